This is an optimization exercise on Yosys and OpenROAD, whose aim is small area, not a production implementation.
The RTL was checked by simulation tests, not by an equivalence proof against the original design.
Order is by start time. A run may have started before the one above it ended, and the first run may already hold edits.
Some runs may be left out. An edit can pass the tests and still lose a function that they never use.

==> flow/run.sh <==
#!/bin/bash
# synth_recipe.tcl (not shown) runs the flow's synth.tcl, then flattens the netlist and writes it again
# the make line also repeats each setting of config.mk as NAME=value (left out here)
make -C /OpenROAD-flow-scripts/flow DESIGN_CONFIG=/design/flow/config.mk WORK_HOME=/design/flow/orfs CLKGATE_MAP_FILE= SYNTH_SCRIPT=/design/flow/synth_recipe.tcl finish
==> flow/config.mk <==
export PLATFORM = sky130hd
export DESIGN_NAME = vfr_nn
export DESIGN_NICKNAME = vfr_nn
export VERILOG_FILES = /design/flow/design.v
export SDC_FILE = /design/flow/constraint.sdc
export NUM_CORES = 4
export LEC_CHECK = 0
export CAP_MARGIN = 20
export CELL_PAD_IN_SITES_DETAIL_PLACEMENT = 2
export CELL_PAD_IN_SITES_GLOBAL_PLACEMENT = 2
export CORE_MARGIN = 2
export CORE_UTILIZATION = 22
export PLACE_DENSITY = 0.4
export SLEW_MARGIN = 20
==> flow/constraint.sdc <==
create_clock -name core_clock -period 12.0 [get_ports {clk}]
set_input_delay 2.4000 -clock core_clock [delete_from_list [all_inputs] [get_ports {clk}]]
set_output_delay 2.4000 -clock core_clock [all_outputs]
set_load 0.01 [all_outputs]
==> flow/design.v <==
module relu_neuron #(
  parameter WIDTH = 16,
  parameter FRAC = 8
)(
    input                           clk,
    input                           rst,
    input 	signed	[WIDTH-1:0] 	input1,
    input 	signed 	[WIDTH-1:0] 	input2,
    input 	signed 	[WIDTH-1:0] 	weight1,
    input 	signed 	[WIDTH-1:0] 	weight2,
    input 	signed 	[WIDTH-1:0] 	bias,
    output 	reg signed 	[WIDTH-1:0] result
);
    wire	signed	[2*WIDTH-1:0]   mult1_full, mult2_full;
    wire 	signed	[WIDTH-1:0]     mult1_scaled, mult2_scaled;
    reg 	signed	[WIDTH-1:0]     mult1_reg, mult2_reg;
    reg     signed  [WIDTH-1:0]     bias_reg;
    wire 	signed	[WIDTH:0]       sum_partial, sum_total;
    reg     signed  [WIDTH:0]       sum_total_reg;
    assign mult1_full = input1 * weight1;
    assign mult2_full = input2 * weight2;
    assign mult1_scaled = mult1_full >>> FRAC;
    assign mult2_scaled = mult2_full >>> FRAC;
    always @(posedge clk or posedge rst) begin
        if (rst) begin
            mult1_reg <= {WIDTH{1'b0}};
            mult2_reg <= {WIDTH{1'b0}};
            bias_reg  <= {WIDTH{1'b0}};
        end else begin
            mult1_reg <= mult1_scaled;
            mult2_reg <= mult2_scaled;
            bias_reg  <= bias;
        end
    end
    assign sum_partial = mult1_reg + mult2_reg;
    assign sum_total = sum_partial + bias_reg;
    always @(posedge clk or posedge rst) begin
        if (rst) begin
            sum_total_reg <= {(WIDTH+1){1'b0}};
        end else begin
            sum_total_reg <= sum_total;
        end
    end
    always @(posedge clk or posedge rst) begin
        if (rst) begin
            result <= {WIDTH{1'b0}};
        end else begin
            result <= sum_total_reg[WIDTH] ? {WIDTH{1'b0}} : sum_total_reg[WIDTH-1:0];
        end
    end
endmodule
module sigmoid_neuron #(
  parameter WIDTH = 16,
  parameter FRAC = 8
)(
    input                           clk,
    input                           rst,
    input 	signed	[WIDTH-1:0] 	input1,
    input 	signed 	[WIDTH-1:0] 	input2,
    input 	signed	[WIDTH-1:0] 	input3,
    input 	signed 	[WIDTH-1:0] 	input4,
    input 	signed 	[WIDTH-1:0] 	weight1,
    input 	signed 	[WIDTH-1:0] 	weight2,
    input 	signed 	[WIDTH-1:0] 	weight3,
    input 	signed 	[WIDTH-1:0] 	weight4,
    input 	signed 	[WIDTH-1:0] 	bias,
    output 	reg signed 	[WIDTH-1:0] result
);
    wire	signed	[2*WIDTH-1:0]   mult1_full, mult2_full, mult3_full, mult4_full;
    wire 	signed	[WIDTH-1:0]     mult1_scaled, mult2_scaled, mult3_scaled, mult4_scaled;
    reg 	signed	[WIDTH-1:0]     mult1_reg, mult2_reg, mult3_reg, mult4_reg;
    reg     signed  [WIDTH-1:0]     bias_reg;
    wire 	signed	[WIDTH:0]       sum_partial, sum_total;
    reg     signed  [WIDTH:0]       sum_total_reg;
    wire    signed  [WIDTH-1:0]     sigmoid_out;
    assign mult1_full = input1 * weight1;
    assign mult2_full = input2 * weight2;
    assign mult3_full = input3 * weight3;
    assign mult4_full = input4 * weight4;
    assign mult1_scaled = mult1_full >>> FRAC;
    assign mult2_scaled = mult2_full >>> FRAC;
    assign mult3_scaled = mult3_full >>> FRAC;
    assign mult4_scaled = mult4_full >>> FRAC;
    always @(posedge clk or posedge rst) begin
        if (rst) begin
            mult1_reg <= {WIDTH{1'b0}};
            mult2_reg <= {WIDTH{1'b0}};
            mult3_reg <= {WIDTH{1'b0}};
            mult4_reg <= {WIDTH{1'b0}};
            bias_reg  <= {WIDTH{1'b0}};
        end else begin
            mult1_reg <= mult1_scaled;
            mult2_reg <= mult2_scaled;
            mult3_reg <= mult3_scaled;
            mult4_reg <= mult4_scaled;
            bias_reg  <= bias;
        end
    end
    assign sum_partial = mult1_reg + mult2_reg + mult3_reg + mult4_reg;
    assign sum_total = sum_partial + bias_reg;
    always @(posedge clk or posedge rst) begin
        if (rst) begin
            sum_total_reg <= {(WIDTH+1){1'b0}};
        end else begin
            sum_total_reg <= sum_total;
        end
    end
    function signed [WIDTH-1:0] sigmoid_lut;
        input signed [WIDTH:0] x;
        begin
            if (x <= -17'sd1024) begin   
                sigmoid_lut = 16'h0000;   
            end
            else if (x >= 17'sd1024) begin   
                sigmoid_lut = 16'h0100;   
            end
            else if (x <= -17'sd768) begin   
                sigmoid_lut = 16'h0005;   
            end
            else if (x <= -17'sd512) begin   
                sigmoid_lut = 16'h0012;   
            end
            else if (x <= -17'sd256) begin   
                sigmoid_lut = 16'h0049;   
            end
            else if (x <= 17'sd0) begin      
                sigmoid_lut = 16'h0080;   
            end
            else if (x <= 17'sd256) begin    
                sigmoid_lut = 16'h00B7;   
            end
            else if (x <= 17'sd512) begin    
                sigmoid_lut = 16'h00EE;   
            end
            else if (x <= 17'sd768) begin    
                sigmoid_lut = 16'h00FB;   
            end
            else begin                        
                sigmoid_lut = 16'h0100;   
            end
        end
    endfunction
    assign sigmoid_out = sigmoid_lut(sum_total_reg);
    always @(posedge clk or posedge rst) begin
        if (rst) begin
            result <= {WIDTH{1'b0}};
        end else begin
            result <= sigmoid_out;
        end
    end
endmodule
module vfr_nn #(
    parameter WIDTH = 16,
    parameter FRAC = 8
)(
    input                           clk,
    input                           rst,
    input signed    [WIDTH-1:0]     f1_input1,
    input signed    [WIDTH-1:0]     f2_input2,
    input signed    [WIDTH-1:0]     h1_w1,       
    input signed    [WIDTH-1:0]     h1_w2,       
    input signed    [WIDTH-1:0]     h1_bias,     
    input signed    [WIDTH-1:0]     h2_w1,       
    input signed    [WIDTH-1:0]     h2_w2,       
    input signed    [WIDTH-1:0]     h2_bias,     
    input signed    [WIDTH-1:0]     h3_w1,       
    input signed    [WIDTH-1:0]     h3_w2,       
    input signed    [WIDTH-1:0]     h3_bias,     
    input signed    [WIDTH-1:0]     h4_w1,       
    input signed    [WIDTH-1:0]     h4_w2,       
    input signed    [WIDTH-1:0]     h4_bias,     
    input signed    [WIDTH-1:0]     out_w11,      
    input signed    [WIDTH-1:0]     out_w12,      
    input signed    [WIDTH-1:0]     out_w13,      
    input signed    [WIDTH-1:0]     out_w14,      
    input signed    [WIDTH-1:0]     out_bias1,    
    input signed    [WIDTH-1:0]     out_w21,      
    input signed    [WIDTH-1:0]     out_w22,      
    input signed    [WIDTH-1:0]     out_w23,      
    input signed    [WIDTH-1:0]     out_w24,      
    input signed    [WIDTH-1:0]     out_bias2,    
    input signed    [WIDTH-1:0]     out_w31,      
    input signed    [WIDTH-1:0]     out_w32,      
    input signed    [WIDTH-1:0]     out_w33,      
    input signed    [WIDTH-1:0]     out_w34,      
    input signed    [WIDTH-1:0]     out_bias3,    
    input signed    [WIDTH-1:0]     out_w41,      
    input signed    [WIDTH-1:0]     out_w42,      
    input signed    [WIDTH-1:0]     out_w43,      
    input signed    [WIDTH-1:0]     out_w44,      
    input signed    [WIDTH-1:0]     out_bias4,    
    input signed    [WIDTH-1:0]     out_w51,      
    input signed    [WIDTH-1:0]     out_w52,      
    input signed    [WIDTH-1:0]     out_w53,      
    input signed    [WIDTH-1:0]     out_w54,      
    input signed    [WIDTH-1:0]     out_bias5,    
    input signed    [WIDTH-1:0]     out_w61,      
    input signed    [WIDTH-1:0]     out_w62,      
    input signed    [WIDTH-1:0]     out_w63,      
    input signed    [WIDTH-1:0]     out_w64,      
    input signed    [WIDTH-1:0]     out_bias6,    
    input signed    [WIDTH-1:0]     out_w71,      
    input signed    [WIDTH-1:0]     out_w72,      
    input signed    [WIDTH-1:0]     out_w73,      
    input signed    [WIDTH-1:0]     out_w74,      
    input signed    [WIDTH-1:0]     out_bias7,    
    input signed    [WIDTH-1:0]     out_w81,      
    input signed    [WIDTH-1:0]     out_w82,      
    input signed    [WIDTH-1:0]     out_w83,      
    input signed    [WIDTH-1:0]     out_w84,      
    input signed    [WIDTH-1:0]     out_bias8,    
    input signed    [WIDTH-1:0]     out_w91,      
    input signed    [WIDTH-1:0]     out_w92,      
    input signed    [WIDTH-1:0]     out_w93,      
    input signed    [WIDTH-1:0]     out_w94,      
    input signed    [WIDTH-1:0]     out_bias9,    
    input signed    [WIDTH-1:0]     out_w101,      
    input signed    [WIDTH-1:0]     out_w102,      
    input signed    [WIDTH-1:0]     out_w103,      
    input signed    [WIDTH-1:0]     out_w104,      
    input signed    [WIDTH-1:0]     out_bias10,    
    output signed   [WIDTH-1:0]     net_output1,
    output signed   [WIDTH-1:0]     net_output2,
    output signed   [WIDTH-1:0]     net_output3,
    output signed   [WIDTH-1:0]     net_output4,
    output signed   [WIDTH-1:0]     net_output5,
    output signed   [WIDTH-1:0]     net_output6,
    output signed   [WIDTH-1:0]     net_output7,
    output signed   [WIDTH-1:0]     net_output8,
    output signed   [WIDTH-1:0]     net_output9,
    output signed   [WIDTH-1:0]     net_output10
);
    wire signed [WIDTH-1:0] hidden1_out;
    wire signed [WIDTH-1:0] hidden2_out;
    wire signed [WIDTH-1:0] hidden3_out;
    wire signed [WIDTH-1:0] hidden4_out;
    relu_neuron #(
        .WIDTH(WIDTH),
        .FRAC(FRAC)
    ) hidden_neuron1 (
        .clk(clk),
        .rst(rst),
        .input1(f1_input1),
        .input2(f2_input2),
        .weight1(h1_w1),
        .weight2(h1_w2),
        .bias(h1_bias),
        .result(hidden1_out)
    );
    relu_neuron #(
        .WIDTH(WIDTH),
        .FRAC(FRAC)
    ) hidden_neuron2 (
        .clk(clk),
        .rst(rst),
        .input1(f1_input1),
        .input2(f2_input2),
        .weight1(h2_w1),
        .weight2(h2_w2),
        .bias(h2_bias),
        .result(hidden2_out)
    );
    relu_neuron #(
        .WIDTH(WIDTH),
        .FRAC(FRAC)
    ) hidden_neuron3 (
        .clk(clk),
        .rst(rst),
        .input1(f1_input1),
        .input2(f2_input2),
        .weight1(h3_w1),
        .weight2(h3_w2),
        .bias(h3_bias),
        .result(hidden3_out)
    );
    relu_neuron #(
        .WIDTH(WIDTH),
        .FRAC(FRAC)
    ) hidden_neuron4 (
        .clk(clk),
        .rst(rst),
        .input1(f1_input1),
        .input2(f2_input2),
        .weight1(h4_w1),
        .weight2(h4_w2),
        .bias(h4_bias),
        .result(hidden4_out)
    );
    sigmoid_neuron #(
        .WIDTH(WIDTH),
        .FRAC(FRAC)
    ) output_neuron1 (
        .clk(clk),
        .rst(rst),
        .input1(hidden1_out),
        .input2(hidden2_out),
        .input3(hidden3_out),
        .input4(hidden4_out),
        .weight1(out_w11),
        .weight2(out_w12),
        .weight3(out_w13),
        .weight4(out_w14),
        .bias(out_bias1),
        .result(net_output1)
    );
    sigmoid_neuron #(
        .WIDTH(WIDTH),
        .FRAC(FRAC)
    ) output_neuron2 (
        .clk(clk),
        .rst(rst),
        .input1(hidden1_out),
        .input2(hidden2_out),
        .input3(hidden3_out),
        .input4(hidden4_out),
        .weight1(out_w21),
        .weight2(out_w22),
        .weight3(out_w23),
        .weight4(out_w24),
        .bias(out_bias2),
        .result(net_output2)
    );
    sigmoid_neuron #(
        .WIDTH(WIDTH),
        .FRAC(FRAC)
    ) output_neuron3 (
        .clk(clk),
        .rst(rst),
        .input1(hidden1_out),
        .input2(hidden2_out),
        .input3(hidden3_out),
        .input4(hidden4_out),
        .weight1(out_w31),
        .weight2(out_w32),
        .weight3(out_w33),
        .weight4(out_w34),
        .bias(out_bias3),
        .result(net_output3)
    );
    sigmoid_neuron #(
        .WIDTH(WIDTH),
        .FRAC(FRAC)
    ) output_neuron4 (
        .clk(clk),
        .rst(rst),
        .input1(hidden1_out),
        .input2(hidden2_out),
        .input3(hidden3_out),
        .input4(hidden4_out),
        .weight1(out_w41),
        .weight2(out_w42),
        .weight3(out_w43),
        .weight4(out_w44),
        .bias(out_bias4),
        .result(net_output4)
    );
    sigmoid_neuron #(
        .WIDTH(WIDTH),
        .FRAC(FRAC)
    ) output_neuron5 (
        .clk(clk),
        .rst(rst),
        .input1(hidden1_out),
        .input2(hidden2_out),
        .input3(hidden3_out),
        .input4(hidden4_out),
        .weight1(out_w51),
        .weight2(out_w52),
        .weight3(out_w53),
        .weight4(out_w54),
        .bias(out_bias5),
        .result(net_output5)
    );
    sigmoid_neuron #(
        .WIDTH(WIDTH),
        .FRAC(FRAC)
    ) output_neuron6 (
        .clk(clk),
        .rst(rst),
        .input1(hidden1_out),
        .input2(hidden2_out),
        .input3(hidden3_out),
        .input4(hidden4_out),
        .weight1(out_w61),
        .weight2(out_w62),
        .weight3(out_w63),
        .weight4(out_w64),
        .bias(out_bias6),
        .result(net_output6)
    );
    sigmoid_neuron #(
        .WIDTH(WIDTH),
        .FRAC(FRAC)
    ) output_neuron7 (
        .clk(clk),
        .rst(rst),
        .input1(hidden1_out),
        .input2(hidden2_out),
        .input3(hidden3_out),
        .input4(hidden4_out),
        .weight1(out_w71),
        .weight2(out_w72),
        .weight3(out_w73),
        .weight4(out_w74),
        .bias(out_bias7),
        .result(net_output7)
    );
    sigmoid_neuron #(
        .WIDTH(WIDTH),
        .FRAC(FRAC)
    ) output_neuron8 (
        .clk(clk),
        .rst(rst),
        .input1(hidden1_out),
        .input2(hidden2_out),
        .input3(hidden3_out),
        .input4(hidden4_out),
        .weight1(out_w81),
        .weight2(out_w82),
        .weight3(out_w83),
        .weight4(out_w84),
        .bias(out_bias8),
        .result(net_output8)
    );
    sigmoid_neuron #(
        .WIDTH(WIDTH),
        .FRAC(FRAC)
    ) output_neuron9 (
        .clk(clk),
        .rst(rst),
        .input1(hidden1_out),
        .input2(hidden2_out),
        .input3(hidden3_out),
        .input4(hidden4_out),
        .weight1(out_w91),
        .weight2(out_w92),
        .weight3(out_w93),
        .weight4(out_w94),
        .bias(out_bias9),
        .result(net_output9)
    );
    sigmoid_neuron #(
        .WIDTH(WIDTH),
        .FRAC(FRAC)
    ) output_neuron10 (
        .clk(clk),
        .rst(rst),
        .input1(hidden1_out),
        .input2(hidden2_out),
        .input3(hidden3_out),
        .input4(hidden4_out),
        .weight1(out_w101),
        .weight2(out_w102),
        .weight3(out_w103),
        .weight4(out_w104),
        .bias(out_bias10),
        .result(net_output10)
    );
endmodule
==> impl_results.md, run 1 <==
* Gpl congestion at between 0.8 and 0.9
* Most used DFF post-synth: dfrtp_1
* Initial antenna violation count at 680
* Yosys top cell by area: fa_1
* CP arrival at 9.92 ns
* Worst-Skew Late Latency at ~1.2 ns
* Skew final at 0.128 ns
* WP depth at 21
* Post-synth top cells: 11700 x inv_1, 9466 x fa_1, 5508 x nand2_1
* Synth Area per Inst at 9.24 µm²
* # DRC at 0
* # fillers at roughly 210k
* Chip width at between 1000 and 1500 µm
* Starting density of the core at 0.221
* TritonCTS clock tree: done
* CTS Hold Bufs at 0
* R2R setup slack at about 3.5 ns
* Drt wl/cell at between 20 and 30 µm
* Resize count post-CTS at 0
* Setup Viol. Count Final at 0
* Max-Cap Viols at 0
* Clock-pin transition on the worst setup and hold timing paths at roughly 0.06 ns
* Vias in the first global route at between 300k and 400k
* Via count at between 200k and 300k
* Setup TNS at 0 ns
* CP Capture Type: register
* Hold path startpoint: hidden_neuron4.sum_total_reg[6]
* Setup Fix Bufs, Post-CTS at 0
* Die footprint at between 1500000 and 2000000 µm²
* Ys Warns at 2
* Post-synth EDFFs at 0
* Largest fanout on the critical path at 16
* DIE HEIGHT at roughly 1400 µm
* Post-synthesis sequential area ratio at 0.0834
* Via density at 4.18
* Final Instance Area at between 400000 and 500000 µm²
* Worst EP required at between 10 and 15 ns
* Cell variety after synth at 87
* Syn Inst Count at ~45000
* R2R depth at 21
* Worst-case clock buffer depth at 5
* Count leader, synth: inv_1
* Outcome: timing/DRC/antenna clean
* Critical-path top delay cell: clkdlybuf4s50_1
* Synth top area cells: fa_1 46%, ha_1 11%, inv_1 11%
* Worst slew pin tran at ~1.4 ns
* Dpl hpwl at approximately 1600000 µm
* CP startpoint kind: input pin
* Critical path buffers and inverters at 6
* # IOs at about 1200
* Rows at approximately 500
* HP Class: register to register
* DR pass1 iterations at 7
* Endpoints failing hold at 0
* WS Path Type: input pin to register
* Cell family with most CP delay: adder cells
* Layout cells sized above 1 at 0.0345
* First-pass GRT wire length at 2800000 µm
* Worst R2R Start: hidden_neuron1.result[8]
* Period Utilization, post-route at 0.744
* Area of the core at 1870000 µm²
* Routed WL at just under 2000000 µm
* Synth-to-layout area growth at 12.6%
* Max-slew violation count at 0
* Crit-path most repeated cell: fa_1
* Mapped Area at 412000 µm²
* Worst setup path startpoint: out_w33[4]
* All-Layer GR Usage at 0.211
* Total grt overflow at 0
* Placed Area at around 450000 µm²
* CP endpoint: output_neuron3.mult3_reg[14]
* Fin util at 0.249
* Max-slew headroom at 0.0921
* Largest net degree at the start of global routing at about 110
* Antenna Nets Post-Route at 0
* Port bufs at around 1100
* Final-stage net count at 58800
* Critical Path Max Stage Delay at ~0.86 ns
* Root buffer cell: clkbuf_16
* CTS Buf Count at approximately 240
* Clock Sinks at around 1400
* H-Tree Depth at 4
* Critical Path, Cell by Cell: clkdlybuf4s50_1, and2_1, fa_1, inv_1, fa_1, fa_1, inv_1, fa_1, fa_1, inv_1, fa_1, inv_1, ha_1, a21o_1, a21oi_1, inv_1, a31oi_1, a21oi_1, a211o_1, a31o_2, xor2_1
* Min Tclk post-route at approximately 8.9 ns
* Unrepaired setup endpoints after global routing: no
* Crit Reg-Reg Endpoint: output_neuron3.mult1_reg[15]
* Ys async rst share at 1.00
* Iteration-0 DRC Markers at 11200
* Max Fclk at ~110 MHz
* Synth Register Bits at about 1400
* Area fraction of the dominant cell type after synthesis at 0.460
-- kinds of logic (layout without fill, tap and decap cells) --
kind of cell,after synthesis,in the layout,share of synthesized area
AO/OA/AOI/OAI,1593,1593,0.0256
multiplexers,18,18,0.000458
XOR/XNOR,1905,1905,0.0405
other,1,654,0.00000910
AND/OR/NAND/NOR,12800,12800,0.155
buffers and inverters,13800,14100,0.126
adder cells (fa/ha/maj),13100,13100,0.569
flip-flops,1374,1374,0.0834
-- layout by cell type, fill, tap and decap left out, types with 584 or more instances in the layout --
master,instances
nand2_1,5508
buf_4,724
dfrtp_1,1296
ha_1,3590
nor2_1,931
and2_1,5200
xnor2_1,1386
fa_1,9466
inv_1,11700
clkdlybuf4s50_1,1070
diode_2,584
-- routing by layer --
| layer | share of wire | track usage |
|---|---|---|
| met3 | 0.031 | 0.0237 |
| met1 | 0.45 | 0.279 |
| met5 | 0.00064 | 0 |
| met4 | 0.026 | 0.0462 |
| met2 | 0.49 | 0.370 |
-- layout make-up --
class | instances | area (µm²) | share of cell area
diodes | 584 | 1460 | 0.00315
clock buffers | 302 | 6470 | 0.0139
clock inverters | 127 | 1560 | 0.00336
inverters | 11700 | 44000 | 0.0948
multi-input cells | 29500 | 327000 | 0.704
flip-flops and latches | 1374 | 34600 | 0.0746
well taps | 24900 | 31200 | 0.0672
repair buffers | 1917 | 17900 | 0.0385
-- per-stage QoR --
stage          std cells  setup slack, ns  hold slack [ns]
2_1_floorplan      44700            -9.41            0.436
6_report           70500             3.07            0.410
3_3_place_gp       69400             1.82            0.462
4_1_cts            69900             3.05            0.432
3_5_place_dp       69400             1.71            0.462
5_1_grt            70300             2.74            0.457
-- how the worst min path moves through the flow --
stage | slack [ns] | depth (start not counted) | end
floorplan | 0.44 | 1 | output_neuron8.result[8]
global placement | 0.46 | 1 | hidden_neuron1.result[11]
detailed placement | 0.46 | 1 | hidden_neuron4.result[6]
CTS | 0.43 | 1 | hidden_neuron4.result[6]
global route | 0.46 | 1 | hidden_neuron4.result[6]
finish | 0.41 | 1 | hidden_neuron4.result[6]
Power of run 1 is not shown: default switching activity piles up to over one toggle a cycle in this logic, so the estimate is an artifact.
==> inputs of run 2 (changes only) <==
==> flow/design.v (replaced) <==
module relu_neuron (
    input  [7:0]  one1,
    input  [7:0]  two1,
    input  [7:0]  neg1,
    input  [7:0]  one2,
    input  [7:0]  two2,
    input  [7:0]  neg2,
    input  [15:0] weight1,
    input  [15:0] weight2,
    input  [15:0] bias,
    output [15:0] result
);
    wire [15:0] s1, c1;
    wire cl1, k1;
    mul_rows p1 (.a(weight1), .one(one1), .two(two1), .neg(neg1), .s(s1), .c(c1), .cl(cl1), .k(k1));
    wire [15:0] s2, c2;
    wire cl2, k2;
    mul_rows p2 (.a(weight2), .one(one2), .two(two2), .neg(neg2), .s(s2), .c(c2), .cl(cl2), .k(k2));
    wire n1 = ~bias[15];
    wire n2, n3;
    add2 un2 (.a(s1[0]), .b(c1[0]), .s(n2), .co(n3));
    wire n4, n5;
    add3 un4 (.a(cl1), .b(s2[0]), .c(c2[0]), .s(n4), .co(n5));
    wire n6, n7;
    add3 un6 (.a(s1[1]), .b(c1[1]), .c(s2[1]), .s(n6), .co(n7));
    wire n8, n9;
    add2 un8 (.a(c2[1]), .b(bias[1]), .s(n8), .co(n9));
    wire n10, n11;
    add3 un10 (.a(s1[2]), .b(c1[2]), .c(s2[2]), .s(n10), .co(n11));
    wire n12, n13;
    add2 un12 (.a(c2[2]), .b(bias[2]), .s(n12), .co(n13));
    wire n14, n15;
    add3 un14 (.a(s1[3]), .b(c1[3]), .c(s2[3]), .s(n14), .co(n15));
    wire n16, n17;
    add2 un16 (.a(c2[3]), .b(bias[3]), .s(n16), .co(n17));
    wire n18, n19;
    add3 un18 (.a(s1[4]), .b(c1[4]), .c(s2[4]), .s(n18), .co(n19));
    wire n20, n21;
    add2 un20 (.a(c2[4]), .b(bias[4]), .s(n20), .co(n21));
    wire n22, n23;
    add3 un22 (.a(s1[5]), .b(c1[5]), .c(s2[5]), .s(n22), .co(n23));
    wire n24, n25;
    add2 un24 (.a(c2[5]), .b(bias[5]), .s(n24), .co(n25));
    wire n26, n27;
    add3 un26 (.a(s1[6]), .b(c1[6]), .c(s2[6]), .s(n26), .co(n27));
    wire n28, n29;
    add2 un28 (.a(c2[6]), .b(bias[6]), .s(n28), .co(n29));
    wire n30, n31;
    add3 un30 (.a(s1[7]), .b(c1[7]), .c(s2[7]), .s(n30), .co(n31));
    wire n32, n33;
    add2 un32 (.a(c2[7]), .b(bias[7]), .s(n32), .co(n33));
    wire n34, n35;
    add3 un34 (.a(s1[8]), .b(c1[8]), .c(s2[8]), .s(n34), .co(n35));
    wire n36, n37;
    add2 un36 (.a(c2[8]), .b(bias[8]), .s(n36), .co(n37));
    wire n38, n39;
    add3 un38 (.a(s1[9]), .b(c1[9]), .c(s2[9]), .s(n38), .co(n39));
    wire n40, n41;
    add2 un40 (.a(c2[9]), .b(bias[9]), .s(n40), .co(n41));
    wire n42, n43;
    add3 un42 (.a(s1[10]), .b(c1[10]), .c(s2[10]), .s(n42), .co(n43));
    wire n44, n45;
    add2 un44 (.a(c2[10]), .b(bias[10]), .s(n44), .co(n45));
    wire n46, n47;
    add3 un46 (.a(s1[11]), .b(c1[11]), .c(s2[11]), .s(n46), .co(n47));
    wire n48, n49;
    add2 un48 (.a(c2[11]), .b(bias[11]), .s(n48), .co(n49));
    wire n50, n51;
    add3 un50 (.a(s1[12]), .b(c1[12]), .c(s2[12]), .s(n50), .co(n51));
    wire n52, n53;
    add2 un52 (.a(c2[12]), .b(bias[12]), .s(n52), .co(n53));
    wire n54, n55;
    add3 un54 (.a(s1[13]), .b(c1[13]), .c(s2[13]), .s(n54), .co(n55));
    wire n56, n57;
    add2 un56 (.a(c2[13]), .b(bias[13]), .s(n56), .co(n57));
    wire n58, n59;
    add3 un58 (.a(s1[14]), .b(c1[14]), .c(s2[14]), .s(n58), .co(n59));
    wire n60, n61;
    add2 un60 (.a(c2[14]), .b(bias[14]), .s(n60), .co(n61));
    wire n62, n63;
    add3 un62 (.a(s1[15]), .b(c1[15]), .c(s2[15]), .s(n62), .co(n63));
    wire n64, n65;
    add2 un64 (.a(c2[15]), .b(n1), .s(n64), .co(n65));
    wire n66, n67;
    add2 un66 (.a(cl2), .b(bias[0]), .s(n66), .co(n67));
    wire n68, n69;
    add3 un68 (.a(n3), .b(n6), .c(n8), .s(n68), .co(n69));
    wire n70, n71;
    add3 un70 (.a(n10), .b(n12), .c(n7), .s(n70), .co(n71));
    wire n72, n73;
    add3 un72 (.a(n14), .b(n16), .c(n11), .s(n72), .co(n73));
    wire n74, n75;
    add3 un74 (.a(n18), .b(n20), .c(n15), .s(n74), .co(n75));
    wire n76, n77;
    add3 un76 (.a(n22), .b(n24), .c(n19), .s(n76), .co(n77));
    wire n78, n79;
    add3 un78 (.a(n26), .b(n28), .c(n23), .s(n78), .co(n79));
    wire n80, n81;
    add3 un80 (.a(n30), .b(n32), .c(n27), .s(n80), .co(n81));
    wire n82, n83;
    add3 un82 (.a(n34), .b(n36), .c(n31), .s(n82), .co(n83));
    wire n84, n85;
    add3 un84 (.a(n38), .b(n40), .c(n35), .s(n84), .co(n85));
    wire n86, n87;
    add3 un86 (.a(n42), .b(n44), .c(n39), .s(n86), .co(n87));
    wire n88, n89;
    add3 un88 (.a(n46), .b(n48), .c(n43), .s(n88), .co(n89));
    wire n90, n91;
    add3 un90 (.a(n50), .b(n52), .c(n47), .s(n90), .co(n91));
    wire n92, n93;
    add3 un92 (.a(n54), .b(n56), .c(n51), .s(n92), .co(n93));
    wire n94, n95;
    add3 un94 (.a(n58), .b(n60), .c(n55), .s(n94), .co(n95));
    wire n96, n97;
    add3 un96 (.a(n62), .b(n64), .c(n59), .s(n96), .co(n97));
    wire n98 = k1 ^ k2 ^ n63;
    wire n99, n100;
    add2 un99 (.a(n2), .b(n4), .s(n99), .co(n100));
    wire n101, n102;
    add3 un101 (.a(n5), .b(n68), .c(n67), .s(n101), .co(n102));
    wire n103, n104;
    add3 un103 (.a(n9), .b(n70), .c(n69), .s(n103), .co(n104));
    wire n105, n106;
    add3 un105 (.a(n13), .b(n72), .c(n71), .s(n105), .co(n106));
    wire n107, n108;
    add3 un107 (.a(n17), .b(n74), .c(n73), .s(n107), .co(n108));
    wire n109, n110;
    add3 un109 (.a(n21), .b(n76), .c(n75), .s(n109), .co(n110));
    wire n111, n112;
    add3 un111 (.a(n25), .b(n78), .c(n77), .s(n111), .co(n112));
    wire n113, n114;
    add3 un113 (.a(n29), .b(n80), .c(n79), .s(n113), .co(n114));
    wire n115, n116;
    add3 un115 (.a(n33), .b(n82), .c(n81), .s(n115), .co(n116));
    wire n117, n118;
    add3 un117 (.a(n37), .b(n84), .c(n83), .s(n117), .co(n118));
    wire n119, n120;
    add3 un119 (.a(n41), .b(n86), .c(n85), .s(n119), .co(n120));
    wire n121, n122;
    add3 un121 (.a(n45), .b(n88), .c(n87), .s(n121), .co(n122));
    wire n123, n124;
    add3 un123 (.a(n49), .b(n90), .c(n89), .s(n123), .co(n124));
    wire n125, n126;
    add3 un125 (.a(n53), .b(n92), .c(n91), .s(n125), .co(n126));
    wire n127, n128;
    add3 un127 (.a(n57), .b(n94), .c(n93), .s(n127), .co(n128));
    wire n129, n130;
    add3 un129 (.a(n61), .b(n96), .c(n95), .s(n129), .co(n130));
    wire n131 = n65 ^ n98 ^ n97;
    wire [16:0] q0 = {n131, n129, n127, n125, n123, n121, n119, n117, n115, n113, n111, n109, n107, n105, n103, n101, n66};
    wire [16:0] q1 = {n130, n128, n126, n124, n122, n120, n118, n116, n114, n112, n110, n108, n106, n104, n102, n100, n99};
    wire [16:0] xs = q0 + q1 + 17'h08000;
    wire [16:0] x = xs;
    assign result = x[16] ? 16'd0 : x[15:0];
endmodule
module mul_rows (
    input  [15:0] a,
    input  [7:0]  one,
    input  [7:0]  two,
    input  [7:0]  neg,
    output [15:0] s,
    output [15:0] c,
    output        cl,
    output        k
);
    wire n1 = ((one[0] & a[0]) ^ neg[0]);
    wire n2 = (((one[0] & a[1]) | (two[0] & a[0])) ^ neg[0]);
    wire n3 = (((one[0] & a[2]) | (two[0] & a[1])) ^ neg[0]);
    wire n4 = (((one[0] & a[3]) | (two[0] & a[2])) ^ neg[0]);
    wire n5 = (((one[0] & a[4]) | (two[0] & a[3])) ^ neg[0]);
    wire n6 = (((one[0] & a[5]) | (two[0] & a[4])) ^ neg[0]);
    wire n7 = (((one[0] & a[6]) | (two[0] & a[5])) ^ neg[0]);
    wire n8 = (((one[0] & a[7]) | (two[0] & a[6])) ^ neg[0]);
    wire n9 = (((one[0] & a[8]) | (two[0] & a[7])) ^ neg[0]);
    wire n10 = (((one[0] & a[9]) | (two[0] & a[8])) ^ neg[0]);
    wire n11 = (((one[0] & a[10]) | (two[0] & a[9])) ^ neg[0]);
    wire n12 = (((one[0] & a[11]) | (two[0] & a[10])) ^ neg[0]);
    wire n13 = (((one[0] & a[12]) | (two[0] & a[11])) ^ neg[0]);
    wire n14 = (((one[0] & a[13]) | (two[0] & a[12])) ^ neg[0]);
    wire n15 = (((one[0] & a[14]) | (two[0] & a[13])) ^ neg[0]);
    wire n16 = (((one[0] & a[15]) | (two[0] & a[14])) ^ neg[0]);
    wire n17 = ~(((one[0] | two[0]) & a[15]) ^ neg[0]);
    wire n18 = neg[0];
    wire n19 = ((one[1] & a[0]) ^ neg[1]);
    wire n20 = (((one[1] & a[1]) | (two[1] & a[0])) ^ neg[1]);
    wire n21 = (((one[1] & a[2]) | (two[1] & a[1])) ^ neg[1]);
    wire n22 = (((one[1] & a[3]) | (two[1] & a[2])) ^ neg[1]);
    wire n23 = (((one[1] & a[4]) | (two[1] & a[3])) ^ neg[1]);
    wire n24 = (((one[1] & a[5]) | (two[1] & a[4])) ^ neg[1]);
    wire n25 = (((one[1] & a[6]) | (two[1] & a[5])) ^ neg[1]);
    wire n26 = (((one[1] & a[7]) | (two[1] & a[6])) ^ neg[1]);
    wire n27 = (((one[1] & a[8]) | (two[1] & a[7])) ^ neg[1]);
    wire n28 = (((one[1] & a[9]) | (two[1] & a[8])) ^ neg[1]);
    wire n29 = (((one[1] & a[10]) | (two[1] & a[9])) ^ neg[1]);
    wire n30 = (((one[1] & a[11]) | (two[1] & a[10])) ^ neg[1]);
    wire n31 = (((one[1] & a[12]) | (two[1] & a[11])) ^ neg[1]);
    wire n32 = (((one[1] & a[13]) | (two[1] & a[12])) ^ neg[1]);
    wire n33 = (((one[1] & a[14]) | (two[1] & a[13])) ^ neg[1]);
    wire n34 = (((one[1] & a[15]) | (two[1] & a[14])) ^ neg[1]);
    wire n35 = ~(((one[1] | two[1]) & a[15]) ^ neg[1]);
    wire n36 = neg[1];
    wire n37 = ((one[2] & a[0]) ^ neg[2]);
    wire n38 = (((one[2] & a[1]) | (two[2] & a[0])) ^ neg[2]);
    wire n39 = (((one[2] & a[2]) | (two[2] & a[1])) ^ neg[2]);
    wire n40 = (((one[2] & a[3]) | (two[2] & a[2])) ^ neg[2]);
    wire n41 = (((one[2] & a[4]) | (two[2] & a[3])) ^ neg[2]);
    wire n42 = (((one[2] & a[5]) | (two[2] & a[4])) ^ neg[2]);
    wire n43 = (((one[2] & a[6]) | (two[2] & a[5])) ^ neg[2]);
    wire n44 = (((one[2] & a[7]) | (two[2] & a[6])) ^ neg[2]);
    wire n45 = (((one[2] & a[8]) | (two[2] & a[7])) ^ neg[2]);
    wire n46 = (((one[2] & a[9]) | (two[2] & a[8])) ^ neg[2]);
    wire n47 = (((one[2] & a[10]) | (two[2] & a[9])) ^ neg[2]);
    wire n48 = (((one[2] & a[11]) | (two[2] & a[10])) ^ neg[2]);
    wire n49 = (((one[2] & a[12]) | (two[2] & a[11])) ^ neg[2]);
    wire n50 = (((one[2] & a[13]) | (two[2] & a[12])) ^ neg[2]);
    wire n51 = (((one[2] & a[14]) | (two[2] & a[13])) ^ neg[2]);
    wire n52 = (((one[2] & a[15]) | (two[2] & a[14])) ^ neg[2]);
    wire n53 = ~(((one[2] | two[2]) & a[15]) ^ neg[2]);
    wire n54 = neg[2];
    wire n55 = ((one[3] & a[0]) ^ neg[3]);
    wire n56 = (((one[3] & a[1]) | (two[3] & a[0])) ^ neg[3]);
    wire n57 = (((one[3] & a[2]) | (two[3] & a[1])) ^ neg[3]);
    wire n58 = (((one[3] & a[3]) | (two[3] & a[2])) ^ neg[3]);
    wire n59 = (((one[3] & a[4]) | (two[3] & a[3])) ^ neg[3]);
    wire n60 = (((one[3] & a[5]) | (two[3] & a[4])) ^ neg[3]);
    wire n61 = (((one[3] & a[6]) | (two[3] & a[5])) ^ neg[3]);
    wire n62 = (((one[3] & a[7]) | (two[3] & a[6])) ^ neg[3]);
    wire n63 = (((one[3] & a[8]) | (two[3] & a[7])) ^ neg[3]);
    wire n64 = (((one[3] & a[9]) | (two[3] & a[8])) ^ neg[3]);
    wire n65 = (((one[3] & a[10]) | (two[3] & a[9])) ^ neg[3]);
    wire n66 = (((one[3] & a[11]) | (two[3] & a[10])) ^ neg[3]);
    wire n67 = (((one[3] & a[12]) | (two[3] & a[11])) ^ neg[3]);
    wire n68 = (((one[3] & a[13]) | (two[3] & a[12])) ^ neg[3]);
    wire n69 = (((one[3] & a[14]) | (two[3] & a[13])) ^ neg[3]);
    wire n70 = (((one[3] & a[15]) | (two[3] & a[14])) ^ neg[3]);
    wire n71 = ~(((one[3] | two[3]) & a[15]) ^ neg[3]);
    wire n72 = neg[3];
    wire n73 = ((one[4] & a[0]) ^ neg[4]);
    wire n74 = (((one[4] & a[1]) | (two[4] & a[0])) ^ neg[4]);
    wire n75 = (((one[4] & a[2]) | (two[4] & a[1])) ^ neg[4]);
    wire n76 = (((one[4] & a[3]) | (two[4] & a[2])) ^ neg[4]);
    wire n77 = (((one[4] & a[4]) | (two[4] & a[3])) ^ neg[4]);
    wire n78 = (((one[4] & a[5]) | (two[4] & a[4])) ^ neg[4]);
    wire n79 = (((one[4] & a[6]) | (two[4] & a[5])) ^ neg[4]);
    wire n80 = (((one[4] & a[7]) | (two[4] & a[6])) ^ neg[4]);
    wire n81 = (((one[4] & a[8]) | (two[4] & a[7])) ^ neg[4]);
    wire n82 = (((one[4] & a[9]) | (two[4] & a[8])) ^ neg[4]);
    wire n83 = (((one[4] & a[10]) | (two[4] & a[9])) ^ neg[4]);
    wire n84 = (((one[4] & a[11]) | (two[4] & a[10])) ^ neg[4]);
    wire n85 = (((one[4] & a[12]) | (two[4] & a[11])) ^ neg[4]);
    wire n86 = (((one[4] & a[13]) | (two[4] & a[12])) ^ neg[4]);
    wire n87 = (((one[4] & a[14]) | (two[4] & a[13])) ^ neg[4]);
    wire n88 = (((one[4] & a[15]) | (two[4] & a[14])) ^ neg[4]);
    wire n89 = neg[4];
    wire n90 = ((one[5] & a[0]) ^ neg[5]);
    wire n91 = (((one[5] & a[1]) | (two[5] & a[0])) ^ neg[5]);
    wire n92 = (((one[5] & a[2]) | (two[5] & a[1])) ^ neg[5]);
    wire n93 = (((one[5] & a[3]) | (two[5] & a[2])) ^ neg[5]);
    wire n94 = (((one[5] & a[4]) | (two[5] & a[3])) ^ neg[5]);
    wire n95 = (((one[5] & a[5]) | (two[5] & a[4])) ^ neg[5]);
    wire n96 = (((one[5] & a[6]) | (two[5] & a[5])) ^ neg[5]);
    wire n97 = (((one[5] & a[7]) | (two[5] & a[6])) ^ neg[5]);
    wire n98 = (((one[5] & a[8]) | (two[5] & a[7])) ^ neg[5]);
    wire n99 = (((one[5] & a[9]) | (two[5] & a[8])) ^ neg[5]);
    wire n100 = (((one[5] & a[10]) | (two[5] & a[9])) ^ neg[5]);
    wire n101 = (((one[5] & a[11]) | (two[5] & a[10])) ^ neg[5]);
    wire n102 = (((one[5] & a[12]) | (two[5] & a[11])) ^ neg[5]);
    wire n103 = (((one[5] & a[13]) | (two[5] & a[12])) ^ neg[5]);
    wire n104 = neg[5];
    wire n105 = ((one[6] & a[0]) ^ neg[6]);
    wire n106 = (((one[6] & a[1]) | (two[6] & a[0])) ^ neg[6]);
    wire n107 = (((one[6] & a[2]) | (two[6] & a[1])) ^ neg[6]);
    wire n108 = (((one[6] & a[3]) | (two[6] & a[2])) ^ neg[6]);
    wire n109 = (((one[6] & a[4]) | (two[6] & a[3])) ^ neg[6]);
    wire n110 = (((one[6] & a[5]) | (two[6] & a[4])) ^ neg[6]);
    wire n111 = (((one[6] & a[6]) | (two[6] & a[5])) ^ neg[6]);
    wire n112 = (((one[6] & a[7]) | (two[6] & a[6])) ^ neg[6]);
    wire n113 = (((one[6] & a[8]) | (two[6] & a[7])) ^ neg[6]);
    wire n114 = (((one[6] & a[9]) | (two[6] & a[8])) ^ neg[6]);
    wire n115 = (((one[6] & a[10]) | (two[6] & a[9])) ^ neg[6]);
    wire n116 = (((one[6] & a[11]) | (two[6] & a[10])) ^ neg[6]);
    wire n117 = neg[6];
    wire n118 = ((one[7] & a[0]) ^ neg[7]);
    wire n119 = (((one[7] & a[1]) | (two[7] & a[0])) ^ neg[7]);
    wire n120 = (((one[7] & a[2]) | (two[7] & a[1])) ^ neg[7]);
    wire n121 = (((one[7] & a[3]) | (two[7] & a[2])) ^ neg[7]);
    wire n122 = (((one[7] & a[4]) | (two[7] & a[3])) ^ neg[7]);
    wire n123 = (((one[7] & a[5]) | (two[7] & a[4])) ^ neg[7]);
    wire n124 = (((one[7] & a[6]) | (two[7] & a[5])) ^ neg[7]);
    wire n125 = (((one[7] & a[7]) | (two[7] & a[6])) ^ neg[7]);
    wire n126 = (((one[7] & a[8]) | (two[7] & a[7])) ^ neg[7]);
    wire n127 = (((one[7] & a[9]) | (two[7] & a[8])) ^ neg[7]);
    wire n128 = neg[7];
    wire n129, n130;
    add2 un129 (.a(n11), .b(n27), .s(n129), .co(n130));
    wire n131, n132;
    add2 un131 (.a(n12), .b(n28), .s(n131), .co(n132));
    wire n133, n134;
    add3 un133 (.a(n13), .b(n29), .c(n45), .s(n133), .co(n134));
    wire n135, n136;
    add2 un135 (.a(n61), .b(n77), .s(n135), .co(n136));
    wire n137, n138;
    add3 un137 (.a(n14), .b(n30), .c(n46), .s(n137), .co(n138));
    wire n139, n140;
    add2 un139 (.a(n62), .b(n78), .s(n139), .co(n140));
    wire n141, n142;
    add3 un141 (.a(n15), .b(n31), .c(n47), .s(n141), .co(n142));
    wire n143, n144;
    add3 un143 (.a(n63), .b(n79), .c(n94), .s(n143), .co(n144));
    wire n145, n146;
    add2 un145 (.a(n107), .b(n118), .s(n145), .co(n146));
    wire n147, n148;
    add3 un147 (.a(n16), .b(n32), .c(n48), .s(n147), .co(n148));
    wire n149, n150;
    add3 un149 (.a(n64), .b(n80), .c(n95), .s(n149), .co(n150));
    wire n151, n152;
    add2 un151 (.a(n108), .b(n119), .s(n151), .co(n152));
    wire n153, n154;
    add3 un153 (.a(n17), .b(n33), .c(n49), .s(n153), .co(n154));
    wire n155, n156;
    add3 un155 (.a(n65), .b(n81), .c(n96), .s(n155), .co(n156));
    wire n157 = ~(n109 ^ n120);
    wire n158 = n109 | n120;
    wire n159, n160;
    add3 un159 (.a(n34), .b(n50), .c(n66), .s(n159), .co(n160));
    wire n161, n162;
    add3 un161 (.a(n82), .b(n97), .c(n110), .s(n161), .co(n162));
    wire n163 = ~n121;
    wire n164, n165;
    add3 un164 (.a(n35), .b(n51), .c(n67), .s(n164), .co(n165));
    wire n166, n167;
    add3 un166 (.a(n83), .b(n98), .c(n111), .s(n166), .co(n167));
    wire n168, n169;
    add3 un168 (.a(n52), .b(n68), .c(n84), .s(n168), .co(n169));
    wire n170, n171;
    add2 un170 (.a(n99), .b(n112), .s(n170), .co(n171));
    wire n172, n173;
    add3 un172 (.a(n53), .b(n69), .c(n85), .s(n172), .co(n173));
    wire n174, n175;
    add2 un174 (.a(n70), .b(n86), .s(n174), .co(n175));
    wire n176, n177;
    add2 un176 (.a(n7), .b(n23), .s(n176), .co(n177));
    wire n178, n179;
    add2 un178 (.a(n8), .b(n24), .s(n178), .co(n179));
    wire n180, n181;
    add3 un180 (.a(n9), .b(n25), .c(n41), .s(n180), .co(n181));
    wire n182, n183;
    add2 un182 (.a(n57), .b(n73), .s(n182), .co(n183));
    wire n184, n185;
    add3 un184 (.a(n10), .b(n26), .c(n42), .s(n184), .co(n185));
    wire n186, n187;
    add2 un186 (.a(n58), .b(n74), .s(n186), .co(n187));
    wire n188, n189;
    add3 un188 (.a(n43), .b(n59), .c(n75), .s(n188), .co(n189));
    wire n190, n191;
    add3 un190 (.a(n90), .b(n104), .c(n129), .s(n190), .co(n191));
    wire n192, n193;
    add3 un192 (.a(n44), .b(n60), .c(n76), .s(n192), .co(n193));
    wire n194, n195;
    add3 un194 (.a(n91), .b(n131), .c(n130), .s(n194), .co(n195));
    wire n196, n197;
    add3 un196 (.a(n92), .b(n105), .c(n117), .s(n196), .co(n197));
    wire n198, n199;
    add3 un198 (.a(n133), .b(n135), .c(n132), .s(n198), .co(n199));
    wire n200, n201;
    add3 un200 (.a(n93), .b(n106), .c(n137), .s(n200), .co(n201));
    wire n202, n203;
    add3 un202 (.a(n139), .b(n134), .c(n136), .s(n202), .co(n203));
    wire n204, n205;
    add3 un204 (.a(n128), .b(n141), .c(n143), .s(n204), .co(n205));
    wire n206, n207;
    add3 un206 (.a(n145), .b(n138), .c(n140), .s(n206), .co(n207));
    wire n208, n209;
    add3 un208 (.a(n147), .b(n149), .c(n151), .s(n208), .co(n209));
    wire n210, n211;
    add3 un210 (.a(n142), .b(n144), .c(n146), .s(n210), .co(n211));
    wire n212, n213;
    add3 un212 (.a(n153), .b(n155), .c(n157), .s(n212), .co(n213));
    wire n214, n215;
    add3 un214 (.a(n148), .b(n150), .c(n152), .s(n214), .co(n215));
    wire n216, n217;
    add3 un216 (.a(n159), .b(n161), .c(n163), .s(n216), .co(n217));
    wire n218, n219;
    add3 un218 (.a(n154), .b(n156), .c(n158), .s(n218), .co(n219));
    wire n220, n221;
    add3 un220 (.a(n122), .b(n164), .c(n166), .s(n220), .co(n221));
    wire n222, n223;
    add3 un222 (.a(n160), .b(n162), .c(n121), .s(n222), .co(n223));
    wire n224, n225;
    add3 un224 (.a(n123), .b(n168), .c(n170), .s(n224), .co(n225));
    wire n226 = ~(n165 ^ n167);
    wire n227 = n165 | n167;
    wire n228, n229;
    add3 un228 (.a(n100), .b(n113), .c(n124), .s(n228), .co(n229));
    wire n230, n231;
    add3 un230 (.a(n172), .b(n169), .c(n171), .s(n230), .co(n231));
    wire n232, n233;
    add3 un232 (.a(n101), .b(n114), .c(n125), .s(n232), .co(n233));
    wire n234 = ~(n174 ^ n173);
    wire n235 = n174 | n173;
    wire n236, n237;
    add3 un236 (.a(n71), .b(n87), .c(n102), .s(n236), .co(n237));
    wire n238, n239;
    add3 un238 (.a(n115), .b(n126), .c(n175), .s(n238), .co(n239));
    wire n240 = n88 ^ n103 ^ n116;
    wire n241, n242;
    add2 un241 (.a(n5), .b(n21), .s(n241), .co(n242));
    wire n243, n244;
    add2 un243 (.a(n6), .b(n22), .s(n243), .co(n244));
    wire n245, n246;
    add3 un245 (.a(n39), .b(n55), .c(n72), .s(n245), .co(n246));
    wire n247, n248;
    add3 un247 (.a(n40), .b(n56), .c(n178), .s(n247), .co(n248));
    wire n249, n250;
    add3 un249 (.a(n89), .b(n180), .c(n182), .s(n249), .co(n250));
    wire n251, n252;
    add3 un251 (.a(n184), .b(n186), .c(n181), .s(n251), .co(n252));
    wire n253, n254;
    add3 un253 (.a(n188), .b(n190), .c(n185), .s(n253), .co(n254));
    wire n255, n256;
    add3 un255 (.a(n192), .b(n194), .c(n189), .s(n255), .co(n256));
    wire n257, n258;
    add3 un257 (.a(n196), .b(n198), .c(n193), .s(n257), .co(n258));
    wire n259, n260;
    add3 un259 (.a(n200), .b(n202), .c(n197), .s(n259), .co(n260));
    wire n261, n262;
    add3 un261 (.a(n204), .b(n206), .c(n201), .s(n261), .co(n262));
    wire n263, n264;
    add3 un263 (.a(n208), .b(n210), .c(n205), .s(n263), .co(n264));
    wire n265, n266;
    add3 un265 (.a(n212), .b(n214), .c(n209), .s(n265), .co(n266));
    wire n267, n268;
    add3 un267 (.a(n216), .b(n218), .c(n213), .s(n267), .co(n268));
    wire n269, n270;
    add3 un269 (.a(n220), .b(n222), .c(n217), .s(n269), .co(n270));
    wire n271, n272;
    add3 un271 (.a(n224), .b(n226), .c(n221), .s(n271), .co(n272));
    wire n273, n274;
    add3 un273 (.a(n228), .b(n230), .c(n225), .s(n273), .co(n274));
    wire n275, n276;
    add3 un275 (.a(n232), .b(n234), .c(n229), .s(n275), .co(n276));
    wire n277, n278;
    add3 un277 (.a(n236), .b(n238), .c(n233), .s(n277), .co(n278));
    wire n279 = n127 ^ n240 ^ n237;
    wire n280, n281;
    add2 un280 (.a(n3), .b(n19), .s(n280), .co(n281));
    wire n282, n283;
    add2 un282 (.a(n4), .b(n20), .s(n282), .co(n283));
    wire n284, n285;
    add3 un284 (.a(n37), .b(n54), .c(n241), .s(n284), .co(n285));
    wire n286, n287;
    add3 un286 (.a(n38), .b(n243), .c(n242), .s(n286), .co(n287));
    wire n288, n289;
    add3 un288 (.a(n176), .b(n245), .c(n244), .s(n288), .co(n289));
    wire n290, n291;
    add3 un290 (.a(n177), .b(n247), .c(n246), .s(n290), .co(n291));
    wire n292, n293;
    add3 un292 (.a(n179), .b(n249), .c(n248), .s(n292), .co(n293));
    wire n294, n295;
    add3 un294 (.a(n183), .b(n251), .c(n250), .s(n294), .co(n295));
    wire n296, n297;
    add3 un296 (.a(n187), .b(n253), .c(n252), .s(n296), .co(n297));
    wire n298, n299;
    add3 un298 (.a(n191), .b(n255), .c(n254), .s(n298), .co(n299));
    wire n300, n301;
    add3 un300 (.a(n195), .b(n257), .c(n256), .s(n300), .co(n301));
    wire n302, n303;
    add3 un302 (.a(n199), .b(n259), .c(n258), .s(n302), .co(n303));
    wire n304, n305;
    add3 un304 (.a(n203), .b(n261), .c(n260), .s(n304), .co(n305));
    wire n306, n307;
    add3 un306 (.a(n207), .b(n263), .c(n262), .s(n306), .co(n307));
    wire n308, n309;
    add3 un308 (.a(n211), .b(n265), .c(n264), .s(n308), .co(n309));
    wire n310, n311;
    add3 un310 (.a(n215), .b(n267), .c(n266), .s(n310), .co(n311));
    wire n312, n313;
    add3 un312 (.a(n219), .b(n269), .c(n268), .s(n312), .co(n313));
    wire n314, n315;
    add3 un314 (.a(n223), .b(n271), .c(n270), .s(n314), .co(n315));
    wire n316, n317;
    add3 un316 (.a(n227), .b(n273), .c(n272), .s(n316), .co(n317));
    wire n318, n319;
    add3 un318 (.a(n231), .b(n275), .c(n274), .s(n318), .co(n319));
    wire n320, n321;
    add3 un320 (.a(n235), .b(n277), .c(n276), .s(n320), .co(n321));
    wire n322 = n239 ^ n279 ^ n278;
    wire [23:0] r0 = {n322, n320, n318, n316, n314, n312, n310, n308, n306, n304, n302, n300, n298, n296, n294, n292, n290, n288, n286, n284, n282, n36, n2, n1};
    wire [23:0] r1 = {n321, n319, n317, n315, n313, n311, n309, n307, n305, n303, n301, n299, n297, n295, n293, n291, n289, n287, n285, n283, n281, n280, 1'b0, n18};
    wire [8:0] lo = r0[7:0] + r1[7:0];
    wire [24:0] all = r0 + r1;
    assign s = r0[23:8];
    assign c = r1[23:8];
    assign cl = lo[8];
    assign k = all[24];
endmodule
module add3 (input a, input b, input c, output s, output co);
    assign s = (a ^ b) ^ c;
    assign co = (b & c) | (a & (b | c));
endmodule
module add2 (input a, input b, output s, output co);
    assign s = a ^ b;
    assign co = a & b;
endmodule
module booth_enc (
    input  [15:0] b,
    output [7:0]  one,
    output [7:0]  two,
    output [7:0]  neg
);
    wire [16:0] bx = {b, 1'b0};
    genvar k;
    generate
        for (k = 0; k < 8; k = k + 1) begin : dig
            assign one[k] = bx[2*k+1] ^ bx[2*k];
            assign two[k] = (bx[2*k+2] & ~bx[2*k+1] & ~bx[2*k]) | (~bx[2*k+2] & bx[2*k+1] & bx[2*k]);
            assign neg[k] = bx[2*k+2];
        end
    endgenerate
endmodule
module sigmoid_neuron (
    input  [7:0]  one1,
    input  [7:0]  two1,
    input  [7:0]  neg1,
    input  [7:0]  one2,
    input  [7:0]  two2,
    input  [7:0]  neg2,
    input  [7:0]  one3,
    input  [7:0]  two3,
    input  [7:0]  neg3,
    input  [7:0]  one4,
    input  [7:0]  two4,
    input  [7:0]  neg4,
    input  [15:0] weight1,
    input  [15:0] weight2,
    input  [15:0] weight3,
    input  [15:0] weight4,
    input  [15:0] bias,
    output [3:0]  idx
);
    wire [15:0] s1, c1;
    wire cl1, k1;
    mul_rows p1 (.a(weight1), .one(one1), .two(two1), .neg(neg1), .s(s1), .c(c1), .cl(cl1), .k(k1));
    wire [15:0] s2, c2;
    wire cl2, k2;
    mul_rows p2 (.a(weight2), .one(one2), .two(two2), .neg(neg2), .s(s2), .c(c2), .cl(cl2), .k(k2));
    wire [15:0] s3, c3;
    wire cl3, k3;
    mul_rows p3 (.a(weight3), .one(one3), .two(two3), .neg(neg3), .s(s3), .c(c3), .cl(cl3), .k(k3));
    wire [15:0] s4, c4;
    wire cl4, k4;
    mul_rows p4 (.a(weight4), .one(one4), .two(two4), .neg(neg4), .s(s4), .c(c4), .cl(cl4), .k(k4));
    wire n1 = ~bias[15];
    wire n2, n3;
    add3 un2 (.a(s1[0]), .b(c1[0]), .c(cl1), .s(n2), .co(n3));
    wire n4, n5;
    add3 un4 (.a(s2[0]), .b(c2[0]), .c(cl2), .s(n4), .co(n5));
    wire n6, n7;
    add3 un6 (.a(s1[1]), .b(c1[1]), .c(s2[1]), .s(n6), .co(n7));
    wire n8, n9;
    add2 un8 (.a(s1[2]), .b(c1[2]), .s(n8), .co(n9));
    wire n10, n11;
    add2 un10 (.a(s1[3]), .b(c1[3]), .s(n10), .co(n11));
    wire n12, n13;
    add2 un12 (.a(s1[4]), .b(c1[4]), .s(n12), .co(n13));
    wire n14, n15;
    add2 un14 (.a(s1[5]), .b(c1[5]), .s(n14), .co(n15));
    wire n16, n17;
    add2 un16 (.a(s1[6]), .b(c1[6]), .s(n16), .co(n17));
    wire n18, n19;
    add2 un18 (.a(s1[7]), .b(c1[7]), .s(n18), .co(n19));
    wire n20, n21;
    add2 un20 (.a(s1[8]), .b(c1[8]), .s(n20), .co(n21));
    wire n22, n23;
    add2 un22 (.a(s1[9]), .b(c1[9]), .s(n22), .co(n23));
    wire n24, n25;
    add2 un24 (.a(s1[10]), .b(c1[10]), .s(n24), .co(n25));
    wire n26, n27;
    add2 un26 (.a(s1[11]), .b(c1[11]), .s(n26), .co(n27));
    wire n28, n29;
    add2 un28 (.a(s1[12]), .b(c1[12]), .s(n28), .co(n29));
    wire n30, n31;
    add2 un30 (.a(s1[13]), .b(c1[13]), .s(n30), .co(n31));
    wire n32, n33;
    add2 un32 (.a(s1[14]), .b(c1[14]), .s(n32), .co(n33));
    wire n34, n35;
    add2 un34 (.a(s1[15]), .b(c1[15]), .s(n34), .co(n35));
    wire n36, n37;
    add3 un36 (.a(s3[0]), .b(c3[0]), .c(cl3), .s(n36), .co(n37));
    wire n38, n39;
    add2 un38 (.a(s4[0]), .b(c4[0]), .s(n38), .co(n39));
    wire n40, n41;
    add3 un40 (.a(c2[1]), .b(s3[1]), .c(c3[1]), .s(n40), .co(n41));
    wire n42, n43;
    add3 un42 (.a(s4[1]), .b(c4[1]), .c(bias[1]), .s(n42), .co(n43));
    wire n44, n45;
    add2 un44 (.a(n6), .b(n3), .s(n44), .co(n45));
    wire n46, n47;
    add3 un46 (.a(s2[2]), .b(c2[2]), .c(s3[2]), .s(n46), .co(n47));
    wire n48, n49;
    add3 un48 (.a(c3[2]), .b(s4[2]), .c(c4[2]), .s(n48), .co(n49));
    wire n50, n51;
    add3 un50 (.a(bias[2]), .b(n8), .c(n7), .s(n50), .co(n51));
    wire n52, n53;
    add3 un52 (.a(s2[3]), .b(c2[3]), .c(s3[3]), .s(n52), .co(n53));
    wire n54, n55;
    add3 un54 (.a(c3[3]), .b(s4[3]), .c(c4[3]), .s(n54), .co(n55));
    wire n56, n57;
    add3 un56 (.a(bias[3]), .b(n10), .c(n9), .s(n56), .co(n57));
    wire n58, n59;
    add3 un58 (.a(s2[4]), .b(c2[4]), .c(s3[4]), .s(n58), .co(n59));
    wire n60, n61;
    add3 un60 (.a(c3[4]), .b(s4[4]), .c(c4[4]), .s(n60), .co(n61));
    wire n62, n63;
    add3 un62 (.a(bias[4]), .b(n12), .c(n11), .s(n62), .co(n63));
    wire n64, n65;
    add3 un64 (.a(s2[5]), .b(c2[5]), .c(s3[5]), .s(n64), .co(n65));
    wire n66, n67;
    add3 un66 (.a(c3[5]), .b(s4[5]), .c(c4[5]), .s(n66), .co(n67));
    wire n68, n69;
    add3 un68 (.a(bias[5]), .b(n14), .c(n13), .s(n68), .co(n69));
    wire n70, n71;
    add3 un70 (.a(s2[6]), .b(c2[6]), .c(s3[6]), .s(n70), .co(n71));
    wire n72, n73;
    add3 un72 (.a(c3[6]), .b(s4[6]), .c(c4[6]), .s(n72), .co(n73));
    wire n74, n75;
    add3 un74 (.a(bias[6]), .b(n16), .c(n15), .s(n74), .co(n75));
    wire n76, n77;
    add3 un76 (.a(s2[7]), .b(c2[7]), .c(s3[7]), .s(n76), .co(n77));
    wire n78, n79;
    add3 un78 (.a(c3[7]), .b(s4[7]), .c(c4[7]), .s(n78), .co(n79));
    wire n80, n81;
    add3 un80 (.a(bias[7]), .b(n18), .c(n17), .s(n80), .co(n81));
    wire n82, n83;
    add3 un82 (.a(s2[8]), .b(c2[8]), .c(s3[8]), .s(n82), .co(n83));
    wire n84, n85;
    add3 un84 (.a(c3[8]), .b(s4[8]), .c(c4[8]), .s(n84), .co(n85));
    wire n86, n87;
    add3 un86 (.a(bias[8]), .b(n20), .c(n19), .s(n86), .co(n87));
    wire n88, n89;
    add3 un88 (.a(s2[9]), .b(c2[9]), .c(s3[9]), .s(n88), .co(n89));
    wire n90, n91;
    add3 un90 (.a(c3[9]), .b(s4[9]), .c(c4[9]), .s(n90), .co(n91));
    wire n92, n93;
    add3 un92 (.a(bias[9]), .b(n22), .c(n21), .s(n92), .co(n93));
    wire n94, n95;
    add3 un94 (.a(s2[10]), .b(c2[10]), .c(s3[10]), .s(n94), .co(n95));
    wire n96, n97;
    add3 un96 (.a(c3[10]), .b(s4[10]), .c(c4[10]), .s(n96), .co(n97));
    wire n98, n99;
    add3 un98 (.a(bias[10]), .b(n24), .c(n23), .s(n98), .co(n99));
    wire n100, n101;
    add3 un100 (.a(s2[11]), .b(c2[11]), .c(s3[11]), .s(n100), .co(n101));
    wire n102, n103;
    add3 un102 (.a(c3[11]), .b(s4[11]), .c(c4[11]), .s(n102), .co(n103));
    wire n104, n105;
    add3 un104 (.a(bias[11]), .b(n26), .c(n25), .s(n104), .co(n105));
    wire n106, n107;
    add3 un106 (.a(s2[12]), .b(c2[12]), .c(s3[12]), .s(n106), .co(n107));
    wire n108, n109;
    add3 un108 (.a(c3[12]), .b(s4[12]), .c(c4[12]), .s(n108), .co(n109));
    wire n110, n111;
    add3 un110 (.a(bias[12]), .b(n28), .c(n27), .s(n110), .co(n111));
    wire n112, n113;
    add3 un112 (.a(s2[13]), .b(c2[13]), .c(s3[13]), .s(n112), .co(n113));
    wire n114, n115;
    add3 un114 (.a(c3[13]), .b(s4[13]), .c(c4[13]), .s(n114), .co(n115));
    wire n116, n117;
    add3 un116 (.a(bias[13]), .b(n30), .c(n29), .s(n116), .co(n117));
    wire n118, n119;
    add3 un118 (.a(s2[14]), .b(c2[14]), .c(s3[14]), .s(n118), .co(n119));
    wire n120, n121;
    add3 un120 (.a(c3[14]), .b(s4[14]), .c(c4[14]), .s(n120), .co(n121));
    wire n122, n123;
    add3 un122 (.a(bias[14]), .b(n32), .c(n31), .s(n122), .co(n123));
    wire n124, n125;
    add3 un124 (.a(s2[15]), .b(c2[15]), .c(s3[15]), .s(n124), .co(n125));
    wire n126, n127;
    add3 un126 (.a(c3[15]), .b(s4[15]), .c(c4[15]), .s(n126), .co(n127));
    wire n128, n129;
    add3 un128 (.a(n1), .b(n34), .c(n33), .s(n128), .co(n129));
    wire n130 = k1 ^ k2 ^ k3;
    wire n131, n132;
    add3 un131 (.a(cl4), .b(bias[0]), .c(n2), .s(n131), .co(n132));
    wire n133, n134;
    add3 un133 (.a(n5), .b(n40), .c(n42), .s(n133), .co(n134));
    wire n135, n136;
    add2 un135 (.a(n44), .b(n37), .s(n135), .co(n136));
    wire n137, n138;
    add3 un137 (.a(n46), .b(n48), .c(n50), .s(n137), .co(n138));
    wire n139, n140;
    add3 un139 (.a(n41), .b(n43), .c(n45), .s(n139), .co(n140));
    wire n141, n142;
    add3 un141 (.a(n52), .b(n54), .c(n56), .s(n141), .co(n142));
    wire n143, n144;
    add3 un143 (.a(n47), .b(n49), .c(n51), .s(n143), .co(n144));
    wire n145, n146;
    add3 un145 (.a(n58), .b(n60), .c(n62), .s(n145), .co(n146));
    wire n147, n148;
    add3 un147 (.a(n53), .b(n55), .c(n57), .s(n147), .co(n148));
    wire n149, n150;
    add3 un149 (.a(n64), .b(n66), .c(n68), .s(n149), .co(n150));
    wire n151, n152;
    add3 un151 (.a(n59), .b(n61), .c(n63), .s(n151), .co(n152));
    wire n153, n154;
    add3 un153 (.a(n70), .b(n72), .c(n74), .s(n153), .co(n154));
    wire n155, n156;
    add3 un155 (.a(n65), .b(n67), .c(n69), .s(n155), .co(n156));
    wire n157, n158;
    add3 un157 (.a(n76), .b(n78), .c(n80), .s(n157), .co(n158));
    wire n159, n160;
    add3 un159 (.a(n71), .b(n73), .c(n75), .s(n159), .co(n160));
    wire n161, n162;
    add3 un161 (.a(n82), .b(n84), .c(n86), .s(n161), .co(n162));
    wire n163, n164;
    add3 un163 (.a(n77), .b(n79), .c(n81), .s(n163), .co(n164));
    wire n165, n166;
    add3 un165 (.a(n88), .b(n90), .c(n92), .s(n165), .co(n166));
    wire n167, n168;
    add3 un167 (.a(n83), .b(n85), .c(n87), .s(n167), .co(n168));
    wire n169, n170;
    add3 un169 (.a(n94), .b(n96), .c(n98), .s(n169), .co(n170));
    wire n171, n172;
    add3 un171 (.a(n89), .b(n91), .c(n93), .s(n171), .co(n172));
    wire n173, n174;
    add3 un173 (.a(n100), .b(n102), .c(n104), .s(n173), .co(n174));
    wire n175, n176;
    add3 un175 (.a(n95), .b(n97), .c(n99), .s(n175), .co(n176));
    wire n177, n178;
    add3 un177 (.a(n106), .b(n108), .c(n110), .s(n177), .co(n178));
    wire n179, n180;
    add3 un179 (.a(n101), .b(n103), .c(n105), .s(n179), .co(n180));
    wire n181, n182;
    add3 un181 (.a(n112), .b(n114), .c(n116), .s(n181), .co(n182));
    wire n183, n184;
    add3 un183 (.a(n107), .b(n109), .c(n111), .s(n183), .co(n184));
    wire n185, n186;
    add3 un185 (.a(n118), .b(n120), .c(n122), .s(n185), .co(n186));
    wire n187, n188;
    add3 un187 (.a(n113), .b(n115), .c(n117), .s(n187), .co(n188));
    wire n189, n190;
    add3 un189 (.a(n124), .b(n126), .c(n128), .s(n189), .co(n190));
    wire n191, n192;
    add3 un191 (.a(n119), .b(n121), .c(n123), .s(n191), .co(n192));
    wire n193 = k4 ^ n35 ^ n130;
    wire n194 = n125 ^ n127 ^ n129;
    wire n195, n196;
    add2 un195 (.a(n4), .b(n36), .s(n195), .co(n196));
    wire n197, n198;
    add3 un197 (.a(n39), .b(n133), .c(n135), .s(n197), .co(n198));
    wire n199, n200;
    add3 un199 (.a(n137), .b(n139), .c(n134), .s(n199), .co(n200));
    wire n201, n202;
    add3 un201 (.a(n141), .b(n143), .c(n138), .s(n201), .co(n202));
    wire n203, n204;
    add3 un203 (.a(n145), .b(n147), .c(n142), .s(n203), .co(n204));
    wire n205, n206;
    add3 un205 (.a(n149), .b(n151), .c(n146), .s(n205), .co(n206));
    wire n207, n208;
    add3 un207 (.a(n153), .b(n155), .c(n150), .s(n207), .co(n208));
    wire n209, n210;
    add3 un209 (.a(n157), .b(n159), .c(n154), .s(n209), .co(n210));
    wire n211, n212;
    add3 un211 (.a(n161), .b(n163), .c(n158), .s(n211), .co(n212));
    wire n213, n214;
    add3 un213 (.a(n165), .b(n167), .c(n162), .s(n213), .co(n214));
    wire n215, n216;
    add3 un215 (.a(n169), .b(n171), .c(n166), .s(n215), .co(n216));
    wire n217, n218;
    add3 un217 (.a(n173), .b(n175), .c(n170), .s(n217), .co(n218));
    wire n219, n220;
    add3 un219 (.a(n177), .b(n179), .c(n174), .s(n219), .co(n220));
    wire n221, n222;
    add3 un221 (.a(n181), .b(n183), .c(n178), .s(n221), .co(n222));
    wire n223, n224;
    add3 un223 (.a(n185), .b(n187), .c(n182), .s(n223), .co(n224));
    wire n225, n226;
    add3 un225 (.a(n189), .b(n191), .c(n186), .s(n225), .co(n226));
    wire n227 = n193 ^ n194 ^ n190;
    wire n228, n229;
    add2 un228 (.a(n38), .b(n131), .s(n228), .co(n229));
    wire n230, n231;
    add3 un230 (.a(n132), .b(n197), .c(n196), .s(n230), .co(n231));
    wire n232, n233;
    add3 un232 (.a(n136), .b(n199), .c(n198), .s(n232), .co(n233));
    wire n234, n235;
    add3 un234 (.a(n140), .b(n201), .c(n200), .s(n234), .co(n235));
    wire n236, n237;
    add3 un236 (.a(n144), .b(n203), .c(n202), .s(n236), .co(n237));
    wire n238, n239;
    add3 un238 (.a(n148), .b(n205), .c(n204), .s(n238), .co(n239));
    wire n240, n241;
    add3 un240 (.a(n152), .b(n207), .c(n206), .s(n240), .co(n241));
    wire n242, n243;
    add3 un242 (.a(n156), .b(n209), .c(n208), .s(n242), .co(n243));
    wire n244, n245;
    add3 un244 (.a(n160), .b(n211), .c(n210), .s(n244), .co(n245));
    wire n246, n247;
    add3 un246 (.a(n164), .b(n213), .c(n212), .s(n246), .co(n247));
    wire n248, n249;
    add3 un248 (.a(n168), .b(n215), .c(n214), .s(n248), .co(n249));
    wire n250, n251;
    add3 un250 (.a(n172), .b(n217), .c(n216), .s(n250), .co(n251));
    wire n252, n253;
    add3 un252 (.a(n176), .b(n219), .c(n218), .s(n252), .co(n253));
    wire n254, n255;
    add3 un254 (.a(n180), .b(n221), .c(n220), .s(n254), .co(n255));
    wire n256, n257;
    add3 un256 (.a(n184), .b(n223), .c(n222), .s(n256), .co(n257));
    wire n258, n259;
    add3 un258 (.a(n188), .b(n225), .c(n224), .s(n258), .co(n259));
    wire n260 = n192 ^ n227 ^ n226;
    wire [16:0] q0 = {n260, n258, n256, n254, n252, n250, n248, n246, n244, n242, n240, n238, n236, n234, n232, n230, n195};
    wire [16:0] q1 = {n259, n257, n255, n253, n251, n249, n247, n245, n243, n241, n239, n237, n235, n233, n231, n229, n228};
    wire [16:0] xs = q0 + q1 + 17'h18000;
    wire [16:0] x = xs;
    wire [9:0] r = {x[16], x[16:8]} - {9'd0, x[7:0] == 8'd0};
    wire below = r[9] & (r < 10'h3FC);       
    wire above = ~r[9] & (r > 10'd2);        
    assign idx = below ? 4'd0 : above ? 4'd8 : r[3:0] + 4'd5;
endmodule
module vfr_nn #(
    parameter WIDTH = 16
)(
    input                           clk,
    input                           rst,
    input signed    [WIDTH-1:0]     f1_input1,
    input signed    [WIDTH-1:0]     f2_input2,
    input signed    [WIDTH-1:0]     h1_w1,       
    input signed    [WIDTH-1:0]     h1_w2,       
    input signed    [WIDTH-1:0]     h1_bias,     
    input signed    [WIDTH-1:0]     h2_w1,       
    input signed    [WIDTH-1:0]     h2_w2,       
    input signed    [WIDTH-1:0]     h2_bias,     
    input signed    [WIDTH-1:0]     h3_w1,       
    input signed    [WIDTH-1:0]     h3_w2,       
    input signed    [WIDTH-1:0]     h3_bias,     
    input signed    [WIDTH-1:0]     h4_w1,       
    input signed    [WIDTH-1:0]     h4_w2,       
    input signed    [WIDTH-1:0]     h4_bias,     
    input signed    [WIDTH-1:0]     out_w11,      
    input signed    [WIDTH-1:0]     out_w12,      
    input signed    [WIDTH-1:0]     out_w13,      
    input signed    [WIDTH-1:0]     out_w14,      
    input signed    [WIDTH-1:0]     out_bias1,    
    input signed    [WIDTH-1:0]     out_w21,      
    input signed    [WIDTH-1:0]     out_w22,      
    input signed    [WIDTH-1:0]     out_w23,      
    input signed    [WIDTH-1:0]     out_w24,      
    input signed    [WIDTH-1:0]     out_bias2,    
    input signed    [WIDTH-1:0]     out_w31,      
    input signed    [WIDTH-1:0]     out_w32,      
    input signed    [WIDTH-1:0]     out_w33,      
    input signed    [WIDTH-1:0]     out_w34,      
    input signed    [WIDTH-1:0]     out_bias3,    
    input signed    [WIDTH-1:0]     out_w41,      
    input signed    [WIDTH-1:0]     out_w42,      
    input signed    [WIDTH-1:0]     out_w43,      
    input signed    [WIDTH-1:0]     out_w44,      
    input signed    [WIDTH-1:0]     out_bias4,    
    input signed    [WIDTH-1:0]     out_w51,      
    input signed    [WIDTH-1:0]     out_w52,      
    input signed    [WIDTH-1:0]     out_w53,      
    input signed    [WIDTH-1:0]     out_w54,      
    input signed    [WIDTH-1:0]     out_bias5,    
    input signed    [WIDTH-1:0]     out_w61,      
    input signed    [WIDTH-1:0]     out_w62,      
    input signed    [WIDTH-1:0]     out_w63,      
    input signed    [WIDTH-1:0]     out_w64,      
    input signed    [WIDTH-1:0]     out_bias6,    
    input signed    [WIDTH-1:0]     out_w71,      
    input signed    [WIDTH-1:0]     out_w72,      
    input signed    [WIDTH-1:0]     out_w73,      
    input signed    [WIDTH-1:0]     out_w74,      
    input signed    [WIDTH-1:0]     out_bias7,    
    input signed    [WIDTH-1:0]     out_w81,      
    input signed    [WIDTH-1:0]     out_w82,      
    input signed    [WIDTH-1:0]     out_w83,      
    input signed    [WIDTH-1:0]     out_w84,      
    input signed    [WIDTH-1:0]     out_bias8,    
    input signed    [WIDTH-1:0]     out_w91,      
    input signed    [WIDTH-1:0]     out_w92,      
    input signed    [WIDTH-1:0]     out_w93,      
    input signed    [WIDTH-1:0]     out_w94,      
    input signed    [WIDTH-1:0]     out_bias9,    
    input signed    [WIDTH-1:0]     out_w101,      
    input signed    [WIDTH-1:0]     out_w102,      
    input signed    [WIDTH-1:0]     out_w103,      
    input signed    [WIDTH-1:0]     out_w104,      
    input signed    [WIDTH-1:0]     out_bias10,    
    output signed   [WIDTH-1:0]     net_output1,
    output signed   [WIDTH-1:0]     net_output2,
    output signed   [WIDTH-1:0]     net_output3,
    output signed   [WIDTH-1:0]     net_output4,
    output signed   [WIDTH-1:0]     net_output5,
    output signed   [WIDTH-1:0]     net_output6,
    output signed   [WIDTH-1:0]     net_output7,
    output signed   [WIDTH-1:0]     net_output8,
    output signed   [WIDTH-1:0]     net_output9,
    output signed   [WIDTH-1:0]     net_output10
);
    wire [15:0] hn1, hn2, hn3, hn4;
    wire [7:0] f1_one, f1_two, f1_neg, f2_one, f2_two, f2_neg;
    booth_enc enc_f1 (.b(f1_input1), .one(f1_one), .two(f1_two), .neg(f1_neg));
    booth_enc enc_f2 (.b(f2_input2), .one(f2_one), .two(f2_two), .neg(f2_neg));
    relu_neuron hidden_neuron1 (.one1(f1_one), .two1(f1_two), .neg1(f1_neg), .one2(f2_one), .two2(f2_two), .neg2(f2_neg), .weight1(h1_w1), .weight2(h1_w2), .bias(h1_bias), .result(hn1));
    relu_neuron hidden_neuron2 (.one1(f1_one), .two1(f1_two), .neg1(f1_neg), .one2(f2_one), .two2(f2_two), .neg2(f2_neg), .weight1(h2_w1), .weight2(h2_w2), .bias(h2_bias), .result(hn2));
    relu_neuron hidden_neuron3 (.one1(f1_one), .two1(f1_two), .neg1(f1_neg), .one2(f2_one), .two2(f2_two), .neg2(f2_neg), .weight1(h3_w1), .weight2(h3_w2), .bias(h3_bias), .result(hn3));
    relu_neuron hidden_neuron4 (.one1(f1_one), .two1(f1_two), .neg1(f1_neg), .one2(f2_one), .two2(f2_two), .neg2(f2_neg), .weight1(h4_w1), .weight2(h4_w2), .bias(h4_bias), .result(hn4));
    reg [63:0] hid_a, hid_b, hid_c;
    always @(posedge clk or posedge rst) begin
        if (rst) begin
            hid_a <= 64'd0;
            hid_b <= 64'd0;
            hid_c <= 64'd0;
        end else begin
            hid_a <= {hn4, hn3, hn2, hn1};
            hid_b <= hid_a;
            hid_c <= hid_b;
        end
    end
    wire [39:0] idx;
    wire [7:0] h1_one, h1_two, h1_neg;
    booth_enc enc_h1 (.b(hid_c[15:0]), .one(h1_one), .two(h1_two), .neg(h1_neg));
    wire [7:0] h2_one, h2_two, h2_neg;
    booth_enc enc_h2 (.b(hid_c[31:16]), .one(h2_one), .two(h2_two), .neg(h2_neg));
    wire [7:0] h3_one, h3_two, h3_neg;
    booth_enc enc_h3 (.b(hid_c[47:32]), .one(h3_one), .two(h3_two), .neg(h3_neg));
    wire [7:0] h4_one, h4_two, h4_neg;
    booth_enc enc_h4 (.b(hid_c[63:48]), .one(h4_one), .two(h4_two), .neg(h4_neg));
    sigmoid_neuron output_neuron1 (.one1(h1_one), .two1(h1_two), .neg1(h1_neg), .one2(h2_one), .two2(h2_two), .neg2(h2_neg), .one3(h3_one), .two3(h3_two), .neg3(h3_neg), .one4(h4_one), .two4(h4_two), .neg4(h4_neg), 
        .weight1(out_w11), .weight2(out_w12), .weight3(out_w13), .weight4(out_w14), .bias(out_bias1), .idx(idx[3:0]));
    sigmoid_neuron output_neuron2 (.one1(h1_one), .two1(h1_two), .neg1(h1_neg), .one2(h2_one), .two2(h2_two), .neg2(h2_neg), .one3(h3_one), .two3(h3_two), .neg3(h3_neg), .one4(h4_one), .two4(h4_two), .neg4(h4_neg), 
        .weight1(out_w21), .weight2(out_w22), .weight3(out_w23), .weight4(out_w24), .bias(out_bias2), .idx(idx[7:4]));
    sigmoid_neuron output_neuron3 (.one1(h1_one), .two1(h1_two), .neg1(h1_neg), .one2(h2_one), .two2(h2_two), .neg2(h2_neg), .one3(h3_one), .two3(h3_two), .neg3(h3_neg), .one4(h4_one), .two4(h4_two), .neg4(h4_neg), 
        .weight1(out_w31), .weight2(out_w32), .weight3(out_w33), .weight4(out_w34), .bias(out_bias3), .idx(idx[11:8]));
    sigmoid_neuron output_neuron4 (.one1(h1_one), .two1(h1_two), .neg1(h1_neg), .one2(h2_one), .two2(h2_two), .neg2(h2_neg), .one3(h3_one), .two3(h3_two), .neg3(h3_neg), .one4(h4_one), .two4(h4_two), .neg4(h4_neg), 
        .weight1(out_w41), .weight2(out_w42), .weight3(out_w43), .weight4(out_w44), .bias(out_bias4), .idx(idx[15:12]));
    sigmoid_neuron output_neuron5 (.one1(h1_one), .two1(h1_two), .neg1(h1_neg), .one2(h2_one), .two2(h2_two), .neg2(h2_neg), .one3(h3_one), .two3(h3_two), .neg3(h3_neg), .one4(h4_one), .two4(h4_two), .neg4(h4_neg), 
        .weight1(out_w51), .weight2(out_w52), .weight3(out_w53), .weight4(out_w54), .bias(out_bias5), .idx(idx[19:16]));
    sigmoid_neuron output_neuron6 (.one1(h1_one), .two1(h1_two), .neg1(h1_neg), .one2(h2_one), .two2(h2_two), .neg2(h2_neg), .one3(h3_one), .two3(h3_two), .neg3(h3_neg), .one4(h4_one), .two4(h4_two), .neg4(h4_neg), 
        .weight1(out_w61), .weight2(out_w62), .weight3(out_w63), .weight4(out_w64), .bias(out_bias6), .idx(idx[23:20]));
    sigmoid_neuron output_neuron7 (.one1(h1_one), .two1(h1_two), .neg1(h1_neg), .one2(h2_one), .two2(h2_two), .neg2(h2_neg), .one3(h3_one), .two3(h3_two), .neg3(h3_neg), .one4(h4_one), .two4(h4_two), .neg4(h4_neg), 
        .weight1(out_w71), .weight2(out_w72), .weight3(out_w73), .weight4(out_w74), .bias(out_bias7), .idx(idx[27:24]));
    sigmoid_neuron output_neuron8 (.one1(h1_one), .two1(h1_two), .neg1(h1_neg), .one2(h2_one), .two2(h2_two), .neg2(h2_neg), .one3(h3_one), .two3(h3_two), .neg3(h3_neg), .one4(h4_one), .two4(h4_two), .neg4(h4_neg), 
        .weight1(out_w81), .weight2(out_w82), .weight3(out_w83), .weight4(out_w84), .bias(out_bias8), .idx(idx[31:28]));
    sigmoid_neuron output_neuron9 (.one1(h1_one), .two1(h1_two), .neg1(h1_neg), .one2(h2_one), .two2(h2_two), .neg2(h2_neg), .one3(h3_one), .two3(h3_two), .neg3(h3_neg), .one4(h4_one), .two4(h4_two), .neg4(h4_neg), 
        .weight1(out_w91), .weight2(out_w92), .weight3(out_w93), .weight4(out_w94), .bias(out_bias9), .idx(idx[35:32]));
    sigmoid_neuron output_neuron10 (.one1(h1_one), .two1(h1_two), .neg1(h1_neg), .one2(h2_one), .two2(h2_two), .neg2(h2_neg), .one3(h3_one), .two3(h3_two), .neg3(h3_neg), .one4(h4_one), .two4(h4_two), .neg4(h4_neg), 
        .weight1(out_w101), .weight2(out_w102), .weight3(out_w103), .weight4(out_w104), .bias(out_bias10), .idx(idx[39:36]));
    reg [39:0] code_a, code_b, code_c;
    always @(posedge clk or posedge rst) begin
        if (rst) begin
            code_a <= {10{4'd4}};
            code_b <= {10{4'd4}};
            code_c <= 40'd0;
        end else begin
            code_a <= idx;
            code_b <= code_a;
            code_c <= code_b;
        end
    end
    function [15:0] sigmoid_value;
        input [3:0] i;
        begin
            case (i)
                4'd1: sigmoid_value = 16'h0005;
                4'd2: sigmoid_value = 16'h0012;
                4'd3: sigmoid_value = 16'h0049;
                4'd4: sigmoid_value = 16'h0080;
                4'd5: sigmoid_value = 16'h00B7;
                4'd6: sigmoid_value = 16'h00EE;
                4'd7: sigmoid_value = 16'h00FB;
                4'd8: sigmoid_value = 16'h0100;
                default: sigmoid_value = 16'h0000;
            endcase
        end
    endfunction
    assign net_output1 = sigmoid_value(code_c[3:0]);
    assign net_output2 = sigmoid_value(code_c[7:4]);
    assign net_output3 = sigmoid_value(code_c[11:8]);
    assign net_output4 = sigmoid_value(code_c[15:12]);
    assign net_output5 = sigmoid_value(code_c[19:16]);
    assign net_output6 = sigmoid_value(code_c[23:20]);
    assign net_output7 = sigmoid_value(code_c[27:24]);
    assign net_output8 = sigmoid_value(code_c[31:28]);
    assign net_output9 = sigmoid_value(code_c[35:32]);
    assign net_output10 = sigmoid_value(code_c[39:36]);
endmodule
==> flow/config.mk (replaced) <==
export PLATFORM = sky130hd
export DESIGN_NAME = vfr_nn
export DESIGN_NICKNAME = vfr_nn
export VERILOG_FILES = /design/flow/design.v
export SDC_FILE = /design/flow/constraint.sdc
export NUM_CORES = 4
export LEC_CHECK = 0
export CAP_MARGIN = 20
export CELL_PAD_IN_SITES_DETAIL_PLACEMENT = 0
export CELL_PAD_IN_SITES_GLOBAL_PLACEMENT = 0
export CORE_MARGIN = 2
export CORE_UTILIZATION = 50
export PLACE_DENSITY = 0.6
export SLEW_MARGIN = 20
export SYNTH_HIERARCHICAL = 1
export SYNTH_MINIMUM_KEEP_SIZE = 0
==> impl_results.md, run 2 <==
* Outcome: timing/DRC/antenna clean
* Die footprint at 579000 µm²
* Area of the core at between 500000 and 600000 µm²
* Final Non-Filler Cells at about 34000
* Count leader, synth: xnor2_1
* Clock-pin transition on the worst setup and hold timing paths at around 0.06 ns
* Post-synth top cells: 5742 x xnor2_1, 5150 x a22oi_1, 4926 x fa_1
* Worst EP required at approximately 13 ns
* Endpoints failing hold at 0
* Post-synth EDFFs at 0
* Max-slew headroom at 0.186
* CP arrival at roughly 12 ns
* Ys async rst share at 1.00
* GR Layer Usage met2 at 0.538
* Global routing's busiest layer: met2
* Largest regs: hid_a: 64 flops, hid_b: 64 flops, hid_c: 64 flops
* CTS Buf Count at 44
* Final-stage net count at around 35000
* Starting density of the core at 0.501
* Met1 Use GR at 0.474
* Iteration-0 DRC Markers at roughly 28000
* Synth Register Bits at around 310
* Chip width at approximately 760 µm
* Cell variety after synth at 82
* Antenna Nets Post-Route at 0
* Drt wl/cell at a little over 30 µm
* Root buffer cell: clkbuf_16
* First-pass GRT wire length at 1570000 µm
* Yosys top cell by area: fa_1
* DIE HEIGHT at between 700 and 800 µm
* CP Capture Type: register
* Critical Path Max Stage Delay at about 0.76 ns
* Setup Fix Bufs, Post-CTS at 0
* Via count at between 200k and 250k
* H-Tree Depth at 2
* # DRC at 0
* Critical-path top delay cell: clkdlybuf4s50_1
* Worst-case clock buffer depth at 3
* Synth-to-layout area growth at 3.36%
* DP Cell Count at 33900
* Setup Viol. Count Final at 0
* Port bufs at 1115
* Commonest non-fill, non-tap cell in the layout: xnor2_1
* Mapped Area at 286000 µm²
* R2R depth at 29
* Routed WL at 1070000 µm
* Commonest cells after routing, fill and taps aside: 5742 x xnor2_1, 5150 x a22oi_1, 4926 x fa_1
* Rows at 278
* # IOs at roughly 1200
* R2R setup slack at about 0.83 ns
* Initial antenna violation count at approximately 320
* All-Layer GR Usage at 0.360
* Hold path startpoint: hid_b[54]
* Hold Path Depth at 0
* Total grt overflow at 0
* Synth top area cells: fa_1 34%, xnor2_1 18%, a22oi_1 13%
* Period Utilization, post-route at 0.944
* Area fraction of the dominant cell type after synthesis at 0.344
* Largest fanout on the critical path at 10
* Largest net degree at the start of global routing at 112
* WS Path Type: input pin to register
* Via density at roughly 6.6
* Gpl congestion at around 1
* Ys Warns at 7
* Min Tclk post-route at approximately 11 ns
* Unrepaired setup endpoints after global routing: no
* TritonCTS clock tree: done
* Clock Sinks at between 300 and 400
* Layout cells sized above 1 at 0.0637
* Max-slew violation count at 0
* Worst R2R Start: hid_c[19]
* Syn Inst Count at 28600
* Max Fclk at ~90 MHz
* Crit-path most repeated cell: ha_1
* M3 GR Usage at 0.0931
* CTS Hold Bufs at 0
* Resize count post-CTS at 0
* Post-synthesis sequential area ratio at 0.0273
* Setup TNS at 0 ns
* Dpl hpwl at just over 800000 µm
* DR pass1 iterations at 10
* CP startpoint kind: input pin
* Skew final at ~0.09 ns
* Most used DFF post-synth: dfrtp_1
* Worst slew pin tran at 1.22 ns
* HP Class: register to register
* Vias in the first global route at around 230k
* Crit Reg-Reg Endpoint: code_a[32]
* Endpoint, Worst Hold: hid_c[54]
* Synth Area per Inst at 10.0 µm²
* Max-Cap Viols at 0
* Worst-Skew Late Latency at just under 0.8 ns
## run 2: worst max-delay path by stage
stage | from | to | slack [ns] | cells after the start
final | out_w31[6] | code_a[10] | 0.67 | 34
after global routing | out_w31[6] | code_a[10] | 0.28 | 34
after CTS | out_w31[6] | code_a[10] | 0.87 | 34
after detailed placement | out_w31[6] | code_a[10] | 0.09 | 34
after global placement | out_w101[13] | code_a[38] | 0.16 | 28
after floorplan | hid_c[2] | code_a[10] | 0.64 | 31
## run 2: worst max-delay path, delay by kind of cell
kind	cells	cell delay [ns]
buffers and inverters	4	1.14
AND/OR/NAND/NOR	4	0.70
multiplexers	1	0.27
adder cells (fa/ha/maj)	14	4.89
XOR/XNOR	1	0.18
AO/OA/AOI/OAI	10	2.45
## run 2: metrics by stage
| stage | instance area [µm²] | worst slack (ns) | util | hold WS, ns |
|---|---|---|---|---|
| floorplan | 287000 | 0.640 | - | 0.331 |
| global placement | 294000 | 0.163 | 0.514 | 0.332 |
| detailed placement | 294000 | 0.0898 | 0.514 | 0.335 |
| CTS | 296000 | 0.869 | 0.517 | 0.279 |
| global route | 296000 | 0.275 | 0.518 | 0.290 |
| finish | 296000 | 0.672 | 0.518 | 0.283 |
## run 2: layout make-up
class	count	area [µm²]
clock inverters	26	405
multi-input cells	23100	252000
diodes	209	523
well taps	7560	9460
clock buffers	55	1200
flip-flops and latches	312	7970
inverters	727	2740
fillers	51800	276000
repair buffers	2268	21900
## run 2: per-layer routing
metal,vias up,share of wire
met3,2382,0.11
met5,-,0.00093
met1,116000,0.39
met2,13700,0.44
met4,164,0.063
li1,93400,-
## run 2: modules after synthesis (local to each module, per instance)
module	cell area, µm²	copies in the design	flops+latches
vfr_nn	10000	1	312
add3	20.0	4912	0
add2	12.5	1030	0
sigmoid_neuron	1610	10	0
mul_rows	2990	48	0
booth_enc	264	6	0
relu_neuron	1060	4	0
## run 2: logic make-up (layout without fill, tap and decap cells)
group           Yosys count  count (layout)  synth area share
mux                      60              60           0.00218
compound gates         7210            7210             0.184
xor+xnor               6250            6250             0.191
fa+ha+maj              7670            7670             0.464
buf+inv                5317            3076            0.0990
simple gates           1805            1805            0.0324
flops                   312             312            0.0273
other cells               1             279         0.0000131
Power of run 2 is left out for the same reason.
==> inputs of run 3 (changes only) <==
--- a/flow/design.v
+++ b/flow/design.v
@@ -79,8 +79,8 @@
     add2 un60 (.a(c2[14]), .b(bias[14]), .s(n60), .co(n61));
     wire n62, n63;
     add3 un62 (.a(s1[15]), .b(c1[15]), .c(s2[15]), .s(n62), .co(n63));
-    wire n64, n65;
-    add2 un64 (.a(c2[15]), .b(n1), .s(n64), .co(n65));
+    wire n64 = ~(c2[15] ^ n1);
+    wire n65 = c2[15] | n1;
     wire n66, n67;
     add2 un66 (.a(cl2), .b(bias[0]), .s(n66), .co(n67));
     wire n68, n69;
@@ -149,7 +149,111 @@
     wire n131 = n65 ^ n98 ^ n97;
     wire [16:0] q0 = {n131, n129, n127, n125, n123, n121, n119, n117, n115, n113, n111, n109, n107, n105, n103, n101, n66};
     wire [16:0] q1 = {n130, n128, n126, n124, n122, n120, n118, n116, n114, n112, n110, n108, n106, n104, n102, n100, n99};
-    wire [16:0] xs = q0 + q1 + 17'h08000;
+    wire n132, n133;
+    add2 un132 (.a(n66), .b(n99), .s(n132), .co(n133));
+    wire n134, n135;
+    add2 un134 (.a(n101), .b(n100), .s(n134), .co(n135));
+    wire n136, n137;
+    add2 un136 (.a(n103), .b(n102), .s(n136), .co(n137));
+    wire n138, n139;
+    add2 un138 (.a(n105), .b(n104), .s(n138), .co(n139));
+    wire n140, n141;
+    add2 un140 (.a(n107), .b(n106), .s(n140), .co(n141));
+    wire n142, n143;
+    add2 un142 (.a(n109), .b(n108), .s(n142), .co(n143));
+    wire n144, n145;
+    add2 un144 (.a(n111), .b(n110), .s(n144), .co(n145));
+    wire n146, n147;
+    add2 un146 (.a(n113), .b(n112), .s(n146), .co(n147));
+    wire n148, n149;
+    add2 un148 (.a(n115), .b(n114), .s(n148), .co(n149));
+    wire n150, n151;
+    add2 un150 (.a(n117), .b(n116), .s(n150), .co(n151));
+    wire n152, n153;
+    add2 un152 (.a(n119), .b(n118), .s(n152), .co(n153));
+    wire n154, n155;
+    add2 un154 (.a(n121), .b(n120), .s(n154), .co(n155));
+    wire n156, n157;
+    add2 un156 (.a(n123), .b(n122), .s(n156), .co(n157));
+    wire n158, n159;
+    add2 un158 (.a(n125), .b(n124), .s(n158), .co(n159));
+    wire n160, n161;
+    add2 un160 (.a(n127), .b(n126), .s(n160), .co(n161));
+    wire n162, n163;
+    add2 un162 (.a(n129), .b(n128), .s(n162), .co(n163));
+    wire n164, n165;
+    add2 un164 (.a(n131), .b(n130), .s(n164), .co(n165));
+    wire n166 = n135 | (n134 & n133);
+    wire n167 = n134 & n132;
+    wire n168 = n139 | (n138 & n137);
+    wire n169 = n138 & n136;
+    wire n170 = n143 | (n142 & n141);
+    wire n171 = n142 & n140;
+    wire n172 = n147 | (n146 & n145);
+    wire n173 = n146 & n144;
+    wire n174 = n151 | (n150 & n149);
+    wire n175 = n150 & n148;
+    wire n176 = n155 | (n154 & n153);
+    wire n177 = n154 & n152;
+    wire n178 = n159 | (n158 & n157);
+    wire n179 = n158 & n156;
+    wire n180 = n163 | (n162 & n161);
+    wire n181 = n162 & n160;
+    wire n182 = n168 | (n169 & n166);
+    wire n183 = n169 & n167;
+    wire n184 = n172 | (n173 & n170);
+    wire n185 = n173 & n171;
+    wire n186 = n176 | (n177 & n174);
+    wire n187 = n177 & n175;
+    wire n188 = n180 | (n181 & n178);
+    wire n189 = n181 & n179;
+    wire n190 = n184 | (n185 & n182);
+    wire n191 = n185 & n183;
+    wire n192 = n188 | (n189 & n186);
+    wire n193 = n189 & n187;
+    wire n194 = n192 | (n193 & n190);
+    wire n195 = n193 & n191;
+    wire n196 = n186 | (n187 & n190);
+    wire n197 = n187 & n191;
+    wire n198 = n170 | (n171 & n182);
+    wire n199 = n171 & n183;
+    wire n200 = n174 | (n175 & n190);
+    wire n201 = n175 & n191;
+    wire n202 = n178 | (n179 & n196);
+    wire n203 = n179 & n197;
+    wire n204 = n137 | (n136 & n166);
+    wire n205 = n136 & n167;
+    wire n206 = n141 | (n140 & n182);
+    wire n207 = n140 & n183;
+    wire n208 = n145 | (n144 & n198);
+    wire n209 = n144 & n199;
+    wire n210 = n149 | (n148 & n190);
+    wire n211 = n148 & n191;
+    wire n212 = n153 | (n152 & n200);
+    wire n213 = n152 & n201;
+    wire n214 = n157 | (n156 & n196);
+    wire n215 = n156 & n197;
+    wire n216 = n161 | (n160 & n202);
+    wire n217 = n160 & n203;
+    wire n218 = n165 | (n164 & n194);
+    wire n219 = n164 & n195;
+    wire n220 = n134 ^ n133;
+    wire n221 = n136 ^ n166;
+    wire n222 = n138 ^ n204;
+    wire n223 = n140 ^ n182;
+    wire n224 = n142 ^ n206;
+    wire n225 = n144 ^ n198;
+    wire n226 = n146 ^ n208;
+    wire n227 = n148 ^ n190;
+    wire n228 = n150 ^ n210;
+    wire n229 = n152 ^ n200;
+    wire n230 = n154 ^ n212;
+    wire n231 = n156 ^ n196;
+    wire n232 = n158 ^ n214;
+    wire n233 = n160 ^ n202;
+    wire n234 = n162 ^ n216;
+    wire n235 = n164 ^ n194;
+    wire [16:0] xs = {n235, n234, n233, n232, n231, n230, n229, n228, n227, n226, n225, n224, n223, n222, n221, n220, n132};
     wire [16:0] x = xs;
     assign result = x[16] ? 16'd0 : x[15:0];
 endmodule
@@ -487,12 +591,100 @@
     wire n322 = n239 ^ n279 ^ n278;
     wire [23:0] r0 = {n322, n320, n318, n316, n314, n312, n310, n308, n306, n304, n302, n300, n298, n296, n294, n292, n290, n288, n286, n284, n282, n36, n2, n1};
     wire [23:0] r1 = {n321, n319, n317, n315, n313, n311, n309, n307, n305, n303, n301, n299, n297, n295, n293, n291, n289, n287, n285, n283, n281, n280, 1'b0, n18};
-    wire [8:0] lo = r0[7:0] + r1[7:0];
-    wire [24:0] all = r0 + r1;
+    wire n323 = r0[0] & r1[0];
+    wire n324 = r0[0] | r1[0];
+    wire n325 = r0[2] & r1[2];
+    wire n326 = r0[2] | r1[2];
+    wire n327 = r0[3] & r1[3];
+    wire n328 = r0[3] | r1[3];
+    wire n329 = r0[4] & r1[4];
+    wire n330 = r0[4] | r1[4];
+    wire n331 = r0[5] & r1[5];
+    wire n332 = r0[5] | r1[5];
+    wire n333 = r0[6] & r1[6];
+    wire n334 = r0[6] | r1[6];
+    wire n335 = r0[7] & r1[7];
+    wire n336 = r0[7] | r1[7];
+    wire n337 = r0[8] & r1[8];
+    wire n338 = r0[8] | r1[8];
+    wire n339 = r0[9] & r1[9];
+    wire n340 = r0[9] | r1[9];
+    wire n341 = r0[10] & r1[10];
+    wire n342 = r0[10] | r1[10];
+    wire n343 = r0[11] & r1[11];
+    wire n344 = r0[11] | r1[11];
+    wire n345 = r0[12] & r1[12];
+    wire n346 = r0[12] | r1[12];
+    wire n347 = r0[13] & r1[13];
+    wire n348 = r0[13] | r1[13];
+    wire n349 = r0[14] & r1[14];
+    wire n350 = r0[14] | r1[14];
+    wire n351 = r0[15] & r1[15];
+    wire n352 = r0[15] | r1[15];
+    wire n353 = r0[16] & r1[16];
+    wire n354 = r0[16] | r1[16];
+    wire n355 = r0[17] & r1[17];
+    wire n356 = r0[17] | r1[17];
+    wire n357 = r0[18] & r1[18];
+    wire n358 = r0[18] | r1[18];
+    wire n359 = r0[19] & r1[19];
+    wire n360 = r0[19] | r1[19];
+    wire n361 = r0[20] & r1[20];
+    wire n362 = r0[20] | r1[20];
+    wire n363 = r0[21] & r1[21];
+    wire n364 = r0[21] | r1[21];
+    wire n365 = r0[22] & r1[22];
+    wire n366 = r0[22] | r1[22];
+    wire n367 = r0[23] & r1[23];
+    wire n368 = r0[23] | r1[23];
+    wire n369 = r0[1] & n323;
+    wire n370 = r0[1] & n324;
+    wire n371 = n327 | (n328 & n325);
+    wire n372 = n328 & n326;
+    wire n373 = n371 | (n372 & n369);
+    wire n374 = n372 & n370;
+    wire n375 = n331 | (n332 & n329);
+    wire n376 = n332 & n330;
+    wire n377 = n335 | (n336 & n333);
+    wire n378 = n336 & n334;
+    wire n379 = n377 | (n378 & n375);
+    wire n380 = n378 & n376;
+    wire n381 = n379 | (n380 & n373);
+    wire n382 = n380 & n374;
+    wire n383 = n339 | (n340 & n337);
+    wire n384 = n340 & n338;
+    wire n385 = n343 | (n344 & n341);
+    wire n386 = n344 & n342;
+    wire n387 = n385 | (n386 & n383);
+    wire n388 = n386 & n384;
+    wire n389 = n347 | (n348 & n345);
+    wire n390 = n348 & n346;
+    wire n391 = n351 | (n352 & n349);
+    wire n392 = n352 & n350;
+    wire n393 = n391 | (n392 & n389);
+    wire n394 = n392 & n390;
+    wire n395 = n393 | (n394 & n387);
+    wire n396 = n394 & n388;
+    wire n397 = n355 | (n356 & n353);
+    wire n398 = n356 & n354;
+    wire n399 = n359 | (n360 & n357);
+    wire n400 = n360 & n358;
+    wire n401 = n399 | (n400 & n397);
+    wire n402 = n400 & n398;
+    wire n403 = n363 | (n364 & n361);
+    wire n404 = n364 & n362;
+    wire n405 = n367 | (n368 & n365);
+    wire n406 = n368 & n366;
+    wire n407 = n405 | (n406 & n403);
+    wire n408 = n406 & n404;
+    wire n409 = n407 | (n408 & n401);
+    wire n410 = n408 & n402;
+    wire n411 = n409 | (n410 & n395);
+    wire n412 = n410 & n396;
+    assign cl = n381;
+    assign k = n411 | (n412 & n381);
     assign s = r0[23:8];
     assign c = r1[23:8];
-    assign cl = lo[8];
-    assign k = all[24];
 endmodule
 module add3 (input a, input b, input c, output s, output co);
     assign s = (a ^ b) ^ c;
@@ -584,7 +776,7 @@
     wire n32, n33;
     add2 un32 (.a(s1[14]), .b(c1[14]), .s(n32), .co(n33));
     wire n34, n35;
-    add2 un34 (.a(s1[15]), .b(c1[15]), .s(n34), .co(n35));
+    add3 un34 (.a(s1[15]), .b(c1[15]), .c(s2[15]), .s(n34), .co(n35));
     wire n36, n37;
     add3 un36 (.a(s3[0]), .b(c3[0]), .c(cl3), .s(n36), .co(n37));
     wire n38, n39;
@@ -674,145 +866,250 @@
     wire n122, n123;
     add3 un122 (.a(bias[14]), .b(n32), .c(n31), .s(n122), .co(n123));
     wire n124, n125;
-    add3 un124 (.a(s2[15]), .b(c2[15]), .c(s3[15]), .s(n124), .co(n125));
+    add3 un124 (.a(c2[15]), .b(s3[15]), .c(c3[15]), .s(n124), .co(n125));
     wire n126, n127;
-    add3 un126 (.a(c3[15]), .b(s4[15]), .c(c4[15]), .s(n126), .co(n127));
-    wire n128, n129;
-    add3 un128 (.a(n1), .b(n34), .c(n33), .s(n128), .co(n129));
+    add3 un126 (.a(s4[15]), .b(c4[15]), .c(n1), .s(n126), .co(n127));
+    wire n128 = ~(n34 ^ n33);
+    wire n129 = n34 | n33;
     wire n130 = k1 ^ k2 ^ k3;
-    wire n131, n132;
-    add3 un131 (.a(cl4), .b(bias[0]), .c(n2), .s(n131), .co(n132));
-    wire n133, n134;
-    add3 un133 (.a(n5), .b(n40), .c(n42), .s(n133), .co(n134));
-    wire n135, n136;
-    add2 un135 (.a(n44), .b(n37), .s(n135), .co(n136));
-    wire n137, n138;
-    add3 un137 (.a(n46), .b(n48), .c(n50), .s(n137), .co(n138));
-    wire n139, n140;
-    add3 un139 (.a(n41), .b(n43), .c(n45), .s(n139), .co(n140));
-    wire n141, n142;
-    add3 un141 (.a(n52), .b(n54), .c(n56), .s(n141), .co(n142));
-    wire n143, n144;
-    add3 un143 (.a(n47), .b(n49), .c(n51), .s(n143), .co(n144));
-    wire n145, n146;
-    add3 un145 (.a(n58), .b(n60), .c(n62), .s(n145), .co(n146));
-    wire n147, n148;
-    add3 un147 (.a(n53), .b(n55), .c(n57), .s(n147), .co(n148));
-    wire n149, n150;
-    add3 un149 (.a(n64), .b(n66), .c(n68), .s(n149), .co(n150));
-    wire n151, n152;
-    add3 un151 (.a(n59), .b(n61), .c(n63), .s(n151), .co(n152));
-    wire n153, n154;
-    add3 un153 (.a(n70), .b(n72), .c(n74), .s(n153), .co(n154));
-    wire n155, n156;
-    add3 un155 (.a(n65), .b(n67), .c(n69), .s(n155), .co(n156));
-    wire n157, n158;
-    add3 un157 (.a(n76), .b(n78), .c(n80), .s(n157), .co(n158));
-    wire n159, n160;
-    add3 un159 (.a(n71), .b(n73), .c(n75), .s(n159), .co(n160));
-    wire n161, n162;
-    add3 un161 (.a(n82), .b(n84), .c(n86), .s(n161), .co(n162));
-    wire n163, n164;
-    add3 un163 (.a(n77), .b(n79), .c(n81), .s(n163), .co(n164));
-    wire n165, n166;
-    add3 un165 (.a(n88), .b(n90), .c(n92), .s(n165), .co(n166));
-    wire n167, n168;
-    add3 un167 (.a(n83), .b(n85), .c(n87), .s(n167), .co(n168));
-    wire n169, n170;
-    add3 un169 (.a(n94), .b(n96), .c(n98), .s(n169), .co(n170));
-    wire n171, n172;
-    add3 un171 (.a(n89), .b(n91), .c(n93), .s(n171), .co(n172));
-    wire n173, n174;
-    add3 un173 (.a(n100), .b(n102), .c(n104), .s(n173), .co(n174));
-    wire n175, n176;
-    add3 un175 (.a(n95), .b(n97), .c(n99), .s(n175), .co(n176));
-    wire n177, n178;
-    add3 un177 (.a(n106), .b(n108), .c(n110), .s(n177), .co(n178));
-    wire n179, n180;
-    add3 un179 (.a(n101), .b(n103), .c(n105), .s(n179), .co(n180));
-    wire n181, n182;
-    add3 un181 (.a(n112), .b(n114), .c(n116), .s(n181), .co(n182));
-    wire n183, n184;
-    add3 un183 (.a(n107), .b(n109), .c(n111), .s(n183), .co(n184));
-    wire n185, n186;
-    add3 un185 (.a(n118), .b(n120), .c(n122), .s(n185), .co(n186));
-    wire n187, n188;
-    add3 un187 (.a(n113), .b(n115), .c(n117), .s(n187), .co(n188));
-    wire n189, n190;
-    add3 un189 (.a(n124), .b(n126), .c(n128), .s(n189), .co(n190));
-    wire n191, n192;
-    add3 un191 (.a(n119), .b(n121), .c(n123), .s(n191), .co(n192));
-    wire n193 = k4 ^ n35 ^ n130;
-    wire n194 = n125 ^ n127 ^ n129;
-    wire n195, n196;
-    add2 un195 (.a(n4), .b(n36), .s(n195), .co(n196));
-    wire n197, n198;
-    add3 un197 (.a(n39), .b(n133), .c(n135), .s(n197), .co(n198));
-    wire n199, n200;
-    add3 un199 (.a(n137), .b(n139), .c(n134), .s(n199), .co(n200));
-    wire n201, n202;
-    add3 un201 (.a(n141), .b(n143), .c(n138), .s(n201), .co(n202));
-    wire n203, n204;
-    add3 un203 (.a(n145), .b(n147), .c(n142), .s(n203), .co(n204));
-    wire n205, n206;
-    add3 un205 (.a(n149), .b(n151), .c(n146), .s(n205), .co(n206));
-    wire n207, n208;
-    add3 un207 (.a(n153), .b(n155), .c(n150), .s(n207), .co(n208));
-    wire n209, n210;
-    add3 un209 (.a(n157), .b(n159), .c(n154), .s(n209), .co(n210));
-    wire n211, n212;
-    add3 un211 (.a(n161), .b(n163), .c(n158), .s(n211), .co(n212));
-    wire n213, n214;
-    add3 un213 (.a(n165), .b(n167), .c(n162), .s(n213), .co(n214));
-    wire n215, n216;
-    add3 un215 (.a(n169), .b(n171), .c(n166), .s(n215), .co(n216));
-    wire n217, n218;
-    add3 un217 (.a(n173), .b(n175), .c(n170), .s(n217), .co(n218));
-    wire n219, n220;
-    add3 un219 (.a(n177), .b(n179), .c(n174), .s(n219), .co(n220));
-    wire n221, n222;
-    add3 un221 (.a(n181), .b(n183), .c(n178), .s(n221), .co(n222));
-    wire n223, n224;
-    add3 un223 (.a(n185), .b(n187), .c(n182), .s(n223), .co(n224));
-    wire n225, n226;
-    add3 un225 (.a(n189), .b(n191), .c(n186), .s(n225), .co(n226));
-    wire n227 = n193 ^ n194 ^ n190;
-    wire n228, n229;
-    add2 un228 (.a(n38), .b(n131), .s(n228), .co(n229));
-    wire n230, n231;
-    add3 un230 (.a(n132), .b(n197), .c(n196), .s(n230), .co(n231));
-    wire n232, n233;
-    add3 un232 (.a(n136), .b(n199), .c(n198), .s(n232), .co(n233));
-    wire n234, n235;
-    add3 un234 (.a(n140), .b(n201), .c(n200), .s(n234), .co(n235));
-    wire n236, n237;
-    add3 un236 (.a(n144), .b(n203), .c(n202), .s(n236), .co(n237));
-    wire n238, n239;
-    add3 un238 (.a(n148), .b(n205), .c(n204), .s(n238), .co(n239));
-    wire n240, n241;
-    add3 un240 (.a(n152), .b(n207), .c(n206), .s(n240), .co(n241));
-    wire n242, n243;
-    add3 un242 (.a(n156), .b(n209), .c(n208), .s(n242), .co(n243));
-    wire n244, n245;
-    add3 un244 (.a(n160), .b(n211), .c(n210), .s(n244), .co(n245));
-    wire n246, n247;
-    add3 un246 (.a(n164), .b(n213), .c(n212), .s(n246), .co(n247));
-    wire n248, n249;
-    add3 un248 (.a(n168), .b(n215), .c(n214), .s(n248), .co(n249));
-    wire n250, n251;
-    add3 un250 (.a(n172), .b(n217), .c(n216), .s(n250), .co(n251));
-    wire n252, n253;
-    add3 un252 (.a(n176), .b(n219), .c(n218), .s(n252), .co(n253));
-    wire n254, n255;
-    add3 un254 (.a(n180), .b(n221), .c(n220), .s(n254), .co(n255));
-    wire n256, n257;
-    add3 un256 (.a(n184), .b(n223), .c(n222), .s(n256), .co(n257));
-    wire n258, n259;
-    add3 un258 (.a(n188), .b(n225), .c(n224), .s(n258), .co(n259));
-    wire n260 = n192 ^ n227 ^ n226;
-    wire [16:0] q0 = {n260, n258, n256, n254, n252, n250, n248, n246, n244, n242, n240, n238, n236, n234, n232, n230, n195};
-    wire [16:0] q1 = {n259, n257, n255, n253, n251, n249, n247, n245, n243, n241, n239, n237, n235, n233, n231, n229, n228};
-    wire [16:0] xs = q0 + q1 + 17'h18000;
+    wire n131 = k4 ^ n35;
+    wire n132, n133;
+    add3 un132 (.a(cl4), .b(bias[0]), .c(n2), .s(n132), .co(n133));
+    wire n134, n135;
+    add3 un134 (.a(n5), .b(n40), .c(n42), .s(n134), .co(n135));
+    wire n136, n137;
+    add2 un136 (.a(n44), .b(n37), .s(n136), .co(n137));
+    wire n138, n139;
+    add3 un138 (.a(n46), .b(n48), .c(n50), .s(n138), .co(n139));
+    wire n140, n141;
+    add3 un140 (.a(n41), .b(n43), .c(n45), .s(n140), .co(n141));
+    wire n142, n143;
+    add3 un142 (.a(n52), .b(n54), .c(n56), .s(n142), .co(n143));
+    wire n144, n145;
+    add3 un144 (.a(n47), .b(n49), .c(n51), .s(n144), .co(n145));
+    wire n146, n147;
+    add3 un146 (.a(n58), .b(n60), .c(n62), .s(n146), .co(n147));
+    wire n148, n149;
+    add3 un148 (.a(n53), .b(n55), .c(n57), .s(n148), .co(n149));
+    wire n150, n151;
+    add3 un150 (.a(n64), .b(n66), .c(n68), .s(n150), .co(n151));
+    wire n152, n153;
+    add3 un152 (.a(n59), .b(n61), .c(n63), .s(n152), .co(n153));
+    wire n154, n155;
+    add3 un154 (.a(n70), .b(n72), .c(n74), .s(n154), .co(n155));
+    wire n156, n157;
+    add3 un156 (.a(n65), .b(n67), .c(n69), .s(n156), .co(n157));
+    wire n158, n159;
+    add3 un158 (.a(n76), .b(n78), .c(n80), .s(n158), .co(n159));
+    wire n160, n161;
+    add3 un160 (.a(n71), .b(n73), .c(n75), .s(n160), .co(n161));
+    wire n162, n163;
+    add3 un162 (.a(n82), .b(n84), .c(n86), .s(n162), .co(n163));
+    wire n164, n165;
+    add3 un164 (.a(n77), .b(n79), .c(n81), .s(n164), .co(n165));
+    wire n166, n167;
+    add3 un166 (.a(n88), .b(n90), .c(n92), .s(n166), .co(n167));
+    wire n168, n169;
+    add3 un168 (.a(n83), .b(n85), .c(n87), .s(n168), .co(n169));
+    wire n170, n171;
+    add3 un170 (.a(n94), .b(n96), .c(n98), .s(n170), .co(n171));
+    wire n172, n173;
+    add3 un172 (.a(n89), .b(n91), .c(n93), .s(n172), .co(n173));
+    wire n174, n175;
+    add3 un174 (.a(n100), .b(n102), .c(n104), .s(n174), .co(n175));
+    wire n176, n177;
+    add3 un176 (.a(n95), .b(n97), .c(n99), .s(n176), .co(n177));
+    wire n178, n179;
+    add3 un178 (.a(n106), .b(n108), .c(n110), .s(n178), .co(n179));
+    wire n180, n181;
+    add3 un180 (.a(n101), .b(n103), .c(n105), .s(n180), .co(n181));
+    wire n182, n183;
+    add3 un182 (.a(n112), .b(n114), .c(n116), .s(n182), .co(n183));
+    wire n184, n185;
+    add3 un184 (.a(n107), .b(n109), .c(n111), .s(n184), .co(n185));
+    wire n186, n187;
+    add3 un186 (.a(n118), .b(n120), .c(n122), .s(n186), .co(n187));
+    wire n188, n189;
+    add3 un188 (.a(n113), .b(n115), .c(n117), .s(n188), .co(n189));
+    wire n190, n191;
+    add3 un190 (.a(n124), .b(n126), .c(n128), .s(n190), .co(n191));
+    wire n192, n193;
+    add3 un192 (.a(n119), .b(n121), .c(n123), .s(n192), .co(n193));
+    wire n194 = n130 ^ n131 ^ n125;
+    wire n195 = n127 ^ n129 ^ 1'b1;
+    wire n196, n197;
+    add2 un196 (.a(n4), .b(n36), .s(n196), .co(n197));
+    wire n198, n199;
+    add3 un198 (.a(n39), .b(n134), .c(n136), .s(n198), .co(n199));
+    wire n200, n201;
+    add3 un200 (.a(n138), .b(n140), .c(n135), .s(n200), .co(n201));
+    wire n202, n203;
+    add3 un202 (.a(n142), .b(n144), .c(n139), .s(n202), .co(n203));
+    wire n204, n205;
+    add3 un204 (.a(n146), .b(n148), .c(n143), .s(n204), .co(n205));
+    wire n206, n207;
+    add3 un206 (.a(n150), .b(n152), .c(n147), .s(n206), .co(n207));
+    wire n208, n209;
+    add3 un208 (.a(n154), .b(n156), .c(n151), .s(n208), .co(n209));
+    wire n210, n211;
+    add3 un210 (.a(n158), .b(n160), .c(n155), .s(n210), .co(n211));
+    wire n212, n213;
+    add3 un212 (.a(n162), .b(n164), .c(n159), .s(n212), .co(n213));
+    wire n214, n215;
+    add3 un214 (.a(n166), .b(n168), .c(n163), .s(n214), .co(n215));
+    wire n216, n217;
+    add3 un216 (.a(n170), .b(n172), .c(n167), .s(n216), .co(n217));
+    wire n218, n219;
+    add3 un218 (.a(n174), .b(n176), .c(n171), .s(n218), .co(n219));
+    wire n220, n221;
+    add3 un220 (.a(n178), .b(n180), .c(n175), .s(n220), .co(n221));
+    wire n222, n223;
+    add3 un222 (.a(n182), .b(n184), .c(n179), .s(n222), .co(n223));
+    wire n224, n225;
+    add3 un224 (.a(n186), .b(n188), .c(n183), .s(n224), .co(n225));
+    wire n226, n227;
+    add3 un226 (.a(n190), .b(n192), .c(n187), .s(n226), .co(n227));
+    wire n228 = n194 ^ n195 ^ n191;
+    wire n229, n230;
+    add2 un229 (.a(n38), .b(n132), .s(n229), .co(n230));
+    wire n231, n232;
+    add3 un231 (.a(n133), .b(n198), .c(n197), .s(n231), .co(n232));
+    wire n233, n234;
+    add3 un233 (.a(n137), .b(n200), .c(n199), .s(n233), .co(n234));
+    wire n235, n236;
+    add3 un235 (.a(n141), .b(n202), .c(n201), .s(n235), .co(n236));
+    wire n237, n238;
+    add3 un237 (.a(n145), .b(n204), .c(n203), .s(n237), .co(n238));
+    wire n239, n240;
+    add3 un239 (.a(n149), .b(n206), .c(n205), .s(n239), .co(n240));
+    wire n241, n242;
+    add3 un241 (.a(n153), .b(n208), .c(n207), .s(n241), .co(n242));
+    wire n243, n244;
+    add3 un243 (.a(n157), .b(n210), .c(n209), .s(n243), .co(n244));
+    wire n245, n246;
+    add3 un245 (.a(n161), .b(n212), .c(n211), .s(n245), .co(n246));
+    wire n247, n248;
+    add3 un247 (.a(n165), .b(n214), .c(n213), .s(n247), .co(n248));
+    wire n249, n250;
+    add3 un249 (.a(n169), .b(n216), .c(n215), .s(n249), .co(n250));
+    wire n251, n252;
+    add3 un251 (.a(n173), .b(n218), .c(n217), .s(n251), .co(n252));
+    wire n253, n254;
+    add3 un253 (.a(n177), .b(n220), .c(n219), .s(n253), .co(n254));
+    wire n255, n256;
+    add3 un255 (.a(n181), .b(n222), .c(n221), .s(n255), .co(n256));
+    wire n257, n258;
+    add3 un257 (.a(n185), .b(n224), .c(n223), .s(n257), .co(n258));
+    wire n259, n260;
+    add3 un259 (.a(n189), .b(n226), .c(n225), .s(n259), .co(n260));
+    wire n261 = n193 ^ n228 ^ n227;
+    wire [16:0] q0 = {n261, n259, n257, n255, n253, n251, n249, n247, n245, n243, n241, n239, n237, n235, n233, n231, n196};
+    wire [16:0] q1 = {n260, n258, n256, n254, n252, n250, n248, n246, n244, n242, n240, n238, n236, n234, n232, n230, n229};
+    wire n262, n263;
+    add2 un262 (.a(n196), .b(n229), .s(n262), .co(n263));
+    wire n264, n265;
+    add2 un264 (.a(n231), .b(n230), .s(n264), .co(n265));
+    wire n266, n267;
+    add2 un266 (.a(n233), .b(n232), .s(n266), .co(n267));
+    wire n268, n269;
+    add2 un268 (.a(n235), .b(n234), .s(n268), .co(n269));
+    wire n270, n271;
+    add2 un270 (.a(n237), .b(n236), .s(n270), .co(n271));
+    wire n272, n273;
+    add2 un272 (.a(n239), .b(n238), .s(n272), .co(n273));
+    wire n274, n275;
+    add2 un274 (.a(n241), .b(n240), .s(n274), .co(n275));
+    wire n276, n277;
+    add2 un276 (.a(n243), .b(n242), .s(n276), .co(n277));
+    wire n278, n279;
+    add2 un278 (.a(n245), .b(n244), .s(n278), .co(n279));
+    wire n280, n281;
+    add2 un280 (.a(n247), .b(n246), .s(n280), .co(n281));
+    wire n282, n283;
+    add2 un282 (.a(n249), .b(n248), .s(n282), .co(n283));
+    wire n284, n285;
+    add2 un284 (.a(n251), .b(n250), .s(n284), .co(n285));
+    wire n286, n287;
+    add2 un286 (.a(n253), .b(n252), .s(n286), .co(n287));
+    wire n288, n289;
+    add2 un288 (.a(n255), .b(n254), .s(n288), .co(n289));
+    wire n290, n291;
+    add2 un290 (.a(n257), .b(n256), .s(n290), .co(n291));
+    wire n292, n293;
+    add2 un292 (.a(n259), .b(n258), .s(n292), .co(n293));
+    wire n294, n295;
+    add2 un294 (.a(n261), .b(n260), .s(n294), .co(n295));
+    wire n296 = n265 | (n264 & n263);
+    wire n297 = n264 & n262;
+    wire n298 = n269 | (n268 & n267);
+    wire n299 = n268 & n266;
+    wire n300 = n273 | (n272 & n271);
+    wire n301 = n272 & n270;
+    wire n302 = n277 | (n276 & n275);
+    wire n303 = n276 & n274;
+    wire n304 = n281 | (n280 & n279);
+    wire n305 = n280 & n278;
+    wire n306 = n285 | (n284 & n283);
+    wire n307 = n284 & n282;
+    wire n308 = n289 | (n288 & n287);
+    wire n309 = n288 & n286;
+    wire n310 = n293 | (n292 & n291);
+    wire n311 = n292 & n290;
+    wire n312 = n298 | (n299 & n296);
+    wire n313 = n299 & n297;
+    wire n314 = n302 | (n303 & n300);
+    wire n315 = n303 & n301;
+    wire n316 = n306 | (n307 & n304);
+    wire n317 = n307 & n305;
+    wire n318 = n310 | (n311 & n308);
+    wire n319 = n311 & n309;
+    wire n320 = n314 | (n315 & n312);
+    wire n321 = n315 & n313;
+    wire n322 = n318 | (n319 & n316);
+    wire n323 = n319 & n317;
+    wire n324 = n322 | (n323 & n320);
+    wire n325 = n323 & n321;
+    wire n326 = n316 | (n317 & n320);
+    wire n327 = n317 & n321;
+    wire n328 = n300 | (n301 & n312);
+    wire n329 = n301 & n313;
+    wire n330 = n304 | (n305 & n320);
+    wire n331 = n305 & n321;
+    wire n332 = n308 | (n309 & n326);
+    wire n333 = n309 & n327;
+    wire n334 = n267 | (n266 & n296);
+    wire n335 = n266 & n297;
+    wire n336 = n271 | (n270 & n312);
+    wire n337 = n270 & n313;
+    wire n338 = n275 | (n274 & n328);
+    wire n339 = n274 & n329;
+    wire n340 = n279 | (n278 & n320);
+    wire n341 = n278 & n321;
+    wire n342 = n283 | (n282 & n330);
+    wire n343 = n282 & n331;
+    wire n344 = n287 | (n286 & n326);
+    wire n345 = n286 & n327;
+    wire n346 = n291 | (n290 & n332);
+    wire n347 = n290 & n333;
+    wire n348 = n295 | (n294 & n324);
+    wire n349 = n294 & n325;
+    wire n350 = n264 ^ n263;
+    wire n351 = n266 ^ n296;
+    wire n352 = n268 ^ n334;
+    wire n353 = n270 ^ n312;
+    wire n354 = n272 ^ n336;
+    wire n355 = n274 ^ n328;
+    wire n356 = n276 ^ n338;
+    wire n357 = n278 ^ n320;
+    wire n358 = n280 ^ n340;
+    wire n359 = n282 ^ n330;
+    wire n360 = n284 ^ n342;
+    wire n361 = n286 ^ n326;
+    wire n362 = n288 ^ n344;
+    wire n363 = n290 ^ n332;
+    wire n364 = n292 ^ n346;
+    wire n365 = n294 ^ n324;
+    wire [16:0] xs = {n365, n364, n363, n362, n361, n360, n359, n358, n357, n356, n355, n354, n353, n352, n351, n350, n262};
     wire [16:0] x = xs;
     wire [9:0] r = {x[16], x[16:8]} - {9'd0, x[7:0] == 8'd0};
     wire below = r[9] & (r < 10'h3FC);       
--- a/flow/config.mk
+++ b/flow/config.mk
@@ -9,8 +9,8 @@
 export CELL_PAD_IN_SITES_DETAIL_PLACEMENT = 0
 export CELL_PAD_IN_SITES_GLOBAL_PLACEMENT = 0
 export CORE_MARGIN = 2
-export CORE_UTILIZATION = 50
-export PLACE_DENSITY = 0.6
+export CORE_UTILIZATION = 60
+export PLACE_DENSITY = 0.7
 export SLEW_MARGIN = 20
 export SYNTH_HIERARCHICAL = 1
 export SYNTH_MINIMUM_KEEP_SIZE = 0
==> impl_results.md, run 3 <==
* Max-slew violation count at 0
* Worst-Skew Late Latency at roughly 0.85 ns
* Clock-pin transition on the worst setup and hold timing paths at 0.06 ns
* # DRC at 0
* CP startpoint kind: input pin
* Total grt overflow at 0
* Die footprint at approximately 460000 µm²
* Gpl congestion at a little over 1
* Iteration-0 DRC Markers at approximately 32000
* # IOs at approximately 1200
* Antenna Nets Post-Route at 0
* Layout cells sized above 1 at 0.0759
* Largest regs: hid_a: 64 flops, hid_b: 64 flops, hid_c: 64 flops
* CP arrival at between 10 and 15 ns
* Via count at about 230k
* Placed Area at ~280000 µm²
* Worst slew pin tran at approximately 1.2 ns
* Max-Cap Viols at 0
* Worst EP required at 12.58 ns
* Dpl hpwl at around 800000 µm
* Via density at approximately 7.1
* Vias in the first global route at ~230k
* Cell variety after synth at between 70 and 80
* Initial antenna violation count at 361
* Final Instance Area at between 200000 and 300000 µm²
* Largest net degree at the start of global routing at about 120
* Commonest cells after routing, fill and taps aside: 5652 x xnor2_1, 5040 x a22oi_1, 4912 x fa_1
* H-Tree Depth at 2
* Skew final at about 0.15 ns
* Syn Inst Count at between 20000 and 30000
* Rows at around 250
* Starting density of the core at 0.603
* Ys Warns at 7
* DIE HEIGHT at 681 µm
* Area of the core at 456000 µm²
* All-Layer GR Usage at 0.433
* Chip width at about 700 µm
* Count leader, synth: xnor2_1
* Clock Sinks at ~310
* Max-slew headroom at 0.181
* Mapped Area at approximately 270000 µm²
* Final-stage net count at ~33000
* First-pass GRT wire length at 1510000 µm
* WS Path Type: input pin to register
* Largest fanout on the critical path at 10
* Port bufs at around 1100
* Root buffer cell: clkbuf_16
* Synth top area cells: fa_1 36%, xnor2_1 18%, a22oi_1 14%
* TritonCTS clock tree: done
* Most used DFF post-synth: dfrtp_1
* Area fraction of the dominant cell type after synthesis at 0.358
* Unrepaired setup endpoints after global routing: no
* Setup Fix Bufs, Post-CTS at 0
* Min Tclk post-route at approximately 11 ns
* Period Utilization, post-route at 0.920
* Endpoints failing hold at 0
* Synth Area per Inst at between 9 and 10 µm²
* Max Fclk at roughly 91 MHz
* Drt wl/cell at 31.8 µm
* Outcome: timing/DRC/antenna clean
* Setup Viol. Count Final at 0
* Worst-case clock buffer depth at 3
* Yosys top cell by area: fa_1
* Synth-to-layout area growth at 3.41%
* DR pass1 iterations at 12
* Setup TNS at 0 ns
* Resize count post-CTS at 0
* Routed WL at slightly above 1000000 µm
* Synth Register Bits at around 310
* Post-synthesis sequential area ratio at 0.0285
* Post-synth top cells: 5652 x xnor2_1, 5040 x a22oi_1, 4912 x fa_1
* HP Class: register to register
* CP Capture Type: register
* Commonest non-fill, non-tap cell in the layout: xnor2_1
* CTS Buf Count at 46
* # fillers at approximately 38000
* Ys async rst share at 1.00
* Post-synth EDFFs at 0
* CTS Hold Bufs at 0
==> run 3: changes by cell type in the layout (fill, tap and decap cells not counted), moves of 110 or more <==
cell | before | now
a211oi_1 | 26 | 174
a21o_1 | 370 | 66
a22oi_1 | 5150 | 5040
a22o_1 | 0 | 144
nand4_1 | 284 | 4
o22ai_1 | 0 | 192
o21ai_0 | 514 | 668
ha_1 | 2744 | 1614
a31oi_1 | 50 | 240
nor2_1 | 363 | 608
==> run 3: metrics by stage <==
| stage | setup slack, ns | instances | util | hold slack, ns |
|---|---|---|---|---|
| final | 0.957 | 32200 | 0.623 | 0.268 |
| after floorplan | 0.777 | 27900 | - | 0.331 |
| after detailed placement | 0.344 | 31800 | 0.618 | 0.335 |
| after CTS | 1.08 | 31900 | 0.621 | 0.270 |
| after global placement | 0.385 | 31800 | 0.618 | 0.331 |
| after global routing | 0.690 | 32100 | 0.623 | 0.275 |
==> run 3: layout make-up <==
class / instances / area, µm² / area share
Clock inverter: 33 / 507 / 0.00178
Inverter: 689 / 2590 / 0.00913
Tap cell: 6000 / 7510 / 0.0264
Timing Repair Buffer: 2302 / 22200 / 0.0780
Multi-Input combinational cell: 22500 / 242000 / 0.850
Sequential cell: 312 / 7970 / 0.0280
Antenna cell: 282 / 706 / 0.00248
Clock buffer: 53 / 1210 / 0.00425
==> run 3: path summary, 6_finish.rpt <==
check,start,slack [ns],cells after the start,to
min in group asynchronous,rst,2.17,2,hid_b[2]
setup reg to reg,hid_c[1],1.08,29,code_a[28]
hold / removal,hid_b[8],0.27,0,hid_c[8]
hold reg to reg,hid_b[8],0.27,0,hid_c[8]
setup / recovery,out_w11[7],0.96,27,code_a[0]
max in group asynchronous,rst,7.53,4,hid_c[19]
==> run 3: metal layers <==
metal | up-vias | part of all wire | global-route usage
met5 | - | 0.00096 | 0
met4 | 152 | 0.10 | 0.362
met3 | 4388 | 0.13 | 0.142
met2 | 17900 | 0.43 | 0.635
met1 | 114000 | 0.34 | 0.517
li1 | 91700 | - | -
==> run 3: logic make-up after synthesis <==
group	count (synthesis)	synth area share
other	1	0.0000136
buffers and inverters	5107	0.0984
AOI/OAI and AO/OA	7790	0.207
adders and majority gates	6526	0.431
DFF	312	0.0285
muxes	50	0.00187
xor gates and xnor gates	6218	0.198
and+or+nand+nor	1874	0.0345
==> run 3: critical path, cell delays in order <==
cell and delay, ns:
clkdlybuf4s50_1 0.80, a22oi_1 0.16, xnor2_1 0.23, fa_1 0.48
fa_1 0.59, fa_1 0.45, fa_1 0.69, ha_1 0.30
fa_1 0.42, fa_1 0.48, fa_1 0.55, fa_1 0.44
ha_1 0.37, a21o_1 0.18, a31o_2 0.22, ha_1 0.26
or4_1 0.40, nor4_1 0.38, buf_4 0.18, ha_1 0.16
ha_1 0.20, or2b_1 0.26, nor4_1 0.36, mux2i_1 0.25
a211oi_1 0.07, mux2i_1 0.25, nor2_1 0.09
==> run 3: Yosys stat by module (local to each module, per instance) <==
module | area (µm²) | flip-flops and latches
add2 | 12.5 | 0
add3 | 20.0 | 0
booth_enc | 264 | 0
mul_rows | 2880 | 0
relu_neuron | 614 | 0
sigmoid_neuron | 856 | 0
vfr_nn | 10000 | 312
Power of run 3 is left out for the same reason.
==> inputs of run 4 (changes only) <==
==> flow/design.v (replaced) <==
module relu_neuron (
    input  [7:0]  one1,
    input  [7:0]  two1,
    input  [7:0]  neg1,
    input  [7:0]  one2,
    input  [7:0]  two2,
    input  [7:0]  neg2,
    input  [15:0] weight1,
    input  [15:0] weight2,
    input  [15:0] bias,
    output [15:0] result
);
    wire [15:0] s1, c1;
    wire cl1, k1;
    mul_rows p1 (.a(weight1), .one(one1), .two(two1), .neg(neg1), .s(s1), .c(c1), .cl(cl1), .k(k1));
    wire [15:0] s2, c2;
    wire cl2, k2;
    mul_rows p2 (.a(weight2), .one(one2), .two(two2), .neg(neg2), .s(s2), .c(c2), .cl(cl2), .k(k2));
    wire n1 = ~bias[15];
    wire n2, n3;
    add3 un2 (.a(s1[0]), .b(c1[0]), .c(cl1), .s(n2), .co(n3));
    wire n4, n5;
    add3 un4 (.a(s2[0]), .b(c2[0]), .c(cl2), .s(n4), .co(n5));
    wire n6, n7;
    add3 un6 (.a(s1[1]), .b(c1[1]), .c(s2[1]), .s(n6), .co(n7));
    wire n8, n9;
    add3 un8 (.a(c2[1]), .b(bias[1]), .c(n3), .s(n8), .co(n9));
    wire n10, n11;
    add3 un10 (.a(s1[2]), .b(c1[2]), .c(s2[2]), .s(n10), .co(n11));
    wire n12, n13;
    add2 un12 (.a(c2[2]), .b(bias[2]), .s(n12), .co(n13));
    wire n14, n15;
    add3 un14 (.a(s1[3]), .b(c1[3]), .c(s2[3]), .s(n14), .co(n15));
    wire n16, n17;
    add2 un16 (.a(c2[3]), .b(bias[3]), .s(n16), .co(n17));
    wire n18, n19;
    add3 un18 (.a(s1[4]), .b(c1[4]), .c(s2[4]), .s(n18), .co(n19));
    wire n20, n21;
    add2 un20 (.a(c2[4]), .b(bias[4]), .s(n20), .co(n21));
    wire n22, n23;
    add3 un22 (.a(s1[5]), .b(c1[5]), .c(s2[5]), .s(n22), .co(n23));
    wire n24, n25;
    add2 un24 (.a(c2[5]), .b(bias[5]), .s(n24), .co(n25));
    wire n26, n27;
    add3 un26 (.a(s1[6]), .b(c1[6]), .c(s2[6]), .s(n26), .co(n27));
    wire n28, n29;
    add2 un28 (.a(c2[6]), .b(bias[6]), .s(n28), .co(n29));
    wire n30, n31;
    add3 un30 (.a(s1[7]), .b(c1[7]), .c(s2[7]), .s(n30), .co(n31));
    wire n32, n33;
    add2 un32 (.a(c2[7]), .b(bias[7]), .s(n32), .co(n33));
    wire n34, n35;
    add3 un34 (.a(s1[8]), .b(c1[8]), .c(s2[8]), .s(n34), .co(n35));
    wire n36, n37;
    add2 un36 (.a(c2[8]), .b(bias[8]), .s(n36), .co(n37));
    wire n38, n39;
    add3 un38 (.a(s1[9]), .b(c1[9]), .c(s2[9]), .s(n38), .co(n39));
    wire n40, n41;
    add2 un40 (.a(c2[9]), .b(bias[9]), .s(n40), .co(n41));
    wire n42, n43;
    add3 un42 (.a(s1[10]), .b(c1[10]), .c(s2[10]), .s(n42), .co(n43));
    wire n44, n45;
    add2 un44 (.a(c2[10]), .b(bias[10]), .s(n44), .co(n45));
    wire n46, n47;
    add3 un46 (.a(s1[11]), .b(c1[11]), .c(s2[11]), .s(n46), .co(n47));
    wire n48, n49;
    add2 un48 (.a(c2[11]), .b(bias[11]), .s(n48), .co(n49));
    wire n50, n51;
    add3 un50 (.a(s1[12]), .b(c1[12]), .c(s2[12]), .s(n50), .co(n51));
    wire n52, n53;
    add2 un52 (.a(c2[12]), .b(bias[12]), .s(n52), .co(n53));
    wire n54, n55;
    add3 un54 (.a(s1[13]), .b(c1[13]), .c(s2[13]), .s(n54), .co(n55));
    wire n56, n57;
    add2 un56 (.a(c2[13]), .b(bias[13]), .s(n56), .co(n57));
    wire n58, n59;
    add3 un58 (.a(s1[14]), .b(c1[14]), .c(s2[14]), .s(n58), .co(n59));
    wire n60, n61;
    add2 un60 (.a(c2[14]), .b(bias[14]), .s(n60), .co(n61));
    wire n62, n63;
    add3 un62 (.a(s1[15]), .b(c1[15]), .c(s2[15]), .s(n62), .co(n63));
    wire n64 = ~(c2[15] ^ n1);
    wire n65 = c2[15] | n1;
    wire n66, n67;
    add3 un66 (.a(n10), .b(n12), .c(n7), .s(n66), .co(n67));
    wire n68, n69;
    add3 un68 (.a(n14), .b(n16), .c(n11), .s(n68), .co(n69));
    wire n70, n71;
    add3 un70 (.a(n18), .b(n20), .c(n15), .s(n70), .co(n71));
    wire n72, n73;
    add3 un72 (.a(n22), .b(n24), .c(n19), .s(n72), .co(n73));
    wire n74, n75;
    add3 un74 (.a(n26), .b(n28), .c(n23), .s(n74), .co(n75));
    wire n76, n77;
    add3 un76 (.a(n30), .b(n32), .c(n27), .s(n76), .co(n77));
    wire n78, n79;
    add3 un78 (.a(n34), .b(n36), .c(n31), .s(n78), .co(n79));
    wire n80, n81;
    add3 un80 (.a(n38), .b(n40), .c(n35), .s(n80), .co(n81));
    wire n82, n83;
    add3 un82 (.a(n42), .b(n44), .c(n39), .s(n82), .co(n83));
    wire n84, n85;
    add3 un84 (.a(n46), .b(n48), .c(n43), .s(n84), .co(n85));
    wire n86, n87;
    add3 un86 (.a(n50), .b(n52), .c(n47), .s(n86), .co(n87));
    wire n88, n89;
    add3 un88 (.a(n54), .b(n56), .c(n51), .s(n88), .co(n89));
    wire n90, n91;
    add3 un90 (.a(n58), .b(n60), .c(n55), .s(n90), .co(n91));
    wire n92, n93;
    add3 un92 (.a(n62), .b(n64), .c(n59), .s(n92), .co(n93));
    wire n94 = k1 ^ k2 ^ n63;
    wire n95, n96;
    add3 un95 (.a(bias[0]), .b(n2), .c(n4), .s(n95), .co(n96));
    wire n97, n98;
    add3 un97 (.a(n6), .b(n8), .c(n5), .s(n97), .co(n98));
    wire n99, n100;
    add2 un99 (.a(n9), .b(n66), .s(n99), .co(n100));
    wire n101, n102;
    add3 un101 (.a(n13), .b(n68), .c(n67), .s(n101), .co(n102));
    wire n103, n104;
    add3 un103 (.a(n17), .b(n70), .c(n69), .s(n103), .co(n104));
    wire n105, n106;
    add3 un105 (.a(n21), .b(n72), .c(n71), .s(n105), .co(n106));
    wire n107, n108;
    add3 un107 (.a(n25), .b(n74), .c(n73), .s(n107), .co(n108));
    wire n109, n110;
    add3 un109 (.a(n29), .b(n76), .c(n75), .s(n109), .co(n110));
    wire n111, n112;
    add3 un111 (.a(n33), .b(n78), .c(n77), .s(n111), .co(n112));
    wire n113, n114;
    add3 un113 (.a(n37), .b(n80), .c(n79), .s(n113), .co(n114));
    wire n115, n116;
    add3 un115 (.a(n41), .b(n82), .c(n81), .s(n115), .co(n116));
    wire n117, n118;
    add3 un117 (.a(n45), .b(n84), .c(n83), .s(n117), .co(n118));
    wire n119, n120;
    add3 un119 (.a(n49), .b(n86), .c(n85), .s(n119), .co(n120));
    wire n121, n122;
    add3 un121 (.a(n53), .b(n88), .c(n87), .s(n121), .co(n122));
    wire n123, n124;
    add3 un123 (.a(n57), .b(n90), .c(n89), .s(n123), .co(n124));
    wire n125, n126;
    add3 un125 (.a(n61), .b(n92), .c(n91), .s(n125), .co(n126));
    wire n127 = n65 ^ n94 ^ n93;
    wire [16:0] q0 = {n127, n125, n123, n121, n119, n117, n115, n113, n111, n109, n107, n105, n103, n101, n99, n97, n95};
    wire [16:0] q1 = {n126, n124, n122, n120, n118, n116, n114, n112, n110, n108, n106, n104, n102, n100, n98, n96, 1'b0};
    wire n128, n129;
    add2 un128 (.a(n97), .b(n96), .s(n128), .co(n129));
    wire n130, n131;
    add2 un130 (.a(n99), .b(n98), .s(n130), .co(n131));
    wire n132, n133;
    add2 un132 (.a(n101), .b(n100), .s(n132), .co(n133));
    wire n134, n135;
    add2 un134 (.a(n103), .b(n102), .s(n134), .co(n135));
    wire n136, n137;
    add2 un136 (.a(n105), .b(n104), .s(n136), .co(n137));
    wire n138, n139;
    add2 un138 (.a(n107), .b(n106), .s(n138), .co(n139));
    wire n140, n141;
    add2 un140 (.a(n109), .b(n108), .s(n140), .co(n141));
    wire n142, n143;
    add2 un142 (.a(n111), .b(n110), .s(n142), .co(n143));
    wire n144, n145;
    add2 un144 (.a(n113), .b(n112), .s(n144), .co(n145));
    wire n146, n147;
    add2 un146 (.a(n115), .b(n114), .s(n146), .co(n147));
    wire n148, n149;
    add2 un148 (.a(n117), .b(n116), .s(n148), .co(n149));
    wire n150, n151;
    add2 un150 (.a(n119), .b(n118), .s(n150), .co(n151));
    wire n152, n153;
    add2 un152 (.a(n121), .b(n120), .s(n152), .co(n153));
    wire n154, n155;
    add2 un154 (.a(n123), .b(n122), .s(n154), .co(n155));
    wire n156, n157;
    add2 un156 (.a(n125), .b(n124), .s(n156), .co(n157));
    wire n158, n159;
    add2 un158 (.a(n127), .b(n126), .s(n158), .co(n159));
    wire n160 = n128 & n95;
    wire n161 = n133 | (n132 & n131);
    wire n162 = n132 & n130;
    wire n163 = n137 | (n136 & n135);
    wire n164 = n136 & n134;
    wire n165 = n141 | (n140 & n139);
    wire n166 = n140 & n138;
    wire n167 = n145 | (n144 & n143);
    wire n168 = n144 & n142;
    wire n169 = n149 | (n148 & n147);
    wire n170 = n148 & n146;
    wire n171 = n153 | (n152 & n151);
    wire n172 = n152 & n150;
    wire n173 = n157 | (n156 & n155);
    wire n174 = n156 & n154;
    wire n175 = n161 | (n162 & n129);
    wire n176 = n162 & n160;
    wire n177 = n165 | (n166 & n163);
    wire n178 = n166 & n164;
    wire n179 = n169 | (n170 & n167);
    wire n180 = n170 & n168;
    wire n181 = n173 | (n174 & n171);
    wire n182 = n174 & n172;
    wire n183 = n177 | (n178 & n175);
    wire n184 = n178 & n176;
    wire n185 = n181 | (n182 & n179);
    wire n186 = n182 & n180;
    wire n187 = n185 | (n186 & n183);
    wire n188 = n186 & n184;
    wire n189 = n179 | (n180 & n183);
    wire n190 = n180 & n184;
    wire n191 = n163 | (n164 & n175);
    wire n192 = n164 & n176;
    wire n193 = n167 | (n168 & n183);
    wire n194 = n168 & n184;
    wire n195 = n171 | (n172 & n189);
    wire n196 = n172 & n190;
    wire n197 = n131 | (n130 & n129);
    wire n198 = n130 & n160;
    wire n199 = n135 | (n134 & n175);
    wire n200 = n134 & n176;
    wire n201 = n139 | (n138 & n191);
    wire n202 = n138 & n192;
    wire n203 = n143 | (n142 & n183);
    wire n204 = n142 & n184;
    wire n205 = n147 | (n146 & n193);
    wire n206 = n146 & n194;
    wire n207 = n151 | (n150 & n189);
    wire n208 = n150 & n190;
    wire n209 = n155 | (n154 & n195);
    wire n210 = n154 & n196;
    wire n211 = n159 | (n158 & n187);
    wire n212 = n158 & n188;
    wire n213 = n130 ^ n129;
    wire n214 = n132 ^ n197;
    wire n215 = n134 ^ n175;
    wire n216 = n136 ^ n199;
    wire n217 = n138 ^ n191;
    wire n218 = n140 ^ n201;
    wire n219 = n142 ^ n183;
    wire n220 = n144 ^ n203;
    wire n221 = n146 ^ n193;
    wire n222 = n148 ^ n205;
    wire n223 = n150 ^ n189;
    wire n224 = n152 ^ n207;
    wire n225 = n154 ^ n195;
    wire n226 = n156 ^ n209;
    wire n227 = n158 ^ n187;
    wire [16:0] xs = {n227, n226, n225, n224, n223, n222, n221, n220, n219, n218, n217, n216, n215, n214, n213, n128, n95};
    wire [16:0] x = xs;
    assign result = x[16] ? 16'd0 : x[15:0];
endmodule
module mul_rows (
    input  [15:0] a,
    input  [7:0]  one,
    input  [7:0]  two,
    input  [7:0]  neg,
    output [15:0] s,
    output [15:0] c,
    output        cl,
    output        k
);
    wire n1 = ((one[0] & a[0]) ^ neg[0]);
    wire n2 = (((one[0] & a[1]) | (two[0] & a[0])) ^ neg[0]);
    wire n3 = (((one[0] & a[2]) | (two[0] & a[1])) ^ neg[0]);
    wire n4 = (((one[0] & a[3]) | (two[0] & a[2])) ^ neg[0]);
    wire n5 = (((one[0] & a[4]) | (two[0] & a[3])) ^ neg[0]);
    wire n6 = (((one[0] & a[5]) | (two[0] & a[4])) ^ neg[0]);
    wire n7 = (((one[0] & a[6]) | (two[0] & a[5])) ^ neg[0]);
    wire n8 = (((one[0] & a[7]) | (two[0] & a[6])) ^ neg[0]);
    wire n9 = (((one[0] & a[8]) | (two[0] & a[7])) ^ neg[0]);
    wire n10 = (((one[0] & a[9]) | (two[0] & a[8])) ^ neg[0]);
    wire n11 = (((one[0] & a[10]) | (two[0] & a[9])) ^ neg[0]);
    wire n12 = (((one[0] & a[11]) | (two[0] & a[10])) ^ neg[0]);
    wire n13 = (((one[0] & a[12]) | (two[0] & a[11])) ^ neg[0]);
    wire n14 = (((one[0] & a[13]) | (two[0] & a[12])) ^ neg[0]);
    wire n15 = (((one[0] & a[14]) | (two[0] & a[13])) ^ neg[0]);
    wire n16 = (((one[0] & a[15]) | (two[0] & a[14])) ^ neg[0]);
    wire n17 = ~(((one[0] | two[0]) & a[15]) ^ neg[0]);
    wire n18 = neg[0];
    wire n19 = ((one[1] & a[0]) ^ neg[1]);
    wire n20 = (((one[1] & a[1]) | (two[1] & a[0])) ^ neg[1]);
    wire n21 = (((one[1] & a[2]) | (two[1] & a[1])) ^ neg[1]);
    wire n22 = (((one[1] & a[3]) | (two[1] & a[2])) ^ neg[1]);
    wire n23 = (((one[1] & a[4]) | (two[1] & a[3])) ^ neg[1]);
    wire n24 = (((one[1] & a[5]) | (two[1] & a[4])) ^ neg[1]);
    wire n25 = (((one[1] & a[6]) | (two[1] & a[5])) ^ neg[1]);
    wire n26 = (((one[1] & a[7]) | (two[1] & a[6])) ^ neg[1]);
    wire n27 = (((one[1] & a[8]) | (two[1] & a[7])) ^ neg[1]);
    wire n28 = (((one[1] & a[9]) | (two[1] & a[8])) ^ neg[1]);
    wire n29 = (((one[1] & a[10]) | (two[1] & a[9])) ^ neg[1]);
    wire n30 = (((one[1] & a[11]) | (two[1] & a[10])) ^ neg[1]);
    wire n31 = (((one[1] & a[12]) | (two[1] & a[11])) ^ neg[1]);
    wire n32 = (((one[1] & a[13]) | (two[1] & a[12])) ^ neg[1]);
    wire n33 = (((one[1] & a[14]) | (two[1] & a[13])) ^ neg[1]);
    wire n34 = (((one[1] & a[15]) | (two[1] & a[14])) ^ neg[1]);
    wire n35 = ~(((one[1] | two[1]) & a[15]) ^ neg[1]);
    wire n36 = neg[1];
    wire n37 = ((one[2] & a[0]) ^ neg[2]);
    wire n38 = (((one[2] & a[1]) | (two[2] & a[0])) ^ neg[2]);
    wire n39 = (((one[2] & a[2]) | (two[2] & a[1])) ^ neg[2]);
    wire n40 = (((one[2] & a[3]) | (two[2] & a[2])) ^ neg[2]);
    wire n41 = (((one[2] & a[4]) | (two[2] & a[3])) ^ neg[2]);
    wire n42 = (((one[2] & a[5]) | (two[2] & a[4])) ^ neg[2]);
    wire n43 = (((one[2] & a[6]) | (two[2] & a[5])) ^ neg[2]);
    wire n44 = (((one[2] & a[7]) | (two[2] & a[6])) ^ neg[2]);
    wire n45 = (((one[2] & a[8]) | (two[2] & a[7])) ^ neg[2]);
    wire n46 = (((one[2] & a[9]) | (two[2] & a[8])) ^ neg[2]);
    wire n47 = (((one[2] & a[10]) | (two[2] & a[9])) ^ neg[2]);
    wire n48 = (((one[2] & a[11]) | (two[2] & a[10])) ^ neg[2]);
    wire n49 = (((one[2] & a[12]) | (two[2] & a[11])) ^ neg[2]);
    wire n50 = (((one[2] & a[13]) | (two[2] & a[12])) ^ neg[2]);
    wire n51 = (((one[2] & a[14]) | (two[2] & a[13])) ^ neg[2]);
    wire n52 = (((one[2] & a[15]) | (two[2] & a[14])) ^ neg[2]);
    wire n53 = ~(((one[2] | two[2]) & a[15]) ^ neg[2]);
    wire n54 = neg[2];
    wire n55 = ((one[3] & a[0]) ^ neg[3]);
    wire n56 = (((one[3] & a[1]) | (two[3] & a[0])) ^ neg[3]);
    wire n57 = (((one[3] & a[2]) | (two[3] & a[1])) ^ neg[3]);
    wire n58 = (((one[3] & a[3]) | (two[3] & a[2])) ^ neg[3]);
    wire n59 = (((one[3] & a[4]) | (two[3] & a[3])) ^ neg[3]);
    wire n60 = (((one[3] & a[5]) | (two[3] & a[4])) ^ neg[3]);
    wire n61 = (((one[3] & a[6]) | (two[3] & a[5])) ^ neg[3]);
    wire n62 = (((one[3] & a[7]) | (two[3] & a[6])) ^ neg[3]);
    wire n63 = (((one[3] & a[8]) | (two[3] & a[7])) ^ neg[3]);
    wire n64 = (((one[3] & a[9]) | (two[3] & a[8])) ^ neg[3]);
    wire n65 = (((one[3] & a[10]) | (two[3] & a[9])) ^ neg[3]);
    wire n66 = (((one[3] & a[11]) | (two[3] & a[10])) ^ neg[3]);
    wire n67 = (((one[3] & a[12]) | (two[3] & a[11])) ^ neg[3]);
    wire n68 = (((one[3] & a[13]) | (two[3] & a[12])) ^ neg[3]);
    wire n69 = (((one[3] & a[14]) | (two[3] & a[13])) ^ neg[3]);
    wire n70 = (((one[3] & a[15]) | (two[3] & a[14])) ^ neg[3]);
    wire n71 = ~(((one[3] | two[3]) & a[15]) ^ neg[3]);
    wire n72 = neg[3];
    wire n73 = ((one[4] & a[0]) ^ neg[4]);
    wire n74 = (((one[4] & a[1]) | (two[4] & a[0])) ^ neg[4]);
    wire n75 = (((one[4] & a[2]) | (two[4] & a[1])) ^ neg[4]);
    wire n76 = (((one[4] & a[3]) | (two[4] & a[2])) ^ neg[4]);
    wire n77 = (((one[4] & a[4]) | (two[4] & a[3])) ^ neg[4]);
    wire n78 = (((one[4] & a[5]) | (two[4] & a[4])) ^ neg[4]);
    wire n79 = (((one[4] & a[6]) | (two[4] & a[5])) ^ neg[4]);
    wire n80 = (((one[4] & a[7]) | (two[4] & a[6])) ^ neg[4]);
    wire n81 = (((one[4] & a[8]) | (two[4] & a[7])) ^ neg[4]);
    wire n82 = (((one[4] & a[9]) | (two[4] & a[8])) ^ neg[4]);
    wire n83 = (((one[4] & a[10]) | (two[4] & a[9])) ^ neg[4]);
    wire n84 = (((one[4] & a[11]) | (two[4] & a[10])) ^ neg[4]);
    wire n85 = (((one[4] & a[12]) | (two[4] & a[11])) ^ neg[4]);
    wire n86 = (((one[4] & a[13]) | (two[4] & a[12])) ^ neg[4]);
    wire n87 = (((one[4] & a[14]) | (two[4] & a[13])) ^ neg[4]);
    wire n88 = (((one[4] & a[15]) | (two[4] & a[14])) ^ neg[4]);
    wire n89 = neg[4];
    wire n90 = ((one[5] & a[0]) ^ neg[5]);
    wire n91 = (((one[5] & a[1]) | (two[5] & a[0])) ^ neg[5]);
    wire n92 = (((one[5] & a[2]) | (two[5] & a[1])) ^ neg[5]);
    wire n93 = (((one[5] & a[3]) | (two[5] & a[2])) ^ neg[5]);
    wire n94 = (((one[5] & a[4]) | (two[5] & a[3])) ^ neg[5]);
    wire n95 = (((one[5] & a[5]) | (two[5] & a[4])) ^ neg[5]);
    wire n96 = (((one[5] & a[6]) | (two[5] & a[5])) ^ neg[5]);
    wire n97 = (((one[5] & a[7]) | (two[5] & a[6])) ^ neg[5]);
    wire n98 = (((one[5] & a[8]) | (two[5] & a[7])) ^ neg[5]);
    wire n99 = (((one[5] & a[9]) | (two[5] & a[8])) ^ neg[5]);
    wire n100 = (((one[5] & a[10]) | (two[5] & a[9])) ^ neg[5]);
    wire n101 = (((one[5] & a[11]) | (two[5] & a[10])) ^ neg[5]);
    wire n102 = (((one[5] & a[12]) | (two[5] & a[11])) ^ neg[5]);
    wire n103 = (((one[5] & a[13]) | (two[5] & a[12])) ^ neg[5]);
    wire n104 = neg[5];
    wire n105 = ((one[6] & a[0]) ^ neg[6]);
    wire n106 = (((one[6] & a[1]) | (two[6] & a[0])) ^ neg[6]);
    wire n107 = (((one[6] & a[2]) | (two[6] & a[1])) ^ neg[6]);
    wire n108 = (((one[6] & a[3]) | (two[6] & a[2])) ^ neg[6]);
    wire n109 = (((one[6] & a[4]) | (two[6] & a[3])) ^ neg[6]);
    wire n110 = (((one[6] & a[5]) | (two[6] & a[4])) ^ neg[6]);
    wire n111 = (((one[6] & a[6]) | (two[6] & a[5])) ^ neg[6]);
    wire n112 = (((one[6] & a[7]) | (two[6] & a[6])) ^ neg[6]);
    wire n113 = (((one[6] & a[8]) | (two[6] & a[7])) ^ neg[6]);
    wire n114 = (((one[6] & a[9]) | (two[6] & a[8])) ^ neg[6]);
    wire n115 = (((one[6] & a[10]) | (two[6] & a[9])) ^ neg[6]);
    wire n116 = (((one[6] & a[11]) | (two[6] & a[10])) ^ neg[6]);
    wire n117 = neg[6];
    wire n118 = ((one[7] & a[0]) ^ neg[7]);
    wire n119 = (((one[7] & a[1]) | (two[7] & a[0])) ^ neg[7]);
    wire n120 = (((one[7] & a[2]) | (two[7] & a[1])) ^ neg[7]);
    wire n121 = (((one[7] & a[3]) | (two[7] & a[2])) ^ neg[7]);
    wire n122 = (((one[7] & a[4]) | (two[7] & a[3])) ^ neg[7]);
    wire n123 = (((one[7] & a[5]) | (two[7] & a[4])) ^ neg[7]);
    wire n124 = (((one[7] & a[6]) | (two[7] & a[5])) ^ neg[7]);
    wire n125 = (((one[7] & a[7]) | (two[7] & a[6])) ^ neg[7]);
    wire n126 = (((one[7] & a[8]) | (two[7] & a[7])) ^ neg[7]);
    wire n127 = (((one[7] & a[9]) | (two[7] & a[8])) ^ neg[7]);
    wire n128 = neg[7];
    wire n129, n130;
    add3 un129 (.a(n11), .b(n27), .c(n43), .s(n129), .co(n130));
    wire n131, n132;
    add3 un131 (.a(n12), .b(n28), .c(n44), .s(n131), .co(n132));
    wire n133, n134;
    add3 un133 (.a(n13), .b(n29), .c(n45), .s(n133), .co(n134));
    wire n135, n136;
    add3 un135 (.a(n61), .b(n77), .c(n92), .s(n135), .co(n136));
    wire n137, n138;
    add3 un137 (.a(n14), .b(n30), .c(n46), .s(n137), .co(n138));
    wire n139, n140;
    add3 un139 (.a(n62), .b(n78), .c(n93), .s(n139), .co(n140));
    wire n141, n142;
    add3 un141 (.a(n15), .b(n31), .c(n47), .s(n141), .co(n142));
    wire n143, n144;
    add3 un143 (.a(n63), .b(n79), .c(n94), .s(n143), .co(n144));
    wire n145, n146;
    add3 un145 (.a(n107), .b(n118), .c(n128), .s(n145), .co(n146));
    wire n147, n148;
    add3 un147 (.a(n16), .b(n32), .c(n48), .s(n147), .co(n148));
    wire n149, n150;
    add3 un149 (.a(n64), .b(n80), .c(n95), .s(n149), .co(n150));
    wire n151, n152;
    add2 un151 (.a(n108), .b(n119), .s(n151), .co(n152));
    wire n153, n154;
    add3 un153 (.a(n17), .b(n33), .c(n49), .s(n153), .co(n154));
    wire n155, n156;
    add3 un155 (.a(n65), .b(n81), .c(n96), .s(n155), .co(n156));
    wire n157 = ~(n109 ^ n120);
    wire n158 = n109 | n120;
    wire n159, n160;
    add3 un159 (.a(n34), .b(n50), .c(n66), .s(n159), .co(n160));
    wire n161, n162;
    add3 un161 (.a(n82), .b(n97), .c(n110), .s(n161), .co(n162));
    wire n163 = ~n121;
    wire n164, n165;
    add3 un164 (.a(n35), .b(n51), .c(n67), .s(n164), .co(n165));
    wire n166, n167;
    add3 un166 (.a(n83), .b(n98), .c(n111), .s(n166), .co(n167));
    wire n168, n169;
    add3 un168 (.a(n52), .b(n68), .c(n84), .s(n168), .co(n169));
    wire n170, n171;
    add3 un170 (.a(n99), .b(n112), .c(n123), .s(n170), .co(n171));
    wire n172, n173;
    add3 un172 (.a(n53), .b(n69), .c(n85), .s(n172), .co(n173));
    wire n174, n175;
    add3 un174 (.a(n70), .b(n86), .c(n101), .s(n174), .co(n175));
    wire n176, n177;
    add3 un176 (.a(n7), .b(n23), .c(n39), .s(n176), .co(n177));
    wire n178, n179;
    add3 un178 (.a(n8), .b(n24), .c(n40), .s(n178), .co(n179));
    wire n180, n181;
    add3 un180 (.a(n9), .b(n25), .c(n41), .s(n180), .co(n181));
    wire n182, n183;
    add3 un182 (.a(n57), .b(n73), .c(n89), .s(n182), .co(n183));
    wire n184, n185;
    add3 un184 (.a(n10), .b(n26), .c(n42), .s(n184), .co(n185));
    wire n186, n187;
    add2 un186 (.a(n58), .b(n74), .s(n186), .co(n187));
    wire n188, n189;
    add3 un188 (.a(n59), .b(n75), .c(n90), .s(n188), .co(n189));
    wire n190, n191;
    add2 un190 (.a(n104), .b(n129), .s(n190), .co(n191));
    wire n192, n193;
    add3 un192 (.a(n60), .b(n76), .c(n91), .s(n192), .co(n193));
    wire n194, n195;
    add2 un194 (.a(n131), .b(n130), .s(n194), .co(n195));
    wire n196, n197;
    add3 un196 (.a(n105), .b(n117), .c(n133), .s(n196), .co(n197));
    wire n198, n199;
    add2 un198 (.a(n135), .b(n132), .s(n198), .co(n199));
    wire n200, n201;
    add3 un200 (.a(n106), .b(n137), .c(n139), .s(n200), .co(n201));
    wire n202, n203;
    add2 un202 (.a(n134), .b(n136), .s(n202), .co(n203));
    wire n204, n205;
    add3 un204 (.a(n141), .b(n143), .c(n145), .s(n204), .co(n205));
    wire n206, n207;
    add2 un206 (.a(n138), .b(n140), .s(n206), .co(n207));
    wire n208, n209;
    add3 un208 (.a(n147), .b(n149), .c(n151), .s(n208), .co(n209));
    wire n210, n211;
    add3 un210 (.a(n142), .b(n144), .c(n146), .s(n210), .co(n211));
    wire n212, n213;
    add3 un212 (.a(n153), .b(n155), .c(n157), .s(n212), .co(n213));
    wire n214, n215;
    add3 un214 (.a(n148), .b(n150), .c(n152), .s(n214), .co(n215));
    wire n216, n217;
    add3 un216 (.a(n159), .b(n161), .c(n163), .s(n216), .co(n217));
    wire n218, n219;
    add3 un218 (.a(n154), .b(n156), .c(n158), .s(n218), .co(n219));
    wire n220, n221;
    add3 un220 (.a(n122), .b(n164), .c(n166), .s(n220), .co(n221));
    wire n222, n223;
    add3 un222 (.a(n160), .b(n162), .c(n121), .s(n222), .co(n223));
    wire n224, n225;
    add3 un224 (.a(n168), .b(n170), .c(n165), .s(n224), .co(n225));
    wire n226 = ~n167;
    wire n227, n228;
    add3 un227 (.a(n100), .b(n113), .c(n124), .s(n227), .co(n228));
    wire n229, n230;
    add3 un229 (.a(n172), .b(n169), .c(n171), .s(n229), .co(n230));
    wire n231, n232;
    add3 un231 (.a(n114), .b(n125), .c(n174), .s(n231), .co(n232));
    wire n233 = ~n173;
    wire n234, n235;
    add3 un234 (.a(n71), .b(n87), .c(n102), .s(n234), .co(n235));
    wire n236, n237;
    add3 un236 (.a(n115), .b(n126), .c(n175), .s(n236), .co(n237));
    wire n238 = n88 ^ n103 ^ n116;
    wire n239, n240;
    add3 un239 (.a(n5), .b(n21), .c(n37), .s(n239), .co(n240));
    wire n241, n242;
    add3 un241 (.a(n6), .b(n22), .c(n38), .s(n241), .co(n242));
    wire n243, n244;
    add3 un243 (.a(n55), .b(n72), .c(n176), .s(n243), .co(n244));
    wire n245, n246;
    add3 un245 (.a(n56), .b(n178), .c(n177), .s(n245), .co(n246));
    wire n247, n248;
    add3 un247 (.a(n180), .b(n182), .c(n179), .s(n247), .co(n248));
    wire n249, n250;
    add3 un249 (.a(n184), .b(n186), .c(n181), .s(n249), .co(n250));
    wire n251, n252;
    add3 un251 (.a(n188), .b(n190), .c(n185), .s(n251), .co(n252));
    wire n253, n254;
    add3 un253 (.a(n192), .b(n194), .c(n189), .s(n253), .co(n254));
    wire n255, n256;
    add3 un255 (.a(n196), .b(n198), .c(n193), .s(n255), .co(n256));
    wire n257, n258;
    add3 un257 (.a(n200), .b(n202), .c(n197), .s(n257), .co(n258));
    wire n259, n260;
    add3 un259 (.a(n204), .b(n206), .c(n201), .s(n259), .co(n260));
    wire n261, n262;
    add3 un261 (.a(n208), .b(n210), .c(n205), .s(n261), .co(n262));
    wire n263, n264;
    add3 un263 (.a(n212), .b(n214), .c(n209), .s(n263), .co(n264));
    wire n265, n266;
    add3 un265 (.a(n216), .b(n218), .c(n213), .s(n265), .co(n266));
    wire n267, n268;
    add3 un267 (.a(n220), .b(n222), .c(n217), .s(n267), .co(n268));
    wire n269, n270;
    add3 un269 (.a(n224), .b(n226), .c(n221), .s(n269), .co(n270));
    wire n271, n272;
    add3 un271 (.a(n227), .b(n229), .c(n225), .s(n271), .co(n272));
    wire n273, n274;
    add3 un273 (.a(n231), .b(n233), .c(n228), .s(n273), .co(n274));
    wire n275, n276;
    add3 un275 (.a(n234), .b(n236), .c(n232), .s(n275), .co(n276));
    wire n277 = n127 ^ n238 ^ n235;
    wire n278, n279;
    add3 un278 (.a(n3), .b(n19), .c(n36), .s(n278), .co(n279));
    wire n280, n281;
    add2 un280 (.a(n4), .b(n20), .s(n280), .co(n281));
    wire n282, n283;
    add2 un282 (.a(n54), .b(n239), .s(n282), .co(n283));
    wire n284, n285;
    add2 un284 (.a(n241), .b(n240), .s(n284), .co(n285));
    wire n286, n287;
    add2 un286 (.a(n243), .b(n242), .s(n286), .co(n287));
    wire n288, n289;
    add2 un288 (.a(n245), .b(n244), .s(n288), .co(n289));
    wire n290, n291;
    add2 un290 (.a(n247), .b(n246), .s(n290), .co(n291));
    wire n292, n293;
    add3 un292 (.a(n183), .b(n249), .c(n248), .s(n292), .co(n293));
    wire n294, n295;
    add3 un294 (.a(n187), .b(n251), .c(n250), .s(n294), .co(n295));
    wire n296, n297;
    add3 un296 (.a(n191), .b(n253), .c(n252), .s(n296), .co(n297));
    wire n298, n299;
    add3 un298 (.a(n195), .b(n255), .c(n254), .s(n298), .co(n299));
    wire n300, n301;
    add3 un300 (.a(n199), .b(n257), .c(n256), .s(n300), .co(n301));
    wire n302, n303;
    add3 un302 (.a(n203), .b(n259), .c(n258), .s(n302), .co(n303));
    wire n304, n305;
    add3 un304 (.a(n207), .b(n261), .c(n260), .s(n304), .co(n305));
    wire n306, n307;
    add3 un306 (.a(n211), .b(n263), .c(n262), .s(n306), .co(n307));
    wire n308, n309;
    add3 un308 (.a(n215), .b(n265), .c(n264), .s(n308), .co(n309));
    wire n310, n311;
    add3 un310 (.a(n219), .b(n267), .c(n266), .s(n310), .co(n311));
    wire n312, n313;
    add3 un312 (.a(n223), .b(n269), .c(n268), .s(n312), .co(n313));
    wire n314, n315;
    add3 un314 (.a(n167), .b(n271), .c(n270), .s(n314), .co(n315));
    wire n316, n317;
    add3 un316 (.a(n230), .b(n273), .c(n272), .s(n316), .co(n317));
    wire n318, n319;
    add3 un318 (.a(n173), .b(n275), .c(n274), .s(n318), .co(n319));
    wire n320 = n237 ^ n277 ^ n276;
    wire [23:0] r0 = {n320, n318, n316, n314, n312, n310, n308, n306, n304, n302, n300, n298, n296, n294, n292, n290, n288, n286, n284, n282, n280, n278, n2, n1};
    wire [23:0] r1 = {n319, n317, n315, n313, n311, n309, n307, n305, n303, n301, n299, n297, n295, n293, n291, n289, n287, n285, n283, n281, n279, 1'b0, 1'b0, n18};
    wire n321 = r0[0] & r1[0];
    wire n322 = r0[0] | r1[0];
    wire n323 = r0[3] & r1[3];
    wire n324 = r0[3] | r1[3];
    wire n325 = r0[4] & r1[4];
    wire n326 = r0[4] | r1[4];
    wire n327 = r0[5] & r1[5];
    wire n328 = r0[5] | r1[5];
    wire n329 = r0[6] & r1[6];
    wire n330 = r0[6] | r1[6];
    wire n331 = r0[7] & r1[7];
    wire n332 = r0[7] | r1[7];
    wire n333 = r0[8] & r1[8];
    wire n334 = r0[8] | r1[8];
    wire n335 = r0[9] & r1[9];
    wire n336 = r0[9] | r1[9];
    wire n337 = r0[10] & r1[10];
    wire n338 = r0[10] | r1[10];
    wire n339 = r0[11] & r1[11];
    wire n340 = r0[11] | r1[11];
    wire n341 = r0[12] & r1[12];
    wire n342 = r0[12] | r1[12];
    wire n343 = r0[13] & r1[13];
    wire n344 = r0[13] | r1[13];
    wire n345 = r0[14] & r1[14];
    wire n346 = r0[14] | r1[14];
    wire n347 = r0[15] & r1[15];
    wire n348 = r0[15] | r1[15];
    wire n349 = r0[16] & r1[16];
    wire n350 = r0[16] | r1[16];
    wire n351 = r0[17] & r1[17];
    wire n352 = r0[17] | r1[17];
    wire n353 = r0[18] & r1[18];
    wire n354 = r0[18] | r1[18];
    wire n355 = r0[19] & r1[19];
    wire n356 = r0[19] | r1[19];
    wire n357 = r0[20] & r1[20];
    wire n358 = r0[20] | r1[20];
    wire n359 = r0[21] & r1[21];
    wire n360 = r0[21] | r1[21];
    wire n361 = r0[22] & r1[22];
    wire n362 = r0[22] | r1[22];
    wire n363 = r0[23] & r1[23];
    wire n364 = r0[23] | r1[23];
    wire n365 = r0[1] & n321;
    wire n366 = r0[1] & n322;
    wire n367 = n324 & r0[2];
    wire n368 = n323 | (n367 & n365);
    wire n369 = n367 & n366;
    wire n370 = n327 | (n328 & n325);
    wire n371 = n328 & n326;
    wire n372 = n331 | (n332 & n329);
    wire n373 = n332 & n330;
    wire n374 = n372 | (n373 & n370);
    wire n375 = n373 & n371;
    wire n376 = n374 | (n375 & n368);
    wire n377 = n375 & n369;
    wire n378 = n335 | (n336 & n333);
    wire n379 = n336 & n334;
    wire n380 = n339 | (n340 & n337);
    wire n381 = n340 & n338;
    wire n382 = n380 | (n381 & n378);
    wire n383 = n381 & n379;
    wire n384 = n343 | (n344 & n341);
    wire n385 = n344 & n342;
    wire n386 = n347 | (n348 & n345);
    wire n387 = n348 & n346;
    wire n388 = n386 | (n387 & n384);
    wire n389 = n387 & n385;
    wire n390 = n388 | (n389 & n382);
    wire n391 = n389 & n383;
    wire n392 = n351 | (n352 & n349);
    wire n393 = n352 & n350;
    wire n394 = n355 | (n356 & n353);
    wire n395 = n356 & n354;
    wire n396 = n394 | (n395 & n392);
    wire n397 = n395 & n393;
    wire n398 = n359 | (n360 & n357);
    wire n399 = n360 & n358;
    wire n400 = n363 | (n364 & n361);
    wire n401 = n364 & n362;
    wire n402 = n400 | (n401 & n398);
    wire n403 = n401 & n399;
    wire n404 = n402 | (n403 & n396);
    wire n405 = n403 & n397;
    wire n406 = n404 | (n405 & n390);
    wire n407 = n405 & n391;
    assign cl = n376;
    assign k = n406 | (n407 & n376);
    assign s = r0[23:8];
    assign c = r1[23:8];
endmodule
module add3 (input a, input b, input c, output s, output co);
    assign s = (a ^ b) ^ c;
    assign co = (b & c) | (a & (b | c));
endmodule
module add2 (input a, input b, output s, output co);
    assign s = a ^ b;
    assign co = a & b;
endmodule
module booth_enc (
    input  [15:0] b,
    output [7:0]  one,
    output [7:0]  two,
    output [7:0]  neg
);
    wire [16:0] bx = {b, 1'b0};
    genvar k;
    generate
        for (k = 0; k < 8; k = k + 1) begin : dig
            assign one[k] = bx[2*k+1] ^ bx[2*k];
            assign two[k] = (bx[2*k+2] & ~bx[2*k+1] & ~bx[2*k]) | (~bx[2*k+2] & bx[2*k+1] & bx[2*k]);
            assign neg[k] = bx[2*k+2];
        end
    endgenerate
endmodule
module sigmoid_neuron (
    input  [7:0]  one1,
    input  [7:0]  two1,
    input  [7:0]  neg1,
    input  [7:0]  one2,
    input  [7:0]  two2,
    input  [7:0]  neg2,
    input  [7:0]  one3,
    input  [7:0]  two3,
    input  [7:0]  neg3,
    input  [7:0]  one4,
    input  [7:0]  two4,
    input  [7:0]  neg4,
    input  [15:0] weight1,
    input  [15:0] weight2,
    input  [15:0] weight3,
    input  [15:0] weight4,
    input  [15:0] bias,
    output [3:0]  idx
);
    wire [15:0] s1, c1;
    wire cl1, k1;
    mul_rows p1 (.a(weight1), .one(one1), .two(two1), .neg(neg1), .s(s1), .c(c1), .cl(cl1), .k(k1));
    wire [15:0] s2, c2;
    wire cl2, k2;
    mul_rows p2 (.a(weight2), .one(one2), .two(two2), .neg(neg2), .s(s2), .c(c2), .cl(cl2), .k(k2));
    wire [15:0] s3, c3;
    wire cl3, k3;
    mul_rows p3 (.a(weight3), .one(one3), .two(two3), .neg(neg3), .s(s3), .c(c3), .cl(cl3), .k(k3));
    wire [15:0] s4, c4;
    wire cl4, k4;
    mul_rows p4 (.a(weight4), .one(one4), .two(two4), .neg(neg4), .s(s4), .c(c4), .cl(cl4), .k(k4));
    wire n1 = ~bias[15];
    wire n2, n3;
    add3 un2 (.a(s1[0]), .b(c1[0]), .c(cl1), .s(n2), .co(n3));
    wire n4, n5;
    add3 un4 (.a(s2[0]), .b(c2[0]), .c(cl2), .s(n4), .co(n5));
    wire n6, n7;
    add3 un6 (.a(s1[1]), .b(c1[1]), .c(s2[1]), .s(n6), .co(n7));
    wire n8, n9;
    add3 un8 (.a(s1[2]), .b(c1[2]), .c(s2[2]), .s(n8), .co(n9));
    wire n10, n11;
    add3 un10 (.a(s1[3]), .b(c1[3]), .c(s2[3]), .s(n10), .co(n11));
    wire n12, n13;
    add3 un12 (.a(s1[4]), .b(c1[4]), .c(s2[4]), .s(n12), .co(n13));
    wire n14, n15;
    add3 un14 (.a(s1[5]), .b(c1[5]), .c(s2[5]), .s(n14), .co(n15));
    wire n16, n17;
    add3 un16 (.a(s1[6]), .b(c1[6]), .c(s2[6]), .s(n16), .co(n17));
    wire n18, n19;
    add3 un18 (.a(s1[7]), .b(c1[7]), .c(s2[7]), .s(n18), .co(n19));
    wire n20, n21;
    add3 un20 (.a(s1[8]), .b(c1[8]), .c(s2[8]), .s(n20), .co(n21));
    wire n22, n23;
    add3 un22 (.a(s1[9]), .b(c1[9]), .c(s2[9]), .s(n22), .co(n23));
    wire n24, n25;
    add3 un24 (.a(s1[10]), .b(c1[10]), .c(s2[10]), .s(n24), .co(n25));
    wire n26, n27;
    add3 un26 (.a(s1[11]), .b(c1[11]), .c(s2[11]), .s(n26), .co(n27));
    wire n28, n29;
    add3 un28 (.a(s1[12]), .b(c1[12]), .c(s2[12]), .s(n28), .co(n29));
    wire n30, n31;
    add3 un30 (.a(s1[13]), .b(c1[13]), .c(s2[13]), .s(n30), .co(n31));
    wire n32, n33;
    add3 un32 (.a(s1[14]), .b(c1[14]), .c(s2[14]), .s(n32), .co(n33));
    wire n34, n35;
    add3 un34 (.a(s1[15]), .b(c1[15]), .c(s2[15]), .s(n34), .co(n35));
    wire n36, n37;
    add3 un36 (.a(s3[0]), .b(c3[0]), .c(cl3), .s(n36), .co(n37));
    wire n38, n39;
    add3 un38 (.a(s4[0]), .b(c4[0]), .c(cl4), .s(n38), .co(n39));
    wire n40, n41;
    add3 un40 (.a(c2[1]), .b(s3[1]), .c(c3[1]), .s(n40), .co(n41));
    wire n42, n43;
    add3 un42 (.a(s4[1]), .b(c4[1]), .c(bias[1]), .s(n42), .co(n43));
    wire n44, n45;
    add3 un44 (.a(n6), .b(n3), .c(n5), .s(n44), .co(n45));
    wire n46, n47;
    add3 un46 (.a(c2[2]), .b(s3[2]), .c(c3[2]), .s(n46), .co(n47));
    wire n48, n49;
    add3 un48 (.a(s4[2]), .b(c4[2]), .c(bias[2]), .s(n48), .co(n49));
    wire n50, n51;
    add2 un50 (.a(n8), .b(n7), .s(n50), .co(n51));
    wire n52, n53;
    add3 un52 (.a(c2[3]), .b(s3[3]), .c(c3[3]), .s(n52), .co(n53));
    wire n54, n55;
    add3 un54 (.a(s4[3]), .b(c4[3]), .c(bias[3]), .s(n54), .co(n55));
    wire n56, n57;
    add2 un56 (.a(n10), .b(n9), .s(n56), .co(n57));
    wire n58, n59;
    add3 un58 (.a(c2[4]), .b(s3[4]), .c(c3[4]), .s(n58), .co(n59));
    wire n60, n61;
    add3 un60 (.a(s4[4]), .b(c4[4]), .c(bias[4]), .s(n60), .co(n61));
    wire n62, n63;
    add2 un62 (.a(n12), .b(n11), .s(n62), .co(n63));
    wire n64, n65;
    add3 un64 (.a(c2[5]), .b(s3[5]), .c(c3[5]), .s(n64), .co(n65));
    wire n66, n67;
    add3 un66 (.a(s4[5]), .b(c4[5]), .c(bias[5]), .s(n66), .co(n67));
    wire n68, n69;
    add2 un68 (.a(n14), .b(n13), .s(n68), .co(n69));
    wire n70, n71;
    add3 un70 (.a(c2[6]), .b(s3[6]), .c(c3[6]), .s(n70), .co(n71));
    wire n72, n73;
    add3 un72 (.a(s4[6]), .b(c4[6]), .c(bias[6]), .s(n72), .co(n73));
    wire n74, n75;
    add2 un74 (.a(n16), .b(n15), .s(n74), .co(n75));
    wire n76, n77;
    add3 un76 (.a(c2[7]), .b(s3[7]), .c(c3[7]), .s(n76), .co(n77));
    wire n78, n79;
    add3 un78 (.a(s4[7]), .b(c4[7]), .c(bias[7]), .s(n78), .co(n79));
    wire n80, n81;
    add2 un80 (.a(n18), .b(n17), .s(n80), .co(n81));
    wire n82, n83;
    add3 un82 (.a(c2[8]), .b(s3[8]), .c(c3[8]), .s(n82), .co(n83));
    wire n84, n85;
    add3 un84 (.a(s4[8]), .b(c4[8]), .c(bias[8]), .s(n84), .co(n85));
    wire n86, n87;
    add2 un86 (.a(n20), .b(n19), .s(n86), .co(n87));
    wire n88, n89;
    add3 un88 (.a(c2[9]), .b(s3[9]), .c(c3[9]), .s(n88), .co(n89));
    wire n90, n91;
    add3 un90 (.a(s4[9]), .b(c4[9]), .c(bias[9]), .s(n90), .co(n91));
    wire n92, n93;
    add2 un92 (.a(n22), .b(n21), .s(n92), .co(n93));
    wire n94, n95;
    add3 un94 (.a(c2[10]), .b(s3[10]), .c(c3[10]), .s(n94), .co(n95));
    wire n96, n97;
    add3 un96 (.a(s4[10]), .b(c4[10]), .c(bias[10]), .s(n96), .co(n97));
    wire n98, n99;
    add2 un98 (.a(n24), .b(n23), .s(n98), .co(n99));
    wire n100, n101;
    add3 un100 (.a(c2[11]), .b(s3[11]), .c(c3[11]), .s(n100), .co(n101));
    wire n102, n103;
    add3 un102 (.a(s4[11]), .b(c4[11]), .c(bias[11]), .s(n102), .co(n103));
    wire n104, n105;
    add2 un104 (.a(n26), .b(n25), .s(n104), .co(n105));
    wire n106, n107;
    add3 un106 (.a(c2[12]), .b(s3[12]), .c(c3[12]), .s(n106), .co(n107));
    wire n108, n109;
    add3 un108 (.a(s4[12]), .b(c4[12]), .c(bias[12]), .s(n108), .co(n109));
    wire n110, n111;
    add2 un110 (.a(n28), .b(n27), .s(n110), .co(n111));
    wire n112, n113;
    add3 un112 (.a(c2[13]), .b(s3[13]), .c(c3[13]), .s(n112), .co(n113));
    wire n114, n115;
    add3 un114 (.a(s4[13]), .b(c4[13]), .c(bias[13]), .s(n114), .co(n115));
    wire n116, n117;
    add2 un116 (.a(n30), .b(n29), .s(n116), .co(n117));
    wire n118, n119;
    add3 un118 (.a(c2[14]), .b(s3[14]), .c(c3[14]), .s(n118), .co(n119));
    wire n120, n121;
    add3 un120 (.a(s4[14]), .b(c4[14]), .c(bias[14]), .s(n120), .co(n121));
    wire n122, n123;
    add2 un122 (.a(n32), .b(n31), .s(n122), .co(n123));
    wire n124, n125;
    add3 un124 (.a(c2[15]), .b(s3[15]), .c(c3[15]), .s(n124), .co(n125));
    wire n126, n127;
    add3 un126 (.a(s4[15]), .b(c4[15]), .c(n1), .s(n126), .co(n127));
    wire n128 = ~(n34 ^ n33);
    wire n129 = n34 | n33;
    wire n130 = k1 ^ k2 ^ k3;
    wire n131 = k4 ^ n35 ^ 1'b1;
    wire n132, n133;
    add3 un132 (.a(bias[0]), .b(n2), .c(n4), .s(n132), .co(n133));
    wire n134, n135;
    add3 un134 (.a(n40), .b(n42), .c(n44), .s(n134), .co(n135));
    wire n136, n137;
    add3 un136 (.a(n46), .b(n48), .c(n50), .s(n136), .co(n137));
    wire n138, n139;
    add3 un138 (.a(n41), .b(n43), .c(n45), .s(n138), .co(n139));
    wire n140, n141;
    add3 un140 (.a(n52), .b(n54), .c(n56), .s(n140), .co(n141));
    wire n142, n143;
    add3 un142 (.a(n47), .b(n49), .c(n51), .s(n142), .co(n143));
    wire n144, n145;
    add3 un144 (.a(n58), .b(n60), .c(n62), .s(n144), .co(n145));
    wire n146, n147;
    add3 un146 (.a(n53), .b(n55), .c(n57), .s(n146), .co(n147));
    wire n148, n149;
    add3 un148 (.a(n64), .b(n66), .c(n68), .s(n148), .co(n149));
    wire n150, n151;
    add3 un150 (.a(n59), .b(n61), .c(n63), .s(n150), .co(n151));
    wire n152, n153;
    add3 un152 (.a(n70), .b(n72), .c(n74), .s(n152), .co(n153));
    wire n154, n155;
    add3 un154 (.a(n65), .b(n67), .c(n69), .s(n154), .co(n155));
    wire n156, n157;
    add3 un156 (.a(n76), .b(n78), .c(n80), .s(n156), .co(n157));
    wire n158, n159;
    add3 un158 (.a(n71), .b(n73), .c(n75), .s(n158), .co(n159));
    wire n160, n161;
    add3 un160 (.a(n82), .b(n84), .c(n86), .s(n160), .co(n161));
    wire n162, n163;
    add3 un162 (.a(n77), .b(n79), .c(n81), .s(n162), .co(n163));
    wire n164, n165;
    add3 un164 (.a(n88), .b(n90), .c(n92), .s(n164), .co(n165));
    wire n166, n167;
    add3 un166 (.a(n83), .b(n85), .c(n87), .s(n166), .co(n167));
    wire n168, n169;
    add3 un168 (.a(n94), .b(n96), .c(n98), .s(n168), .co(n169));
    wire n170, n171;
    add3 un170 (.a(n89), .b(n91), .c(n93), .s(n170), .co(n171));
    wire n172, n173;
    add3 un172 (.a(n100), .b(n102), .c(n104), .s(n172), .co(n173));
    wire n174, n175;
    add3 un174 (.a(n95), .b(n97), .c(n99), .s(n174), .co(n175));
    wire n176, n177;
    add3 un176 (.a(n106), .b(n108), .c(n110), .s(n176), .co(n177));
    wire n178, n179;
    add3 un178 (.a(n101), .b(n103), .c(n105), .s(n178), .co(n179));
    wire n180, n181;
    add3 un180 (.a(n112), .b(n114), .c(n116), .s(n180), .co(n181));
    wire n182, n183;
    add3 un182 (.a(n107), .b(n109), .c(n111), .s(n182), .co(n183));
    wire n184, n185;
    add3 un184 (.a(n118), .b(n120), .c(n122), .s(n184), .co(n185));
    wire n186, n187;
    add3 un186 (.a(n113), .b(n115), .c(n117), .s(n186), .co(n187));
    wire n188, n189;
    add3 un188 (.a(n124), .b(n126), .c(n128), .s(n188), .co(n189));
    wire n190, n191;
    add3 un190 (.a(n119), .b(n121), .c(n123), .s(n190), .co(n191));
    wire n192 = n130 ^ n131 ^ n125;
    wire n193 = n127 ^ n129;
    wire n194, n195;
    add3 un194 (.a(n37), .b(n39), .c(n134), .s(n194), .co(n195));
    wire n196, n197;
    add3 un196 (.a(n136), .b(n138), .c(n135), .s(n196), .co(n197));
    wire n198, n199;
    add3 un198 (.a(n140), .b(n142), .c(n137), .s(n198), .co(n199));
    wire n200, n201;
    add3 un200 (.a(n144), .b(n146), .c(n141), .s(n200), .co(n201));
    wire n202, n203;
    add3 un202 (.a(n148), .b(n150), .c(n145), .s(n202), .co(n203));
    wire n204, n205;
    add3 un204 (.a(n152), .b(n154), .c(n149), .s(n204), .co(n205));
    wire n206, n207;
    add3 un206 (.a(n156), .b(n158), .c(n153), .s(n206), .co(n207));
    wire n208, n209;
    add3 un208 (.a(n160), .b(n162), .c(n157), .s(n208), .co(n209));
    wire n210, n211;
    add3 un210 (.a(n164), .b(n166), .c(n161), .s(n210), .co(n211));
    wire n212, n213;
    add3 un212 (.a(n168), .b(n170), .c(n165), .s(n212), .co(n213));
    wire n214, n215;
    add3 un214 (.a(n172), .b(n174), .c(n169), .s(n214), .co(n215));
    wire n216, n217;
    add3 un216 (.a(n176), .b(n178), .c(n173), .s(n216), .co(n217));
    wire n218, n219;
    add3 un218 (.a(n180), .b(n182), .c(n177), .s(n218), .co(n219));
    wire n220, n221;
    add3 un220 (.a(n184), .b(n186), .c(n181), .s(n220), .co(n221));
    wire n222, n223;
    add3 un222 (.a(n188), .b(n190), .c(n185), .s(n222), .co(n223));
    wire n224 = n192 ^ n193 ^ n189;
    wire n225, n226;
    add3 un225 (.a(n36), .b(n38), .c(n132), .s(n225), .co(n226));
    wire n227, n228;
    add2 un227 (.a(n133), .b(n194), .s(n227), .co(n228));
    wire n229, n230;
    add2 un229 (.a(n196), .b(n195), .s(n229), .co(n230));
    wire n231, n232;
    add3 un231 (.a(n139), .b(n198), .c(n197), .s(n231), .co(n232));
    wire n233, n234;
    add3 un233 (.a(n143), .b(n200), .c(n199), .s(n233), .co(n234));
    wire n235, n236;
    add3 un235 (.a(n147), .b(n202), .c(n201), .s(n235), .co(n236));
    wire n237, n238;
    add3 un237 (.a(n151), .b(n204), .c(n203), .s(n237), .co(n238));
    wire n239, n240;
    add3 un239 (.a(n155), .b(n206), .c(n205), .s(n239), .co(n240));
    wire n241, n242;
    add3 un241 (.a(n159), .b(n208), .c(n207), .s(n241), .co(n242));
    wire n243, n244;
    add3 un243 (.a(n163), .b(n210), .c(n209), .s(n243), .co(n244));
    wire n245, n246;
    add3 un245 (.a(n167), .b(n212), .c(n211), .s(n245), .co(n246));
    wire n247, n248;
    add3 un247 (.a(n171), .b(n214), .c(n213), .s(n247), .co(n248));
    wire n249, n250;
    add3 un249 (.a(n175), .b(n216), .c(n215), .s(n249), .co(n250));
    wire n251, n252;
    add3 un251 (.a(n179), .b(n218), .c(n217), .s(n251), .co(n252));
    wire n253, n254;
    add3 un253 (.a(n183), .b(n220), .c(n219), .s(n253), .co(n254));
    wire n255, n256;
    add3 un255 (.a(n187), .b(n222), .c(n221), .s(n255), .co(n256));
    wire n257 = n191 ^ n224 ^ n223;
    wire [16:0] q0 = {n257, n255, n253, n251, n249, n247, n245, n243, n241, n239, n237, n235, n233, n231, n229, n227, n225};
    wire [16:0] q1 = {n256, n254, n252, n250, n248, n246, n244, n242, n240, n238, n236, n234, n232, n230, n228, n226, 1'b0};
    wire n258, n259;
    add2 un258 (.a(n227), .b(n226), .s(n258), .co(n259));
    wire n260, n261;
    add2 un260 (.a(n229), .b(n228), .s(n260), .co(n261));
    wire n262, n263;
    add2 un262 (.a(n231), .b(n230), .s(n262), .co(n263));
    wire n264, n265;
    add2 un264 (.a(n233), .b(n232), .s(n264), .co(n265));
    wire n266, n267;
    add2 un266 (.a(n235), .b(n234), .s(n266), .co(n267));
    wire n268, n269;
    add2 un268 (.a(n237), .b(n236), .s(n268), .co(n269));
    wire n270, n271;
    add2 un270 (.a(n239), .b(n238), .s(n270), .co(n271));
    wire n272, n273;
    add2 un272 (.a(n241), .b(n240), .s(n272), .co(n273));
    wire n274, n275;
    add2 un274 (.a(n243), .b(n242), .s(n274), .co(n275));
    wire n276, n277;
    add2 un276 (.a(n245), .b(n244), .s(n276), .co(n277));
    wire n278, n279;
    add2 un278 (.a(n247), .b(n246), .s(n278), .co(n279));
    wire n280, n281;
    add2 un280 (.a(n249), .b(n248), .s(n280), .co(n281));
    wire n282, n283;
    add2 un282 (.a(n251), .b(n250), .s(n282), .co(n283));
    wire n284, n285;
    add2 un284 (.a(n253), .b(n252), .s(n284), .co(n285));
    wire n286, n287;
    add2 un286 (.a(n255), .b(n254), .s(n286), .co(n287));
    wire n288, n289;
    add2 un288 (.a(n257), .b(n256), .s(n288), .co(n289));
    wire n290 = n258 & n225;
    wire n291 = n263 | (n262 & n261);
    wire n292 = n262 & n260;
    wire n293 = n267 | (n266 & n265);
    wire n294 = n266 & n264;
    wire n295 = n271 | (n270 & n269);
    wire n296 = n270 & n268;
    wire n297 = n275 | (n274 & n273);
    wire n298 = n274 & n272;
    wire n299 = n279 | (n278 & n277);
    wire n300 = n278 & n276;
    wire n301 = n283 | (n282 & n281);
    wire n302 = n282 & n280;
    wire n303 = n287 | (n286 & n285);
    wire n304 = n286 & n284;
    wire n305 = n291 | (n292 & n259);
    wire n306 = n292 & n290;
    wire n307 = n295 | (n296 & n293);
    wire n308 = n296 & n294;
    wire n309 = n299 | (n300 & n297);
    wire n310 = n300 & n298;
    wire n311 = n303 | (n304 & n301);
    wire n312 = n304 & n302;
    wire n313 = n307 | (n308 & n305);
    wire n314 = n308 & n306;
    wire n315 = n311 | (n312 & n309);
    wire n316 = n312 & n310;
    wire n317 = n315 | (n316 & n313);
    wire n318 = n316 & n314;
    wire n319 = n309 | (n310 & n313);
    wire n320 = n310 & n314;
    wire n321 = n293 | (n294 & n305);
    wire n322 = n294 & n306;
    wire n323 = n297 | (n298 & n313);
    wire n324 = n298 & n314;
    wire n325 = n301 | (n302 & n319);
    wire n326 = n302 & n320;
    wire n327 = n261 | (n260 & n259);
    wire n328 = n260 & n290;
    wire n329 = n265 | (n264 & n305);
    wire n330 = n264 & n306;
    wire n331 = n269 | (n268 & n321);
    wire n332 = n268 & n322;
    wire n333 = n273 | (n272 & n313);
    wire n334 = n272 & n314;
    wire n335 = n277 | (n276 & n323);
    wire n336 = n276 & n324;
    wire n337 = n281 | (n280 & n319);
    wire n338 = n280 & n320;
    wire n339 = n285 | (n284 & n325);
    wire n340 = n284 & n326;
    wire n341 = n289 | (n288 & n317);
    wire n342 = n288 & n318;
    wire n343 = n260 ^ n259;
    wire n344 = n262 ^ n327;
    wire n345 = n264 ^ n305;
    wire n346 = n266 ^ n329;
    wire n347 = n268 ^ n321;
    wire n348 = n270 ^ n331;
    wire n349 = n272 ^ n313;
    wire n350 = n274 ^ n333;
    wire n351 = n276 ^ n323;
    wire n352 = n278 ^ n335;
    wire n353 = n280 ^ n319;
    wire n354 = n282 ^ n337;
    wire n355 = n284 ^ n325;
    wire n356 = n286 ^ n339;
    wire n357 = n288 ^ n317;
    wire [16:0] xs = {n357, n356, n355, n354, n353, n352, n351, n350, n349, n348, n347, n346, n345, n344, n343, n258, n225};
    wire [16:0] x = xs;
    wire [9:0] r = {x[16], x[16:8]} - {9'd0, x[7:0] == 8'd0};
    wire below = r[9] & (r < 10'h3FC);       
    wire above = ~r[9] & (r > 10'd2);        
    assign idx = below ? 4'd0 : above ? 4'd8 : r[3:0] + 4'd5;
endmodule
module vfr_nn #(
    parameter WIDTH = 16
)(
    input                           clk,
    input                           rst,
    input signed    [WIDTH-1:0]     f1_input1,
    input signed    [WIDTH-1:0]     f2_input2,
    input signed    [WIDTH-1:0]     h1_w1,       
    input signed    [WIDTH-1:0]     h1_w2,       
    input signed    [WIDTH-1:0]     h1_bias,     
    input signed    [WIDTH-1:0]     h2_w1,       
    input signed    [WIDTH-1:0]     h2_w2,       
    input signed    [WIDTH-1:0]     h2_bias,     
    input signed    [WIDTH-1:0]     h3_w1,       
    input signed    [WIDTH-1:0]     h3_w2,       
    input signed    [WIDTH-1:0]     h3_bias,     
    input signed    [WIDTH-1:0]     h4_w1,       
    input signed    [WIDTH-1:0]     h4_w2,       
    input signed    [WIDTH-1:0]     h4_bias,     
    input signed    [WIDTH-1:0]     out_w11,      
    input signed    [WIDTH-1:0]     out_w12,      
    input signed    [WIDTH-1:0]     out_w13,      
    input signed    [WIDTH-1:0]     out_w14,      
    input signed    [WIDTH-1:0]     out_bias1,    
    input signed    [WIDTH-1:0]     out_w21,      
    input signed    [WIDTH-1:0]     out_w22,      
    input signed    [WIDTH-1:0]     out_w23,      
    input signed    [WIDTH-1:0]     out_w24,      
    input signed    [WIDTH-1:0]     out_bias2,    
    input signed    [WIDTH-1:0]     out_w31,      
    input signed    [WIDTH-1:0]     out_w32,      
    input signed    [WIDTH-1:0]     out_w33,      
    input signed    [WIDTH-1:0]     out_w34,      
    input signed    [WIDTH-1:0]     out_bias3,    
    input signed    [WIDTH-1:0]     out_w41,      
    input signed    [WIDTH-1:0]     out_w42,      
    input signed    [WIDTH-1:0]     out_w43,      
    input signed    [WIDTH-1:0]     out_w44,      
    input signed    [WIDTH-1:0]     out_bias4,    
    input signed    [WIDTH-1:0]     out_w51,      
    input signed    [WIDTH-1:0]     out_w52,      
    input signed    [WIDTH-1:0]     out_w53,      
    input signed    [WIDTH-1:0]     out_w54,      
    input signed    [WIDTH-1:0]     out_bias5,    
    input signed    [WIDTH-1:0]     out_w61,      
    input signed    [WIDTH-1:0]     out_w62,      
    input signed    [WIDTH-1:0]     out_w63,      
    input signed    [WIDTH-1:0]     out_w64,      
    input signed    [WIDTH-1:0]     out_bias6,    
    input signed    [WIDTH-1:0]     out_w71,      
    input signed    [WIDTH-1:0]     out_w72,      
    input signed    [WIDTH-1:0]     out_w73,      
    input signed    [WIDTH-1:0]     out_w74,      
    input signed    [WIDTH-1:0]     out_bias7,    
    input signed    [WIDTH-1:0]     out_w81,      
    input signed    [WIDTH-1:0]     out_w82,      
    input signed    [WIDTH-1:0]     out_w83,      
    input signed    [WIDTH-1:0]     out_w84,      
    input signed    [WIDTH-1:0]     out_bias8,    
    input signed    [WIDTH-1:0]     out_w91,      
    input signed    [WIDTH-1:0]     out_w92,      
    input signed    [WIDTH-1:0]     out_w93,      
    input signed    [WIDTH-1:0]     out_w94,      
    input signed    [WIDTH-1:0]     out_bias9,    
    input signed    [WIDTH-1:0]     out_w101,      
    input signed    [WIDTH-1:0]     out_w102,      
    input signed    [WIDTH-1:0]     out_w103,      
    input signed    [WIDTH-1:0]     out_w104,      
    input signed    [WIDTH-1:0]     out_bias10,    
    output signed   [WIDTH-1:0]     net_output1,
    output signed   [WIDTH-1:0]     net_output2,
    output signed   [WIDTH-1:0]     net_output3,
    output signed   [WIDTH-1:0]     net_output4,
    output signed   [WIDTH-1:0]     net_output5,
    output signed   [WIDTH-1:0]     net_output6,
    output signed   [WIDTH-1:0]     net_output7,
    output signed   [WIDTH-1:0]     net_output8,
    output signed   [WIDTH-1:0]     net_output9,
    output signed   [WIDTH-1:0]     net_output10
);
    wire [15:0] hn1, hn2, hn3, hn4;
    wire [7:0] f1_one, f1_two, f1_neg, f2_one, f2_two, f2_neg;
    booth_enc enc_f1 (.b(f1_input1), .one(f1_one), .two(f1_two), .neg(f1_neg));
    booth_enc enc_f2 (.b(f2_input2), .one(f2_one), .two(f2_two), .neg(f2_neg));
    relu_neuron hidden_neuron1 (.one1(f1_one), .two1(f1_two), .neg1(f1_neg), .one2(f2_one), .two2(f2_two), .neg2(f2_neg), .weight1(h1_w1), .weight2(h1_w2), .bias(h1_bias), .result(hn1));
    relu_neuron hidden_neuron2 (.one1(f1_one), .two1(f1_two), .neg1(f1_neg), .one2(f2_one), .two2(f2_two), .neg2(f2_neg), .weight1(h2_w1), .weight2(h2_w2), .bias(h2_bias), .result(hn2));
    relu_neuron hidden_neuron3 (.one1(f1_one), .two1(f1_two), .neg1(f1_neg), .one2(f2_one), .two2(f2_two), .neg2(f2_neg), .weight1(h3_w1), .weight2(h3_w2), .bias(h3_bias), .result(hn3));
    relu_neuron hidden_neuron4 (.one1(f1_one), .two1(f1_two), .neg1(f1_neg), .one2(f2_one), .two2(f2_two), .neg2(f2_neg), .weight1(h4_w1), .weight2(h4_w2), .bias(h4_bias), .result(hn4));
    reg [63:0] hid_a, hid_b, hid_c;
    always @(posedge clk or posedge rst) begin
        if (rst) begin
            hid_a <= 64'd0;
            hid_b <= 64'd0;
            hid_c <= 64'd0;
        end else begin
            hid_a <= {hn4, hn3, hn2, hn1};
            hid_b <= hid_a;
            hid_c <= hid_b;
        end
    end
    wire [39:0] idx;
    wire [7:0] h1_one, h1_two, h1_neg;
    booth_enc enc_h1 (.b(hid_c[15:0]), .one(h1_one), .two(h1_two), .neg(h1_neg));
    wire [7:0] h2_one, h2_two, h2_neg;
    booth_enc enc_h2 (.b(hid_c[31:16]), .one(h2_one), .two(h2_two), .neg(h2_neg));
    wire [7:0] h3_one, h3_two, h3_neg;
    booth_enc enc_h3 (.b(hid_c[47:32]), .one(h3_one), .two(h3_two), .neg(h3_neg));
    wire [7:0] h4_one, h4_two, h4_neg;
    booth_enc enc_h4 (.b(hid_c[63:48]), .one(h4_one), .two(h4_two), .neg(h4_neg));
    sigmoid_neuron output_neuron1 (.one1(h1_one), .two1(h1_two), .neg1(h1_neg), .one2(h2_one), .two2(h2_two), .neg2(h2_neg), .one3(h3_one), .two3(h3_two), .neg3(h3_neg), .one4(h4_one), .two4(h4_two), .neg4(h4_neg), 
        .weight1(out_w11), .weight2(out_w12), .weight3(out_w13), .weight4(out_w14), .bias(out_bias1), .idx(idx[3:0]));
    sigmoid_neuron output_neuron2 (.one1(h1_one), .two1(h1_two), .neg1(h1_neg), .one2(h2_one), .two2(h2_two), .neg2(h2_neg), .one3(h3_one), .two3(h3_two), .neg3(h3_neg), .one4(h4_one), .two4(h4_two), .neg4(h4_neg), 
        .weight1(out_w21), .weight2(out_w22), .weight3(out_w23), .weight4(out_w24), .bias(out_bias2), .idx(idx[7:4]));
    sigmoid_neuron output_neuron3 (.one1(h1_one), .two1(h1_two), .neg1(h1_neg), .one2(h2_one), .two2(h2_two), .neg2(h2_neg), .one3(h3_one), .two3(h3_two), .neg3(h3_neg), .one4(h4_one), .two4(h4_two), .neg4(h4_neg), 
        .weight1(out_w31), .weight2(out_w32), .weight3(out_w33), .weight4(out_w34), .bias(out_bias3), .idx(idx[11:8]));
    sigmoid_neuron output_neuron4 (.one1(h1_one), .two1(h1_two), .neg1(h1_neg), .one2(h2_one), .two2(h2_two), .neg2(h2_neg), .one3(h3_one), .two3(h3_two), .neg3(h3_neg), .one4(h4_one), .two4(h4_two), .neg4(h4_neg), 
        .weight1(out_w41), .weight2(out_w42), .weight3(out_w43), .weight4(out_w44), .bias(out_bias4), .idx(idx[15:12]));
    sigmoid_neuron output_neuron5 (.one1(h1_one), .two1(h1_two), .neg1(h1_neg), .one2(h2_one), .two2(h2_two), .neg2(h2_neg), .one3(h3_one), .two3(h3_two), .neg3(h3_neg), .one4(h4_one), .two4(h4_two), .neg4(h4_neg), 
        .weight1(out_w51), .weight2(out_w52), .weight3(out_w53), .weight4(out_w54), .bias(out_bias5), .idx(idx[19:16]));
    sigmoid_neuron output_neuron6 (.one1(h1_one), .two1(h1_two), .neg1(h1_neg), .one2(h2_one), .two2(h2_two), .neg2(h2_neg), .one3(h3_one), .two3(h3_two), .neg3(h3_neg), .one4(h4_one), .two4(h4_two), .neg4(h4_neg), 
        .weight1(out_w61), .weight2(out_w62), .weight3(out_w63), .weight4(out_w64), .bias(out_bias6), .idx(idx[23:20]));
    sigmoid_neuron output_neuron7 (.one1(h1_one), .two1(h1_two), .neg1(h1_neg), .one2(h2_one), .two2(h2_two), .neg2(h2_neg), .one3(h3_one), .two3(h3_two), .neg3(h3_neg), .one4(h4_one), .two4(h4_two), .neg4(h4_neg), 
        .weight1(out_w71), .weight2(out_w72), .weight3(out_w73), .weight4(out_w74), .bias(out_bias7), .idx(idx[27:24]));
    sigmoid_neuron output_neuron8 (.one1(h1_one), .two1(h1_two), .neg1(h1_neg), .one2(h2_one), .two2(h2_two), .neg2(h2_neg), .one3(h3_one), .two3(h3_two), .neg3(h3_neg), .one4(h4_one), .two4(h4_two), .neg4(h4_neg), 
        .weight1(out_w81), .weight2(out_w82), .weight3(out_w83), .weight4(out_w84), .bias(out_bias8), .idx(idx[31:28]));
    sigmoid_neuron output_neuron9 (.one1(h1_one), .two1(h1_two), .neg1(h1_neg), .one2(h2_one), .two2(h2_two), .neg2(h2_neg), .one3(h3_one), .two3(h3_two), .neg3(h3_neg), .one4(h4_one), .two4(h4_two), .neg4(h4_neg), 
        .weight1(out_w91), .weight2(out_w92), .weight3(out_w93), .weight4(out_w94), .bias(out_bias9), .idx(idx[35:32]));
    sigmoid_neuron output_neuron10 (.one1(h1_one), .two1(h1_two), .neg1(h1_neg), .one2(h2_one), .two2(h2_two), .neg2(h2_neg), .one3(h3_one), .two3(h3_two), .neg3(h3_neg), .one4(h4_one), .two4(h4_two), .neg4(h4_neg), 
        .weight1(out_w101), .weight2(out_w102), .weight3(out_w103), .weight4(out_w104), .bias(out_bias10), .idx(idx[39:36]));
    reg [39:0] code_a, code_b, code_c;
    always @(posedge clk or posedge rst) begin
        if (rst) begin
            code_a <= {10{4'd4}};
            code_b <= {10{4'd4}};
            code_c <= 40'd0;
        end else begin
            code_a <= idx;
            code_b <= code_a;
            code_c <= code_b;
        end
    end
    function [15:0] sigmoid_value;
        input [3:0] i;
        begin
            case (i)
                4'd1: sigmoid_value = 16'h0005;
                4'd2: sigmoid_value = 16'h0012;
                4'd3: sigmoid_value = 16'h0049;
                4'd4: sigmoid_value = 16'h0080;
                4'd5: sigmoid_value = 16'h00B7;
                4'd6: sigmoid_value = 16'h00EE;
                4'd7: sigmoid_value = 16'h00FB;
                4'd8: sigmoid_value = 16'h0100;
                default: sigmoid_value = 16'h0000;
            endcase
        end
    endfunction
    assign net_output1 = sigmoid_value(code_c[3:0]);
    assign net_output2 = sigmoid_value(code_c[7:4]);
    assign net_output3 = sigmoid_value(code_c[11:8]);
    assign net_output4 = sigmoid_value(code_c[15:12]);
    assign net_output5 = sigmoid_value(code_c[19:16]);
    assign net_output6 = sigmoid_value(code_c[23:20]);
    assign net_output7 = sigmoid_value(code_c[27:24]);
    assign net_output8 = sigmoid_value(code_c[31:28]);
    assign net_output9 = sigmoid_value(code_c[35:32]);
    assign net_output10 = sigmoid_value(code_c[39:36]);
endmodule
--- a/flow/config.mk
+++ b/flow/config.mk
@@ -9,8 +9,8 @@
 export CELL_PAD_IN_SITES_DETAIL_PLACEMENT = 0
 export CELL_PAD_IN_SITES_GLOBAL_PLACEMENT = 0
 export CORE_MARGIN = 2
-export CORE_UTILIZATION = 60
-export PLACE_DENSITY = 0.7
+export CORE_UTILIZATION = 66
+export PLACE_DENSITY = 0.74
 export SLEW_MARGIN = 20
 export SYNTH_HIERARCHICAL = 1
 export SYNTH_MINIMUM_KEEP_SIZE = 0
==> impl_results.md, run 4 <==
* WS Path Type: input pin to register
* Total grt overflow at 0
* Area of the core at around 420000 µm²
* Routed WL at around 1000000 µm
* Period Utilization, post-route at 0.928
* Count leader, synth: xnor2_1
* Iteration-0 DRC Markers at 35700
* Largest fanout on the critical path at 10
* Syn Inst Count at 27800
* Crit-path most repeated cell: fa_1
* Final-stage net count at ~33000
* Port bufs at 1115
* Via density at 7.32
* Post-synth EDFFs at 0
* HP Class: register to register
* Gpl congestion at 1.03
* Chip width at 651 µm
* Starting density of the core at 0.663
* Min Tclk post-route at between 10 and 15 ns
* Synth Area per Inst at 9.95 µm²
* Drt wl/cell at about 33 µm
* # IOs at 1186
* Vias in the first global route at about 230k
* Commonest non-fill, non-tap cell in the layout: xnor2_1
* Max-slew violation count at 0
* Global routing's busiest layer: met2
* Layout cells sized above 1 at 0.0735
* M3 GR Usage at 0.169
* Mapped Area at about 280000 µm²
* Critical-path top delay cell: clkdlybuf4s50_1
* Max Fclk at 89.8 MHz
* # DRC at 0
* CP Capture Type: register
* Skew final at between 0.1 and 0.15 ns
* Post-synth top cells: 5450 x xnor2_1, 5280 x a22oi_1, 5070 x fa_1
* CP startpoint kind: input pin
* All-Layer GR Usage at 0.481
* Outcome: timing/DRC/antenna clean
* Most used DFF post-synth: dfrtp_1
* Yosys top cell by area: fa_1
* Commonest cells after routing, fill and taps aside: 5450 x xnor2_1, 5280 x a22oi_1, 5070 x fa_1
* GR Layer Usage met2 at 0.686
* Max-slew headroom at 0.201
* Cell variety after synth at 77
* Synth-to-layout area growth at 3.07%
* DR pass1 iterations at 12
* Dpl hpwl at slightly below 800000 µm
* Worst-Skew Late Latency at between 0.8 and 0.9 ns
* Ys Warns at 7
* CP arrival at 11.87 ns
* CTS Buf Count at between 40 and 50
* Met1 Use GR at 0.595
* Clock-pin transition on the worst setup and hold timing paths at around 0.080 ns
* # fillers at 32800
* Clock Sinks at between 300 and 400
* TritonCTS clock tree: done
* Setup TNS at 0 ns
* DIE HEIGHT at about 650 µm
* Critical Path Max Stage Delay at between 0.7 and 0.8 ns
* First-pass GRT wire length at between 1500000 and 2000000 µm
* Worst-case clock buffer depth at 3
* Worst slew pin tran at about 1.2 ns
* CTS Hold Bufs at 0
* Antenna Nets Post-Route at 0
* Resize count post-CTS at 0
* Worst EP required at between 10 and 15 ns
* Initial antenna violation count at 304
* Root buffer cell: clkbuf_16
* Endpoints failing hold at 0
* Setup Fix Bufs, Post-CTS at 0
* Critical path buffers and inverters at 3
* H-Tree Depth at 2
* Cell family with most CP delay: adder cells
* Largest net degree at the start of global routing at approximately 130
* Rows at 237
* Via count at ~230k
* Footprint of the multi-input gates at 243000 µm²
* Largest regs: hid_a: 64 flops, hid_b: 64 flops, hid_c: 64 flops
* Unrepaired setup endpoints after global routing: no
* Storage cell area at 7970 µm²
* Die footprint at 424000 µm²
* Post-synthesis sequential area ratio at 0.0284
* Area fraction of the dominant cell type after synthesis at 0.367
* Max-Cap Viols at 0
* Synth Register Bits at 312
* Ys async rst share at 1.00
* Setup Viol. Count Final at 0
* Synth top area cells: fa_1 37%, xnor2_1 17%, a22oi_1 14%
-- run 4: worst paths after layout --
path | endpoint | start | slack (ns) | cells after the start
min in group asynchronous | code_b[39] | rst | 2.20 | 2
hold reg to reg | hid_b[43] | hid_a[43] | 0.26 | 0
setup / recovery | code_a[38] | out_w102[11] | 0.86 | 27
hold / removal | hid_b[43] | hid_a[43] | 0.26 | 0
max in group asynchronous | hid_c[61] | rst | 7.57 | 4
setup reg to reg | code_a[38] | hid_c[21] | 0.93 | 29
-- run 4: per-layer routing --
layer	share of wire	vias up
met5	0.00090	-
met3	0.14	4413
met4	0.095	148
met2	0.42	19400
met1	0.34	115000
li1	-	91400
-- run 4: kinds of logic after synthesis --
logic type | count (synthesis) | share of synthesized area
AOI/OAI and AO/OA | 7568 | 0.203
adders and majority gates | 6422 | 0.428
DFF | 312 | 0.0284
buffers and inverters | 4971 | 0.0961
xor gates and xnor gates | 6064 | 0.200
and+or+nand+nor | 2386 | 0.0431
muxes | 44 | 0.00165
other | 1 | 0.0000136
-- run 4: worst register-to-register path: cells and delay by family (launching register included) --
| family | cells | cell delay (ns) |
|---|---|---|
| AOI/OAI and AO/OA | 6 | 2.07 |
| DFF | 1 | 1.01 |
| adders and majority gates | 13 | 5.50 |
| xor gates and xnor gates | 1 | 0.22 |
| and+or+nand+nor | 4 | 1.30 |
| muxes | 2 | 0.37 |
| buffers and inverters | 3 | 0.61 |
-- run 4: area by class of cell --
| type | instances | share of cell area |
|---|---|---|
| multi-input cells | 22600 | 0.855 |
| repair buffers | 2350 | 0.0794 |
| flip-flops and latches | 312 | 0.0280 |
| well taps | 5497 | 0.0242 |
| inverters | 457 | 0.00605 |
| clock buffers | 54 | 0.00429 |
| diodes | 225 | 0.00198 |
| clock inverters | 30 | 0.00123 |
-- run 4: metrics by stage --
step                      cells  hold slack (ns)   util  worst slack [ns]  cell area [µm²]
after detailed placement  31200            0.335  0.678             0.241           283000
final                     31500            0.259  0.683             0.862           285000
after global placement    31200            0.331  0.678             0.423           283000
after floorplan           27800            0.331      -             0.873           276000
after CTS                 31300            0.256  0.682              1.06           284000
after global routing      31400            0.254  0.683             0.513           285000
-- run 4: Yosys stat by module (local to each module, per instance) --
module,cell area [µm²],cells inside,flops+latches,copies in the design
vfr_nn,10000,598,312,1
mul_rows,2890,402,0,48
sigmoid_neuron,848,115,0,10
relu_neuron,711,93,0,4
booth_enc,264,38,0,6
add3,20.0,1,0,5070
add2,12.5,1,0,1054
Power of run 4 is left out for the same reason.
==> inputs of run 5 (changes only) <==
--- a/flow/design.v
+++ b/flow/design.v
@@ -18,9 +18,9 @@
     mul_rows p2 (.a(weight2), .one(one2), .two(two2), .neg(neg2), .s(s2), .c(c2), .cl(cl2), .k(k2));
     wire n1 = ~bias[15];
     wire n2, n3;
-    add3 un2 (.a(s1[0]), .b(c1[0]), .c(cl1), .s(n2), .co(n3));
+    add3 un2 (.a(s1[0]), .b(c1[0]), .c(s2[0]), .s(n2), .co(n3));
     wire n4, n5;
-    add3 un4 (.a(s2[0]), .b(c2[0]), .c(cl2), .s(n4), .co(n5));
+    add3 un4 (.a(c2[0]), .b(bias[0]), .c(cl1), .s(n4), .co(n5));
     wire n6, n7;
     add3 un6 (.a(s1[1]), .b(c1[1]), .c(s2[1]), .s(n6), .co(n7));
     wire n8, n9;
@@ -111,7 +111,7 @@
     add3 un92 (.a(n62), .b(n64), .c(n59), .s(n92), .co(n93));
     wire n94 = k1 ^ k2 ^ n63;
     wire n95, n96;
-    add3 un95 (.a(bias[0]), .b(n2), .c(n4), .s(n95), .co(n96));
+    add3 un95 (.a(cl2), .b(n2), .c(n4), .s(n95), .co(n96));
     wire n97, n98;
     add3 un97 (.a(n6), .b(n8), .c(n5), .s(n97), .co(n98));
     wire n99, n100;
@@ -625,51 +625,46 @@
     wire n362 = r0[22] | r1[22];
     wire n363 = r0[23] & r1[23];
     wire n364 = r0[23] | r1[23];
-    wire n365 = r0[1] & n321;
-    wire n366 = r0[1] & n322;
-    wire n367 = n324 & r0[2];
-    wire n368 = n323 | (n367 & n365);
-    wire n369 = n367 & n366;
-    wire n370 = n327 | (n328 & n325);
-    wire n371 = n328 & n326;
-    wire n372 = n331 | (n332 & n329);
-    wire n373 = n332 & n330;
-    wire n374 = n372 | (n373 & n370);
-    wire n375 = n373 & n371;
-    wire n376 = n374 | (n375 & n368);
-    wire n377 = n375 & n369;
-    wire n378 = n335 | (n336 & n333);
-    wire n379 = n336 & n334;
-    wire n380 = n339 | (n340 & n337);
-    wire n381 = n340 & n338;
-    wire n382 = n380 | (n381 & n378);
-    wire n383 = n381 & n379;
-    wire n384 = n343 | (n344 & n341);
-    wire n385 = n344 & n342;
-    wire n386 = n347 | (n348 & n345);
-    wire n387 = n348 & n346;
-    wire n388 = n386 | (n387 & n384);
-    wire n389 = n387 & n385;
-    wire n390 = n388 | (n389 & n382);
-    wire n391 = n389 & n383;
-    wire n392 = n351 | (n352 & n349);
-    wire n393 = n352 & n350;
-    wire n394 = n355 | (n356 & n353);
-    wire n395 = n356 & n354;
-    wire n396 = n394 | (n395 & n392);
-    wire n397 = n395 & n393;
-    wire n398 = n359 | (n360 & n357);
-    wire n399 = n360 & n358;
-    wire n400 = n363 | (n364 & n361);
-    wire n401 = n364 & n362;
-    wire n402 = n400 | (n401 & n398);
-    wire n403 = n401 & n399;
-    wire n404 = n402 | (n403 & n396);
-    wire n405 = n403 & n397;
-    wire n406 = n404 | (n405 & n390);
-    wire n407 = n405 & n391;
-    assign cl = n376;
-    assign k = n406 | (n407 & n376);
+    wire n365 = r0[0] & r1[0];
+    wire n366 = r0[1] & n365;
+    wire n367 = r0[2] & n366;
+    wire n368 = (r0[3] & r1[3]) | (n367 & (r0[3] | r1[3]));
+    wire n369 = (r0[4] & r1[4]) | (n368 & (r0[4] | r1[4]));
+    wire n370 = (r0[5] & r1[5]) | (n369 & (r0[5] | r1[5]));
+    wire n371 = (r0[6] & r1[6]) | (n370 & (r0[6] | r1[6]));
+    wire n372 = (r0[7] & r1[7]) | (n371 & (r0[7] | r1[7]));
+    wire n373 = n335 | (n336 & n333);
+    wire n374 = n336 & n334;
+    wire n375 = n339 | (n340 & n337);
+    wire n376 = n340 & n338;
+    wire n377 = n375 | (n376 & n373);
+    wire n378 = n376 & n374;
+    wire n379 = n343 | (n344 & n341);
+    wire n380 = n344 & n342;
+    wire n381 = n347 | (n348 & n345);
+    wire n382 = n348 & n346;
+    wire n383 = n381 | (n382 & n379);
+    wire n384 = n382 & n380;
+    wire n385 = n383 | (n384 & n377);
+    wire n386 = n384 & n378;
+    wire n387 = n351 | (n352 & n349);
+    wire n388 = n352 & n350;
+    wire n389 = n355 | (n356 & n353);
+    wire n390 = n356 & n354;
+    wire n391 = n389 | (n390 & n387);
+    wire n392 = n390 & n388;
+    wire n393 = n359 | (n360 & n357);
+    wire n394 = n360 & n358;
+    wire n395 = n363 | (n364 & n361);
+    wire n396 = n364 & n362;
+    wire n397 = n395 | (n396 & n393);
+    wire n398 = n396 & n394;
+    wire n399 = n397 | (n398 & n391);
+    wire n400 = n398 & n392;
+    wire n401 = n399 | (n400 & n385);
+    wire n402 = n400 & n386;
+    assign cl = n372;
+    assign k = n401 | (n402 & n372);
     assign s = r0[23:8];
     assign c = r1[23:8];
 endmodule
@@ -731,9 +726,9 @@
     mul_rows p4 (.a(weight4), .one(one4), .two(two4), .neg(neg4), .s(s4), .c(c4), .cl(cl4), .k(k4));
     wire n1 = ~bias[15];
     wire n2, n3;
-    add3 un2 (.a(s1[0]), .b(c1[0]), .c(cl1), .s(n2), .co(n3));
+    add3 un2 (.a(s1[0]), .b(c1[0]), .c(s2[0]), .s(n2), .co(n3));
     wire n4, n5;
-    add3 un4 (.a(s2[0]), .b(c2[0]), .c(cl2), .s(n4), .co(n5));
+    add3 un4 (.a(c2[0]), .b(s3[0]), .c(c3[0]), .s(n4), .co(n5));
     wire n6, n7;
     add3 un6 (.a(s1[1]), .b(c1[1]), .c(s2[1]), .s(n6), .co(n7));
     wire n8, n9;
@@ -765,9 +760,9 @@
     wire n34, n35;
     add3 un34 (.a(s1[15]), .b(c1[15]), .c(s2[15]), .s(n34), .co(n35));
     wire n36, n37;
-    add3 un36 (.a(s3[0]), .b(c3[0]), .c(cl3), .s(n36), .co(n37));
+    add3 un36 (.a(s4[0]), .b(c4[0]), .c(bias[0]), .s(n36), .co(n37));
     wire n38, n39;
-    add3 un38 (.a(s4[0]), .b(c4[0]), .c(cl4), .s(n38), .co(n39));
+    add3 un38 (.a(cl1), .b(cl2), .c(cl3), .s(n38), .co(n39));
     wire n40, n41;
     add3 un40 (.a(c2[1]), .b(s3[1]), .c(c3[1]), .s(n40), .co(n41));
     wire n42, n43;
@@ -861,7 +856,7 @@
     wire n130 = k1 ^ k2 ^ k3;
     wire n131 = k4 ^ n35 ^ 1'b1;
     wire n132, n133;
-    add3 un132 (.a(bias[0]), .b(n2), .c(n4), .s(n132), .co(n133));
+    add3 un132 (.a(cl4), .b(n2), .c(n4), .s(n132), .co(n133));
     wire n134, n135;
     add3 un134 (.a(n40), .b(n42), .c(n44), .s(n134), .co(n135));
     wire n136, n137;
--- a/flow/config.mk
+++ b/flow/config.mk
@@ -9,8 +9,8 @@
 export CELL_PAD_IN_SITES_DETAIL_PLACEMENT = 0
 export CELL_PAD_IN_SITES_GLOBAL_PLACEMENT = 0
 export CORE_MARGIN = 2
-export CORE_UTILIZATION = 66
-export PLACE_DENSITY = 0.74
+export CORE_UTILIZATION = 60
+export PLACE_DENSITY = 0.7
 export SLEW_MARGIN = 20
 export SYNTH_HIERARCHICAL = 1
 export SYNTH_MINIMUM_KEEP_SIZE = 0
==> impl_results.md, run 5 <==
* Total grt overflow at 0
* Root buffer cell: clkbuf_16
* Worst EP required at about 13 ns
* Synth-to-layout area growth at 3.30%
* Endpoints failing hold at 0
* Count leader, synth: xnor2_1
* Max Fclk at around 90 MHz
* Synth Register Bits at approximately 310
* Yosys top cell by area: fa_1
* Max-Cap Viols at 0
* Ys async rst share at 1.00
* Post-synth EDFFs at 0
* Setup TNS at 0 ns
* HP Class: register to register
* R2R setup slack at between 1 and 1.5 ns
* Cell variety after synth at 77
* Post-synthesis sequential area ratio at 0.0288
* Rows at 247
* Largest regs: hid_a: 64 flops, hid_b: 64 flops, hid_c: 64 flops
* Area fraction of the dominant cell type after synthesis at 0.373
* Worst slew pin tran at approximately 1.2 ns
* Worst R2R Start: hid_c[9]
* Die footprint at between 400000 and 500000 µm²
* Dpl hpwl at ~800000 µm
* Ys Warns at 7
* All-Layer GR Usage at 0.439
* Layout cells sized above 1 at 0.0776
* CP Capture Type: register
* Initial antenna violation count at 320
* WS Path Type: input pin to register
* DIE HEIGHT at ~680 µm
* Post-synth top cells: 5642 x xnor2_1, 5088 x a22oi_1, 5070 x fa_1
* Max-slew violation count at 0
* Outcome: timing/DRC/antenna clean
* Mapped Area at ~270000 µm²
* Crit Reg-Reg Endpoint: code_a[1]
* First-pass GRT wire length at ~1500000 µm
* Largest fanout on the critical path at 12
* Vias in the first global route at 229000
* Hold path startpoint: hid_b[19]
* Resize count post-CTS at 0
* CP startpoint kind: input pin
* Via density at 7.09
* Chip width at 678 µm
* Synth Area per Inst at 10.1 µm²
* # IOs at 1186
* CTS Hold Bufs at 0
* Final Non-Filler Cells at between 30000 and 40000
* Clock-pin transition on the worst setup and hold timing paths at around 0.10 ns
* Skew final at 0.120 ns
* Endpoint, Worst Hold: hid_c[19]
* Via count at 223000
* Max-slew headroom at 0.216
* Commonest non-fill, non-tap cell in the layout: xnor2_1
* CP arrival at approximately 12 ns
* Clock Sinks at 312
* Synth top area cells: fa_1 37%, xnor2_1 18%, a22oi_1 14%
* Setup Fix Bufs, Post-CTS at 0
* TritonCTS clock tree: done
* Syn Inst Count at approximately 27000
* CTS Buf Count at 42
* Area of the core at roughly 450000 µm²
* Unrepaired setup endpoints after global routing: no
* Worst-Skew Late Latency at around 0.8 ns
* Setup Viol. Count Final at 0
* Routed WL at around 1000000 µm
* Gpl congestion at between 1 and 1.5
* DR pass1 iterations at 12
* Hold slack at between 0.2 and 0.25 ns
* Period Utilization, post-route at 0.926
* DP Cell Count at a little over 30000
* Commonest cells after routing, fill and taps aside: 5642 x xnor2_1, 5088 x a22oi_1, 5070 x fa_1
* Iteration-0 DRC Markers at ~32000
* Final-stage net count at roughly 33000
* H-Tree Depth at 2
* Most used DFF post-synth: dfrtp_1
* Port bufs at about 1100
* Starting density of the core at 0.602
* Drt wl/cell at around 33 µm
* R2R depth at 29
* # DRC at 0
* Hold Path Depth at 0
* Antenna Nets Post-Route at 0
* Largest net degree at the start of global routing at about 140
* Min Tclk post-route at 11.11 ns
* Fin util at 0.622
* Worst-case clock buffer depth at 3
## run 5: cell types whose count changed after synthesis, sizes merged, moves of 96 or more
| cell | previous run | this run |
|---|---|---|
| a22oi | 5328 | 5184 |
| o22ai | 150 | 246 |
| a31oi | 212 | 308 |
| xnor3 | 144 | 0 |
| or3 | 212 | 20 |
| nand2 | 754 | 514 |
| a22o | 48 | 144 |
| xnor2 | 5450 | 5690 |
| clkbuf | 1968 | 1824 |
## run 5: cell type report
cell class / instances / area (µm²)
diodes: 259 / 648
clock buffers: 55 / 1170
clock inverters: 23 / 245
fillers: 37700 / 171000
inverters: 457 / 1720
multi-input cells: 22000 / 239000
flip-flops and latches: 312 / 7970
well taps: 5976 / 7480
repair buffers: 2375 / 22900
## run 5: metrics by stage
step                area [µm²]  setup slack, ns
global placement        279000            0.172
global route            281000            0.457
floorplan               273000            0.514
detailed placement      279000            0.205
CTS                     281000            0.989
finish                  281000            0.886
## run 5: metal layers
metal  vias up  track usage  wire length (µm)
li1      89200            -                 -
met1    113000        0.545            361000
met2     17200        0.626            434000
met3      3724        0.148            137000
met4       140        0.345             96400
met5         -     0.000937               920
## run 5: cells by family (layout without fill, tap and decap cells)
family	count (synthesis)	in the layout	share of synthesized area
flops	312	312	0.0288
mux	44	44	0.00167
other cells	1	329	0.0000138
fa+ha+maj	6422	6422	0.435
compound gates	7568	7568	0.205
buf+inv	4875	2910	0.0988
simple gates	1666	1666	0.0285
xor+xnor	6208	6208	0.202
## run 5: how the worst max path moves through the flow
stage                            from         end  slack, ns  cells past startpoint
after floorplan              hid_c[8]  code_a[10]       0.51                     27
after global placement    out_w22[13]   code_a[5]       0.17                     29
after detailed placement  out_w22[13]   code_a[4]       0.21                     29
after CTS                  out_w24[8]   code_a[4]       0.99                     28
after global routing        hid_c[19]  code_a[30]       0.46                     29
final                      out_w24[8]   code_a[4]       0.89                     28
## run 5: modules after synthesis, one instance, submodules excluded
module	cell area, µm²	cells inside	flops+latches
vfr_nn	10000	598	312
mul_rows	2810	388	0
sigmoid_neuron	848	115	0
relu_neuron	711	93	0
booth_enc	264	38	0
add3	20.0	1	0
add2	12.5	1	0
## run 5: critical path, stage by stage
cell and delay (ns):
clkdlybuf4s50_1 0.81, a22oi_1 0.19, xnor2_1 0.24, fa_1 0.49
fa_1 0.55, fa_1 0.61, fa_1 0.51, fa_1 0.70
fa_1 0.49, fa_1 0.58, fa_1 0.43, ha_1 0.35
o211ai_1 0.12, o21ai_0 0.28, ha_1 0.28, or4_1 0.40
nor4_1 0.52, buf_4 0.21, ha_1 0.17, ha_1 0.19
inv_1 0.08, ha_1 0.21, nor2_1 0.09, nor3_1 0.06
and3_2 0.21, o31a_1 0.27, mux2i_1 0.23, nor2_1 0.07
Power of run 5 is left out for the same reason.
==> inputs of run 6 (changes only) <==
--- a/flow/config.mk
+++ b/flow/config.mk
@@ -5,12 +5,12 @@
 export SDC_FILE = /design/flow/constraint.sdc
 export NUM_CORES = 4
 export LEC_CHECK = 0
-export CAP_MARGIN = 20
+export CAP_MARGIN = 10
 export CELL_PAD_IN_SITES_DETAIL_PLACEMENT = 0
 export CELL_PAD_IN_SITES_GLOBAL_PLACEMENT = 0
 export CORE_MARGIN = 2
 export CORE_UTILIZATION = 60
 export PLACE_DENSITY = 0.7
-export SLEW_MARGIN = 20
+export SLEW_MARGIN = 10
 export SYNTH_HIERARCHICAL = 1
 export SYNTH_MINIMUM_KEEP_SIZE = 0
==> impl_results.md, run 6 <==
* Outcome: timing/DRC/antenna clean
* Port bufs at between 1000 and 1500
* Worst setup path startpoint: out_w22[13]
* Post-synth top cells: 5642 x xnor2_1, 5088 x a22oi_1, 5070 x fa_1
* Synth-to-layout area growth at 3.30%
* Final Non-Filler Cells at between 30000 and 40000
* Clock Sinks at ~310
* Synth Area per Inst at between 10 and 15 µm²
* Setup Fix Bufs, Post-CTS at 0
* Synth Register Bits at ~310
* H-Tree Depth at 2
* Total grt overflow at 0
* Area fraction of the dominant cell type after synthesis at 0.373
* CP startpoint kind: input pin
* Drt wl/cell at between 30 and 40 µm
* Rows at 247
* Max-Cap Viols at 0
* Antenna Nets Post-Route at 0
* DP Cell Count at roughly 31000
* Cell variety after synth at 77
* HP Class: register to register
* Syn Inst Count at ~27000
* Worst-case clock buffer depth at 3
* Max-slew headroom at 0.135
* Die footprint at about 460000 µm²
* Unrepaired setup endpoints after global routing: no
* # IOs at 1186
* Ys async rst share at 1.00
* Yosys top cell by area: fa_1
* Count leader, synth: xnor2_1
* Mapped Area at 272000 µm²
* CP endpoint: code_a[4]
* DR pass1 iterations at 13
* Critical-path top delay cell: clkdlybuf4s50_1
* Max Fclk at approximately 90 MHz
* WS Path Type: input pin to register
* DIE HEIGHT at 678 µm
* Layout cells sized above 1 at 0.0776
* Initial antenna violation count at between 300 and 400
* CP arrival at ~12 ns
* Setup TNS at 0 ns
* Period Utilization, post-route at 0.930
* Post-synth EDFFs at 0
* Largest fanout on the critical path at 3
* First-pass GRT wire length at approximately 1500000 µm
* Via count at roughly 220k
* Crit Reg-Reg Endpoint: code_a[9]
* Clock-pin transition on the worst setup and hold timing paths at about 0.10 ns
* Critical Path Max Stage Delay at around 0.70 ns
* Worst slew pin tran at between 1 and 1.5 ns
* Area of the core at roughly 450000 µm²
* Skew final at 0.140 ns
* Setup Viol. Count Final at 0
* CP Capture Type: register
* WP depth at 29
* All-Layer GR Usage at 0.438
* R2R depth at 31
* CTS Hold Bufs at 0
* Cell family with most CP delay: adder cells
* Min Tclk post-route at 11.16 ns
* Vias in the first global route at ~230k
* Ys Warns at 7
* CTS Buf Count at 42
* Max-slew violation count at 0
* Synth top area cells: fa_1 37%, xnor2_1 18%, a22oi_1 14%
* Fin util at 0.622
* Starting density of the core at 0.602
* Critical path buffers and inverters at 3
* Worst EP required at 12.67 ns
* Commonest cells after routing, fill and taps aside: 5642 x xnor2_1, 5088 x a22oi_1, 5070 x fa_1
* TritonCTS clock tree: done
* Crit-path most repeated cell: fa_1
* Worst-Skew Late Latency at approximately 0.82 ns
* Via density at roughly 7.1
* Largest regs: hid_a: 64 flops, hid_b: 64 flops, hid_c: 64 flops
* Worst R2R Start: hid_c[19]
* Commonest non-fill, non-tap cell in the layout: xnor2_1
* Routed WL at just over 1000000 µm
* Hold slack at 0.221 ns
* Post-synthesis sequential area ratio at 0.0288
* Most used DFF post-synth: dfrtp_1
* Dpl hpwl at a little under 800000 µm
* Largest net degree at the start of global routing at about 140
* R2R setup slack at between 0.9 and 1 ns
* Chip width at around 680 µm
* Gpl congestion at between 1 and 1.5
* Root buffer cell: clkbuf_16
* # DRC at 0
* Final-stage net count at between 30000 and 40000
* Iteration-0 DRC Markers at around 32000
* Endpoints failing hold at 0
* Resize count post-CTS at 0
## run 6: worst min-delay path by stage
stage,endpoint,cells after the start,slack [ns],from
floorplan,code_b[0],0,0.33,code_a[0]
global placement,hid_b[55],0,0.33,hid_a[55]
detailed placement,code_c[37],0,0.33,code_b[37]
CTS,hid_c[19],0,0.22,hid_b[19]
global route,hid_c[19],0,0.23,hid_b[19]
finish,hid_c[19],0,0.22,hid_b[19]
## run 6: logic make-up (layout without fill, tap and decap cells)
logic type	count (synthesis)	count (layout)	share of synthesized area
fa+ha+maj	6422	6422	0.435
buf+inv	4875	2908	0.0988
xor+xnor	6208	6208	0.202
compound gates	7568	7568	0.205
simple gates	1666	1666	0.0285
other cells	1	328	0.0000138
flops	312	312	0.0288
mux	44	44	0.00167
## run 6: area by class of cell
cell class / instances / area, µm²
inverters: 457 / 1720
well taps: 5976 / 7480
fillers: 37700 / 171000
repair buffers: 2373 / 22900
flip-flops and latches: 312 / 7970
clock buffers: 54 / 1180
multi-input cells: 22000 / 239000
clock inverters: 24 / 283
diodes: 258 / 646
## run 6: per-stage QoR
stage,setup slack [ns],area [µm²]
2_1_floorplan,0.514,273000
3_3_place_gp,0.172,279000
3_5_place_dp,0.248,279000
4_1_cts,1.01,281000
5_1_grt,0.413,281000
6_report,0.837,281000
## run 6: per-module statistics from Yosys (local to each module, per instance)
module | cells | flip-flops and latches | area (µm²)
booth_enc | 38 | 0 | 264
relu_neuron | 93 | 0 | 711
vfr_nn | 598 | 312 | 10000
add3 | 1 | 0 | 20.0
sigmoid_neuron | 115 | 0 | 848
add2 | 1 | 0 | 12.5
mul_rows | 388 | 0 | 2810
## run 6: routing by layer
metal | up-vias | GRT usage | share of wire
met3 | 3734 | 0.152 | 0.13
met2 | 17400 | 0.629 | 0.42
met1 | 112000 | 0.539 | 0.35
met4 | 140 | 0.341 | 0.092
met5 | - | 0.00573 | 0.0011
li1 | 89200 | - | -
Power of run 6 is left out for the same reason.

[static timing again, ports no longer ideal]
Ports are ideal in the flow. The routed layouts listed here were re-timed in OpenROAD. Step 1: set_driving_cell puts a clkbuf_16 on clk and a buf_2 on each other input, an assumption about the parent block. Step 2, shift: input delay + t, output delay - t, t = (earliest + latest rising clock arrival at the registers) / 2. This alone moves slack from input paths to output paths. a / b / c = ideal / step 1 / step 2; a / b = the first two.
run | shift t [ns] | setup WS [ns] | clock arrival spread, ns
run 1 | 1.310 | 3.071 / 2.993 / 1.683 | 0.145 / 0.145
run 2 | 0.866 | 0.672 / 0.580 / -0.286 | 0.090 / 0.090
run 3 | 0.904 | 0.957 / 0.803 / -0.101 | 0.152 / 0.152
run 4 | 0.877 | 0.862 / 0.926 / 0.048 | 0.122 / 0.123
run 5 | 0.881 | 0.886 / 0.605 / -0.277 | 0.123 / 0.123
run 6 | 0.881 | 0.837 / 0.708 / -0.173 | 0.141 / 0.141
Met with ideal ports but missed after step 2: setup timing in run 2, run 3, run 5 and run 6. For run 1, which loses most, drivers alone change the setup slack by -0.078 ns; drivers and shift together by -1.388 ns.
